This is an optimization exercise on Yosys and OpenROAD, whose aim is small area and a short achievable clock period, not a production implementation. The RTL was checked by simulation tests, not by an equivalence proof against the original design. The runs stand in the order in which they began. Some may have run side by side, so a run need not build on the results above it, and the first need not be the original design. Not every run is shown, and edits may drop behaviour that the tests do not exercise.

## flow/design.v

```verilog
module Core(
  input         clock,
  input         reset,
  output [31:0] io_imem_addr,
  input  [31:0] io_imem_inst,
  output [31:0] io_dmem_addr,
  input  [31:0] io_dmem_rdata,
  output        io_dmem_wen,
  output [31:0] io_dmem_wdata,
  output        io_exit
);
  reg [31:0] regfile [0:31];  
  wire  regfile_rs1_data_MPORT_en;  
  wire [4:0] regfile_rs1_data_MPORT_addr;  
  wire [31:0] regfile_rs1_data_MPORT_data;  
  wire  regfile_rs2_data_MPORT_en;  
  wire [4:0] regfile_rs2_data_MPORT_addr;  
  wire [31:0] regfile_rs2_data_MPORT_data;  
  wire [31:0] regfile_MPORT_data;  
  wire [4:0] regfile_MPORT_addr;  
  wire  regfile_MPORT_mask;  
  wire  regfile_MPORT_en;  
  reg [31:0] pc_reg;  
  wire [31:0] pc_plus4 = pc_reg + 32'h4;  
  wire [31:0] _jmp_flg_T = io_imem_inst & 32'h7f;  
  wire  _jmp_flg_T_1 = 32'h6f == _jmp_flg_T;  
  wire [31:0] _jmp_flg_T_2 = io_imem_inst & 32'h707f;  
  wire  _jmp_flg_T_3 = 32'h67 == _jmp_flg_T_2;  
  wire  jmp_flg = 32'h6f == _jmp_flg_T | 32'h67 == _jmp_flg_T_2;  
  wire  _csignals_T_1 = 32'h2003 == _jmp_flg_T_2;  
  wire  _csignals_T_3 = 32'h2023 == _jmp_flg_T_2;  
  wire [31:0] _csignals_T_4 = io_imem_inst & 32'hfe00707f;  
  wire  _csignals_T_5 = 32'h33 == _csignals_T_4;  
  wire  _csignals_T_7 = 32'h13 == _jmp_flg_T_2;  
  wire  _csignals_T_9 = 32'h40000033 == _csignals_T_4;  
  wire  _csignals_T_11 = 32'h7033 == _csignals_T_4;  
  wire  _csignals_T_13 = 32'h6033 == _csignals_T_4;  
  wire  _csignals_T_15 = 32'h4033 == _csignals_T_4;  
  wire  _csignals_T_17 = 32'h7013 == _jmp_flg_T_2;  
  wire  _csignals_T_19 = 32'h6013 == _jmp_flg_T_2;  
  wire  _csignals_T_21 = 32'h4013 == _jmp_flg_T_2;  
  wire  _csignals_T_23 = 32'h1033 == _csignals_T_4;  
  wire  _csignals_T_25 = 32'h5033 == _csignals_T_4;  
  wire  _csignals_T_27 = 32'h40005033 == _csignals_T_4;  
  wire  _csignals_T_29 = 32'h1013 == _csignals_T_4;  
  wire  _csignals_T_31 = 32'h5013 == _csignals_T_4;  
  wire  _csignals_T_33 = 32'h40005013 == _csignals_T_4;  
  wire  _csignals_T_35 = 32'h2033 == _csignals_T_4;  
  wire  _csignals_T_37 = 32'h3033 == _csignals_T_4;  
  wire  _csignals_T_39 = 32'h2013 == _jmp_flg_T_2;  
  wire  _csignals_T_41 = 32'h3013 == _jmp_flg_T_2;  
  wire  _csignals_T_43 = 32'h63 == _jmp_flg_T_2;  
  wire  _csignals_T_45 = 32'h1063 == _jmp_flg_T_2;  
  wire  _csignals_T_47 = 32'h5063 == _jmp_flg_T_2;  
  wire  _csignals_T_49 = 32'h7063 == _jmp_flg_T_2;  
  wire  _csignals_T_51 = 32'h4063 == _jmp_flg_T_2;  
  wire  _csignals_T_53 = 32'h6063 == _jmp_flg_T_2;  
  wire  _csignals_T_59 = 32'h37 == _jmp_flg_T;  
  wire  _csignals_T_61 = 32'h17 == _jmp_flg_T;  
  wire  _csignals_T_63 = 32'h73 == io_imem_inst;  
  wire [4:0] _csignals_T_65 = _csignals_T_61 ? 5'h1 : 5'h0;  
  wire [4:0] _csignals_T_66 = _csignals_T_59 ? 5'h1 : _csignals_T_65;  
  wire [4:0] _csignals_T_67 = _jmp_flg_T_3 ? 5'h11 : _csignals_T_66;  
  wire [4:0] _csignals_T_68 = _jmp_flg_T_1 ? 5'h1 : _csignals_T_67;  
  wire [4:0] _csignals_T_69 = _csignals_T_53 ? 5'hf : _csignals_T_68;  
  wire [4:0] _csignals_T_70 = _csignals_T_51 ? 5'hd : _csignals_T_69;  
  wire [4:0] _csignals_T_71 = _csignals_T_49 ? 5'h10 : _csignals_T_70;  
  wire [4:0] _csignals_T_72 = _csignals_T_47 ? 5'he : _csignals_T_71;  
  wire [4:0] _csignals_T_73 = _csignals_T_45 ? 5'hc : _csignals_T_72;  
  wire [4:0] _csignals_T_74 = _csignals_T_43 ? 5'hb : _csignals_T_73;  
  wire [4:0] _csignals_T_75 = _csignals_T_41 ? 5'ha : _csignals_T_74;  
  wire [4:0] _csignals_T_76 = _csignals_T_39 ? 5'h9 : _csignals_T_75;  
  wire [4:0] _csignals_T_77 = _csignals_T_37 ? 5'ha : _csignals_T_76;  
  wire [4:0] _csignals_T_78 = _csignals_T_35 ? 5'h9 : _csignals_T_77;  
  wire [4:0] _csignals_T_79 = _csignals_T_33 ? 5'h8 : _csignals_T_78;  
  wire [4:0] _csignals_T_80 = _csignals_T_31 ? 5'h7 : _csignals_T_79;  
  wire [4:0] _csignals_T_81 = _csignals_T_29 ? 5'h6 : _csignals_T_80;  
  wire [4:0] _csignals_T_82 = _csignals_T_27 ? 5'h8 : _csignals_T_81;  
  wire [4:0] _csignals_T_83 = _csignals_T_25 ? 5'h7 : _csignals_T_82;  
  wire [4:0] _csignals_T_84 = _csignals_T_23 ? 5'h6 : _csignals_T_83;  
  wire [4:0] _csignals_T_85 = _csignals_T_21 ? 5'h5 : _csignals_T_84;  
  wire [4:0] _csignals_T_86 = _csignals_T_19 ? 5'h4 : _csignals_T_85;  
  wire [4:0] _csignals_T_87 = _csignals_T_17 ? 5'h3 : _csignals_T_86;  
  wire [4:0] _csignals_T_88 = _csignals_T_15 ? 5'h5 : _csignals_T_87;  
  wire [4:0] _csignals_T_89 = _csignals_T_13 ? 5'h4 : _csignals_T_88;  
  wire [4:0] _csignals_T_90 = _csignals_T_11 ? 5'h3 : _csignals_T_89;  
  wire [4:0] _csignals_T_91 = _csignals_T_9 ? 5'h2 : _csignals_T_90;  
  wire [4:0] _csignals_T_92 = _csignals_T_7 ? 5'h1 : _csignals_T_91;  
  wire [4:0] _csignals_T_93 = _csignals_T_5 ? 5'h1 : _csignals_T_92;  
  wire [4:0] _csignals_T_94 = _csignals_T_3 ? 5'h1 : _csignals_T_93;  
  wire [4:0] csignals_0 = _csignals_T_1 ? 5'h1 : _csignals_T_94;  
  wire  _alu_out_T = csignals_0 == 5'h1;  
  wire [1:0] _csignals_T_95 = _csignals_T_63 ? 2'h2 : 2'h0;  
  wire [1:0] _csignals_T_96 = _csignals_T_61 ? 2'h1 : _csignals_T_95;  
  wire [1:0] _csignals_T_97 = _csignals_T_59 ? 2'h2 : _csignals_T_96;  
  wire [1:0] _csignals_T_98 = _jmp_flg_T_3 ? 2'h0 : _csignals_T_97;  
  wire [1:0] _csignals_T_99 = _jmp_flg_T_1 ? 2'h1 : _csignals_T_98;  
  wire [1:0] _csignals_T_100 = _csignals_T_53 ? 2'h0 : _csignals_T_99;  
  wire [1:0] _csignals_T_101 = _csignals_T_51 ? 2'h0 : _csignals_T_100;  
  wire [1:0] _csignals_T_102 = _csignals_T_49 ? 2'h0 : _csignals_T_101;  
  wire [1:0] _csignals_T_103 = _csignals_T_47 ? 2'h0 : _csignals_T_102;  
  wire [1:0] _csignals_T_104 = _csignals_T_45 ? 2'h0 : _csignals_T_103;  
  wire [1:0] _csignals_T_105 = _csignals_T_43 ? 2'h0 : _csignals_T_104;  
  wire [1:0] _csignals_T_106 = _csignals_T_41 ? 2'h0 : _csignals_T_105;  
  wire [1:0] _csignals_T_107 = _csignals_T_39 ? 2'h0 : _csignals_T_106;  
  wire [1:0] _csignals_T_108 = _csignals_T_37 ? 2'h0 : _csignals_T_107;  
  wire [1:0] _csignals_T_109 = _csignals_T_35 ? 2'h0 : _csignals_T_108;  
  wire [1:0] _csignals_T_110 = _csignals_T_33 ? 2'h0 : _csignals_T_109;  
  wire [1:0] _csignals_T_111 = _csignals_T_31 ? 2'h0 : _csignals_T_110;  
  wire [1:0] _csignals_T_112 = _csignals_T_29 ? 2'h0 : _csignals_T_111;  
  wire [1:0] _csignals_T_113 = _csignals_T_27 ? 2'h0 : _csignals_T_112;  
  wire [1:0] _csignals_T_114 = _csignals_T_25 ? 2'h0 : _csignals_T_113;  
  wire [1:0] _csignals_T_115 = _csignals_T_23 ? 2'h0 : _csignals_T_114;  
  wire [1:0] _csignals_T_116 = _csignals_T_21 ? 2'h0 : _csignals_T_115;  
  wire [1:0] _csignals_T_117 = _csignals_T_19 ? 2'h0 : _csignals_T_116;  
  wire [1:0] _csignals_T_118 = _csignals_T_17 ? 2'h0 : _csignals_T_117;  
  wire [1:0] _csignals_T_119 = _csignals_T_15 ? 2'h0 : _csignals_T_118;  
  wire [1:0] _csignals_T_120 = _csignals_T_13 ? 2'h0 : _csignals_T_119;  
  wire [1:0] _csignals_T_121 = _csignals_T_11 ? 2'h0 : _csignals_T_120;  
  wire [1:0] _csignals_T_122 = _csignals_T_9 ? 2'h0 : _csignals_T_121;  
  wire [1:0] _csignals_T_123 = _csignals_T_7 ? 2'h0 : _csignals_T_122;  
  wire [1:0] _csignals_T_124 = _csignals_T_5 ? 2'h0 : _csignals_T_123;  
  wire [1:0] _csignals_T_125 = _csignals_T_3 ? 2'h0 : _csignals_T_124;  
  wire [1:0] csignals_1 = _csignals_T_1 ? 2'h0 : _csignals_T_125;  
  wire  _op1_data_T = csignals_1 == 2'h0;  
  wire [4:0] rs1_addr = io_imem_inst[19:15];  
  wire [31:0] _GEN_5 = {{27'd0}, rs1_addr};  
  wire [31:0] rs1_data = _GEN_5 == 32'h0 ? 32'h0 : regfile_rs1_data_MPORT_data;  
  wire  _op1_data_T_1 = csignals_1 == 2'h1;  
  wire  _op1_data_T_2 = csignals_1 == 2'h3;  
  wire [31:0] imm_z_uext = {27'h0,rs1_addr};  
  wire [31:0] _op1_data_T_3 = _op1_data_T_2 ? imm_z_uext : 32'h0;  
  wire [31:0] _op1_data_T_4 = _op1_data_T_1 ? pc_reg : _op1_data_T_3;  
  wire [31:0] op1_data = _op1_data_T ? rs1_data : _op1_data_T_4;  
  wire [2:0] _csignals_T_126 = _csignals_T_63 ? 3'h0 : 3'h1;  
  wire [2:0] _csignals_T_127 = _csignals_T_61 ? 3'h5 : _csignals_T_126;  
  wire [2:0] _csignals_T_128 = _csignals_T_59 ? 3'h5 : _csignals_T_127;  
  wire [2:0] _csignals_T_129 = _jmp_flg_T_3 ? 3'h2 : _csignals_T_128;  
  wire [2:0] _csignals_T_130 = _jmp_flg_T_1 ? 3'h4 : _csignals_T_129;  
  wire [2:0] _csignals_T_131 = _csignals_T_53 ? 3'h1 : _csignals_T_130;  
  wire [2:0] _csignals_T_132 = _csignals_T_51 ? 3'h1 : _csignals_T_131;  
  wire [2:0] _csignals_T_133 = _csignals_T_49 ? 3'h1 : _csignals_T_132;  
  wire [2:0] _csignals_T_134 = _csignals_T_47 ? 3'h1 : _csignals_T_133;  
  wire [2:0] _csignals_T_135 = _csignals_T_45 ? 3'h1 : _csignals_T_134;  
  wire [2:0] _csignals_T_136 = _csignals_T_43 ? 3'h1 : _csignals_T_135;  
  wire [2:0] _csignals_T_137 = _csignals_T_41 ? 3'h2 : _csignals_T_136;  
  wire [2:0] _csignals_T_138 = _csignals_T_39 ? 3'h2 : _csignals_T_137;  
  wire [2:0] _csignals_T_139 = _csignals_T_37 ? 3'h1 : _csignals_T_138;  
  wire [2:0] _csignals_T_140 = _csignals_T_35 ? 3'h1 : _csignals_T_139;  
  wire [2:0] _csignals_T_141 = _csignals_T_33 ? 3'h2 : _csignals_T_140;  
  wire [2:0] _csignals_T_142 = _csignals_T_31 ? 3'h2 : _csignals_T_141;  
  wire [2:0] _csignals_T_143 = _csignals_T_29 ? 3'h2 : _csignals_T_142;  
  wire [2:0] _csignals_T_144 = _csignals_T_27 ? 3'h1 : _csignals_T_143;  
  wire [2:0] _csignals_T_145 = _csignals_T_25 ? 3'h1 : _csignals_T_144;  
  wire [2:0] _csignals_T_146 = _csignals_T_23 ? 3'h1 : _csignals_T_145;  
  wire [2:0] _csignals_T_147 = _csignals_T_21 ? 3'h2 : _csignals_T_146;  
  wire [2:0] _csignals_T_148 = _csignals_T_19 ? 3'h2 : _csignals_T_147;  
  wire [2:0] _csignals_T_149 = _csignals_T_17 ? 3'h2 : _csignals_T_148;  
  wire [2:0] _csignals_T_150 = _csignals_T_15 ? 3'h1 : _csignals_T_149;  
  wire [2:0] _csignals_T_151 = _csignals_T_13 ? 3'h1 : _csignals_T_150;  
  wire [2:0] _csignals_T_152 = _csignals_T_11 ? 3'h1 : _csignals_T_151;  
  wire [2:0] _csignals_T_153 = _csignals_T_9 ? 3'h1 : _csignals_T_152;  
  wire [2:0] _csignals_T_154 = _csignals_T_7 ? 3'h2 : _csignals_T_153;  
  wire [2:0] _csignals_T_155 = _csignals_T_5 ? 3'h1 : _csignals_T_154;  
  wire [2:0] _csignals_T_156 = _csignals_T_3 ? 3'h3 : _csignals_T_155;  
  wire [2:0] csignals_2 = _csignals_T_1 ? 3'h2 : _csignals_T_156;  
  wire  _op2_data_T = csignals_2 == 3'h1;  
  wire [4:0] rs2_addr = io_imem_inst[24:20];  
  wire [31:0] rs2_data = rs2_addr == 5'h0 ? 32'h0 : regfile_rs2_data_MPORT_data;  
  wire  _op2_data_T_1 = csignals_2 == 3'h2;  
  wire [11:0] imm_i = io_imem_inst[31:20];  
  wire [19:0] _imm_i_sext_T_2 = imm_i[11] ? 20'hfffff : 20'h0;  
  wire [31:0] imm_i_sext = {_imm_i_sext_T_2,imm_i};  
  wire  _op2_data_T_2 = csignals_2 == 3'h3;  
  wire [11:0] imm_s = {io_imem_inst[31:25],io_imem_inst[11:7]};  
  wire [19:0] _imm_s_sext_T_2 = imm_s[11] ? 20'hfffff : 20'h0;  
  wire [31:0] imm_s_sext = {_imm_s_sext_T_2,io_imem_inst[31:25],io_imem_inst[11:7]};  
  wire  _op2_data_T_3 = csignals_2 == 3'h4;  
  wire [19:0] imm_j = {io_imem_inst[31],io_imem_inst[19:12],io_imem_inst[20],io_imem_inst[30:21]};  
  wire [10:0] _imm_j_sext_T_2 = imm_j[19] ? 11'h7ff : 11'h0;  
  wire [31:0] imm_j_sext = {_imm_j_sext_T_2,io_imem_inst[31],io_imem_inst[19:12],io_imem_inst[20],io_imem_inst[30:21],1'h0
    };  
  wire  _op2_data_T_4 = csignals_2 == 3'h5;  
  wire [19:0] imm_u = io_imem_inst[31:12];  
  wire [31:0] imm_u_shifted = {imm_u,12'h0};  
  wire [31:0] _op2_data_T_5 = _op2_data_T_4 ? imm_u_shifted : 32'h0;  
  wire [31:0] _op2_data_T_6 = _op2_data_T_3 ? imm_j_sext : _op2_data_T_5;  
  wire [31:0] _op2_data_T_7 = _op2_data_T_2 ? imm_s_sext : _op2_data_T_6;  
  wire [31:0] _op2_data_T_8 = _op2_data_T_1 ? imm_i_sext : _op2_data_T_7;  
  wire [31:0] op2_data = _op2_data_T ? rs2_data : _op2_data_T_8;  
  wire [31:0] _alu_out_T_2 = op1_data + op2_data;  
  wire  _alu_out_T_3 = csignals_0 == 5'h2;  
  wire [31:0] _alu_out_T_5 = op1_data - op2_data;  
  wire  _alu_out_T_6 = csignals_0 == 5'h3;  
  wire [31:0] _alu_out_T_7 = op1_data & op2_data;  
  wire  _alu_out_T_8 = csignals_0 == 5'h4;  
  wire [31:0] _alu_out_T_9 = op1_data | op2_data;  
  wire  _alu_out_T_10 = csignals_0 == 5'h5;  
  wire [31:0] _alu_out_T_11 = op1_data ^ op2_data;  
  wire  _alu_out_T_12 = csignals_0 == 5'h6;  
  wire [62:0] _GEN_0 = {{31'd0}, op1_data};  
  wire [62:0] _alu_out_T_14 = _GEN_0 << op2_data[4:0];  
  wire  _alu_out_T_16 = csignals_0 == 5'h7;  
  wire [31:0] _alu_out_T_18 = op1_data >> op2_data[4:0];  
  wire  _alu_out_T_19 = csignals_0 == 5'h8;  
  wire [31:0] _alu_out_T_20 = _op1_data_T ? rs1_data : _op1_data_T_4;  
  wire [31:0] _alu_out_T_23 = $signed(_alu_out_T_20) >>> op2_data[4:0];  
  wire  _alu_out_T_24 = csignals_0 == 5'h9;  
  wire [31:0] _alu_out_T_26 = _op2_data_T ? rs2_data : _op2_data_T_8;  
  wire  _alu_out_T_27 = $signed(_alu_out_T_20) < $signed(_alu_out_T_26);  
  wire  _alu_out_T_28 = csignals_0 == 5'ha;  
  wire  _alu_out_T_29 = op1_data < op2_data;  
  wire  _alu_out_T_30 = csignals_0 == 5'h11;  
  wire [31:0] _alu_out_T_34 = _alu_out_T_2 & 32'hfffffffe;  
  wire  _alu_out_T_35 = csignals_0 == 5'h12;  
  wire [31:0] _alu_out_T_36 = _alu_out_T_35 ? op1_data : 32'h0;  
  wire [31:0] _alu_out_T_37 = _alu_out_T_30 ? _alu_out_T_34 : _alu_out_T_36;  
  wire [31:0] _alu_out_T_38 = _alu_out_T_28 ? {{31'd0}, _alu_out_T_29} : _alu_out_T_37;  
  wire [31:0] _alu_out_T_39 = _alu_out_T_24 ? {{31'd0}, _alu_out_T_27} : _alu_out_T_38;  
  wire [31:0] _alu_out_T_40 = _alu_out_T_19 ? _alu_out_T_23 : _alu_out_T_39;  
  wire [31:0] _alu_out_T_41 = _alu_out_T_16 ? _alu_out_T_18 : _alu_out_T_40;  
  wire [31:0] _alu_out_T_42 = _alu_out_T_12 ? _alu_out_T_14[31:0] : _alu_out_T_41;  
  wire [31:0] _alu_out_T_43 = _alu_out_T_10 ? _alu_out_T_11 : _alu_out_T_42;  
  wire [31:0] _alu_out_T_44 = _alu_out_T_8 ? _alu_out_T_9 : _alu_out_T_43;  
  wire [31:0] _alu_out_T_45 = _alu_out_T_6 ? _alu_out_T_7 : _alu_out_T_44;  
  wire [31:0] _alu_out_T_46 = _alu_out_T_3 ? _alu_out_T_5 : _alu_out_T_45;  
  wire [31:0] alu_out = _alu_out_T ? _alu_out_T_2 : _alu_out_T_46;  
  wire  _br_flg_T = csignals_0 == 5'hb;  
  wire  _br_flg_T_1 = op1_data == op2_data;  
  wire  _br_flg_T_2 = csignals_0 == 5'hc;  
  wire  _br_flg_T_4 = ~_br_flg_T_1;  
  wire  _br_flg_T_5 = csignals_0 == 5'hd;  
  wire  _br_flg_T_9 = csignals_0 == 5'he;  
  wire  _br_flg_T_13 = ~_alu_out_T_27;  
  wire  _br_flg_T_14 = csignals_0 == 5'hf;  
  wire  _br_flg_T_16 = csignals_0 == 5'h10;  
  wire  _br_flg_T_18 = ~_alu_out_T_29;  
  wire  _br_flg_T_20 = _br_flg_T_14 ? _alu_out_T_29 : _br_flg_T_16 & _br_flg_T_18;  
  wire  _br_flg_T_21 = _br_flg_T_9 ? _br_flg_T_13 : _br_flg_T_20;  
  wire  _br_flg_T_22 = _br_flg_T_5 ? _alu_out_T_27 : _br_flg_T_21;  
  wire  _br_flg_T_23 = _br_flg_T_2 ? _br_flg_T_4 : _br_flg_T_22;  
  wire  br_flg = _br_flg_T ? _br_flg_T_1 : _br_flg_T_23;  
  wire [11:0] imm_b = {io_imem_inst[31],io_imem_inst[7],io_imem_inst[30:25],io_imem_inst[11:8]};  
  wire [18:0] _imm_b_sext_T_2 = imm_b[11] ? 19'h7ffff : 19'h0;  
  wire [31:0] imm_b_sext = {_imm_b_sext_T_2,io_imem_inst[31],io_imem_inst[7],io_imem_inst[30:25],io_imem_inst[11:8],1'h0
    };  
  wire [31:0] br_target = pc_reg + imm_b_sext;  
  wire [31:0] _GEN_6 = {{27'd0}, rs2_addr};  
  wire [1:0] _csignals_T_187 = _csignals_T_3 ? 2'h1 : 2'h0;  
  wire [1:0] csignals_3 = _csignals_T_1 ? 2'h0 : _csignals_T_187;  
  wire [1:0] _csignals_T_188 = _csignals_T_63 ? 2'h1 : 2'h0;  
  wire [1:0] _csignals_T_189 = _csignals_T_61 ? 2'h1 : _csignals_T_188;  
  wire [1:0] _csignals_T_190 = _csignals_T_59 ? 2'h1 : _csignals_T_189;  
  wire [1:0] _csignals_T_191 = _jmp_flg_T_3 ? 2'h1 : _csignals_T_190;  
  wire [1:0] _csignals_T_192 = _jmp_flg_T_1 ? 2'h1 : _csignals_T_191;  
  wire [1:0] _csignals_T_193 = _csignals_T_53 ? 2'h0 : _csignals_T_192;  
  wire [1:0] _csignals_T_194 = _csignals_T_51 ? 2'h0 : _csignals_T_193;  
  wire [1:0] _csignals_T_195 = _csignals_T_49 ? 2'h0 : _csignals_T_194;  
  wire [1:0] _csignals_T_196 = _csignals_T_47 ? 2'h0 : _csignals_T_195;  
  wire [1:0] _csignals_T_197 = _csignals_T_45 ? 2'h0 : _csignals_T_196;  
  wire [1:0] _csignals_T_198 = _csignals_T_43 ? 2'h0 : _csignals_T_197;  
  wire [1:0] _csignals_T_199 = _csignals_T_41 ? 2'h1 : _csignals_T_198;  
  wire [1:0] _csignals_T_200 = _csignals_T_39 ? 2'h1 : _csignals_T_199;  
  wire [1:0] _csignals_T_201 = _csignals_T_37 ? 2'h1 : _csignals_T_200;  
  wire [1:0] _csignals_T_202 = _csignals_T_35 ? 2'h1 : _csignals_T_201;  
  wire [1:0] _csignals_T_203 = _csignals_T_33 ? 2'h1 : _csignals_T_202;  
  wire [1:0] _csignals_T_204 = _csignals_T_31 ? 2'h1 : _csignals_T_203;  
  wire [1:0] _csignals_T_205 = _csignals_T_29 ? 2'h1 : _csignals_T_204;  
  wire [1:0] _csignals_T_206 = _csignals_T_27 ? 2'h1 : _csignals_T_205;  
  wire [1:0] _csignals_T_207 = _csignals_T_25 ? 2'h1 : _csignals_T_206;  
  wire [1:0] _csignals_T_208 = _csignals_T_23 ? 2'h1 : _csignals_T_207;  
  wire [1:0] _csignals_T_209 = _csignals_T_21 ? 2'h1 : _csignals_T_208;  
  wire [1:0] _csignals_T_210 = _csignals_T_19 ? 2'h1 : _csignals_T_209;  
  wire [1:0] _csignals_T_211 = _csignals_T_17 ? 2'h1 : _csignals_T_210;  
  wire [1:0] _csignals_T_212 = _csignals_T_15 ? 2'h1 : _csignals_T_211;  
  wire [1:0] _csignals_T_213 = _csignals_T_13 ? 2'h1 : _csignals_T_212;  
  wire [1:0] _csignals_T_214 = _csignals_T_11 ? 2'h1 : _csignals_T_213;  
  wire [1:0] _csignals_T_215 = _csignals_T_9 ? 2'h1 : _csignals_T_214;  
  wire [1:0] _csignals_T_216 = _csignals_T_7 ? 2'h1 : _csignals_T_215;  
  wire [1:0] _csignals_T_217 = _csignals_T_5 ? 2'h1 : _csignals_T_216;  
  wire [1:0] _csignals_T_218 = _csignals_T_3 ? 2'h0 : _csignals_T_217;  
  wire [1:0] csignals_4 = _csignals_T_1 ? 2'h1 : _csignals_T_218;  
  wire [2:0] _csignals_T_222 = _jmp_flg_T_3 ? 3'h2 : 3'h0;  
  wire [2:0] _csignals_T_223 = _jmp_flg_T_1 ? 3'h2 : _csignals_T_222;  
  wire [2:0] _csignals_T_224 = _csignals_T_53 ? 3'h0 : _csignals_T_223;  
  wire [2:0] _csignals_T_225 = _csignals_T_51 ? 3'h0 : _csignals_T_224;  
  wire [2:0] _csignals_T_226 = _csignals_T_49 ? 3'h0 : _csignals_T_225;  
  wire [2:0] _csignals_T_227 = _csignals_T_47 ? 3'h0 : _csignals_T_226;  
  wire [2:0] _csignals_T_228 = _csignals_T_45 ? 3'h0 : _csignals_T_227;  
  wire [2:0] _csignals_T_229 = _csignals_T_43 ? 3'h0 : _csignals_T_228;  
  wire [2:0] _csignals_T_230 = _csignals_T_41 ? 3'h0 : _csignals_T_229;  
  wire [2:0] _csignals_T_231 = _csignals_T_39 ? 3'h0 : _csignals_T_230;  
  wire [2:0] _csignals_T_232 = _csignals_T_37 ? 3'h0 : _csignals_T_231;  
  wire [2:0] _csignals_T_233 = _csignals_T_35 ? 3'h0 : _csignals_T_232;  
  wire [2:0] _csignals_T_234 = _csignals_T_33 ? 3'h0 : _csignals_T_233;  
  wire [2:0] _csignals_T_235 = _csignals_T_31 ? 3'h0 : _csignals_T_234;  
  wire [2:0] _csignals_T_236 = _csignals_T_29 ? 3'h0 : _csignals_T_235;  
  wire [2:0] _csignals_T_237 = _csignals_T_27 ? 3'h0 : _csignals_T_236;  
  wire [2:0] _csignals_T_238 = _csignals_T_25 ? 3'h0 : _csignals_T_237;  
  wire [2:0] _csignals_T_239 = _csignals_T_23 ? 3'h0 : _csignals_T_238;  
  wire [2:0] _csignals_T_240 = _csignals_T_21 ? 3'h0 : _csignals_T_239;  
  wire [2:0] _csignals_T_241 = _csignals_T_19 ? 3'h0 : _csignals_T_240;  
  wire [2:0] _csignals_T_242 = _csignals_T_17 ? 3'h0 : _csignals_T_241;  
  wire [2:0] _csignals_T_243 = _csignals_T_15 ? 3'h0 : _csignals_T_242;  
  wire [2:0] _csignals_T_244 = _csignals_T_13 ? 3'h0 : _csignals_T_243;  
  wire [2:0] _csignals_T_245 = _csignals_T_11 ? 3'h0 : _csignals_T_244;  
  wire [2:0] _csignals_T_246 = _csignals_T_9 ? 3'h0 : _csignals_T_245;  
  wire [2:0] _csignals_T_247 = _csignals_T_7 ? 3'h0 : _csignals_T_246;  
  wire [2:0] _csignals_T_248 = _csignals_T_5 ? 3'h0 : _csignals_T_247;  
  wire [2:0] _csignals_T_249 = _csignals_T_3 ? 3'h0 : _csignals_T_248;  
  wire [2:0] csignals_5 = _csignals_T_1 ? 3'h1 : _csignals_T_249;  
  wire  _wb_data_T = csignals_5 == 3'h1;  
  wire  _wb_data_T_1 = csignals_5 == 3'h2;  
  wire [31:0] _wb_data_T_2 = _wb_data_T_1 ? pc_plus4 : alu_out;  
  assign regfile_rs1_data_MPORT_en = 1'h1;
  assign regfile_rs1_data_MPORT_addr = io_imem_inst[19:15];
  assign regfile_rs1_data_MPORT_data = regfile[regfile_rs1_data_MPORT_addr];  
  assign regfile_rs2_data_MPORT_en = 1'h1;
  assign regfile_rs2_data_MPORT_addr = io_imem_inst[24:20];
  assign regfile_rs2_data_MPORT_data = regfile[regfile_rs2_data_MPORT_addr];  
  assign regfile_MPORT_data = _wb_data_T ? io_dmem_rdata : _wb_data_T_2;
  assign regfile_MPORT_addr = io_imem_inst[11:7];
  assign regfile_MPORT_mask = 1'h1;
  assign regfile_MPORT_en = csignals_4 == 2'h1;
  assign io_imem_addr = pc_reg;  
  assign io_dmem_addr = _alu_out_T ? _alu_out_T_2 : _alu_out_T_46;  
  assign io_dmem_wen = csignals_3[0];  
  assign io_dmem_wdata = _GEN_6 == 32'h0 ? 32'h0 : regfile_rs2_data_MPORT_data;  
  assign io_exit = io_imem_inst == 32'h34333231 | 32'h100073 == io_imem_inst;  
  always @(posedge clock) begin
    if (regfile_MPORT_en & regfile_MPORT_mask) begin
      regfile[regfile_MPORT_addr] <= regfile_MPORT_data;  
    end
    if (reset) begin  
      pc_reg <= 32'h0;  
    end else if (br_flg) begin  
      pc_reg <= br_target;
    end else if (jmp_flg) begin  
      if (_alu_out_T) begin  
        pc_reg <= _alu_out_T_2;
      end else begin
        pc_reg <= _alu_out_T_46;
      end
    end else begin
      pc_reg <= pc_plus4;
    end
  end
endmodule
```

## flow/run.sh

```bash
#!/bin/bash
# synth_recipe.tcl (not shown) runs the flow's synth.tcl, then flattens the netlist and writes it again
# the make line also repeats each setting of config.mk as NAME=value (left out here)
make -C /OpenROAD-flow-scripts/flow DESIGN_CONFIG=/design/flow/config.mk WORK_HOME=/design/flow/orfs CLKGATE_MAP_FILE= SYNTH_SCRIPT=/design/flow/synth_recipe.tcl finish
```

## flow/config.mk

```make
export PLATFORM = sky130hd
export DESIGN_NAME = Core
export DESIGN_NICKNAME = Core
export VERILOG_FILES = /design/flow/design.v
export SDC_FILE = /design/flow/constraint.sdc
export NUM_CORES = 4
export LEC_CHECK = 0
export CAP_MARGIN = 20
export CORE_MARGIN = 2
export CORE_UTILIZATION = 45
export SETUP_SLACK_MARGIN = 0.4
export SLEW_MARGIN = 20
```

## flow/constraint.sdc

```tcl
create_clock -name core_clock -period 11.0 [get_ports {clock}]
set_input_delay 2.2000 -clock core_clock [delete_from_list [all_inputs] [get_ports {clock}]]
set_output_delay 2.2000 -clock core_clock [all_outputs]
set_load 0.01 [all_outputs]
```

==> results of run 1 <==
## cell families (layout without fill, tap and decap cells)
group | after synthesis | after routing | synth area share, %
DFF | 1056 | 1056 | 50.7
adders and majority gates | 131 | 131 | 2.68
AOI/OAI and AO/OA | 1019 | 1019 | 11.7
and+or+nand+nor | 924 | 924 | 7.26
buffers and inverters | 476 | 1086 | 3.37
muxes | 801 | 801 | 23.1
other | 0 | 14 | 0
xor gates and xnor gates | 80 | 80 | 1.13
## Yosys cell counts (19+ instances only)
cell type | instances | area share (%)
nand4_1 | 21 | 0.21
o22ai_1 | 59 | 0.60
o21bai_1 | 23 | 0.28
a211oi_1 | 48 | 0.58
and3_1 | 29 | 0.29
buf_1 | 43 | 0.26
a221oi_1 | 31 | 0.44
o21ai_1 | 22 | 0.18
o211ai_1 | 30 | 0.36
nand3_1 | 80 | 0.65
buf_4 | 35 | 0.42
edfxtp_1 | 1024 | 50
o21a_1 | 33 | 0.40
dfxtp_1 | 32 | 1.0
ha_1 | 128 | 2.6
a31oi_1 | 29 | 0.29
xnor2_1 | 56 | 0.79
mux4_2 | 499 | 18
buf_2 | 53 | 0.43
o221ai_1 | 51 | 0.72
nor4_1 | 41 | 0.41
a211o_1 | 25 | 0.35
a21oi_1 | 206 | 1.7
nand2b_1 | 26 | 0.26
or3_1 | 19 | 0.19
nor2b_1 | 31 | 0.31
a22oi_1 | 83 | 1.0
nor2_1 | 242 | 1.5
o21ai_0 | 119 | 0.96
mux2i_1 | 264 | 4.3
nand2_1 | 249 | 1.5
a32oi_1 | 24 | 0.34
clkbuf_1 | 189 | 1.1
nor3_1 | 96 | 0.78
xor2_1 | 24 | 0.34
a21o_1 | 35 | 0.42
inv_1 | 136 | 0.82
mux2_2 | 34 | 0.62
a22o_1 | 45 | 0.64
## layout by cell type, fill, tap and decap left out, types with 33 or more instances in the layout
| master | netlist | final |
|---|---|---|
| clkdlybuf4s50_1 | 0 | 142 |
| buf_4 | 35 | 526 |
| inv_1 | 136 | 135 |
| mux2i_1 | 264 | 263 |
| o221ai_1 | 51 | 49 |
| xnor2_1 | 56 | 56 |
| a21o_1 | 35 | 35 |
| o22ai_1 | 59 | 59 |
| a22oi_1 | 83 | 77 |
| o21ai_0 | 119 | 113 |
| nor3_1 | 96 | 84 |
| buf_12 | 0 | 38 |
| nand3_1 | 80 | 79 |
| ha_1 | 128 | 125 |
| nor2_1 | 242 | 207 |
| mux2_2 | 34 | 34 |
| a211oi_1 | 48 | 44 |
| a21oi_1 | 206 | 188 |
| edfxtp_1 | 1024 | 1024 |
| a22o_1 | 45 | 42 |
| nand2_1 | 249 | 245 |
| mux4_2 | 499 | 499 |
| clkbuf_16 | 0 | 118 |
| o21a_1 | 33 | 33 |
## timing repair
action,CTS,global route
setup buffers,8,18
hold buffers,0,0
setup endpoints to repair,19,22
resized for setup,48,61
cloned,1,5
pin swaps,7,24
## worst max-delay path: stages
cell,delay (ns)
buf_2,0.39
buf_4,0.27
buf_4,0.27
nor2b_4,0.10
buf_4,0.27
a32oi_1,0.80
a32o_1,0.39
ha_1,0.30
or2_2,0.31
or3_1,0.40
nor4_1,0.32
nand2b_1,0.11
a31oi_1,0.18
buf_4,0.14
a31o_2,0.17
a21oi_1,0.07
o21ba_2,0.23
a21oi_1,0.20
xnor2_1,0.15
o22ai_1,0.11
buf_4,0.18
nor2_1,0.12
buf_4,0.14
clkdlybuf4s50_1,0.56
## through the flow
stage	hold WS, ns	TNS [ns]	instances	cell area [µm²]
floorplan	0.574	0	4487	61900
finish	0.737	0	6905	73800
CTS	0.711	0	6866	73200
global route	0.721	0	6897	73800
global placement	0.701	-1.71	6649	69100
detailed placement	0.700	-1.00	6652	69200
## layout make-up
cell class,count,area share (%)
Clock buffer,140,3.97
Timing Repair Buffer,738,9.05
Multi-Input combinational cell,2955,39.7
Clock inverter,65,0.990
Tap cell,1794,3.04
Sequential cell,1056,42.5
Antenna cell,14,0.0474
Inverter,143,0.737
## final timing paths
check	depth (start not counted)	slack (ns)	from	to
min reg2reg	1	0.74	pc_reg[0]$_SDFFE_PP0P_	pc_reg[0]$_SDFFE_PP0P_
min	1	0.74	pc_reg[0]$_SDFFE_PP0P_	pc_reg[0]$_SDFFE_PP0P_
max	24	0.36	io_imem_inst[19]	io_dmem_addr[31]
max reg2reg	25	3.97	regfile[27][0]$_DFFE_PP_	regfile[20][24]$_DFFE_PP_
## metal layers
| layer | share of wire [%] | vias up |
|---|---|---|
| met2 | 44 | 3988 |
| met1 | 35 | 25210 |
| li1 | - | 19426 |
| met5 | 0.025 | - |
| met3 | 12 | 884 |
| met4 | 8.2 | 12 |
==> reports/results.tsv, run 1 <==
stage	metric	value	unit
global_routing	grt_max_degree	63	
global_routing	use_met3	9.21	%
clock_network	clock_latency	0.76	ns
place	port_buffers	163	
synth	synth_seq_area_share	50.7	%
synth	synth_edf_count	1024	
synth	ys.flop_type	edfxtp_1	
global_routing	antenna_found_initial	23	
clock_network	clk_pin_slew	0.05	ns
global_routing	grt_pass1_vias	46920	
die	die_h	375	µm
timing	grt_setup_unrepaired	true	
layout	multi_input_area	29300	µm²
global_routing	gr-total-overflow	0	
critical_path	cp.arrival	8.44	ns
detailed_routing	ant_nets	0	
critical_path	path_max_fanout	13	
timing	worst_pin_slew	1.29	ns
die	core-area	137000	µm²
die	dieArea	141000	µm²
layout	drive_above_1_share	28.8	%
clock_network	clock_sinks	1056	
layout	area_delta_synth_final	19.3	%
synth	synthCells	4487	
job	cap_violations	0	
layout	final-seq-area	31400	µm²
timing	hold_violations	0	
timing	fin_crit	10.64	ns
timing	slew_viol_final	0	
detailed_routing	wl	282	mm
detailed_routing	vias	49520	
timing	period_share	96.7	%
global_routing	grt_pass1_wl	382	mm
synth	syn_avg_cell_area	13.8	µm²
outcome	status	timing/DRC/antenna clean	
synth	ys_ff_latch	1056	
layout	largest_reg_flops	1024	
global_routing	use_met2	59.7	%
clock_network	cts_max_level	3	
timing	setup_viol	0	
global_routing	track_usage	39.4	%
die	initial_core_util	45.2	%
place	gp_congestion	1.13	
global_routing	grt.met1_usage	50.5	%
min_path	hold_class	flip-flop to flip-flop	
layout	nFillCells	11310	
synth	async_flop_share	0	%
critical_path	critPathKind	input pin to output pin	
clock_network	clockBufferDepth	3	
layout	finish.utilization	53.9	%
die	dieWidth	375	µm
synth	yosys.cell_types.count	111	
synth	synth_area	61900	µm²
timing	finClkSkew	0.0654	ns
global_routing	grt_busiest_layer	met2	
timing	clock.fmax	94.0	MHz
place	dpl.hpwl	198	mm
critical_path	end_kind	output pin	
critical_path	critPathRequiredTime	8.80	ns
clock_network	clk_root_buffer_cell	clkbuf_16	
synth	ys_warn_count	1	
place	pre_cts_ws	-0.466	ns
clock_network	cts_tree	done	
die	row_count	136	
layout	finalNetCount	5202	
detailed_routing	drtIter0Drc	7976	
die	ios	164	
clock_network	numCtsBuffers	111	
detailed_routing	viasPerCell	7.17	
timing	slew_headroom	13.4	%
detailed_routing	remaining_drc_errors	0	
detailed_routing	dr.pass1.iters	6	
critical_path	crit_path_start_kind	input pin	
detailed_routing	wl_per_cell	40.8	µm
timing	fin_ws	0.362	ns
Power of run 1 is not shown: the default activity estimate is doubtful for this run.
==> inputs of run 2 (changes only) <==
==> flow/design.v (replaced) <==
module Core(
  input         clock,
  input         reset,
  output [31:0] io_imem_addr,
  input  [31:0] io_imem_inst,
  output [31:0] io_dmem_addr,
  input  [31:0] io_dmem_rdata,
  output        io_dmem_wen,
  output [31:0] io_dmem_wdata,
  output        io_exit
);
  wire [31:0] inst = io_imem_inst;
  wire [6:0]  opc  = inst[6:0];
  wire [2:0]  f3   = inst[14:12];
  wire [4:0]  rd   = inst[11:7];
  wire [4:0]  rs1  = inst[19:15];
  wire [4:0]  rs2  = inst[24:20];
  reg  [31:0] pc;
  wire is_lui   = opc == 7'b0110111;
  wire is_auipc = opc == 7'b0010111;
  wire is_jal   = opc == 7'b1101111;
  wire is_jalr  = opc == 7'b1100111;
  wire is_br    = opc == 7'b1100011;
  wire is_lw    = opc == 7'b0000011;
  wire is_sw    = opc == 7'b0100011;
  wire is_opi   = opc == 7'b0010011;
  wire is_op    = opc == 7'b0110011;
  wire is_alu   = is_op | is_opi;
  wire [31:0] wd;
  wire        we = is_lui | is_auipc | is_jal | is_jalr | is_lw | is_alu;
  wire [31:0] sel1, sel2, wsel;
  genvar gi, gb;
  generate
    for (gi = 0; gi < 32; gi = gi + 1) begin : g_dec
      assign sel1[gi] = rs1 == gi;
      assign sel2[gi] = rs2 == gi;
      assign wsel[gi] = we & (rd == gi);
    end
  endgenerate
  wire [31:0] rf_q [0:31];
  assign rf_q[0] = 32'h0;
  generate
    for (gi = 1; gi < 32; gi = gi + 1) begin : g_rf
      reg  [31:0] r;
      wire [31:0] d;
      wire        wen  = wsel[gi];
      wire        wenb = ~wsel[gi];
      for (gb = 0; gb < 32; gb = gb + 1) begin : g_bit
        c_a22o u_h (.a1(wen), .a2(wd[gb]), .b1(wenb), .b2(r[gb]), .x(d[gb]));
      end
      always @(posedge clock) r <= d;
      assign rf_q[gi] = r;
    end
  endgenerate
  wire [31:0] rs1_v, rs2_v;
  generate
    for (gb = 0; gb < 32; gb = gb + 1) begin : g_rd
      wire [10:0] t1, t2;
      for (gi = 0; gi < 11; gi = gi + 1) begin : g_grp
        if (gi < 10) begin : g3
          c_aoi222 u1 (.a1(sel1[3*gi+1]), .a2(rf_q[3*gi+1][gb]), .b1(sel1[3*gi+2]), .b2(rf_q[3*gi+2][gb]),
                       .c1(sel1[3*gi+3]), .c2(rf_q[3*gi+3][gb]), .y(t1[gi]));
          c_aoi222 u2 (.a1(sel2[3*gi+1]), .a2(rf_q[3*gi+1][gb]), .b1(sel2[3*gi+2]), .b2(rf_q[3*gi+2][gb]),
                       .c1(sel2[3*gi+3]), .c2(rf_q[3*gi+3][gb]), .y(t2[gi]));
        end else begin : g1
          assign t1[gi] = ~(sel1[31] & rf_q[31][gb]);
          assign t2[gi] = ~(sel2[31] & rf_q[31][gb]);
        end
      end
      wire [2:0] u1, u2;
      wire       v1n, v2n;
      c_nand4 n10 (.a(t1[0]), .b(t1[1]), .c(t1[2]), .d(t1[3]), .y(u1[0]));
      c_nand4 n11 (.a(t1[4]), .b(t1[5]), .c(t1[6]), .d(t1[7]), .y(u1[1]));
      c_nand3 n12 (.a(t1[8]), .b(t1[9]), .c(t1[10]), .y(u1[2]));
      assign v1n = ~(u1[0] | u1[1] | u1[2]);
      c_nand4 n20 (.a(t2[0]), .b(t2[1]), .c(t2[2]), .d(t2[3]), .y(u2[0]));
      c_nand4 n21 (.a(t2[4]), .b(t2[5]), .c(t2[6]), .d(t2[7]), .y(u2[1]));
      c_nand3 n22 (.a(t2[8]), .b(t2[9]), .c(t2[10]), .y(u2[2]));
      assign v2n = ~(u2[0] | u2[1] | u2[2]);
      assign rs1_v[gb] = ~v1n;
      assign rs2_v[gb] = ~v2n;
    end
  endgenerate
  wire        s_imm  = ~opc[6] & opc[5] & ~opc[4];   
  wire [31:0] imm_is = {{21{inst[31]}}, inst[30:25], s_imm ? inst[11:7] : inst[24:20]};
  wire [31:0] agen   = rs1_v + imm_is;
  wire [31:0] imm_i  = {{21{inst[31]}}, inst[30:20]};
  wire [31:0] op2    = opc[5] ? rs2_v : imm_i;
  wire        f3_slt = f3[2:1] == 2'b01;
  wire        sub    = is_br | (is_alu & f3_slt) | (is_op & (f3 == 3'b000) & inst[30]);
  wire [31:0] opb    = op2 ^ {32{sub}};
  wire [32:0] sum    = {1'b0, rs1_v} + {1'b0, opb} + {32'h0, sub};
  wire [31:0] p      = rs1_v ^ opb;
  wire [31:0] g      = rs1_v & opb;
  wire        ltu    = ~sum[32];
  wire        lt     = (rs1_v[31] ^ op2[31]) ? rs1_v[31] : sum[31];
  wire        eq     = &p;    
  wire        shl    = ~f3[2];
  wire [4:0]  shamt  = op2[4:0];
  wire        fill_n = ~(inst[30] & rs1_v[31] & ~shl);
  wire [31:0] s0n, s1, s2n, s3, s4n, shr;
  generate
    for (gb = 0; gb < 32; gb = gb + 1) begin : g_sh
      c_mux2i m0 (.a0(rs1_v[gb]), .a1(rs1_v[31-gb]), .s(shl), .y(s0n[gb]));
      c_mux2i m1 (.a0(s0n[gb]), .a1(gb + 1  < 32 ? s0n[(gb+1)  % 32] : fill_n),  .s(shamt[0]), .y(s1[gb]));
      c_mux2i m2 (.a0(s1[gb]),  .a1(gb + 2  < 32 ? s1[(gb+2)   % 32] : ~fill_n), .s(shamt[1]), .y(s2n[gb]));
      c_mux2i m3 (.a0(s2n[gb]), .a1(gb + 4  < 32 ? s2n[(gb+4)  % 32] : fill_n),  .s(shamt[2]), .y(s3[gb]));
      c_mux2i m4 (.a0(s3[gb]),  .a1(gb + 8  < 32 ? s3[(gb+8)   % 32] : ~fill_n), .s(shamt[3]), .y(s4n[gb]));
      c_mux2i m5 (.a0(s4n[gb]), .a1(gb + 16 < 32 ? s4n[(gb+16) % 32] : fill_n),  .s(shamt[4]), .y(shr[gb]));
    end
  endgenerate
  wire [31:0] pc4    = pc + 32'd4;
  wire [31:0] imm_b  = {{20{inst[31]}}, inst[7], inst[30:25], inst[11:8], 1'b0};
  wire [31:0] imm_j  = {{12{inst[31]}}, inst[19:12], inst[20], inst[30:21], 1'b0};
  wire [31:0] imm_u  = {inst[31:12], 12'h0};
  wire [31:0] pcimm  = pc + (opc[2] ? (opc[3] ? imm_j : imm_u) : imm_b);
  reg brt;
  always @(*) begin
    case (f3)
      3'b000: brt = eq;
      3'b001: brt = ~eq;
      3'b100: brt = lt;
      3'b101: brt = ~lt;
      3'b110: brt = ltu;
      3'b111: brt = ~ltu;
      default: brt = 1'b0;
    endcase
  end
  wire w_lw   = ~opc[4] & ~opc[2];            
  wire w_lui  = is_lui;
  wire w_aui  = is_auipc;
  wire w_jmp  = opc[6] & opc[2];
  wire w_sum  = is_alu & (f3 == 3'b000);
  wire w_shr  = is_alu & (f3 == 3'b101);
  wire w_shl  = is_alu & (f3 == 3'b001);
  wire w_p    = is_alu & f3[2] & ~f3[0];      
  wire w_g    = is_alu & f3[2] & f3[1];       
  wire w_slt  = is_alu & (f3 == 3'b010);
  wire w_sltu = is_alu & (f3 == 3'b011);
  wire slt_v  = (w_slt & lt) | (w_sltu & ltu);
  generate
    for (gb = 0; gb < 32; gb = gb + 1) begin : g_wb
      wire ta, tb, tc;
      c_aoi222 ua (.a1(w_lw), .a2(io_dmem_rdata[gb]), .b1(w_aui), .b2(pcimm[gb]), .c1(w_jmp), .c2(pc4[gb]), .y(ta));
      c_aoi222 ub (.a1(w_sum), .a2(sum[gb]), .b1(w_p), .b2(p[gb]), .c1(w_g), .c2(g[gb]), .y(tb));
      if (gb >= 12) begin : g_hi
        c_aoi222 uc (.a1(w_shr), .a2(shr[gb]), .b1(w_shl), .b2(shr[31-gb]), .c1(w_lui), .c2(imm_u[gb]), .y(tc));
      end else if (gb == 0) begin : g_lo0
        c_aoi222 uc (.a1(w_shr), .a2(shr[gb]), .b1(w_shl), .b2(shr[31-gb]), .c1(1'b1), .c2(slt_v), .y(tc));
      end else begin : g_lo
        c_aoi22 uc (.a1(w_shr), .a2(shr[gb]), .b1(w_shl), .b2(shr[31-gb]), .y(tc));
      end
      assign wd[gb] = ~(ta & tb & tc);
    end
  endgenerate
  wire n_jalr = is_jalr;
  wire n_tk   = is_jal | (is_br & brt);
  wire n_seq  = ~(is_jalr | n_tk);
  wire [31:0] pc_d;
  generate
    for (gb = 0; gb < 32; gb = gb + 1) begin : g_pc
      wire t;
      c_aoi222 u (.a1(n_jalr), .a2(gb == 0 ? 1'b0 : agen[gb]), .b1(n_tk), .b2(pcimm[gb]), .c1(n_seq), .c2(pc4[gb]), .y(t));
      assign pc_d[gb] = ~(t | reset);
    end
  endgenerate
  always @(posedge clock) pc <= pc_d;
  assign io_imem_addr  = pc;
  assign io_dmem_addr  = agen;
  assign io_dmem_wen   = is_sw;
  assign io_dmem_wdata = rs2_v;
  assign io_exit       = inst == 32'h34333231 | inst == 32'h00100073;
endmodule
module c_a22o(input a1, input a2, input b1, input b2, output x);
  assign x = (a1 & a2) | (b1 & b2);
endmodule
module c_aoi22(input a1, input a2, input b1, input b2, output y);
  assign y = ~((a1 & a2) | (b1 & b2));
endmodule
module c_aoi222(input a1, input a2, input b1, input b2, input c1, input c2, output y);
  assign y = ~((a1 & a2) | (b1 & b2) | (c1 & c2));
endmodule
module c_mux2i(input a0, input a1, input s, output y);
  assign y = ~(s ? a1 : a0);
endmodule
module c_nand4(input a, input b, input c, input d, output y);
  assign y = ~(a & b & c & d);
endmodule
module c_nand3(input a, input b, input c, output y);
  assign y = ~(a & b & c);
endmodule
==> flow/flow/run.sh (new file) <==
#!/bin/bash
# Own layout flow: the standard synthesis unchanged, then the standard ORFS
# layout with two changes: ports are buffered with buf_4 instead of the
# buffer_ports default, and timing repair may resize across cell footprints.
set -euo pipefail
bash standard.sh synth > synth.log 2>&1
bash standard.sh MATCH_CELL_FOOTPRINT=0 "BUFFER_PORTS_ARGS=-buffer_cell sky130_fd_sc_hd__buf_4" finish > layout.log 2>&1
==> flow/standard.sh (new file) <==
#!/bin/bash
# synth_recipe.tcl (not shown) runs the flow's synth.tcl, then flattens the netlist and writes it again
# the make line also repeats each setting of config.mk as NAME=value (left out here)
make -C /OpenROAD-flow-scripts/flow DESIGN_CONFIG=/design/flow/config.mk WORK_HOME=/design/flow/orfs CLKGATE_MAP_FILE= SYNTH_SCRIPT=/design/flow/synth_recipe.tcl "${@:-finish}"
--- a/flow/config.mk
+++ b/flow/config.mk
@@ -6,7 +6,11 @@
 export NUM_CORES = 4
 export LEC_CHECK = 0
 export CAP_MARGIN = 20
+export CELL_PAD_IN_SITES_DETAIL_PLACEMENT = 1
+export CELL_PAD_IN_SITES_GLOBAL_PLACEMENT = 2
 export CORE_MARGIN = 2
-export CORE_UTILIZATION = 45
-export SETUP_SLACK_MARGIN = 0.4
+export CORE_UTILIZATION = 40
+export PLACE_DENSITY = 0.5
+export SETUP_SLACK_MARGIN = 2.0
 export SLEW_MARGIN = 20
+export SYNTH_HIERARCHICAL = 1
removed: flow/run.sh
==> reports/results.tsv, run 2 <==
stage	metric	value	unit
critical_path	cpMostUsedCell	buf_4	
timing	slew_headroom	18.0	%
critical_path	end_kind	output pin	
layout	finish.utilization	49.8	%
layout	layout_common_cells	1024 x dfxtp_1, 992 x a22o_1, 757 x a222oi_1	
detailed_routing	wl	281	mm
timing	fin_crit	9.17	ns
synth	yosysTopAreaCell	dfxtp_1	
clock_network	cts_max_level	3	
die	core-area	120000	µm²
synth	ys_warn_count	7	
critical_path	path_cells	buf_12 -> or3b_4 -> buf_12 -> nor2_4 -> a222oi_1 -> nand4_1 -> or3_4 -> ha_1 -> o21ai_1 -> a21oi_2 -> a2111oi_4 -> nor4b_4 -> o41ai_4 -> buf_4 -> buf_4 -> buf_6 -> o21bai_4 -> a21oi_4 -> xnor2_2 -> buf_4	
synth	synth_area_leaders	dfxtp_1 42%, a22o_1 18%, a222oi_1 16%	
critical_path	slowest_stage	or3_4	
synth	yosysMostFrequentCell	dfxtp_1	
detailed_routing	wl_per_cell	41.2	µm
synth	synth_edf_count	0	
critical_path	critPathKind	input pin to output pin	
place	dp.cells	6458	
detailed_routing	ant_nets	0	
clock_network	clock_latency	0.78	ns
detailed_routing	dr.pass1.iters	11	
synth	yosysTopAreaCellShare	42.5	%
detailed_routing	drtIter0Drc	10306	
min_path	whs_path_depth	1	
timing	setup_viol	0	
critical_path	critPathRequiredTime	8.80	ns
clock_network	clockBufferDepth	3	
layout	layout_commonest_cell	dfxtp_1	
global_routing	grt_max_degree	40	
synth	yosys-top-cells-count	1024 x dfxtp_1, 992 x a22o_1, 757 x a222oi_1, 200 x mux2i_1, 180 x nand2_1	
synth	yosys.cell_types.count	81	
timing	finClkSkew	0.0617	ns
place	port_buffers	163	
global_routing	use_met2	62.9	%
synth	async_flop_share	0	%
synth	synth_seq_area_share	42.5	%
synth	synthCells	4522	
layout	regMostFlops	g_rf.r	
critical_path	critPathBufInv	6	
clock_network	clock_sinks	1024	
timing	grt_setup_unrepaired	true	
critical_path	cp.arrival	6.97	ns
critical_path	r2r_cells	19	
place	dpl.hpwl	187	mm
synth	ys.flop_type	dfxtp_1	
layout	final_cell_count_no_fill	6809	
die	ios	164	
timing	period_share	83.4	%
layout	largest_reg_flops	992	
place	place_area	53700	µm²
timing	slew_viol_final	0	
timing	tns	0	ns
detailed_routing	vias	52121	
die	dieArea	123000	µm²
global_routing	grt.met1_usage	58.5	%
global_routing	track_usage	43.4	%
detailed_routing	viasPerCell	7.65	
global_routing	grt_pass1_vias	48900	
timing	hold_violations	0	
layout	multi_input_area	28600	µm²
clock_network	cts_hold_buf	0	
layout	area_delta_synth_final	23.7	%
synth	syn_avg_cell_area	10.7	µm²
layout	finalNetCount	5259	
critical_path	path_max_fanout	7	
detailed_routing	remaining_drc_errors	0	
die	row_count	127	
global_routing	grt_busiest_layer	met2	
job	cap_violations	0	
global_routing	gr-total-overflow	0	
timing	clock.fmax	109	MHz
clock_network	numCtsBuffers	112	
critical_path	cp_num_cells	20	
synth	synth_area	48300	µm²
min_path	hold_class	flip-flop to flip-flop	
die	die_h	351	µm
layout	final-seq-area	20500	µm²
timing	worst_pin_slew	1.22	ns
global_routing	use_met3	10.5	%
place	gp_congestion	1.03	
layout	nFillCells	12921	
clock_network	cts_tree	done	
synth	ys_ff_latch	1024	
die	initial_core_util	40.3	%
layout	drive_above_1_share	18.3	%
clock_network	clk_root_buffer_cell	clkbuf_16	
critical_path	cp_top_family	compound AO/OA/AOI/OAI gates	
die	dieWidth	351	µm
global_routing	antenna_found_initial	12	
clock_network	clk_pin_slew	0.05	ns
critical_path	crit_path_start_kind	input pin	
layout	fin_area	59700	µm²
critical_path	cpPeakStageDelay	0.59	ns
outcome	status	timing/DRC/antenna clean	
global_routing	grt_pass1_wl	387	mm
-- run 2: changes by cell type in the layout (fill, tap and decap cells not counted), sizes merged, moves of 69 or more --
cell           change
a22oi             -73
o21ai             -92
nand4            +130
mux4             -499
buf               -73
a222oi           +757
nand2             -69
clkdlybuf4s50    -142
a21oi            -104
dfxtp            +992
a22o             +948
edfxtp          -1024
-- run 2: layout make-up --
cell class / instances / share of cell area [%]
clock inverter: 39 / 0.883
clock buffer: 167 / 5.53
sequential: 1024 / 34.4
timing repair buffer: 509 / 7.32
multi-input combinational: 3359 / 47.9
inverter: 90 / 0.566
antenna: 9 / 0.0377
tap: 1612 / 3.38
-- run 2: cell families after synthesis --
| logic type | count (synthesis) | synth area share [%] |
|---|---|---|
| buffers and inverters | 147 | 1.17 |
| other | 2 | 0.0156 |
| AO/OA/AOI/OAI | 2053 | 38.0 |
| adder cells (fa/ha/maj) | 98 | 2.58 |
| AND/OR/NAND/NOR | 840 | 8.67 |
| XOR/XNOR | 150 | 2.72 |
| flip-flops | 1024 | 42.5 |
| multiplexers | 208 | 4.34 |
-- run 2: metrics by stage --
stage	hold WS [ns]	setup WS [ns]
global placement	0.473	0.477
CTS	0.499	1.95
global route	0.508	1.85
floorplan	0.460	2.03
detailed placement	0.478	0.479
finish	0.498	1.83
-- run 2: routing by layer --
| metal | wire (µm) | up-vias |
|---|---|---|
| li1 | - | 21134 |
| met1 | 111000 | 26288 |
| met2 | 114000 | 3950 |
| met3 | 35400 | 741 |
| met4 | 20200 | 8 |
| met5 | 50 | - |
-- run 2: path summary, 6_finish.rpt --
check / from / to / slack, ns
max: io_imem_inst[16] / io_dmem_addr[24] / 1.83
max reg2reg: g_rf[10].r[3]$_DFF_P_ / g_rf[8].r[29]$_DFF_P_ / 4.30
min reg2reg: g_rf[20].r[24]$_DFF_P_ / g_rf[20].r[24]$_DFF_P_ / 0.50
min: g_rf[20].r[24]$_DFF_P_ / g_rf[20].r[24]$_DFF_P_ / 0.50
-- run 2: what timing repair did --
item                                    CTS  global route
pin swaps                                82            94
cloned                                    5             7
endpoints found under the setup margin   27           203
setup buffers                            81            42
gates resized for setup                 108            67
-- run 2: modules after synthesis (local to each module, per instance) --
module	copies in the design	area [µm²]	flip-flops and latches
Core	1	28800	1024
c_aoi22	11	12.5	0
c_aoi222	757	10.0	0
c_mux2i	192	10.0	0
c_a22o	992	8.76	0
c_nand4	128	6.26	0
c_nand3	64	5.00	0
Power of run 2 is not shown: the default activity estimate is doubtful for this run.
==> inputs of run 3 (changes only) <==
==> flow/config.mk (replaced) <==
export PLATFORM = sky130hd
export DESIGN_NAME = Core
export DESIGN_NICKNAME = Core
export VERILOG_FILES = /design/flow/design.v
export SDC_FILE = /design/flow/constraint.sdc
export NUM_CORES = 4
export LEC_CHECK = 0
export CAP_MARGIN = 20
export CORE_MARGIN = 2
export CORE_UTILIZATION = 35
export PLACE_DENSITY = 0.4
export SETUP_SLACK_MARGIN = 2.0
export SLEW_MARGIN = 20
export SYNTH_HIERARCHICAL = 1
==> reports/results.tsv, run 3 <==
stage	metric	value	unit
place	gp_congestion	1.02	
detailed_routing	remaining_drc_errors	0	
synth	synth_area	48300	µm²
place	dpl.hpwl	189	mm
global_routing	grt_max_degree	40	
synth	synthCells	4522	
synth	yosys.cell_types.count	81	
critical_path	crit_path_start_kind	input pin	
synth	ys_ff_latch	1024	
clock_network	clock_sinks	1024	
synth	yosys-top-cells-count	1024 x dfxtp_1, 992 x a22o_1, 757 x a222oi_1, 200 x mux2i_1, 180 x nand2_1	
timing	slew_viol_final	0	
clock_network	cts_tree	done	
critical_path	reg2reg_to	g_rf[12].r[0]$_DFF_P_	
die	dieWidth	375	µm
timing	grt_setup_unrepaired	true	
die	dieArea	141000	µm²
layout	nFillCells	13155	
clock_network	cts_hold_buf	0	
clock_network	cts_max_level	3	
layout	area_delta_synth_final	23.9	%
clock_network	clock_latency	0.77	ns
critical_path	r2r_cells	20	
clock_network	clk_root_buffer_cell	clkbuf_16	
clock_network	numCtsBuffers	116	
critical_path	cp.arrival	6.98	ns
detailed_routing	wl	282	mm
detailed_routing	ant_nets	0	
global_routing	track_usage	37.9	%
critical_path	cpPeakStageDelay	0.52	ns
die	row_count	136	
job	cap_violations	0	
synth	yosysMostFrequentCell	dfxtp_1	
global_routing	grt_pass1_vias	46117	
layout	regMostFlops	g_rf.r	
timing	hold_violations	0	
synth	ys_warn_count	7	
critical_path	critPathRequiredTime	8.80	ns
layout	largest_reg_flops	992	
critical_path	critPathKind	input pin to output pin	
timing	clock.fmax	109	MHz
layout	drive_above_1_share	18.1	%
layout	layout_common_cells	1024 x dfxtp_1, 992 x a22o_1, 757 x a222oi_1	
global_routing	grt_pass1_wl	383	mm
critical_path	reg2reg_setup_slack	4.51	ns
synth	async_flop_share	0	%
detailed_routing	viasPerCell	7.31	
timing	fin_crit	9.18	ns
critical_path	cp_top_family	compound AO/OA/AOI/OAI gates	
timing	tns	0	ns
die	core-area	137000	µm²
detailed_routing	vias	50947	
layout	finalNetCount	5231	
die	ios	164	
timing	period_share	83.4	%
global_routing	antenna_found_initial	15	
min_path	hold_class	flip-flop to flip-flop	
timing	worst_pin_slew	1.29	ns
detailed_routing	wl_per_cell	40.4	µm
critical_path	slowest_stage	or3_4	
critical_path	cpMostUsedCell	buf_12	
detailed_routing	drtIter0Drc	11461	
layout	layout_commonest_cell	dfxtp_1	
critical_path	critPathBufInv	3	
synth	syn_avg_cell_area	10.7	µm²
critical_path	path_max_fanout	6	
min_path	whs_path_depth	1	
synth	yosysTopAreaCell	dfxtp_1	
critical_path	rr_startpoint	g_rf[19].r[16]$_DFF_P_	
clock_network	clk_pin_slew	0.06	ns
synth	synth_seq_area_share	42.5	%
synth	yosysTopAreaCellShare	42.5	%
synth	synth_edf_count	0	
detailed_routing	dr.pass1.iters	14	
critical_path	path_cells	buf_12 -> or3b_4 -> buf_12 -> nor2_4 -> a222oi_1 -> nand4_1 -> or3_4 -> ha_4 -> fa_2 -> a211oi_4 -> o21ai_4 -> a2111oi_4 -> nor4b_4 -> o41ai_4 -> o211ai_1 -> a31o_1 -> a21oi_2 -> xnor2_2 -> buf_4	
clock_network	clockBufferDepth	3	
min_path	hold_start	g_rf[19].r[28]$_DFF_P_	
min_path	min_to	g_rf[19].r[28]$_DFF_P_	
die	die_h	375	µm
critical_path	end_kind	output pin	
place	port_buffers	163	
outcome	status	timing/DRC/antenna clean	
global_routing	gr-total-overflow	0	
timing	finClkSkew	0.0550	ns
synth	synth_area_leaders	dfxtp_1 42%, a22o_1 18%, a222oi_1 16%	
synth	ys.flop_type	dfxtp_1	
die	initial_core_util	35.2	%
timing	setup_viol	0	
timing	slew_headroom	13.9	%
==> run 3: cell count changes in the layout (fill, tap and decap cells not counted), sizes merged <==
cell,change
clkinvlp,+6
nor2,-5
diode,-3
buf,-29
clkbuf,-5
clkinv,+19
or2,+1
inv,-13
bufinv,+9
==> run 3: modules after synthesis, one instance, submodules excluded, a selection <==
module	flip-flops and latches	cells	copies in the design	area [µm²]
c_nand3	0	1	64	5.00
c_aoi22	0	1	11	12.5
c_nand4	0	1	128	6.26
c_aoi222	0	1	757	10.0
Core	1024	2378	1	28800
c_mux2i	0	1	192	10.0
==> run 3: timing repair <==
action / in CTS / in global routing
pin swaps: 54 / 85
endpoints found under the setup margin: 25 / 207
buffers inserted: 41 / 51
gates cloned: 4 / 3
gates resized for setup: 75 / 72
==> run 3: worst register-to-register path, stage by stage, from the launching register on <==
cell	delay, ns
dfxtp_1	0.34
a222oi_1	1.10
nand4_1	0.48
nor3_1	0.42
buf_4	0.23
a21oi_1	0.10
xnor2_1	0.32
ha_1	0.40
a21oi_1	0.16
o21ai_0	0.10
a31oi_1	0.38
nand4_1	0.17
o21ai_2	0.30
o21ai_2	0.13
xnor2_1	0.16
maj3_2	0.36
o21a_1	0.20
a222oi_1	0.28
nand3_1	0.12
buf_4	0.32
a22o_1	0.30
==> run 3: kinds of logic (layout without fill, tap and decap cells) <==
logic type	after synthesis	after routing	share of synthesized area, %
and+or+nand+nor	840	844	8.67
other	2	8	0.0156
adders and majority gates	98	98	2.58
buffers and inverters	147	792	1.17
AOI/OAI and AO/OA	2053	2053	38.0
DFF	1024	1024	42.5
muxes	208	208	4.34
xor gates and xnor gates	150	150	2.72
==> run 3: final cells by class <==
type	count	area [µm²]	share of cell area, %
inverter	90	338	0.565
timing repair buffer	481	3960	6.62
tap	1794	2240	3.75
clock inverter	60	852	1.43
multi-input combinational	3355	28400	47.6
sequential	1024	20500	34.3
antenna	6	15.0	0.0251
clock buffer	161	3430	5.73
==> run 3: worst max-delay path by stage <==
| stage | depth (start not counted) | slack (ns) | from | to |
|---|---|---|---|---|
| 2_1_floorplan | 16 | 2.03 | io_imem_inst[17] | io_dmem_addr[28] |
| 3_3_place_gp | 18 | 0.68 | io_imem_inst[19] | io_dmem_addr[28] |
| 3_5_place_dp | 20 | 0.68 | io_imem_inst[19] | io_dmem_addr[28] |
| 4_1_cts | 19 | 1.92 | io_imem_inst[17] | io_dmem_addr[28] |
| 5_1_grt | 19 | 1.78 | io_imem_inst[17] | io_dmem_addr[28] |
| 6_report | 19 | 1.82 | io_imem_inst[17] | io_dmem_addr[28] |
==> run 3: per-stage QoR <==
stage / instance area (µm²) / cells / worst slack [ns] / utilization [%] / hold WS, ns
CTS: 58900 / 6911 / 1.92 / 43.0 / 0.496
detailed placement: 53900 / 6645 / 0.680 / 39.3 / 0.475
global placement: 53900 / 6642 / 0.676 / 39.3 / 0.473
global route: 59800 / 6965 / 1.78 / 43.6 / 0.505
finish: 59800 / 6971 / 1.82 / 43.6 / 0.496
floorplan: 48300 / 4522 / 2.03 / - / 0.460
==> run 3: routing by layer <==
metal | wire, µm | global-route usage, %
met5 | 80 | 0
met4 | 18900 | 21.6
met3 | 33300 | 8.50
met2 | 115000 | 54.1
met1 | 115000 | 52.3
Power of run 3 is not shown: the default activity estimate is doubtful for this run.
==> inputs of run 4 (changes only) <==
--- a/flow/design.v
+++ b/flow/design.v
@@ -83,16 +83,16 @@
   endgenerate
   wire        s_imm  = ~opc[6] & opc[5] & ~opc[4];   
   wire [31:0] imm_is = {{21{inst[31]}}, inst[30:25], s_imm ? inst[11:7] : inst[24:20]};
-  wire [31:0] agen   = rs1_v + imm_is;
+  wire [31:0] agen;
+  add_ks32 u_agen (.a(rs1_v), .b(imm_is), .s(agen));
   wire [31:0] imm_i  = {{21{inst[31]}}, inst[30:20]};
   wire [31:0] op2    = opc[5] ? rs2_v : imm_i;
   wire        f3_slt = f3[2:1] == 2'b01;
   wire        sub    = is_br | (is_alu & f3_slt) | (is_op & (f3 == 3'b000) & inst[30]);
   wire [31:0] opb    = op2 ^ {32{sub}};
-  wire [32:0] sum    = {1'b0, rs1_v} + {1'b0, opb} + {32'h0, sub};
-  wire [31:0] p      = rs1_v ^ opb;
-  wire [31:0] g      = rs1_v & opb;
-  wire        ltu    = ~sum[32];
+  wire [31:0] sum, p, g;
+  wire        ltu;
+  add_ks32c u_alu (.a(rs1_v), .b(opb), .cin(sub), .s(sum), .p(p), .g(g), .cout_n(ltu));
   wire        lt     = (rs1_v[31] ^ op2[31]) ? rs1_v[31] : sum[31];
   wire        eq     = &p;    
   wire        shl    = ~f3[2];
@@ -189,3 +189,129 @@
 module c_nand3(input a, input b, input c, output y);
   assign y = ~(a & b & c);
 endmodule
+module add_ks32(input [31:0] a, input [31:0] b, output [31:0] s);
+  wire [31:0] p, g;
+  wire [31:0] g1n, p1n, g2, p2, g3n, p3n, g4, p4, g5n;
+  genvar i;
+  generate
+    for (i = 0; i < 32; i = i + 1) begin : l
+      c_ha h (.a(a[i]), .b(b[i]), .s(p[i]), .c(g[i]));
+      if (i >= 1) begin : l1
+        c_a21oi gg (.a1(p[i]), .a2(g[i-1]), .b1(g[i]), .y(g1n[i]));
+        c_nand2 pp (.a(p[i]), .b(p[i-1]), .y(p1n[i]));
+      end else begin : l1b
+        c_inv gg (.a(g[i]), .y(g1n[i]));
+        assign p1n[i] = 1'b1;
+      end
+      if (i >= 2) begin : l2
+        c_o21ai gg (.a1(p1n[i]), .a2(g1n[i-2]), .b1(g1n[i]), .y(g2[i]));
+        c_nor2 pp (.a(p1n[i]), .b(p1n[i-2]), .y(p2[i]));
+      end else begin : l2b
+        c_inv gg (.a(g1n[i]), .y(g2[i]));
+        assign p2[i] = 1'b0;
+      end
+      if (i >= 4) begin : l3
+        c_a21oi gg (.a1(p2[i]), .a2(g2[i-4]), .b1(g2[i]), .y(g3n[i]));
+        c_nand2 pp (.a(p2[i]), .b(p2[i-4]), .y(p3n[i]));
+      end else begin : l3b
+        c_inv gg (.a(g2[i]), .y(g3n[i]));
+        assign p3n[i] = 1'b1;
+      end
+      if (i >= 8) begin : l4
+        c_o21ai gg (.a1(p3n[i]), .a2(g3n[i-8]), .b1(g3n[i]), .y(g4[i]));
+        c_nor2 pp (.a(p3n[i]), .b(p3n[i-8]), .y(p4[i]));
+      end else begin : l4b
+        c_inv gg (.a(g3n[i]), .y(g4[i]));
+        assign p4[i] = 1'b0;
+      end
+      if (i >= 16) begin : l5
+        c_a21oi gg (.a1(p4[i]), .a2(g4[i-16]), .b1(g4[i]), .y(g5n[i]));
+      end else begin : l5b
+        c_inv gg (.a(g4[i]), .y(g5n[i]));
+      end
+      if (i == 0) begin : s0
+        assign s[i] = p[i];
+      end else begin : sx
+        c_xnor2 x (.a(p[i]), .b(g5n[i-1]), .y(s[i]));
+      end
+    end
+  endgenerate
+endmodule
+module add_ks32c(input [31:0] a, input [31:0] b, input cin, output [31:0] s, output [31:0] p, output [31:0] g, output cout_n);
+  wire g0c;   
+  c_a21o gc (.a1(p[0]), .a2(cin), .b1(g[0]), .x(g0c));
+  wire [31:0] g1n, p1n, g2, p2, g3n, p3n, g4, p4, g5n;
+  genvar i;
+  generate
+    for (i = 0; i < 32; i = i + 1) begin : l
+      c_ha h (.a(a[i]), .b(b[i]), .s(p[i]), .c(g[i]));
+      if (i >= 1) begin : l1
+        c_a21oi gg (.a1(p[i]), .a2(i == 1 ? g0c : g[i-1]), .b1(g[i]), .y(g1n[i]));
+        c_nand2 pp (.a(p[i]), .b(p[i-1]), .y(p1n[i]));
+      end else begin : l1b
+        c_inv gg (.a(g0c), .y(g1n[i]));
+        assign p1n[i] = 1'b1;
+      end
+      if (i >= 2) begin : l2
+        c_o21ai gg (.a1(p1n[i]), .a2(g1n[i-2]), .b1(g1n[i]), .y(g2[i]));
+        c_nor2 pp (.a(p1n[i]), .b(p1n[i-2]), .y(p2[i]));
+      end else begin : l2b
+        c_inv gg (.a(g1n[i]), .y(g2[i]));
+        assign p2[i] = 1'b0;
+      end
+      if (i >= 4) begin : l3
+        c_a21oi gg (.a1(p2[i]), .a2(g2[i-4]), .b1(g2[i]), .y(g3n[i]));
+        c_nand2 pp (.a(p2[i]), .b(p2[i-4]), .y(p3n[i]));
+      end else begin : l3b
+        c_inv gg (.a(g2[i]), .y(g3n[i]));
+        assign p3n[i] = 1'b1;
+      end
+      if (i >= 8) begin : l4
+        c_o21ai gg (.a1(p3n[i]), .a2(g3n[i-8]), .b1(g3n[i]), .y(g4[i]));
+        c_nor2 pp (.a(p3n[i]), .b(p3n[i-8]), .y(p4[i]));
+      end else begin : l4b
+        c_inv gg (.a(g3n[i]), .y(g4[i]));
+        assign p4[i] = 1'b0;
+      end
+      if (i >= 16) begin : l5
+        c_a21oi gg (.a1(p4[i]), .a2(g4[i-16]), .b1(g4[i]), .y(g5n[i]));
+      end else begin : l5b
+        c_inv gg (.a(g4[i]), .y(g5n[i]));
+      end
+      if (i == 0) begin : s0
+        c_xor2 x (.a(p[i]), .b(cin), .y(s[i]));
+      end else begin : sx
+        c_xnor2 x (.a(p[i]), .b(g5n[i-1]), .y(s[i]));
+      end
+    end
+  endgenerate
+  assign cout_n = g5n[31];
+endmodule
+module c_ha(input a, input b, output s, output c);
+  assign s = a ^ b;
+  assign c = a & b;
+endmodule
+module c_a21oi(input a1, input a2, input b1, output y);
+  assign y = ~((a1 & a2) | b1);
+endmodule
+module c_o21ai(input a1, input a2, input b1, output y);
+  assign y = ~((a1 | a2) & b1);
+endmodule
+module c_nand2(input a, input b, output y);
+  assign y = ~(a & b);
+endmodule
+module c_nor2(input a, input b, output y);
+  assign y = ~(a | b);
+endmodule
+module c_inv(input a, output y);
+  assign y = ~a;
+endmodule
+module c_xnor2(input a, input b, output y);
+  assign y = ~(a ^ b);
+endmodule
+module c_a21o(input a1, input a2, input b1, output x);
+  assign x = (a1 & a2) | b1;
+endmodule
+module c_xor2(input a, input b, output y);
+  assign y = a ^ b;
+endmodule
--- a/flow/config.mk
+++ b/flow/config.mk
@@ -6,9 +6,13 @@
 export NUM_CORES = 4
 export LEC_CHECK = 0
 export CAP_MARGIN = 20
+export CELL_PAD_IN_SITES_DETAIL_PLACEMENT = 1
+export CELL_PAD_IN_SITES_GLOBAL_PLACEMENT = 2
 export CORE_MARGIN = 2
-export CORE_UTILIZATION = 35
-export PLACE_DENSITY = 0.4
-export SETUP_SLACK_MARGIN = 2.0
+export CORE_UTILIZATION = 40
+export CTS_BUF_LIST = sky130_fd_sc_hd__clkbuf_8
+export CTS_CLUSTER_SIZE = 20
+export PLACE_DENSITY = 0.5
+export SETUP_SLACK_MARGIN = 3.0
 export SLEW_MARGIN = 20
 export SYNTH_HIERARCHICAL = 1
==> reports/results.tsv, run 4 <==
stage	metric	value	unit
synth	synth_seq_area_share	41.6	%
critical_path	cp_num_cells	17	
detailed_routing	vias	55116	
critical_path	reg2reg_setup_slack	4.70	ns
die	row_count	128	
layout	area_delta_synth_final	27.8	%
synth	synth_area	49300	µm²
timing	fin_crit	8.57	ns
synth	synthAdderAreaFrac	2.47	%
min_path	min_to	g_rf[25].r[5]$_DFF_P_	
synth	synthCells	4739	
global_routing	grt_pass1_vias	52118	
die	core-area	122000	µm²
critical_path	cpMostUsedCell	buf_4	
critical_path	reg2reg_to	pc[16]$_DFF_P_	
global_routing	grt_max_degree	44	
layout	finalNetCount	5630	
global_routing	track_usage	45.6	%
critical_path	critPathBufInv	5	
critical_path	end_kind	output pin	
clock_network	clock_latency	0.96	ns
clock_network	clockBufferDepth	3	
synth	ys_warn_count	7	
critical_path	cp_top_family	simple AND/OR/NAND/NOR gates	
layout	layout_commonest_cell	dfxtp_1	
synth	synth_area_leaders	dfxtp_1 42%, a22o_1 18%, a222oi_1 15%	
detailed_routing	dr.pass1.iters	13	
global_routing	gr-total-overflow	0	
critical_path	critPathKind	input pin to output pin	
synth	synth_xor_area_share	2.61	%
clock_network	cts_tree	done	
outcome	status	timing/DRC/antenna clean	
layout	nFillCells	13278	
synth	synth_edf_count	0	
synth	yosysTopAreaCell	dfxtp_1	
timing	grt_setup_unrepaired	true	
critical_path	slowest_stage	nand4_1	
place	gp_congestion	1.02	
die	dieArea	126000	µm²
detailed_routing	drtIter0Drc	10937	
die	dieWidth	355	µm
synth	synth-compound-area-share	38.7	%
critical_path	cpPeakStageDelay	0.78	ns
layout	largest_reg_flops	992	
critical_path	cp.arrival	6.37	ns
timing	tns	0	ns
critical_path	crit_path_start_kind	input pin	
synth	yosysMostFrequentCell	dfxtp_1	
critical_path	path_cells	buf_12 -> or2_4 -> buf_8 -> nor2_4 -> buf_4 -> a222oi_1 -> nand4_1 -> or3_4 -> ha_4 -> a21oi_4 -> o21ai_4 -> a21oi_2 -> buf_4 -> o21ai_2 -> a21oi_2 -> xnor2_2 -> buf_4	
critical_path	r2r_cells	22	
die	initial_core_util	40.4	%
synth	synthSimpleGateAreaFrac	8.97	%
place	port_buffers	163	
global_routing	grt_pass1_wl	414	mm
clock_network	numCtsBuffers	177	
detailed_routing	wl_per_cell	41.8	µm
synth	async_flop_share	0	%
clock_network	clk_pin_slew	0.06	ns
synth	ys_ff_latch	1024	
synth	ys.flop_type	dfxtp_1	
timing	slew_viol_final	0	
clock_network	cts_max_level	4	
global_routing	antenna_found_initial	25	
detailed_routing	ant_nets	0	
layout	regMostFlops	g_rf.r	
die	die_h	355	µm
critical_path	rr_startpoint	g_rf[10].r[5]$_DFF_P_	
die	ios	164	
synth	yosys.cell_types.count	61	
synth	syn_avg_cell_area	10.4	µm²
timing	finClkSkew	0.0388	ns
min_path	hold_class	flip-flop to flip-flop	
detailed_routing	viasPerCell	7.61	
critical_path	path_max_fanout	6	
job	cap_violations	0	
layout	drive_above_1_share	25.9	%
timing	worst_pin_slew	1.27	ns
timing	setup_viol	0	
min_path	whs_path_depth	1	
timing	slew_headroom	15.4	%
synth	yosysTopAreaCellShare	41.6	%
timing	hold_violations	0	
place	dpl.hpwl	199	mm
timing	period_share	77.9	%
layout	layout_common_cells	1024 x dfxtp_1, 992 x a22o_1, 757 x a222oi_1	
synth	synth_top_family_by_area	compound AO/OA/AOI/OAI gates	
synth	yosys-top-cells-count	1024 x dfxtp_1, 992 x a22o_1, 757 x a222oi_1, 256 x nand2_1, 236 x nor2_1	
detailed_routing	wl	303	mm
detailed_routing	remaining_drc_errors	0	
critical_path	critPathRequiredTime	8.80	ns
clock_network	clk_root_buffer_cell	clkbuf_8	
min_path	hold_start	g_rf[25].r[5]$_DFF_P_	
timing	clock.fmax	117	MHz
clock_network	clock_sinks	1024	
synth	muxShareOfSynthArea	4.25	%
[run 4: cell types whose count changed in the layout (fill, tap and decap cells not counted), sizes merged, moves of 19 or more]
| cell | change |
|---|---|
| a21o | -19 |
| inv | +112 |
| clkinv | -22 |
| a21oi | +98 |
| clkbuf | +69 |
| nand2 | +76 |
| nor2 | +59 |
| buf | +116 |
| o21ai | +80 |
[run 4: worst max path at each step]
stage                           from               end  slack (ns)
global placement    io_imem_inst[24]    pc[31]$_DFF_P_        1.11
global route        io_imem_inst[17]  io_dmem_addr[31]        2.50
CTS                 io_imem_inst[16]  io_dmem_addr[26]        2.75
detailed placement  io_imem_inst[21]    pc[16]$_DFF_P_        1.10
finish              io_imem_inst[18]  io_dmem_addr[31]        2.43
floorplan           io_imem_inst[21]     pc[0]$_DFF_P_        3.01
[run 4: cell families after synthesis]
logic type	after synthesis
flip-flops	1024
buffers and inverters	186
adder cells (fa/ha/maj)	97
multiplexers	208
AO/OA/AOI/OAI	2145
AND/OR/NAND/NOR	930
XOR/XNOR	147
other	2
[run 4: worst reg2reg max path: stages (launching register included)]
cell and delay (ns):
dfxtp_1 0.34, a222oi_1 0.50, nand4_1 0.70, or3_4 0.69, buf_4 0.17, buf_4 0.15
ha_1 0.44, nand2_1 0.18, o21ai_1 0.33, a21oi_2 0.10, o21ai_2 0.20, a21oi_2 0.08
xnor2_1 0.22, inv_1 0.07, maj3_1 0.43, o21ai_1 0.18, xnor2_1 0.10, o21ai_0 0.16
nand2_1 0.16, a2bb2oi_4 0.28, buf_8 0.24, a222oi_1 0.36, nor2_1 0.08
[run 4: metrics by stage]
step	hold slack [ns]	cells	cell area [µm²]	setup WS, ns	util [%]
final	0.497	7247	63000	2.43	51.6
after global routing	0.511	7236	63000	2.50	51.6
after CTS	0.499	7157	61700	2.75	50.5
after detailed placement	0.479	6694	54800	1.10	44.9
after global placement	0.472	6693	54800	1.11	44.9
after floorplan	0.460	4739	49400	3.01	-
[run 4: per-module statistics from Yosys (local to each module, per instance), a selection]
| module | cells | cell area (µm²) |
|---|---|---|
| c_a21oi | 1 | 8.76 |
| Core | 1959 | 25700 |
| c_nand3 | 1 | 5.00 |
| c_a21o | 1 | 7.51 |
| c_inv | 1 | 3.75 |
| c_mux2i | 1 | 10.0 |
| c_o21ai | 1 | 5.00 |
| add_ks32 | 1 | 7.51 |
| c_aoi22 | 1 | 12.5 |
| c_aoi222 | 1 | 10.0 |
| c_nor2 | 1 | 3.75 |
| c_ha | 1 | 12.5 |
[run 4: layout make-up]
| cell class | count | area [µm²] | area share (%) |
|---|---|---|---|
| antenna | 14 | 35.0 | 0.0556 |
| timing repair buffer | 596 | 5070 | 8.05 |
| sequential | 1024 | 20500 | 32.5 |
| tap | 1625 | 2030 | 3.23 |
| clock buffer | 231 | 3180 | 5.05 |
| inverter | 133 | 504 | 0.800 |
| clock inverter | 88 | 668 | 1.06 |
| multi-input combinational | 3536 | 31000 | 49.2 |
[run 4: timing repair]
| action | in CTS | in global routing |
|---|---|---|
| gates cloned | 8 | 2 |
| buffers inserted | 136 | 73 |
| pin swaps | 192 | 143 |
| hold buffers | 0 | 0 |
| setup endpoints to repair | 593 | 174 |
| resized for setup | 348 | 140 |
[run 4: routing by layer]
metal | up-vias | global-route usage (%) | wire length, µm | part of all wire (%)
li1 | 22140 | - | - | -
met2 | 4203 | 63.7 | 123000 | 41
met5 | - | 0.566 | 241 | 0.080
met1 | 27790 | 56.8 | 113000 | 37
met3 | 965 | 18.1 | 42300 | 14
met4 | 18 | 32.5 | 24300 | 8.0
Power of run 4 is not shown: the default activity estimate is doubtful for this run.
==> inputs of run 5 (changes only) <==
--- a/flow/design.v
+++ b/flow/design.v
@@ -52,7 +52,7 @@
       assign rf_q[gi] = r;
     end
   endgenerate
-  wire [31:0] rs1_v, rs2_v;
+  wire [31:0] rs1_v, rs2_v, rs1_n;
   generate
     for (gb = 0; gb < 32; gb = gb + 1) begin : g_rd
       wire [10:0] t1, t2;
@@ -77,6 +77,7 @@
       c_nand4 n21 (.a(t2[4]), .b(t2[5]), .c(t2[6]), .d(t2[7]), .y(u2[1]));
       c_nand3 n22 (.a(t2[8]), .b(t2[9]), .c(t2[10]), .y(u2[2]));
       assign v2n = ~(u2[0] | u2[1] | u2[2]);
+      assign rs1_n[gb] = v1n;
       assign rs1_v[gb] = ~v1n;
       assign rs2_v[gb] = ~v2n;
     end
@@ -84,7 +85,7 @@
   wire        s_imm  = ~opc[6] & opc[5] & ~opc[4];   
   wire [31:0] imm_is = {{21{inst[31]}}, inst[30:25], s_imm ? inst[11:7] : inst[24:20]};
   wire [31:0] agen;
-  add_ks32 u_agen (.a(rs1_v), .b(imm_is), .s(agen));
+  add_ks32 u_agen (.an(rs1_n), .b(imm_is), .s(agen));
   wire [31:0] imm_i  = {{21{inst[31]}}, inst[30:20]};
   wire [31:0] op2    = opc[5] ? rs2_v : imm_i;
   wire        f3_slt = f3[2:1] == 2'b01;
@@ -164,7 +165,9 @@
       assign pc_d[gb] = ~(t | reset);
     end
   endgenerate
-  always @(posedge clock) pc <= pc_d;
+  reg [31:1] pc_r;
+  always @(posedge clock) pc_r <= pc_d[31:1];
+  always @(*) pc = {pc_r, 1'b0};
   assign io_imem_addr  = pc;
   assign io_dmem_addr  = agen;
   assign io_dmem_wen   = is_sw;
@@ -189,13 +192,14 @@
 module c_nand3(input a, input b, input c, output y);
   assign y = ~(a & b & c);
 endmodule
-module add_ks32(input [31:0] a, input [31:0] b, output [31:0] s);
+module add_ks32(input [31:0] an, input [31:0] b, output [31:0] s);
   wire [31:0] p, g;
+  wire [31:0] bn = ~b;
   wire [31:0] g1n, p1n, g2, p2, g3n, p3n, g4, p4, g5n;
   genvar i;
   generate
     for (i = 0; i < 32; i = i + 1) begin : l
-      c_ha h (.a(a[i]), .b(b[i]), .s(p[i]), .c(g[i]));
+      c_han h (.an(an[i]), .b(b[i]), .bn(bn[i]), .s(p[i]), .c(g[i]));
       if (i >= 1) begin : l1
         c_a21oi gg (.a1(p[i]), .a2(g[i-1]), .b1(g[i]), .y(g1n[i]));
         c_nand2 pp (.a(p[i]), .b(p[i-1]), .y(p1n[i]));
@@ -287,6 +291,10 @@
   endgenerate
   assign cout_n = g5n[31];
 endmodule
+module c_han(input an, input b, input bn, output s, output c);
+  assign s = ~(an ^ b);
+  assign c = ~(an | bn);
+endmodule
 module c_ha(input a, input b, output s, output c);
   assign s = a ^ b;
   assign c = a & b;
==> flow/flow/run.sh (replaced) <==
#!/bin/bash
# Own layout flow: the standard synthesis unchanged, then the standard ORFS
# layout with these changes: ports are buffered with buf_4 instead of the
# buffer_ports default, timing repair may resize across cell footprints, and
# clock tree synthesis inserts no dummy load cells.
set -euo pipefail
bash standard.sh synth > synth.log 2>&1
bash standard.sh MATCH_CELL_FOOTPRINT=0 \
  "BUFFER_PORTS_ARGS=-buffer_cell sky130_fd_sc_hd__buf_4" \
  "CTS_ARGS=-sink_clustering_enable -repair_clock_nets -dont_use_dummy_load -buf_list sky130_fd_sc_hd__clkbuf_8" \
  finish > layout.log 2>&1
--- a/flow/config.mk
+++ b/flow/config.mk
@@ -10,8 +10,6 @@
 export CELL_PAD_IN_SITES_GLOBAL_PLACEMENT = 2
 export CORE_MARGIN = 2
 export CORE_UTILIZATION = 40
-export CTS_BUF_LIST = sky130_fd_sc_hd__clkbuf_8
-export CTS_CLUSTER_SIZE = 20
 export PLACE_DENSITY = 0.5
 export SETUP_SLACK_MARGIN = 3.0
 export SLEW_MARGIN = 20
==> reports/results.tsv, run 5 <==
stage	metric	value	unit
outcome	status	timing/DRC/antenna clean	
detailed_routing	viasPerCell	7.75	
timing	finClkSkew	0.142	ns
critical_path	end_kind	output pin	
min_path	hold_class	flip-flop to flip-flop	
timing	worst_pin_slew	1.25	ns
critical_path	cpMostUsedCell	buf_4	
layout	finalNetCount	5799	
critical_path	crit_path_start_kind	input pin	
global_routing	grt_pass1_vias	52998	
timing	clock.fmax	113	MHz
critical_path	reg2reg_setup_slack	4.74	ns
timing	tns	0	ns
synth	synthCells	4848	
min_path	whs_path_depth	1	
min_path	min_to	g_rf[29].r[20]$_DFF_P_	
die	row_count	129	
layout	regMostFlops	g_rf.r	
die	core-area	123000	µm²
die	dieArea	127000	µm²
global_routing	grt_pass1_wl	426	mm
min_path	hold_start	g_rf[29].r[20]$_DFF_P_	
clock_network	clock_sinks	1023	
timing	hold_violations	0	
critical_path	rr_startpoint	g_rf[4].r[12]$_DFF_P_	
clock_network	cts_hold_buf	0	
clock_network	clk_pin_slew	0.05	ns
layout	drive_above_1_share	25.8	%
critical_path	slowest_stage	xnor2_2	
global_routing	grt.met1_usage	58.9	%
critical_path	critPathBufInv	7	
critical_path	path_cells	buf_6 -> or3b_4 -> buf_12 -> buf_12 -> nor2_4 -> buf_4 -> a222oi_1 -> nand4_1 -> or3_4 -> inv_1 -> xnor2_2 -> nand2_1 -> nor2_4 -> nand2_1 -> nor2_1 -> a21oi_2 -> xnor2_2 -> buf_4 -> buf_4	
clock_network	clk_root_buffer_cell	clkbuf_8	
layout	layout_common_cells	1023 x dfxtp_1, 993 x a22o_1, 756 x a222oi_1	
synth	ys_warn_count	7	
global_routing	use_met2	65.4	%
die	die_h	356	µm
timing	fin_crit	8.84	ns
timing	setup_viol	0	
global_routing	grt_busiest_layer	met2	
critical_path	cp_top_family	simple AND/OR/NAND/NOR gates	
global_routing	gr-total-overflow	0	
synth	synth_area	49600	µm²
detailed_routing	ant_nets	0	
detailed_routing	dr.pass1.iters	14	
place	gp_congestion	1.05	
critical_path	cp.arrival	6.64	ns
global_routing	track_usage	47.0	%
global_routing	grt_max_degree	48	
die	ios	164	
layout	largest_reg_flops	992	
critical_path	reg2reg_to	pc_r[15]$_DFF_P_	
clock_network	cts_max_level	4	
timing	slew_headroom	16.5	%
critical_path	r2r_cells	20	
place	pre_cts_ws	0.804	ns
global_routing	use_met3	17.5	%
layout	multi_input_area	31300	µm²
critical_path	critPathKind	input pin to output pin	
clock_network	cts_tree	done	
global_routing	antenna_found_initial	25	
clock_network	clockBufferDepth	3	
detailed_routing	wl_per_cell	42.9	µm
layout	layout_commonest_cell	dfxtp_1	
critical_path	cpPeakStageDelay	0.45	ns
die	initial_core_util	40.2	%
clock_network	clock_latency	0.95	ns
detailed_routing	wl	314	mm
detailed_routing	remaining_drc_errors	0	
timing	period_share	80.4	%
job	cap_violations	0	
layout	nFillCells	13491	
timing	slew_viol_final	0	
timing	grt_setup_unrepaired	true	
place	port_buffers	162	
timing	fin_ws	2.16	ns
synth	syn_avg_cell_area	10.2	µm²
clock_network	numCtsBuffers	177	
die	dieWidth	356	µm
detailed_routing	vias	56695	
detailed_routing	drtIter0Drc	11736	
layout	area_delta_synth_final	26.4	%
place	dpl.hpwl	196	mm
critical_path	path_max_fanout	11	
critical_path	critPathRequiredTime	8.80	ns
layout	final-seq-area	20500	µm²
[run 5: worst register-to-register path: cells and delay by family (launching register included)]
kind / cells / cell delay, ns
compound gates: 7 / 1.89
xor+xnor: 1 / 0.18
fa+ha+maj: 1 / 0.47
buf+inv: 2 / 0.44
flops: 1 / 0.32
mux: 1 / 0.22
simple gates: 8 / 2.50
[run 5: stage by stage]
stage          cell area (µm²)  hold WS, ns  cells  utilization [%]
2_1_floorplan            49700        0.460   4850                -
3_3_place_gp             55100        0.473   6793             44.6
6_report                 62700        0.495   7319             50.8
5_1_grt                  62700        0.506   7308             50.8
4_1_cts                  61100        0.495   7216             49.5
3_5_place_dp             55100        0.476   6797             44.6
[run 5: layout make-up]
type	instances	area share, %
multi-input combinational	3628	49.9
clock buffer	177	3.88
sequential	1023	32.6
antenna	15	0.0598
inverter	182	1.14
tap	1637	3.26
timing repair buffer	657	9.14
[run 5: repair_timing]
item / CTS / global route
endpoints found under the setup margin: 895 / 148
pin swaps: 162 / 148
setup buffers: 208 / 80
gates cloned: 34 / 5
hold endpoints to repair: 0 / 0
gates resized for setup: 293 / 165
[run 5: how the worst max path moves through the flow]
stage | from | cells after the start | to | slack, ns
after floorplan | io_imem_inst[17] | 14 | io_dmem_addr[29] | 3.00
after global placement | io_imem_inst[24] | 24 | pc_r[15]$_DFF_P_ | 0.89
after detailed placement | io_imem_inst[24] | 24 | pc_r[15]$_DFF_P_ | 0.80
after CTS | io_imem_inst[18] | 17 | io_dmem_addr[26] | 2.53
after global routing | io_imem_inst[15] | 19 | io_dmem_addr[29] | 2.20
final | io_imem_inst[15] | 19 | io_dmem_addr[26] | 2.16
[run 5: metal layers]
layer	part of all wire, %	wire (µm)
met1	37	117000
met2	40	126000
met3	14	44200
met4	8.6	27100
met5	0.037	116
Power of run 5 is not shown: the default activity estimate is doubtful for this run.
==> inputs of run 6 (changes only) <==
--- a/flow/design.v
+++ b/flow/design.v
@@ -72,7 +72,7 @@
       c_nand4 n10 (.a(t1[0]), .b(t1[1]), .c(t1[2]), .d(t1[3]), .y(u1[0]));
       c_nand4 n11 (.a(t1[4]), .b(t1[5]), .c(t1[6]), .d(t1[7]), .y(u1[1]));
       c_nand3 n12 (.a(t1[8]), .b(t1[9]), .c(t1[10]), .y(u1[2]));
-      assign v1n = ~(u1[0] | u1[1] | u1[2]);
+      c_nor3  n13 (.a(u1[0]), .b(u1[1]), .c(u1[2]), .y(v1n));
       c_nand4 n20 (.a(t2[0]), .b(t2[1]), .c(t2[2]), .d(t2[3]), .y(u2[0]));
       c_nand4 n21 (.a(t2[4]), .b(t2[5]), .c(t2[6]), .d(t2[7]), .y(u2[1]));
       c_nand3 n22 (.a(t2[8]), .b(t2[9]), .c(t2[10]), .y(u2[2]));
@@ -323,3 +323,6 @@
 module c_xor2(input a, input b, output y);
   assign y = a ^ b;
 endmodule
+module c_nor3(input a, input b, input c, output y);
+  assign y = ~(a | b | c);
+endmodule
==> reports/results.tsv, run 6 <==
stage	metric	value	unit
global_routing	gr-total-overflow	0	
critical_path	cp.arrival	6.31	ns
timing	fin_crit	8.51	ns
detailed_routing	viasPerCell	7.66	
timing	clock.fmax	118	MHz
die	initial_core_util	40.2	%
clock_network	clock_latency	0.96	ns
timing	slew_headroom	18.0	%
critical_path	reg2reg_setup_slack	4.91	ns
clock_network	clk_root_buffer_cell	clkbuf_8	
timing	worst_pin_slew	1.23	ns
global_routing	grt_busiest_layer	met2	
clock_network	cts_max_level	4	
critical_path	crit_path_start_kind	input pin	
layout	area_delta_synth_final	26.4	%
layout	nFillCells	13382	
critical_path	path_max_fanout	18	
die	row_count	129	
synth	ys_warn_count	7	
min_path	hold_class	flip-flop to flip-flop	
global_routing	grt_pass1_vias	51685	
clock_network	cts_hold_buf	0	
die	ios	164	
clock_network	clockBufferDepth	3	
global_routing	use_met2	65.0	%
detailed_routing	ant_nets	0	
layout	finalNetCount	5734	
die	dieArea	127000	µm²
timing	grt_setup_unrepaired	true	
timing	hold_violations	0	
detailed_routing	drtIter0Drc	10796	
timing	finClkSkew	0.112	ns
detailed_routing	wl_per_cell	42.4	µm
detailed_routing	dr.pass1.iters	13	
job	cap_violations	0	
layout	drive_above_1_share	25.1	%
timing	setup_viol	0	
synth	syn_avg_cell_area	10.3	µm²
place	gp_congestion	1.04	
die	dieWidth	356	µm
critical_path	critPathKind	input pin to output pin	
layout	layout_commonest_cell	dfxtp_1	
detailed_routing	vias	55480	
place	port_buffers	162	
outcome	status	timing/DRC/antenna clean	
global_routing	grt_max_degree	48	
detailed_routing	remaining_drc_errors	0	
clock_network	clk_pin_slew	0.05	ns
global_routing	use_met3	15.6	%
timing	slew_viol_final	0	
detailed_routing	wl	307	mm
timing	period_share	77.4	%
global_routing	track_usage	46.0	%
clock_network	cts_tree	done	
layout	regMostFlops	g_rf.r	
place	dpl.hpwl	198	mm
synth	synth_area	49600	µm²
critical_path	end_kind	output pin	
critical_path	critPathRequiredTime	8.80	ns
global_routing	grt_pass1_wl	416	mm
clock_network	numCtsBuffers	180	
die	core-area	123000	µm²
clock_network	clock_sinks	1023	
timing	tns	0	ns
die	die_h	356	µm
global_routing	antenna_found_initial	17	
layout	layout_common_cells	1023 x dfxtp_1, 992 x a22o_1, 756 x a222oi_1	
global_routing	grt.met1_usage	58.8	%
synth	synthCells	4818	
layout	largest_reg_flops	992	
-- run 6: final cells by class --
class / instances / area, µm² / area share (%)
well taps: 1637 / 2050 / 3.27
flip-flops and latches: 1023 / 20500 / 32.7
repair buffers: 643 / 5860 / 9.35
diodes: 5 / 12.5 / 0.0200
inverters: 193 / 727 / 1.16
clock buffers: 180 / 2480 / 3.95
multi-input cells: 3563 / 31100 / 49.6
-- run 6: routing by layer --
metal  vias up  share of wire [%]
li1      22260                  -
met5         -              0.041
met3       928                 14
met4        14                8.0
met1     28016                 38
met2      4262                 41
-- run 6: final timing paths --
path,start,endpoint,depth (start not counted)
hold / removal,g_rf[11].r[9]$_DFF_P_,g_rf[11].r[9]$_DFF_P_,1
hold reg to reg,g_rf[11].r[9]$_DFF_P_,g_rf[11].r[9]$_DFF_P_,1
setup reg to reg,g_rf[10].r[23]$_DFF_P_,pc_r[25]$_DFF_P_,23
setup / recovery,io_imem_inst[17],io_dmem_addr[29],17
-- run 6: timing repair --
item,in CTS,in global routing
hold endpoints to repair,0,0
gates cloned,15,5
pin swaps,189,159
gates resized for setup,319,174
endpoints found under the setup margin,304,105
setup buffers,148,101
-- run 6: stage by stage --
| step | std cells | worst slack, ns | hold slack (ns) | cell area, µm² | util (%) |
|---|---|---|---|---|---|
| final | 7244 | 2.49 | 0.494 | 62700 | 50.8 |
| after global routing | 7243 | 2.57 | 0.509 | 62700 | 50.8 |
| after CTS | 7133 | 2.83 | 0.497 | 60900 | 49.4 |
| after detailed placement | 6790 | 1.26 | 0.481 | 55100 | 44.7 |
| after global placement | 6786 | 1.01 | 0.473 | 55000 | 44.6 |
| after floorplan | 4820 | 3.06 | 0.460 | 49700 | - |
-- run 6: worst max-delay path, stage by stage --
cell and delay (ns):
buf_12 0.12, or3b_4 0.30, buf_6 0.12, nor2_4 0.06, buf_6 0.20, a222oi_1 0.50, nand4_1 0.65, nor3_4 0.42
buf_12 0.17, xnor2_4 0.20, nand2_2 0.19, o21ai_2 0.25, a21oi_2 0.08, o21ai_2 0.21, a21oi_2 0.11, xnor2_2 0.30
buf_4 0.18
Power of run 6 is not shown: the default activity estimate is doubtful for this run.
==> inputs of run 7 (changes only) <==
--- a/flow/design.v
+++ b/flow/design.v
@@ -28,12 +28,30 @@
   wire is_alu   = is_op | is_opi;
   wire [31:0] wd;
   wire        we = is_lui | is_auipc | is_jal | is_jalr | is_lw | is_alu;
-  wire [31:0] sel1, sel2, wsel;
+  wire [31:0] sel1, sel2, wsel;       
+  wire [31:0] sel1l, sel2l;            
+  wire [3:0] pa1n, pa2n;
+  wire [7:0] pb1n, pb2n;
+  genvar gj;
+  generate
+    for (gj = 0; gj < 4; gj = gj + 1) begin : g_pa
+      assign pa1n[gj] = ~(rs1[1:0] == gj);
+      assign pa2n[gj] = ~(rs2[1:0] == gj);
+    end
+    for (gj = 0; gj < 8; gj = gj + 1) begin : g_pb
+      assign pb1n[gj] = ~(rs1[4:2] == gj);
+      assign pb2n[gj] = ~(rs2[4:2] == gj);
+    end
+    for (gj = 0; gj < 32; gj = gj + 1) begin : g_sel
+      c_nor2 s1h (.a(pa1n[gj % 4]), .b(pb1n[gj / 4]), .y(sel1[gj]));
+      c_nor2 s1l (.a(pa1n[gj % 4]), .b(pb1n[gj / 4]), .y(sel1l[gj]));
+      c_nor2 s2h (.a(pa2n[gj % 4]), .b(pb2n[gj / 4]), .y(sel2[gj]));
+      c_nor2 s2l (.a(pa2n[gj % 4]), .b(pb2n[gj / 4]), .y(sel2l[gj]));
+    end
+  endgenerate
   genvar gi, gb;
   generate
     for (gi = 0; gi < 32; gi = gi + 1) begin : g_dec
-      assign sel1[gi] = rs1 == gi;
-      assign sel2[gi] = rs2 == gi;
       assign wsel[gi] = we & (rd == gi);
     end
   endgenerate
@@ -55,16 +73,18 @@
   wire [31:0] rs1_v, rs2_v, rs1_n;
   generate
     for (gb = 0; gb < 32; gb = gb + 1) begin : g_rd
+      wire [31:0] q1 = gb < 16 ? sel1l : sel1;
+      wire [31:0] q2 = gb < 16 ? sel2l : sel2;
       wire [10:0] t1, t2;
       for (gi = 0; gi < 11; gi = gi + 1) begin : g_grp
         if (gi < 10) begin : g3
-          c_aoi222 u1 (.a1(sel1[3*gi+1]), .a2(rf_q[3*gi+1][gb]), .b1(sel1[3*gi+2]), .b2(rf_q[3*gi+2][gb]),
-                       .c1(sel1[3*gi+3]), .c2(rf_q[3*gi+3][gb]), .y(t1[gi]));
-          c_aoi222 u2 (.a1(sel2[3*gi+1]), .a2(rf_q[3*gi+1][gb]), .b1(sel2[3*gi+2]), .b2(rf_q[3*gi+2][gb]),
-                       .c1(sel2[3*gi+3]), .c2(rf_q[3*gi+3][gb]), .y(t2[gi]));
+          c_aoi222 u1 (.a1(q1[3*gi+1]), .a2(rf_q[3*gi+1][gb]), .b1(q1[3*gi+2]), .b2(rf_q[3*gi+2][gb]),
+                       .c1(q1[3*gi+3]), .c2(rf_q[3*gi+3][gb]), .y(t1[gi]));
+          c_aoi222 u2 (.a1(q2[3*gi+1]), .a2(rf_q[3*gi+1][gb]), .b1(q2[3*gi+2]), .b2(rf_q[3*gi+2][gb]),
+                       .c1(q2[3*gi+3]), .c2(rf_q[3*gi+3][gb]), .y(t2[gi]));
         end else begin : g1
-          assign t1[gi] = ~(sel1[31] & rf_q[31][gb]);
-          assign t2[gi] = ~(sel2[31] & rf_q[31][gb]);
+          assign t1[gi] = ~(q1[31] & rf_q[31][gb]);
+          assign t2[gi] = ~(q2[31] & rf_q[31][gb]);
         end
       end
       wire [2:0] u1, u2;
==> reports/results.tsv, run 7 <==
stage	metric	value	unit
outcome	status	timing/DRC/antenna clean	
critical_path	critPathBufInv	6	
timing	worst_pin_slew	1.14	ns
critical_path	path_cells	buf_12 -> nand2b_4 -> buf_6 -> buf_12 -> buf_4 -> nor2_4 -> a222oi_1 -> nand4_1 -> nor3_4 -> buf_4 -> xnor2_2 -> nand2_2 -> nor2_2 -> nand2_1 -> o21ai_1 -> a21oi_2 -> xnor2_2 -> buf_4	
clock_network	cts_tree	done	
global_routing	grt_max_degree	48	
timing	grt_setup_unrepaired	true	
critical_path	cp.arrival	6.25	ns
die	core-area	124000	µm²
timing	setup_viol	0	
layout	layout_commonest_cell	dfxtp_1	
detailed_routing	dr.pass1.iters	12	
place	gp_congestion	1.01	
die	dieArea	128000	µm²
critical_path	end_kind	output pin	
critical_path	cpPeakStageDelay	0.64	ns
layout	largest_reg_flops	992	
critical_path	crit_path_start_kind	input pin	
critical_path	critPathRequiredTime	8.80	ns
job	cap_violations	0	
synth	syn_avg_cell_area	10.2	µm²
timing	finClkSkew	0.138	ns
timing	clock.fmax	118	MHz
clock_network	clk_pin_slew	0.06	ns
clock_network	clock_latency	0.98	ns
global_routing	grt_pass1_vias	51625	
detailed_routing	wl_per_cell	40.4	µm
layout	final_cell_count_no_fill	7228	
place	dpl.hpwl	194	mm
min_path	hold_class	flip-flop to flip-flop	
clock_network	clk_root_buffer_cell	clkbuf_8	
detailed_routing	wl	292	mm
synth	synthCells	4909	
detailed_routing	vias	54985	
die	ios	164	
global_routing	track_usage	43.5	%
global_routing	antenna_found_initial	12	
timing	fin_crit	8.45	ns
clock_network	clockBufferDepth	3	
die	initial_core_util	40.4	%
die	row_count	129	
layout	nFillCells	13432	
layout	drive_above_1_share	23.3	%
clock_network	cts_max_level	4	
die	dieWidth	358	µm
timing	period_share	76.8	%
layout	layout_common_cells	1023 x dfxtp_1, 993 x a22o_1, 756 x a222oi_1	
synth	synth_area	50000	µm²
critical_path	cp_top_family	simple AND/OR/NAND/NOR gates	
place	port_buffers	162	
timing	slew_headroom	24.2	%
clock_network	numCtsBuffers	175	
detailed_routing	ant_nets	0	
detailed_routing	viasPerCell	7.61	
timing	slew_viol_final	0	
layout	finalNetCount	5719	
timing	tns	0	ns
global_routing	gr-total-overflow	0	
detailed_routing	remaining_drc_errors	0	
global_routing	grt_pass1_wl	402	mm
timing	hold_violations	0	
layout	regMostFlops	g_rf.r	
layout	area_delta_synth_final	23.9	%
synth	ys_warn_count	7	
detailed_routing	drtIter0Drc	11029	
clock_network	clock_sinks	1023	
critical_path	slowest_stage	nand4_1	
critical_path	path_max_fanout	16	
timing	hold_slack	0.497	ns
place	dp.cells	6882	
critical_path	critPathKind	input pin to output pin	
die	die_h	358	µm
critical_path	cpMostUsedCell	buf_4	
run 7: final timing paths:
path                              start                    end  slack [ns]  cells past startpoint
hold reg to reg   g_rf[29].r[2]$_DFF_P_  g_rf[29].r[2]$_DFF_P_        0.50                      1
setup / recovery       io_imem_inst[15]       io_dmem_addr[29]        2.55                     18
setup reg to reg  g_rf[19].r[8]$_DFF_P_       pc_r[28]$_DFF_P_        4.60                     22
hold / removal    g_rf[29].r[2]$_DFF_P_  g_rf[29].r[2]$_DFF_P_        0.50                      1
run 7: metal layers:
layer	GRT usage (%)	wire length, µm	vias up
met5	0	76	-
met2	63.3	121000	4104
met3	12.2	35900	944
li1	-	-	22367
met1	56.7	113000	27566
met4	27.5	22000	4
run 7: final cells by class:
cell class	instances	area, µm²	share of cell area [%]
timing repair buffer	551	4930	7.95
inverter	175	662	1.07
clock buffer	175	2410	3.88
multi-input combinational	3663	31500	50.8
tap	1637	2050	3.30
sequential	1023	20500	33.0
antenna	4	10.0	0.0161
run 7: metrics by stage:
stage	cell area, µm²	utilization (%)	setup slack [ns]
finish	62000	50.0	2.55
global route	62000	50.0	2.63
CTS	60800	49.1	2.89
detailed placement	55300	44.6	0.879
global placement	55300	44.6	0.696
floorplan	50100	-	3.00
run 7: worst register-to-register path, cell delays in order, from the launching register on:
cell and delay, ns:
dfxtp_1 0.33, a222oi_1 0.47, nand4_1 0.75, nor3_4 0.42, buf_6 0.17, buf_6 0.12
buf_4 0.14, inv_1 0.12, ha_2 0.45, nand2_1 0.13, nor2_1 0.27, nand2_1 0.19
o21ai_2 0.25, a21oi_2 0.12, xnor2_1 0.26, inv_1 0.08, maj3_1 0.39, or4_1 0.41
o311ai_1 0.18, o31ai_4 0.12, buf_4 0.28, a222oi_1 0.40, nor2_1 0.09
run 7: repair_timing:
item	4_1_cts	5_1_grt
setup endpoints to repair	507	122
gates resized for setup	339	166
gates cloned	4	4
hold buffers	0	0
pin swaps	152	148
setup buffers	122	37
Power of run 7 is not shown: the default activity estimate is doubtful for this run.
==> inputs of run 8 (changes only) <==
--- a/flow/design.v
+++ b/flow/design.v
@@ -88,16 +88,17 @@
         end
       end
       wire [2:0] u1, u2;
-      wire       v1n, v2n;
+      wire       v1n, v1a, v2n;
       c_nand4 n10 (.a(t1[0]), .b(t1[1]), .c(t1[2]), .d(t1[3]), .y(u1[0]));
       c_nand4 n11 (.a(t1[4]), .b(t1[5]), .c(t1[6]), .d(t1[7]), .y(u1[1]));
       c_nand3 n12 (.a(t1[8]), .b(t1[9]), .c(t1[10]), .y(u1[2]));
       c_nor3  n13 (.a(u1[0]), .b(u1[1]), .c(u1[2]), .y(v1n));
+      c_nor3  n14 (.a(u1[0]), .b(u1[1]), .c(u1[2]), .y(v1a));   
       c_nand4 n20 (.a(t2[0]), .b(t2[1]), .c(t2[2]), .d(t2[3]), .y(u2[0]));
       c_nand4 n21 (.a(t2[4]), .b(t2[5]), .c(t2[6]), .d(t2[7]), .y(u2[1]));
       c_nand3 n22 (.a(t2[8]), .b(t2[9]), .c(t2[10]), .y(u2[2]));
       assign v2n = ~(u2[0] | u2[1] | u2[2]);
-      assign rs1_n[gb] = v1n;
+      assign rs1_n[gb] = v1a;
       assign rs1_v[gb] = ~v1n;
       assign rs2_v[gb] = ~v2n;
     end
--- a/flow/config.mk
+++ b/flow/config.mk
@@ -14,3 +14,4 @@
 export SETUP_SLACK_MARGIN = 3.0
 export SLEW_MARGIN = 20
 export SYNTH_HIERARCHICAL = 1
+export TNS_END_PERCENT = 10
==> reports/results.tsv, run 8 <==
stage	metric	value	unit
layout	regMostFlops	g_rf.r	
job	cap_violations	0	
timing	slew_viol_final	0	
timing	worst_pin_slew	1.25	ns
detailed_routing	dr.pass1.iters	14	
detailed_routing	viasPerCell	7.57	
die	die_h	359	µm
timing	slew_headroom	16.5	%
detailed_routing	vias	55321	
detailed_routing	highest_layer	met5	
global_routing	grt_pass1_wl	404	mm
die	ios	164	
timing	hold_violations	0	
place	dp.cells	6928	
timing	finClkSkew	0.132	ns
detailed_routing	drtIter0Drc	10849	
detailed_routing	remaining_drc_errors	0	
layout	multi_input_area	31300	µm²
clock_network	clk_pin_slew	0.05	ns
detailed_routing	wl_met3	38.9	mm
place	port_buffers	162	
timing	setup_viol	0	
layout	largest_reg_flops	992	
place	dpl.hpwl	197	mm
detailed_routing	wl_met2	119	mm
detailed_routing	wl_per_cell	39.9	µm
place	gp_congestion	1.04	
critical_path	path_max_fanout	19	
layout	finalNetCount	5783	
clock_network	numCtsBuffers	178	
min_path	hold_class	flip-flop to flip-flop	
synth	ys_warn_count	7	
layout	nFillCells	13794	
synth	syn_avg_cell_area	10.2	µm²
critical_path	rr_startpoint	g_rf[19].r[31]$_DFF_P_	
critical_path	setup.worst_path.start	io_imem_inst[17]	
layout	area_delta_synth_final	22.8	%
outcome	status	timing/DRC/antenna clean	
global_routing	track_usage	43.0	%
min_path	min_to	g_rf[25].r[5]$_DFF_P_	
timing	clock.fmax	121	MHz
global_routing	antenna_found_initial	14	
die	initial_core_util	40.2	%
critical_path	reg2reg_to	g_rf[19].r[21]$_DFF_P_	
clock_network	clk_root_buffer_cell	clkbuf_8	
die	row_count	130	
global_routing	grt_max_degree	48	
timing	period_share	75.0	%
detailed_routing	ant_nets	0	
min_path	hold_start	g_rf[25].r[5]$_DFF_P_	
clock_network	cts_tree	done	
die	dieArea	129000	µm²
detailed_routing	wl	291	mm
critical_path	critPathRequiredTime	11.74	ns
die	core-area	125000	µm²
critical_path	r2r_cells	14	
critical_path	reg2reg_setup_slack	4.70	ns
synth	synthCells	4941	
critical_path	critPathKind	input pin to flip-flop	
layout	drive_above_1_share	23.4	%
detailed_routing	wl_met1	115	mm
critical_path	crit_path_start_kind	input pin	
timing	grt_setup_unrepaired	true	
global_routing	gr-total-overflow	0	
global_routing	grt_pass1_vias	51976	
critical_path	end_kind	flip-flop	
critical_path	cp.arrival	9.00	ns
die	dieWidth	359	µm
layout	final-seq-area	20500	µm²
clock_network	clockBufferDepth	3	
min_path	whs_path_depth	1	
layout	layout_common_cells	1023 x dfxtp_1, 993 x a22o_1, 756 x a222oi_1	
clock_network	clock_latency	0.95	ns
layout	final_cell_count_no_fill	7305	
clock_network	cts_max_level	4	
timing	fin_crit	8.25	ns
layout	layout_commonest_cell	dfxtp_1	
timing	tns	0	ns
clock_network	clock_sinks	1023	
synth	synth_area	50400	µm²
==> run 8: worst max-delay path, cell delays in order <==
cell      delay, ns
buf_6          0.19
or3b_4         0.33
nor2_1         0.11
buf_4          0.22
a222oi_1       1.04
nand4_1        0.59
nor3_2         0.38
inv_1          0.20
nand3_1        0.50
inv_1          0.37
mux2i_1        0.30
mux2i_1        0.14
mux2i_1        0.22
mux2i_1        0.18
a222oi_1       0.72
nand3_2        0.52
buf_4          0.44
a22o_1         0.26
==> run 8: layout make-up <==
class                           instances  share of cell area, %
Antenna cell                            4                 0.0162
Clock buffer                          178                   3.96
Inverter                              175                   1.06
Multi-Input combinational cell       3697                   50.5
Sequential cell                      1023                   33.1
Tap cell                             1650                   3.34
Timing Repair Buffer                  578                   7.99
==> run 8: how the worst max path moves through the flow <==
stage | cells past startpoint | endpoint
2_1_floorplan | 23 | pc_r[10]$_DFF_P_
3_3_place_gp | 24 | g_rf[27].r[0]$_DFF_P_
3_5_place_dp | 25 | g_rf[28].r[0]$_DFF_P_
4_1_cts | 26 | pc_r[31]$_DFF_P_
5_1_grt | 17 | io_dmem_addr[30]
6_report | 18 | g_rf[19].r[21]$_DFF_P_
==> run 8: metal layers <==
layer	global-route usage, %	vias up
met3	13.7	771
met1	57.4	27938
met4	23.4	16
li1	-	22552
met2	61.2	4044
met5	0.629	-
==> run 8: timing repair <==
item | 4_1_cts | 5_1_grt
gates resized for setup | 200 | 137
hold buffers | 0 | 0
pin swaps | 146 | 115
endpoints found under the setup margin | 229 | 296
buffers inserted | 148 | 35
gates cloned | 2 | 3
==> run 8: through the flow <==
stage                     instance area, µm²  hold WS (ns)  util [%]  setup WS, ns
after floorplan                        50400         0.460         -          3.00
after global placement                 55600         0.472      44.4          1.22
after detailed placement               55700         0.479      44.5          1.19
after CTS                              60700         0.495      48.5          2.77
after global routing                   61900         0.509      49.4          2.85
final                                  61900         0.497      49.4          2.75
Power of run 8 is not shown: the default activity estimate is doubtful for this run.
==> inputs of run 9 (changes only) <==
--- a/flow/config.mk
+++ b/flow/config.mk
@@ -11,7 +11,6 @@
 export CORE_MARGIN = 2
 export CORE_UTILIZATION = 40
 export PLACE_DENSITY = 0.5
-export SETUP_SLACK_MARGIN = 3.0
+export SETUP_SLACK_MARGIN = 2.5
 export SLEW_MARGIN = 20
 export SYNTH_HIERARCHICAL = 1
-export TNS_END_PERCENT = 10
==> reports/results.tsv, run 9 <==
stage	metric	value	unit
min_path	min_to	g_rf[29].r[3]$_DFF_P_	
critical_path	cp_top_family	buffers and inverters	
critical_path	cpPeakStageDelay	0.83	ns
global_routing	grt_pass1_wl	401	mm
global_routing	track_usage	42.7	%
critical_path	path_max_fanout	16	
detailed_routing	wl_per_cell	40.1	µm
timing	slew_headroom	20.2	%
detailed_routing	drtIter0Drc	10531	
synth	ys_warn_count	7	
timing	fin_crit	8.57	ns
detailed_routing	dr.pass1.iters	15	
timing	setup_viol	0	
critical_path	critPathKind	input pin to output pin	
critical_path	critPathBufInv	6	
place	port_buffers	162	
min_path	hold_class	flip-flop to flip-flop	
timing	hold_violations	0	
place	place_area	55600	µm²
layout	largest_reg_flops	992	
clock_network	clk_root_buffer_cell	clkbuf_8	
layout	area_delta_synth_final	18.8	%
place	gp_congestion	1.02	
timing	slew_viol_final	0	
critical_path	r2r_cells	16	
detailed_routing	wl	289	mm
detailed_routing	remaining_drc_errors	0	
global_routing	grt_pass1_vias	51164	
clock_network	clock_sinks	1023	
critical_path	end_kind	output pin	
synth	synth_area	50400	µm²
clock_network	cts_tree	done	
critical_path	critPathRequiredTime	8.80	ns
timing	grt_setup_unrepaired	true	
critical_path	cp.arrival	6.37	ns
layout	nFillCells	13915	
timing	clock.fmax	117	MHz
clock_network	cts_max_level	4	
global_routing	grt_max_degree	48	
critical_path	setup.worst_path.start	io_imem_inst[19]	
timing	worst_pin_slew	1.19	ns
die	core-area	125000	µm²
die	dieArea	129000	µm²
synth	synthCells	4941	
critical_path	path_cells	buf_4 -> nand3b_1 -> buf_4 -> buf_4 -> nor2_2 -> buf_4 -> a222oi_1 -> nand4_1 -> buf_4 -> nor3_4 -> xnor2_2 -> nand2_1 -> nor2_1 -> nand2_1 -> o21ai_1 -> a21oi_2 -> xnor2_2 -> buf_4	
die	ios	164	
global_routing	antenna_found_initial	13	
detailed_routing	viasPerCell	7.57	
layout	regMostFlops	g_rf.r	
job	cap_violations	0	
critical_path	crit_path_start_kind	input pin	
place	dpl.hpwl	196	mm
detailed_routing	ant_nets	0	
layout	fin_area	59800	µm²
layout	finalNetCount	5679	
global_routing	gr-total-overflow	0	
layout	layout_commonest_cell	dfxtp_1	
critical_path	reg2reg_setup_slack	4.57	ns
die	initial_core_util	40.2	%
timing	period_share	77.9	%
place	pre_cts_ws	1.33	ns
clock_network	clockBufferDepth	3	
critical_path	cpMostUsedCell	buf_4	
min_path	whs_path_depth	1	
die	die_h	359	µm
clock_network	numCtsBuffers	178	
timing	finClkSkew	0.123	ns
critical_path	reg2reg_to	g_rf[21].r[29]$_DFF_P_	
layout	layout_common_cells	1023 x dfxtp_1, 993 x a22o_1, 756 x a222oi_1	
min_path	hold_start	g_rf[29].r[3]$_DFF_P_	
critical_path	rr_startpoint	g_rf[16].r[3]$_DFF_P_	
critical_path	slowest_stage	a222oi_1	
die	dieWidth	359	µm
synth	syn_avg_cell_area	10.2	µm²
layout	drive_above_1_share	20.5	%
timing	fin_ws	2.43	ns
timing	tns	0	ns
detailed_routing	vias	54517	
layout	multi_input_area	30300	µm²
die	row_count	130	
clock_network	clock_latency	0.93	ns
clock_network	cts_hold_buf	0	
clock_network	clk_pin_slew	0.05	ns
layout	final-seq-area	20500	µm²
outcome	status	timing/DRC/antenna clean	
-- run 9: changes by cell type in the layout (fill, tap and decap cells not counted), moves of 10 or more --
cell,change
o21ai_1,+20
a21oi_4,-10
xnor2_4,-18
nand2_2,-16
nand2_1,+21
xnor2_2,+13
a21oi_2,+10
nor2_1,+17
buf_4,-55
buf_12,-18
o21ai_2,-13
buf_6,-19
nor2_4,-24
-- run 9: area by class of cell --
type | count | share of cell area, %
multi-input combinational | 3693 | 50.7
sequential | 1023 | 34.2
timing repair buffer | 478 | 6.42
antenna | 5 | 0.0209
inverter | 175 | 1.10
tap | 1650 | 3.45
clock buffer | 178 | 4.09
-- run 9: timing repair --
item | 4_1_cts | 5_1_grt
gates cloned | 0 | 0
buffers inserted | 69 | 25
setup endpoints to repair | 84 | 129
pin swaps | 66 | 67
gates resized for setup | 80 | 70
-- run 9: metal layers --
layer  GRT usage (%)  vias to the layer above  share of wire (%)
met2            62.3                     3840                 42
met3            12.7                      800                 12
met4            24.6                        8                6.8
met5               0                        -              0.017
met1            55.9                    27552                 39
li1                -                    22317                  -
-- run 9: how the worst max path moves through the flow --
stage | to | slack (ns) | depth (start not counted)
3_5_place_dp | pc_r[31]$_DFF_P_ | 1.33 | 25
2_1_floorplan | pc_r[10]$_DFF_P_ | 2.69 | 23
5_1_grt | io_dmem_addr[15] | 2.38 | 18
3_3_place_gp | pc_r[14]$_DFF_P_ | 1.05 | 25
6_report | io_dmem_addr[29] | 2.43 | 18
4_1_cts | io_dmem_addr[17] | 2.45 | 16
-- run 9: stage by stage --
step                std cells  utilization [%]  hold WS [ns]
floorplan                4943                -         0.460
global placement         6923             44.4         0.473
detailed placement       6924             44.4         0.478
CTS                      7171             47.2         0.497
global route             7200             47.8         0.511
finish                   7202             47.8         0.494
-- run 9: worst register-to-register path: stages (launching register included) --
cell	delay (ns)
dfxtp_1	0.33
a222oi_1	0.86
nand4_1	0.52
or3_4	0.56
mux2_2	0.33
xor2_1	0.15
ha_1	0.47
nand2_1	0.18
nor2_1	0.30
a21oi_2	0.11
o21ai_1	0.43
a21oi_2	0.15
xnor2_1	0.16
a222oi_1	0.51
nand3_2	0.54
buf_4	0.44
a22o_1	0.28
Power of run 9 is not shown: the default activity estimate is doubtful for this run.
==> inputs of run 10 (changes only) <==
--- a/flow/config.mk
+++ b/flow/config.mk
@@ -11,6 +11,7 @@
 export CORE_MARGIN = 2
 export CORE_UTILIZATION = 40
 export PLACE_DENSITY = 0.5
-export SETUP_SLACK_MARGIN = 2.5
+export SETUP_SLACK_MARGIN = 3.5
 export SLEW_MARGIN = 20
 export SYNTH_HIERARCHICAL = 1
+export TNS_END_PERCENT = 10
==> reports/results.tsv, run 10 <==
stage	metric	value	unit
outcome	status	timing/DRC/antenna clean	
timing	hold_violations	0	
layout	largest_reg_flops	992	
place	port_buffers	162	
critical_path	reg2reg_setup_slack	4.94	ns
die	row_count	130	
layout	nFillCells	13628	
clock_network	numCtsBuffers	181	
global_routing	grt_max_degree	48	
layout	layout_commonest_cell	dfxtp_1	
clock_network	clk_pin_slew	0.04	ns
clock_network	cts_tree	done	
detailed_routing	viasPerCell	7.49	
min_path	hold_start	g_rf[14].r[18]$_DFF_P_	
clock_network	clock_sinks	1023	
global_routing	gr-total-overflow	0	
clock_network	clock_latency	0.95	ns
timing	clock.fmax	126	MHz
synth	synth_area	50400	µm²
detailed_routing	vias	55469	
critical_path	reg2reg_to	g_rf[26].r[0]$_DFF_P_	
detailed_routing	wl_met3	33.8	mm
detailed_routing	highest_layer	met5	
place	pre_cts_ws	1.63	ns
die	initial_core_util	40.2	%
timing	finClkSkew	0.160	ns
global_routing	grt_pass1_vias	53245	
timing	tns	0	ns
timing	setup_viol	0	
die	ios	164	
global_routing	antenna_found_initial	11	
layout	layout_common_cells	1023 x dfxtp_1, 993 x a22o_1, 756 x a222oi_1	
layout	area_delta_synth_final	26.4	%
die	die_h	359	µm
clock_network	cts_max_level	4	
detailed_routing	ant_nets	0	
min_path	min_to	g_rf[14].r[18]$_DFF_P_	
timing	fin_crit	7.94	ns
detailed_routing	wl_per_cell	38.4	µm
min_path	whs_path_depth	1	
die	core-area	125000	µm²
detailed_routing	drtIter0Drc	10352	
job	cap_violations	0	
clock_network	clockBufferDepth	3	
critical_path	end_kind	output pin	
global_routing	track_usage	41.6	%
critical_path	r2r_cells	21	
timing	slew_viol_final	0	
synth	ys_warn_count	7	
clock_network	clk_root_buffer_cell	clkbuf_8	
timing	grt_setup_unrepaired	true	
detailed_routing	wl	284	mm
critical_path	critPathRequiredTime	8.80	ns
critical_path	rr_startpoint	g_rf[16].r[0]$_DFF_P_	
critical_path	cp.arrival	5.74	ns
layout	regMostFlops	g_rf.r	
critical_path	critPathKind	input pin to output pin	
detailed_routing	remaining_drc_errors	0	
place	dpl.hpwl	191	mm
layout	drive_above_1_share	25.5	%
die	dieWidth	359	µm
timing	slew_headroom	15.7	%
critical_path	crit_path_start_kind	input pin	
timing	worst_pin_slew	1.26	ns
synth	syn_avg_cell_area	10.2	µm²
layout	finalNetCount	5884	
timing	fin_ws	3.06	ns
global_routing	grt_pass1_wl	397	mm
detailed_routing	wl_met2	120	mm
min_path	hold_class	flip-flop to flip-flop	
die	dieArea	129000	µm²
critical_path	path_max_fanout	10	
detailed_routing	wl_met1	112	mm
synth	synthCells	4941	
place	gp_congestion	1.01	
detailed_routing	dr.pass1.iters	15	
timing	period_share	72.2	%
## run 10: per-stage QoR
step / instance area [µm²] / cells / hold slack (ns) / utilization (%)
6_report: 63700 / 7409 / 0.495 / 50.8
5_1_grt: 63600 / 7404 / 0.507 / 50.8
4_1_cts: 62200 / 7319 / 0.495 / 49.7
3_5_place_dp: 55600 / 6920 / 0.479 / 44.4
3_3_place_gp: 55600 / 6917 / 0.472 / 44.4
2_1_floorplan: 50600 / 4943 / 0.460 / -
## run 10: layer usage
metal | global-route usage, % | vias up
met3 | 11.2 | 884
met5 | 0 | -
met4 | 23.4 | 10
met1 | 54.1 | 27908
met2 | 62.3 | 3910
li1 | - | 22757
## run 10: worst max path at each step
stage / startpoint / to / slack (ns)
floorplan: io_imem_inst[24] / pc_r[10]$_DFF_P_ / 3.51
global placement: io_imem_inst[24] / pc_r[31]$_DFF_P_ / 1.58
detailed placement: io_imem_inst[24] / pc_r[24]$_DFF_P_ / 1.63
CTS: io_imem_inst[18] / io_dmem_addr[21] / 3.33
global route: io_imem_inst[16] / io_dmem_addr[24] / 3.05
finish: io_imem_inst[19] / io_dmem_addr[18] / 3.06
## run 10: layout make-up
cell class                 instances  area (µm²)  area share (%)
multi-input combinational       3696       31900            50.2
antenna                            7        17.5          0.0275
tap                             1650        2060            3.24
timing repair buffer             677        6010            9.44
inverter                         175         659            1.04
sequential                      1023       20500            32.2
clock buffer                     181        2490            3.91
## run 10: critical path, stage by stage
cell and delay (ns):
buf_8 0.13, or3b_4 0.50, buf_6 0.16, nor2_2 0.23, clkbuf_4 0.28, a222oi_1 0.13
nand4_1 0.13, buf_4 0.16, nor3_4 0.04, buf_4 0.17, xnor2_4 0.33, nand2_2 0.16
nor2_4 0.20, nand2_2 0.11, o21ai_2 0.16, a21oi_2 0.07, xnor2_2 0.34, buf_4 0.20
## run 10: what timing repair did
item                       4_1_cts  5_1_grt
setup buffers                  209       70
resized for setup              401      132
cloned                           9        9
setup endpoints to repair      704      317
hold buffers                     0        0
pin swaps                      248      109
Power of run 10 is not shown: the default activity estimate is doubtful for this run.
==> inputs of run 11 (changes only) <==
==> flow/flow/run.sh (replaced) <==
#!/bin/bash
# Own layout flow: the standard synthesis unchanged, then the standard ORFS
# layout with these changes: ports are buffered with buf_2 instead of the
# buffer_ports default, timing repair may resize across cell footprints, and
# clock tree synthesis inserts no dummy load cells.
set -euo pipefail
bash standard.sh synth > synth.log 2>&1
bash standard.sh MATCH_CELL_FOOTPRINT=0 \
  "BUFFER_PORTS_ARGS=-buffer_cell sky130_fd_sc_hd__buf_2" \
  "CTS_ARGS=-sink_clustering_enable -repair_clock_nets -dont_use_dummy_load -buf_list sky130_fd_sc_hd__clkbuf_8" \
  finish > layout.log 2>&1
==> flow/config.mk (replaced) <==
export PLATFORM = sky130hd
export DESIGN_NAME = Core
export DESIGN_NICKNAME = Core
export VERILOG_FILES = /design/flow/design.v
export SDC_FILE = /design/flow/constraint.sdc
export NUM_CORES = 4
export LEC_CHECK = 0
export CAP_MARGIN = 10
export CELL_PAD_IN_SITES_DETAIL_PLACEMENT = 1
export CELL_PAD_IN_SITES_GLOBAL_PLACEMENT = 2
export CORE_MARGIN = 2
export CORE_UTILIZATION = 40
export PLACE_DENSITY = 0.5
export SETUP_SLACK_MARGIN = 2.5
export SLEW_MARGIN = 10
export SYNTH_HIERARCHICAL = 1
export TNS_END_PERCENT = 10
==> reports/results.tsv, run 11 <==
stage	metric	value	unit
outcome	status	complete, but fails checks	
outcome	so.violations	max-capacitance violations, max-slew violations	
die	dieWidth	359	µm
critical_path	crit_path_start_kind	input pin	
clock_network	numCtsBuffers	176	
die	dieArea	129000	µm²
die	die_h	359	µm
die	core-area	125000	µm²
min_path	hold_class	flip-flop to flip-flop	
detailed_routing	vias	54866	
detailed_routing	wl_per_cell	40.0	µm
timing	grt_setup_unrepaired	true	
place	dpl.hpwl	197	mm
synth	synthCells	4941	
timing	hold_violations	0	
synth	syn_avg_cell_area	10.2	µm²
layout	largest_reg_flops	992	
timing	period_share	78.8	%
die	ios	164	
clock_network	clk_pin_slew	0.05	ns
layout	area_delta_synth_final	18.7	%
clock_network	clockBufferDepth	3	
detailed_routing	ant_nets	0	
timing	clock.fmax	115	MHz
timing	tns	0	ns
synth	synth_area	50400	µm²
job	cap_violations	1	
critical_path	critPathRequiredTime	8.80	ns
layout	layout_commonest_cell	dfxtp_1	
timing	finClkSkew	0.165	ns
layout	layout_common_cells	1023 x dfxtp_1, 993 x a22o_1, 756 x a222oi_1	
clock_network	clk_root_buffer_cell	clkbuf_8	
global_routing	grt_pass1_wl	401	mm
die	initial_core_util	40.2	%
global_routing	grt_pass1_vias	51269	
place	port_buffers	162	
timing	setup_viol	0	
clock_network	clock_latency	0.98	ns
detailed_routing	viasPerCell	7.60	
critical_path	critPathKind	input pin to output pin	
global_routing	track_usage	42.6	%
timing	worst_pin_slew	2.82	ns
die	row_count	130	
clock_network	cts_hold_buf	0	
critical_path	end_kind	output pin	
global_routing	antenna_found_initial	16	
critical_path	r2r_cells	21	
layout	regMostFlops	g_rf.r	
timing	slew_viol_final	4	
timing	fin_crit	8.66	ns
global_routing	grt_max_degree	48	
critical_path	cp.arrival	6.46	ns
min_path	whs_path_depth	1	
layout	finalNetCount	5693	
clock_network	cts_tree	done	
synth	ys_warn_count	7	
detailed_routing	wl	289	mm
global_routing	gr-total-overflow	0	
clock_network	cts_max_level	4	
clock_network	clock_sinks	1023	
timing	slew_headroom	-87.9	%
place	gp_congestion	0.974	
detailed_routing	drtIter0Drc	11247	
detailed_routing	remaining_drc_errors	0	
critical_path	path_max_fanout	16	
detailed_routing	dr.pass1.iters	14	
layout	drive_above_1_share	21.1	%
## run 11: worst max-delay path: stages
cell and delay [ns]:
buf_2 0.36, nand3b_1 0.22, buf_12 0.16, buf_4 0.18
nor2_1 0.06, buf_4 0.21, a222oi_1 0.50, nand4_1 0.54
nor3_4 0.59, nor2_1 0.19, inv_1 0.15, inv_1 0.10
a21oi_2 0.16, o21ai_1 0.13, a21oi_2 0.29, xnor2_2 0.21
buf_2 0.20
## run 11: final timing paths
check / start / slack (ns) / end
min: g_rf[26].r[13]$_DFF_P_ / 0.49 / g_rf[26].r[13]$_DFF_P_
max reg2reg: g_rf[19].r[4]$_DFF_P_ / 4.42 / g_rf[15].r[0]$_DFF_P_
max: io_imem_inst[19] / 2.34 / io_dmem_addr[29]
min reg2reg: g_rf[26].r[13]$_DFF_P_ / 0.49 / g_rf[26].r[13]$_DFF_P_
## run 11: per-stage QoR
stage                     area [µm²]  std cells  setup slack (ns)  utilization [%]  hold WS (ns)
after floorplan                50400       4943              2.69                -         0.460
after global placement         55200       6923              1.05             44.0         0.473
after detailed placement       55200       6923              1.06             44.0         0.479
after CTS                      59100       7183              2.50             47.2         0.497
after global routing           59800       7215              2.38             47.7         0.508
final                          59800       7219              2.34             47.7         0.494
## run 11: cell type report
class	count	area, µm²
clock buffers	176	2420
well taps	1650	2060
flip-flops and latches	1023	20500
multi-input cells	3695	30600
fillers	13897	65400
diodes	8	20.0
inverters	175	657
repair buffers	492	3550
## run 11: layer usage
layer / part of all wire, % / vias to the layer above / global-route usage (%) / routed length [µm]
met5: 0.028 / - / 0 / 82
met1: 40 / 27635 / 57.0 / 114000
li1: - / 22369 / - / -
met3: 13 / 724 / 12.8 / 37900
met2: 41 / 4126 / 61.5 / 118000
met4: 6.3 / 12 / 22.5 / 18300
## run 11: timing repair
action | 4_1_cts | 5_1_grt
endpoints found under the setup margin | 93 | 91
pin swaps | 74 | 70
resized for setup | 134 | 83
gates cloned | 1 | 1
buffers inserted | 83 | 27
Power of run 11 is not shown: the default activity estimate is doubtful for this run.
==> inputs of run 12 (changes only) <==
==> flow/config.mk (replaced) <==
export PLATFORM = sky130hd
export DESIGN_NAME = Core
export DESIGN_NICKNAME = Core
export VERILOG_FILES = /design/flow/design.v
export SDC_FILE = /design/flow/constraint.sdc
export NUM_CORES = 4
export LEC_CHECK = 0
export CAP_MARGIN = 20
export CELL_PAD_IN_SITES_DETAIL_PLACEMENT = 1
export CELL_PAD_IN_SITES_GLOBAL_PLACEMENT = 2
export CORE_MARGIN = 2
export CORE_UTILIZATION = 40
export PLACE_DENSITY = 0.5
export SETUP_SLACK_MARGIN = 3.5
export SLEW_MARGIN = 20
export SYNTH_HIERARCHICAL = 1
export TNS_END_PERCENT = 10
==> reports/results.tsv, run 12 <==
stage	metric	value	unit
layout	finalNetCount	5883	
place	dpl.hpwl	192	mm
die	initial_core_util	40.2	%
clock_network	clk_root_buffer_cell	clkbuf_8	
die	row_count	130	
place	port_buffers	162	
timing	setup_viol	0	
place	dp.cells	6899	
timing	worst_pin_slew	1.19	ns
critical_path	cp.arrival	5.79	ns
clock_network	clockBufferDepth	3	
global_routing	grt_pass1_vias	53800	
timing	hold_violations	0	
clock_network	numCtsBuffers	176	
global_routing	antenna_found_initial	12	
layout	regMostFlops	g_rf.r	
layout	layout_commonest_cell	dfxtp_1	
synth	ys_warn_count	7	
detailed_routing	ant_nets	0	
timing	grt_setup_unrepaired	true	
detailed_routing	vias	55925	
timing	tns	0	ns
timing	fin_crit	7.99	ns
critical_path	path_max_fanout	7	
clock_network	clock_sinks	1023	
global_routing	grt_max_degree	37	
die	die_h	359	µm
global_routing	use_met3	12.0	%
layout	final_cell_count_no_fill	7413	
critical_path	crit_path_start_kind	input pin	
outcome	status	timing/DRC/antenna clean	
die	dieWidth	359	µm
detailed_routing	drtIter0Drc	10928	
detailed_routing	remaining_drc_errors	0	
synth	synth_area	50400	µm²
timing	clock.fmax	125	MHz
place	gp_congestion	1.03	
global_routing	track_usage	42.8	%
timing	fin_ws	3.01	ns
global_routing	use_met2	64.1	%
global_routing	grt_busiest_layer	met2	
clock_network	clock_latency	0.92	ns
critical_path	end_kind	output pin	
clock_network	cts_max_level	4	
timing	slew_headroom	20.6	%
timing	slew_viol_final	0	
layout	layout_common_cells	1023 x dfxtp_1, 993 x a22o_1, 756 x a222oi_1	
global_routing	grt.met1_usage	56.0	%
die	dieArea	129000	µm²
global_routing	gr-total-overflow	0	
detailed_routing	dr.pass1.iters	13	
die	ios	164	
layout	nFillCells	13630	
clock_network	cts_tree	done	
job	cap_violations	0	
global_routing	grt_pass1_wl	406	mm
critical_path	critPathRequiredTime	8.80	ns
synth	synthCells	4941	
min_path	hold_class	flip-flop to flip-flop	
timing	period_share	72.6	%
die	core-area	125000	µm²
detailed_routing	viasPerCell	7.54	
timing	hold_slack	0.496	ns
critical_path	critPathKind	input pin to output pin	
layout	area_delta_synth_final	26.6	%
layout	drive_above_1_share	25.9	%
layout	largest_reg_flops	992	
clock_network	cts_hold_buf	0	
timing	finClkSkew	0.153	ns
synth	syn_avg_cell_area	10.2	µm²
clock_network	clk_pin_slew	0.05	ns
detailed_routing	wl	291	mm
detailed_routing	wl_per_cell	39.2	µm
place	pre_cts_ws	1.35	ns
==> run 12: cell types whose count changed in the layout (fill, tap and decap cells not counted), sizes merged, moves of 2 or more <==
cell / before / now
buf: 488 / 664
clkbuf: 180 / 186
diode: 8 / 12
mux2: 10 / 14
clkinv: 3 / 0
inv: 172 / 175
nor2: 336 / 338
==> run 12: path summary, 6_finish.rpt <==
kind	start	endpoint	slack (ns)	cells after the start
setup / recovery	io_imem_inst[16]	io_dmem_addr[20]	3.01	18
hold / removal	g_rf[31].r[23]$_DFF_P_	g_rf[31].r[23]$_DFF_P_	0.50	1
setup reg to reg	g_rf[6].r[0]$_DFF_P_	g_rf[22].r[12]$_DFF_P_	4.95	16
hold reg to reg	g_rf[31].r[23]$_DFF_P_	g_rf[31].r[23]$_DFF_P_	0.50	1
==> run 12: metal layers <==
metal	up-vias	part of all wire [%]	wire (µm)
li1	22772	-	-
met1	28349	40	115000
met2	4003	43	124000
met3	795	12	34600
met4	6	5.9	17300
met5	-	0.014	40
==> run 12: cell type report <==
type / instances / area [µm²] / area share (%)
multi-input cells: 3703 / 32300 / 50.6
well taps: 1650 / 2060 / 3.24
clock buffers: 176 / 2420 / 3.80
flip-flops and latches: 1023 / 20500 / 32.1
inverters: 175 / 657 / 1.03
repair buffers: 674 / 5820 / 9.12
diodes: 12 / 30.0 / 0.0471
==> run 12: timing repair <==
| action | 4_1_cts | 5_1_grt |
|---|---|---|
| setup endpoints to repair | 1036 | 565 |
| gates cloned | 13 | 7 |
| pin swaps | 267 | 122 |
| buffers inserted | 232 | 71 |
| gates resized for setup | 490 | 114 |
==> run 12: per-stage QoR <==
step / area, µm² / util (%)
after floorplan: 50600 / -
after global placement: 55000 / 43.9
after detailed placement: 55100 / 44.0
after CTS: 62500 / 49.9
after global routing: 63700 / 50.9
final: 63700 / 50.9
==> run 12: critical path: stages <==
cell      delay [ns]
buf_16          0.12
nand2b_4        0.20
buf_12          0.14
nor2_4          0.06
buf_12          0.15
a222oi_1        0.65
nand4_1         0.15
buf_4           0.20
nor3_4          0.21
buf_12          0.17
xnor2_4         0.14
a21oi_4         0.27
o21ai_4         0.12
a21oi_4         0.20
o21ai_1         0.11
a21oi_2         0.26
xnor2_2         0.19
buf_2           0.19
Power of run 12 is not shown: the default activity estimate is doubtful for this run.
==> inputs of run 13 (changes only) <==
==> flow/flow/run.sh (replaced) <==
#!/bin/bash
# Own layout flow: the standard synthesis unchanged, then the standard ORFS
# layout with these changes: ports are buffered with buf_4 instead of the
# buffer_ports default, timing repair may resize across cell footprints, and
# clock tree synthesis inserts no dummy load cells.
set -euo pipefail
bash standard.sh synth > synth.log 2>&1
bash standard.sh MATCH_CELL_FOOTPRINT=0 \
  "BUFFER_PORTS_ARGS=-buffer_cell sky130_fd_sc_hd__buf_4" \
  "CTS_ARGS=-sink_clustering_enable -repair_clock_nets -dont_use_dummy_load -buf_list sky130_fd_sc_hd__clkbuf_8" \
  finish > layout.log 2>&1
--- a/flow/config.mk
+++ b/flow/config.mk
@@ -11,7 +11,7 @@
 export CORE_MARGIN = 2
 export CORE_UTILIZATION = 40
 export PLACE_DENSITY = 0.5
-export SETUP_SLACK_MARGIN = 3.5
+export SETUP_SLACK_MARGIN = 4.5
 export SLEW_MARGIN = 20
 export SYNTH_HIERARCHICAL = 1
-export TNS_END_PERCENT = 10
+export TNS_END_PERCENT = 5
==> reports/results.tsv, run 13 <==
stage	metric	value	unit
layout	area_delta_synth_final	28.0	%
clock_network	clk_pin_slew	0.05	ns
synth	syn_avg_cell_area	10.2	µm²
min_path	hold_start	g_rf[7].r[6]$_DFF_P_	
layout	nFillCells	13563	
critical_path	reg2reg_setup_slack	4.94	ns
global_routing	grt_pass1_wl	417	mm
timing	hold_violations	0	
timing	clock.fmax	121	MHz
critical_path	critPathRequiredTime	8.80	ns
timing	setup_viol	0	
die	initial_core_util	40.2	%
timing	grt_setup_unrepaired	true	
critical_path	cp.arrival	6.04	ns
critical_path	cpMostUsedCell	buf_6	
critical_path	crit_path_start_kind	input pin	
place	gp_congestion	1.03	
layout	finalNetCount	5893	
synth	synthCells	4941	
critical_path	cp_top_family	buffers and inverters	
layout	largest_reg_flops	992	
clock_network	clock_sinks	1023	
critical_path	setup.worst_path.start	io_imem_inst[16]	
layout	drive_above_1_share	27.3	%
synth	ys_warn_count	7	
outcome	status	timing/DRC/antenna clean	
timing	fin_ws	2.76	ns
die	dieArea	129000	µm²
detailed_routing	ant_nets	0	
timing	finClkSkew	0.112	ns
detailed_routing	viasPerCell	7.58	
critical_path	critPathKind	input pin to output pin	
detailed_routing	remaining_drc_errors	0	
die	ios	164	
detailed_routing	dr.pass1.iters	14	
clock_network	cts_max_level	4	
die	dieWidth	359	µm
critical_path	r2r_cells	16	
layout	layout_common_cells	1023 x dfxtp_1, 993 x a22o_1, 756 x a222oi_1	
min_path	whs_path_depth	1	
layout	regMostFlops	g_rf.r	
critical_path	cp_num_cells	20	
min_path	hold_class	flip-flop to flip-flop	
clock_network	clk_root_buffer_cell	clkbuf_8	
die	core-area	125000	µm²
detailed_routing	vias	56194	
place	pre_cts_ws	1.40	ns
job	cap_violations	0	
clock_network	cts_tree	done	
place	port_buffers	162	
global_routing	antenna_found_initial	15	
clock_network	clock_latency	0.94	ns
detailed_routing	wl	302	mm
layout	layout_commonest_cell	dfxtp_1	
critical_path	rr_startpoint	g_rf[16].r[3]$_DFF_P_	
global_routing	track_usage	44.5	%
timing	period_share	74.9	%
timing	tns	0	ns
critical_path	path_max_fanout	10	
clock_network	clockBufferDepth	3	
timing	slew_viol_final	0	
die	row_count	130	
critical_path	slowest_stage	a222oi_1	
timing	hold_slack	0.496	ns
timing	worst_pin_slew	1.22	ns
timing	fin_crit	8.24	ns
global_routing	grt_pass1_vias	53559	
critical_path	end_kind	output pin	
detailed_routing	wl_per_cell	40.7	µm
synth	synth_area	50400	µm²
clock_network	numCtsBuffers	180	
detailed_routing	drtIter0Drc	10930	
die	die_h	359	µm
critical_path	path_cells	buf_16 -> nand2b_4 -> buf_12 -> buf_8 -> nor2_2 -> buf_12 -> buf_4 -> a222oi_1 -> nand4_1 -> buf_6 -> nor3_4 -> buf_6 -> xnor2_4 -> nand2_4 -> nor2_4 -> nand2_1 -> o21ai_4 -> inv_2 -> xnor2_4 -> buf_6	
critical_path	critPathBufInv	9	
global_routing	gr-total-overflow	0	
place	dpl.hpwl	197	mm
critical_path	cpPeakStageDelay	0.62	ns
global_routing	grt_max_degree	48	
timing	slew_headroom	18.2	%
-- run 13: final timing paths --
check	to
max	io_dmem_addr[14]
min	g_rf[7].r[6]$_DFF_P_
max reg2reg	g_rf[16].r[13]$_DFF_P_
min reg2reg	g_rf[7].r[6]$_DFF_P_
-- run 13: area by class of cell --
class                      instances  area (µm²)  share of cell area [%]
sequential                      1023       20500                    31.8
antenna                            6        15.0                  0.0233
tap                             1650        2060                    3.20
inverter                         175         667                    1.03
multi-input combinational       3705       32400                    50.3
timing repair buffer             678        6320                    9.81
clock buffer                     180        2480                    3.84
-- run 13: through the flow --
| stage | std cells | area [µm²] | util, % |
|---|---|---|---|
| after floorplan | 4943 | 50800 | - |
| after global placement | 6906 | 55800 | 44.5 |
| after detailed placement | 6908 | 55800 | 44.6 |
| after CTS | 7391 | 63800 | 51.0 |
| after global routing | 7416 | 64500 | 51.5 |
| final | 7417 | 64500 | 51.5 |
-- run 13: routing by layer --
metal / track usage (%) / part of all wire, % / vias up
li1: - / - / 22763
met1: 56.9 / 38 / 28484
met2: 64.0 / 41 / 4123
met3: 14.7 / 13 / 812
met4: 28.8 / 7.6 / 12
met5: 0 / 0.027 / -
-- run 13: timing repair --
| action | 4_1_cts | 5_1_grt |
|---|---|---|
| pin swaps | 336 | 70 |
| endpoints found under the setup margin | 1088 | 1088 |
| cloned | 19 | 0 |
| buffers inserted | 284 | 18 |
| hold buffers | 0 | 0 |
| resized for setup | 555 | 82 |
Power of run 13 is not shown: the default activity estimate is doubtful for this run.

==> separate check: timing with driven ports <==
How much do the figures lean on ideal ports? The routed layouts below were timed once more, with nothing changed but the port constraints.
Step 1, drivers: a clkbuf_16 drives clock and a buf_2 each remaining input, both assumed.
Step 2, shift: input delay + t, output delay - t, t = (earliest + latest rising clock arrival at the registers) / 2. This alone moves slack from input paths to output paths.
Three values: ideal ports, drivers, drivers and shift; two values: the first two.
run	t (ns)	setup WS [ns]	hold WS [ns]	worst register clock-pin slew, ns
run 1	0.800	0.362 / 0.333 / 0.333	0.737 / 0.737 / 0.737	0.09 / 0.09
run 2	0.827	1.826 / 1.716 / 1.204	0.498 / 0.498 / 0.498	0.08 / 0.08
run 3	0.817	1.821 / 1.677 / 1.337	0.496 / 0.496 / 0.496	0.07 / 0.07
run 4	1.027	2.433 / 2.289 / 1.936	0.497 / 0.497 / 0.497	0.08 / 0.08
run 5	0.960	2.160 / 2.004 / 1.947	0.495 / 0.495 / 0.495	0.08 / 0.08
run 6	0.974	2.490 / 2.361 / 2.023	0.494 / 0.494 / 0.494	0.07 / 0.07
run 7	0.986	2.551 / 2.351 / 1.904	0.497 / 0.497 / 0.497	0.07 / 0.07
run 8	0.966	2.746 / 2.762 / 1.817	0.497 / 0.497 / 0.497	0.07 / 0.07
run 9	0.946	2.430 / 2.400 / 1.731	0.494 / 0.494 / 0.494	0.06 / 0.06
run 10	0.948	3.062 / 2.906 / 2.292	0.495 / 0.495 / 0.495	0.07 / 0.07
run 11	0.978	2.337 / 2.312 / 1.429	0.494 / 0.494 / 0.494	0.07 / 0.07
run 12	0.922	3.012 / 2.838 / 2.235	0.496 / 0.496 / 0.496	0.07 / 0.07
run 13	0.968	2.763 / 2.606 / 2.363	0.496 / 0.496 / 0.496	0.07 / 0.07
The setup slack of run 8, which loses most, moves by +0.016 ns with the drivers and by -0.929 ns with both steps.
